Background: an optimization exercise with open tools, aiming at small area. Do not read the settings as production practice. Function was checked by simulation only, so behaviour that the tests miss may differ from the original. Order is by start time. A run may have started before the one above it ended, and the first run may already hold edits. The series may have gaps, and a smaller design here may also do less where the tests do not look. The clock port is modelled as an ideal driver; clocking choices that lean on that would not hold on a real chip.

==> design.v <==
`timescale 1ns / 1ps
module line_buffer #(
    parameter WIDTH=8,
    parameter DEPTH=512,
    parameter LINE_BITS=10
)
(
    input clk,
    input reset,     
    input [WIDTH-1:0] data_in,  
    input data_in_valid, 
    output [WIDTH-1:0]  data_out,
    output data_out_done
    );
reg [WIDTH-1:0] line [DEPTH-1:0];
reg [LINE_BITS-1:0] wrPntr;  
reg [LINE_BITS-1:0] rdPntr;  
reg [LINE_BITS-1:0] cnt;  
reg done;
assign data_out = line[rdPntr];
always @(posedge clk) begin
    if (reset) begin
        done <= 0;
    end
    else begin
        done <= (cnt == DEPTH) ? 1:0;
    end 
end   
assign data_out_done = done;        
always @(posedge clk) begin : counter
    if (reset) begin
        cnt <= 0;
    end else begin
        if (data_in_valid==1) begin
            cnt <= (cnt == DEPTH) ? cnt:cnt+1;
        end
    end
end
always @(posedge clk) begin : write_pointer_logic
    if(reset) begin
        wrPntr <= 0;
    end else begin 
        if(data_in_valid==1) begin 
            line[wrPntr] <= data_in;
            wrPntr <= (wrPntr == DEPTH-1) ? 0:wrPntr+1;
        end 
    end                    
end
always @(posedge clk) begin : read_pointer_logic
    if(reset) begin 
        rdPntr <= 0;
    end else begin
        if(data_in_valid==1) begin 
            if (cnt == DEPTH) begin
                rdPntr <= (rdPntr == DEPTH-1)? 0:rdPntr+1;
            end
        end
    end                    
end
endmodule
`timescale 1ns / 1ps
module buffer_controller #(
    parameter WIDTH = 8,
    parameter DEPTH = 512,  
    parameter LINE_BITS = 10   
)
(
    input clk,
    input reset,
    input [WIDTH-1:0] data_in,
    input  data_in_valid,
    output  [WIDTH-1 :0] data_out_0,
    output  [WIDTH-1 :0] data_out_1,
    output  [WIDTH-1 :0] data_out_2,
    output data_out_valid
);
wire [WIDTH-1:0] line0_data_out;
wire [WIDTH-1:0] line1_data_out;
wire line0_data_out_ready;
wire line1_data_out_ready;
line_buffer #(
    .WIDTH(WIDTH),
    .DEPTH(DEPTH),
    .LINE_BITS(LINE_BITS)
)
inst0
(
    .clk(clk),
    .reset(reset),     
    .data_in(data_in),  
    .data_in_valid(data_in_valid),    
    .data_out(line0_data_out),   
    .data_out_done(line0_data_out_ready)  
    );
line_buffer #(
    .WIDTH(WIDTH),
    .DEPTH(DEPTH),
    .LINE_BITS(LINE_BITS)
)
inst1
(
    .clk(clk),
    .reset(reset),     
    .data_in(line0_data_out),  
    .data_in_valid(line0_data_out_ready),    
    .data_out(line1_data_out),
    .data_out_done(line1_data_out_ready)
    );
assign data_out_0 = data_in;
assign data_out_1 = line0_data_out;
assign data_out_2 = line1_data_out;
assign data_out_valid = line0_data_out_ready;
endmodule
`timescale 1ns / 1ps
module data_modulate#(
    parameter WIDTH = 8,
    parameter ROWS = 512,  
    parameter COLS = 512,  
    parameter LINE_BITS = 10  
)    
(
    input clk,
    input reset,
    input  [WIDTH-1 :0] data_in_0,
    input  [WIDTH-1 :0] data_in_1,
    input  [WIDTH-1 :0] data_in_2,
    input data_in_valid,
    output  [WIDTH-1 :0] data_out_0,
    output  [WIDTH-1 :0] data_out_1,
    output  [WIDTH-1 :0] data_out_2,
    output  [WIDTH-1 :0] data_out_3,
    output  [WIDTH-1 :0] data_out_4,
    output  [WIDTH-1 :0] data_out_5,
    output  [WIDTH-1 :0] data_out_6,
    output  [WIDTH-1 :0] data_out_7,
    output  [WIDTH-1 :0] data_out_8,
    output  data_out_done
    );
reg [WIDTH-1 :0] data_0;
reg [WIDTH-1 :0] data_1;
reg [WIDTH-1 :0] data_2;
reg [WIDTH-1 :0] data_3;
reg [WIDTH-1 :0] data_4;
reg [WIDTH-1 :0] data_5;
reg [WIDTH-1 :0] data_6;
reg [WIDTH-1 :0] data_7;
reg [WIDTH-1 :0] data_8;
reg [WIDTH-1 :0] cnt;
reg [LINE_BITS-1:0] iRows, iCols;
reg [WIDTH-1 :0] data_out0;
reg [WIDTH-1 :0] data_out1;
reg [WIDTH-1 :0] data_out2;
reg [WIDTH-1 :0] data_out3;
reg [WIDTH-1 :0] data_out4;
reg [WIDTH-1 :0] data_out5;
reg [WIDTH-1 :0] data_out6;
reg [WIDTH-1 :0] data_out7;
reg [WIDTH-1 :0] data_out8;
assign data_out_0 = data_out0;  
assign data_out_1 = data_out1;
assign data_out_2 = data_out2;
assign data_out_3 = data_out3;
assign data_out_4 = data_out4;
assign data_out_5 = data_out5;
assign data_out_6 = data_out6;
assign data_out_7 = data_out7;
assign data_out_8 = data_out8;
always @(posedge clk) begin
    if (reset) begin
        iRows <= 0;
        iCols <= 0;
    end else begin
        if (data_out_done ==1) begin
            iCols <= (iCols ==COLS-1) ? 0:iCols+1;
            if (iCols ==COLS-1) begin
                iRows <= (iRows==ROWS-1) ? 0:iRows + 1;
            end 
        end 
    end  
end
assign data_out_done = (cnt ==2) ? 1:0;
always @(posedge clk) begin
    if (reset) begin
        cnt <= 0;
    end else begin
        if (data_in_valid ==1) begin
            cnt <= (cnt ==2)? cnt: cnt+1;
        end 
    end         
end
always @(*) begin
    if (reset) begin
        data_out0<=0;
        data_out1<=0;
        data_out2<=0;
        data_out3<=0;
        data_out4<=0;
        data_out5<=0;
        data_out6<=0;
        data_out7<=0;
        data_out8<=0;
    end  else begin
        data_out0<=0;
        data_out1<=0;
        data_out2<=0;
        data_out3<=0;
        data_out4<=0;
        data_out5<=0;
        data_out6<=0;
        data_out7<=0;
        data_out8<=0;
        if (data_out_done==1) begin
            if (iRows ==0 && iCols ==0) 
            begin  
                data_out0<=0;
                data_out1<=0;
                data_out2<=0;
                data_out3<=0;
                data_out4<=data_4;
                data_out5<=data_5;
                data_out6<=0;
                data_out7<=data_7;
                data_out8<=data_8;
            end 
            else if (iRows ==0 && iCols >0 && iCols < COLS-1) 
            begin   
                data_out0<=0;
                data_out1<=0;
                data_out2<=0;
                data_out3<=data_3;
                data_out4<=data_4;
                data_out5<=data_5;
                data_out6<=data_6;
                data_out7<=data_7;
                data_out8<=data_8;
            end 
            else if (iRows ==0 && iCols == COLS-1) 
            begin   
                data_out0<=0;
                data_out1<=0;
                data_out2<=0;
                data_out3<=data_3;
                data_out4<=data_4;
                data_out5<=0;
                data_out6<=data_6;
                data_out7<=data_7;
                data_out8<=0;
            end 
            else if (iRows >0 && iRows < ROWS-1 && iCols ==0) 
            begin   
                data_out0<=0;
                data_out1<=data_1;
                data_out2<=data_2;
                data_out3<=0;
                data_out4<=data_4;
                data_out5<=data_5;
                data_out6<=0;
                data_out7<=data_7;
                data_out8<=data_8;
            end
            else if (iRows >0 && iRows < ROWS-1 && iCols >0 && iCols < COLS-1) 
            begin   
                data_out0<=data_0;
                data_out1<=data_1;
                data_out2<=data_2;
                data_out3<=data_3;
                data_out4<=data_4;
                data_out5<=data_5;
                data_out6<=data_6;
                data_out7<=data_7;
                data_out8<=data_8;
            end                        
            else if (iRows > 0 && iRows < ROWS-1 &&  iCols == COLS-1) 
            begin   
                data_out0<=data_0;
                data_out1<=data_1;
                data_out2<=0;
                data_out3<=data_3;
                data_out4<=data_4;
                data_out5<=0;
                data_out6<=data_6;
                data_out7<=data_7;
                data_out8<=0;
            end                        
            else if (iRows ==ROWS-1 && iCols ==0) 
            begin   
                data_out0<=0;
                data_out1<=data_1;
                data_out2<=data_2;
                data_out3<=0;
                data_out4<=data_4;
                data_out5<=data_5;
                data_out6<=0;
                data_out7<=0;
                data_out8<=0;
            end                        
            else if (iRows == ROWS-1  && iCols >0 && iCols < COLS-1) 
            begin   
                data_out0<=data_0;
                data_out1<=data_1;
                data_out2<=data_2;
                data_out3<=data_3;
                data_out4<=data_4;
                data_out5<=data_5;
                data_out6<=0;
                data_out7<=0;
                data_out8<=0;
            end                        
            else if (iRows ==ROWS-1  && iCols == COLS-1)
            begin   
                data_out0<=data_0;
                data_out1<=data_1;
                data_out2<=0;
                data_out3<=data_3;
                data_out4<=data_4;
                data_out5<=0;
                data_out6<=0;
                data_out7<=0;
                data_out8<=0;
            end                        
        end 
    end 
end 
always @(posedge clk) begin
    if (reset) begin
        data_0 <= 0;
        data_1 <= 0;
        data_2 <= 0;
        data_3 <= 0;
        data_4 <= 0;
        data_5 <= 0;
        data_6 <= 0;
        data_7 <= 0;
        data_8 <= 0;
    end else begin
        if (data_in_valid==1) begin
            data_0<= data_1;
            data_1<= data_2;
            data_2<= data_in_2;
            data_3<= data_4;
            data_4<= data_5;
            data_5<= data_in_1;
            data_6<= data_7;
            data_7<= data_8;
            data_8<= data_in_0;
        end  
    end
end 
endmodule
`timescale 1ns / 1ps
module filter_data_buffer #(
    parameter WIDTH = 8,
    parameter DEPTH = 512,
    parameter LINE_BITS = 10,
    parameter ROWS = 512,
    parameter COLS = 512
)
(
    input clk,
    input reset, 
    input [WIDTH-1:0] data_in,  
    input data_in_done,
    output  [WIDTH-1 :0] data_out_0,
    output  [WIDTH-1 :0] data_out_1,
    output  [WIDTH-1 :0] data_out_2,
    output  [WIDTH-1 :0] data_out_3,
    output  [WIDTH-1 :0] data_out_4,
    output  [WIDTH-1 :0] data_out_5,
    output  [WIDTH-1 :0] data_out_6,
    output  [WIDTH-1 :0] data_out_7,
    output  [WIDTH-1 :0] data_out_8,
    output   data_out_done
    );
wire [WIDTH-1 :0] double_line_fifo_data0;
wire [WIDTH-1 :0] double_line_fifo_data1;
wire [WIDTH-1 :0] double_line_fifo_data2;
wire double_line_fifo_done;
buffer_controller #(
    .WIDTH(WIDTH),
    .DEPTH(DEPTH), 
    .LINE_BITS(LINE_BITS) 
)
inst0
(
    .clk(clk),
    .reset(reset),
    .data_in(data_in),
    .data_in_valid(data_in_done),
    .data_out_0(double_line_fifo_data0),
    .data_out_1(double_line_fifo_data1),
    .data_out_2(double_line_fifo_data2),
    .data_out_valid(double_line_fifo_done)
);
data_modulate #(
    .WIDTH(WIDTH),
    .ROWS(ROWS),  
    .COLS(COLS),  
    .LINE_BITS(LINE_BITS)  
)    inst1
(
    .clk(clk),
    .reset(reset),
    .data_in_0(double_line_fifo_data0),
    .data_in_1(double_line_fifo_data1),
    .data_in_2(double_line_fifo_data2),
    .data_in_valid(double_line_fifo_done),
    .data_out_0(data_out_0),
    .data_out_1(data_out_1),
    .data_out_2(data_out_2),
    .data_out_3(data_out_3),
    .data_out_4(data_out_4),
    .data_out_5(data_out_5),
    .data_out_6(data_out_6),
    .data_out_7(data_out_7),
    .data_out_8(data_out_8),
    .data_out_done(data_out_done)
    );
endmodule
`timescale 1ns / 1ps
module mult_addition2 #(
    parameter WIDTH=8
)(
    input clk,
    input reset, 
    input  [WIDTH-1 :0] data_in_0,
    input  [WIDTH-1 :0] data_in_1,
    input  [WIDTH-1 :0] data_in_2,
    input  [WIDTH-1 :0] data_in_3,
    input  [WIDTH-1 :0] data_in_4,
    input  [WIDTH-1 :0] data_in_5,
    input  [WIDTH-1 :0] data_in_6,
    input  [WIDTH-1 :0] data_in_7,
    input  [WIDTH-1 :0] data_in_8,
    input  data_in_done,
    output reg [WIDTH-1 :0] data_out,
    output data_out_done     
    );
reg [11:0] g_p;
reg [11:0] g_n;
reg [11:0] g_d;
reg [11:0] d0, d1, d2, d3, d4, d5, d6, d7, d8;
reg [11:0] sum;
reg [3:0] done_shift;
always @(posedge clk) begin
    if (reset) begin 
        g_p <= 0;
        g_n <= 0;
    end  else begin 
        g_p <= (data_in_4 *4) + data_in_4;  
        g_n <= data_in_1 + data_in_3 + data_in_5 + data_in_7;  
    end
end 
always @(posedge clk) begin
    if (reset) begin 
        g_d <= 0;
    end  else begin 
        if (g_p>g_n) begin
            if (g_p-g_n >=255) begin
                g_d<= 255;
            end else begin
                g_d <= g_p-g_n;
            end
        end else begin
            g_d<= 0;
        end
    end 
end    
always @(posedge clk) begin
    if (reset) begin 
        sum <= 0;
    end  else begin 
        sum<= g_d;
    end 
end 
always @(posedge clk) begin
    if (reset) begin 
        data_out <= 0;
    end  else begin 
        data_out<= sum[7:0];
    end 
end 
always @(posedge clk) begin
    if (reset) begin 
        done_shift <= 0;
    end  else begin 
        done_shift<= {done_shift[2:0], data_in_done};
    end 
end    
assign data_out_done = done_shift[3];
endmodule
`timescale 1ns / 1ps
module filter_kernel #(
    parameter WIDTH = 8,
    parameter DEPTH = 6,
    parameter LINE_BITS = 10,
    parameter ROWS = 5,
    parameter COLS = 6
)
(
    input clk,     
    input reset,   
    input [WIDTH-1:0] data_in,
    input data_in_done,
    output [WIDTH-1:0] data_out,
    output data_out_done
    );
wire [WIDTH-1:0] data [0:8];    
wire filter_data_buffer_done;    
filter_data_buffer #(
    .WIDTH(WIDTH),
    .DEPTH(DEPTH),
    .LINE_BITS(LINE_BITS),
    .ROWS(ROWS),
    .COLS(COLS)
)
inst0
(
    .clk(clk),
    .reset(reset),
    .data_in(data_in),  
    .data_in_done(data_in_done),
    .data_out_0(data[0]),
    .data_out_1(data[1]),
    .data_out_2(data[2]),
    .data_out_3(data[3]),
    .data_out_4(data[4]),
    .data_out_5(data[5]),
    .data_out_6(data[6]),
    .data_out_7(data[7]),
    .data_out_8(data[8]),
    .data_out_done(filter_data_buffer_done)
    );
mult_addition2 #(
    .WIDTH(WIDTH)
)
inst1
(
    .clk(clk),
    .reset(reset),
    .data_in_0(data[0]),
    .data_in_1(data[1]),
    .data_in_2(data[2]),
    .data_in_3(data[3]),
    .data_in_4(data[4]),
    .data_in_5(data[5]),
    .data_in_6(data[6]),
    .data_in_7(data[7]),
    .data_in_8(data[8]),
    .data_in_done(filter_data_buffer_done),
    .data_out(data_out),
    .data_out_done(data_out_done)     
    );    
endmodule
`timescale 1ns / 1ps
module rgb2gray #(
    parameter WIDTH = 8
)
(
    input clk,
    input reset,
    input [WIDTH-1:0] r_data_in,
    input [WIDTH-1:0] g_data_in,
    input [WIDTH-1:0] b_data_in,
    input [1:0] mode,  
    input data_in_done,
    output reg [WIDTH-1:0] data_out,
    output reg data_out_done
    );
always @(posedge clk) 
begin 
    if (reset) 
    begin 
        data_out <= 0;
        data_out_done<= 0;
    end else 
        begin 
            if (data_in_done) 
            begin
                case (mode) 
                0: begin 
                    data_out<= r_data_in;
                end
                1: begin 
                    data_out<= g_data_in;
                end             
                2: begin 
                    data_out<= b_data_in;
                end             
                3: begin                                              
                    data_out <= (r_data_in>>2) + (r_data_in>>5) + (g_data_in>>1) + (g_data_in>>4) + (b_data_in>>4) + (b_data_in>>5);
                end
                endcase                                            
                data_out_done<= 1;
            end
            else 
            begin 
                data_out <=0;
                data_out_done<= 0;
            end  
        end
end 
endmodule
`timescale 1ns / 1ps
module channels2RGB #(
    parameter WIDTH = 8
)
(
    input clk,
    input reset,
    input [WIDTH-1:0] r_data_in,  
    input [WIDTH-1:0] g_data_in,  
    input [WIDTH-1:0] b_data_in,  
    input data_in_done, 
    output reg [WIDTH-1:0] r_data_out,
    output reg [WIDTH-1:0] g_data_out,
    output reg [WIDTH-1:0] b_data_out,
    output reg data_out_done
    );
always @(posedge clk) begin 
    if (reset) begin
        r_data_out <= 8'd0;
        g_data_out <= 8'd0;
        b_data_out <= 8'd0;
        data_out_done <= 1'b0;
    end else begin 
    if (data_in_done) begin 
        r_data_out <= r_data_in;
        g_data_out <= g_data_in;
        b_data_out <= b_data_in;
    end 
    data_out_done <= data_in_done;
    end
end     
endmodule
`timescale 1ns / 1ps
module filter_mod #( 
    parameter WIDTH = 8, 
    parameter DEPTH = 64,
    parameter LINE_BITS = 10,
    parameter ROWS = 48,
    parameter COLS = 64
)
(
    input clk,     
    input reset,   
    input [WIDTH-1:0] r_data_in,
    input [WIDTH-1:0] g_data_in,
    input [WIDTH-1:0] b_data_in,
    input data_in_done,
    output [WIDTH-1:0] r_data_out,
    output [WIDTH-1:0] g_data_out,
    output [WIDTH-1:0] b_data_out,
    output data_out_done
    );
wire [WIDTH-1:0] r_channel_i;
wire [WIDTH-1:0] g_channel_i;     
wire [WIDTH-1:0] b_channel_i;     
wire r_channel_i_done;
wire b_channel_i_done;
wire g_channel_i_done;
wire [WIDTH-1:0] r_channel_filtered_o;     
wire [WIDTH-1:0] g_channel_filtered_o;
wire [WIDTH-1:0] b_channel_filtered_o;
wire r_channel_filtered_o_done;
wire g_channel_filtered_o_done;
wire b_channel_filtered_o_done;
rgb2gray #(
    .WIDTH(WIDTH)
)
inst0
(
    .clk(clk),
    .reset(reset),
    .r_data_in(r_data_in),
    .g_data_in(g_data_in),
    .b_data_in(b_data_in),
    .mode(2'b00),
    .data_in_done(data_in_done),
    .data_out(r_channel_i),
    .data_out_done(r_channel_i_done)
    );
rgb2gray #(
    .WIDTH(WIDTH)
)
inst1
(
    .clk(clk),
    .reset(reset),
    .r_data_in(r_data_in),
    .g_data_in(g_data_in),
    .b_data_in(b_data_in),
    .mode(2'b01),
    .data_in_done(data_in_done),
    .data_out(g_channel_i),
    .data_out_done(g_channel_i_done)
    );
rgb2gray #(
    .WIDTH(WIDTH)
)
inst2
(
    .clk(clk),
    .reset(reset),
    .r_data_in(r_data_in),
    .g_data_in(g_data_in),
    .b_data_in(b_data_in),
    .mode(2'b10),
    .data_in_done(data_in_done),
    .data_out(b_channel_i),
    .data_out_done(b_channel_i_done)
    );    
filter_kernel #(
    .WIDTH(WIDTH),
    .DEPTH(DEPTH),
    .LINE_BITS(LINE_BITS),
    .ROWS(ROWS),
    .COLS(COLS)
)
inst3
(
    .clk(clk),
    .reset(reset),
    .data_in(r_channel_i),
    .data_in_done(r_channel_i_done),
    .data_out(r_channel_filtered_o),
    .data_out_done(r_channel_filtered_o_done)
    );    
filter_kernel #(
    .WIDTH(WIDTH),
    .DEPTH(DEPTH),
    .LINE_BITS(LINE_BITS),
    .ROWS(ROWS),
    .COLS(COLS)
)
inst4
(
    .clk(clk),
    .reset(reset),
    .data_in(g_channel_i),
    .data_in_done(g_channel_i_done),
    .data_out(g_channel_filtered_o),
    .data_out_done(g_channel_filtered_o_done)
    );    
filter_kernel #(
    .WIDTH(WIDTH),
    .DEPTH(DEPTH),
    .LINE_BITS(LINE_BITS),
    .ROWS(ROWS),
    .COLS(COLS)
)
inst5
(
    .clk(clk),
    .reset(reset),
    .data_in(b_channel_i),
    .data_in_done(b_channel_i_done),
    .data_out(b_channel_filtered_o),
    .data_out_done(b_channel_filtered_o_done)
    );    
channels2RGB #(
    .WIDTH(WIDTH)
)
inst6
(
    .clk(clk),
    .reset(reset),
    .r_data_in(b_channel_filtered_o),
    .g_data_in(g_channel_filtered_o),
    .b_data_in(r_channel_filtered_o),
    .data_in_done(r_channel_filtered_o_done),
    .r_data_out(r_data_out),
    .g_data_out(g_data_out),
    .b_data_out(b_data_out),
    .data_out_done(data_out_done)
    );
endmodule
==> run.sh <==
#!/bin/bash
# synth_recipe.tcl (not shown) runs the flow's synth.tcl, then flattens the netlist and writes it again
# the make line also repeats each setting of config.mk as NAME=value (left out here)
make -C /OpenROAD-flow-scripts/flow DESIGN_CONFIG=/design/flow/config.mk WORK_HOME=/design/flow/orfs CLKGATE_MAP_FILE= SYNTH_SCRIPT=/design/flow/synth_recipe.tcl finish
==> config.mk <==
export PLATFORM = sky130hd
export DESIGN_NAME = filter_mod
export DESIGN_NICKNAME = filter_mod
export VERILOG_FILES = /design/flow/design.v
export SDC_FILE = /design/flow/constraint.sdc
export NUM_CORES = 4
export LEC_CHECK = 0
export CAP_MARGIN = 20
export CORE_MARGIN = 2
export CORE_UTILIZATION = 40
export SLEW_MARGIN = 20
==> constraint.sdc <==
create_clock -name core_clock -period 6.0 [get_ports {clk}]
set_input_delay 1.2000 -clock core_clock [delete_from_list [all_inputs] [get_ports {clk}]]
set_output_delay 1.2000 -clock core_clock [all_outputs]
set_load 0.01 [all_outputs]
==> flow_metrics.py, run 1 <==
metrics = {
    "outcome": {
        "outcome": "no timing/DRC/antenna violations",
    },
    "clock_tree": {
        "h-tree-depth": 5,
        "cts_tree": "done",
        "postCtsSetupRepairBufs": 0,
        "tritoncts_num_sinks": 3714,
        "cts-root-to-sink-buffers": 4,
        "cts_buffers": 370,
        "clk_pin_slew_ps": 60,
        "cts_resized": 0,
        "clk_latency_ps": 930,
        "ctsHoldBuffers": 0,
        "cts-root-buf": "sky130_fd_sc_hd__clkbuf_16",
    },
    "critical_path": {
        "worst-endpoint-arrival_ps": 6010,
        "max_fanout_on_critical_path": 10,
        "startpoint": "inst3.inst0.inst1.cnt[1]",
        "worst-r2r-setup-slack_ps": 760,
        "worst-endpoint-required_ps": 6770,
        "critPathKind": "flip-flop to flip-flop",
        "endpoint_class_of_the_critical_path": "flip-flop",
        "worstReg2RegStart": "inst3.inst0.inst1.cnt[1]",
        "worst-r2r-cell-count": 17,
        "regToRegEndpoint": "inst3.inst1.g_n[9]",
        "start_kind": "flip-flop",
    },
    "timing": {
        "fin_crit_sh_pct": 87.26,
        "worst_slew_pin_slew_ps": 1100,
        "timing.clock.skew_ps": 41.26,
        "grt_setup_unrepaired": "false",
        "final_period_minus_worst_setup_slack_ps": 5236,
        "pins_over_their_slew_limit": 0,
        "finalSetupViolations": 0,
        "fin_worst_hold_slack_ps": 433.2,
        "max_slew_margin_pct": 26.65,
        "hold_violations": 0,
        "fmax_ghz": 0.1910,
        "totalNegativeSetupSlack_ps": 0,
    },
    "detailed_routing": {
        "avgViaCountPerCell": 5.448,
        "drt.antenna.violating_nets": 0,
        "vias": 77020,
        "detail_route.first_pass.iterations": 5,
        "wirelength_um": 331200,
        "route.detailed.drc": 0,
        "routed_wire_length_per_instance_um": 23.43,
        "drt-initial-drc-count": 6972,
    },
    "die": {
        "placementRows": 223,
        "core_area_um2": 368300,
        "floorplan.io_pins": 52,
        "die_y_um": 611.9,
        "die_w_um": 611.9,
        "floorplan.die_area_um2": 374400,
        "start_util_pct": 40.14,
    },
    "yosys": {
        "synth.lib_cells_used.distinct": 81,
        "syn-num-nets": 9063,
        "syn_inst": 8865,
        "synth_simple_gate_area_share_pct": 6.768,
        "ys_warns": 6,
        "synth_mux_area_share_pct": 13.84,
        "postSynthAreaPerCell_um2": 16.68,
        "synth_top_family_by_area": "multiplexers",
        "yosys.area_share.adder_pct": 1.722,
        "synth-main-ff-cell": "sky130_fd_sc_hd__edfxtp_1",
        "postSynthRegisterBits": 3714,
        "synth_compound_gate_area_share_pct": 3.174,
        "synth-edff-count": 3072,
        "postSynth.asyncResetShare_pct": 0,
        "synthXorXnorAreaFrac_pct": 1.552,
        "synth-seq-area-share_pct": 71.10,
        "post_synth_instance_area_um2": 147800,
    },
    "layout": {
        "multi_input_combinational_cell_area_um2": 40240,
        "drive_above_1_share_pct": 16.10,
        "n_fill_cell": 31450,
        "finalNetCount": 9183,
        "layout.area.seq_um2": 105200,
        "syn_to_final_growth_pct": 12.51,
    },
    "placed_design": {
        "place.port_buffers": 51,
        "gpl.final_weighted_congestion": 0.8263,
        "post-dp-hpwl_um": 206700,
    },
    "worst_hold_path": {
        "hold_start": "inst4.inst1.sum[3]",
        "holdPathStages": 1,
        "whs_endpoint": "inst4.inst1.data_out[3]",
        "hold_class": "flip-flop to flip-flop",
    },
    "global_route": {
        "first_pass_grt_wire_length_um": 497900,
        "track_usage_pct": 17.36,
        "antenna_violations_before_repair": 2,
        "globalRouteOverflowTotal": 0,
        "pin_count_of_the_biggest_net_entering_global_routing": 110,
        "grt_pass1_vias": 78160,
    },
    "flow_run": {
        "max_cap_viol_count": 0,
    },
}
==> worst max-delay path by stage <==
stage                                     to  slack [ps]
final                     inst3.inst1.g_n[9]         760
after global routing      inst3.inst1.g_n[9]         260
after CTS                 inst3.inst1.g_n[9]         800
after detailed placement  inst3.inst1.g_n[9]         560
after global placement    inst3.inst1.g_n[9]         540
after floorplan           inst3.inst1.g_n[9]         970
==> cell usage in the layout, fill, tap and decap left out, types with 88 or more instances in the layout <==
master                      synthesis  routed
sky130_fd_sc_hd__a21oi_1          164     164
sky130_fd_sc_hd__a22oi_1          120     120
sky130_fd_sc_hd__and2_1           129     129
sky130_fd_sc_hd__buf_4             27     122
sky130_fd_sc_hd__clkbuf_16          0     387
sky130_fd_sc_hd__dfxtp_1          642     594
sky130_fd_sc_hd__edfxtp_1        3072    3072
sky130_fd_sc_hd__ha_1             117     117
sky130_fd_sc_hd__inv_1            202     195
sky130_fd_sc_hd__mux2i_1          536     536
sky130_fd_sc_hd__mux4_2           655     655
sky130_fd_sc_hd__nand2_1          362     362
sky130_fd_sc_hd__nand3_1          130     130
sky130_fd_sc_hd__nand4_1           88      88
sky130_fd_sc_hd__nor2_1           968     963
sky130_fd_sc_hd__nor2b_1          156     153
sky130_fd_sc_hd__nor3_1            94      90
sky130_fd_sc_hd__xnor2_1           98      98
sky130_fd_sc_hd__xor2_1           164     164
==> state kept, by name, indices dropped and copies added, names as in the netlist, 11 cells and up, named ones only <==
register and flops:
inst3.inst0.inst0.inst0.line 512, inst3.inst0.inst0.inst1.line 512, inst4.inst0.inst0.inst0.line 512, inst4.inst0.inst0.inst1.line 512, inst5.inst0.inst0.inst0.line 512, inst5.inst0.inst0.inst1.line 512
inst3.inst1.g_p 11, inst4.inst1.g_p 11, inst5.inst1.g_p 11
==> stage by stage <==
stage	std cells	instance area [um2]	setup WS [ps]	utilization [%]
floorplan	8865	147800	967.8	-
global placement	13440	154000	536.7	41.81
detailed placement	13450	154000	557.2	41.83
CTS	14130	166200	804.4	45.13
global route	14140	166300	264.9	45.16
finish	14140	166300	764.2	45.16
==> final cells by class <==
cell class,instances,area share (%)
flip-flops and latches,3714,63.25
clock inverters,206,1.174
multi-input cells,4498,24.19
repair buffers,195,1.137
diodes,1,0.001505
well taps,4837,3.639
inverters,206,0.4664
clock buffers,479,6.138
==> metal layers <==
metal | track usage (%) | vias to the layer above | routed length, um | part of all wire, %
met5 | 0 | - | 0 | 0
met4 | 4.337 | 0 | 7397 | 2.2
met3 | 2.580 | 417 | 19220 | 5.8
met2 | 28.12 | 2249 | 158000 | 48
met1 | 24.63 | 39980 | 146500 | 44
li1 | - | 34370 | - | -
==> cell usage after synthesis, drive strengths merged (29+ instances only) <==
master | count | area [um2]
nand2b | 32 | 200.2
o21ai | 59 | 295.3
clkbuf | 240 | 900.9
a22oi | 120 | 900.9
nor4 | 31 | 200.2
nor2b | 156 | 975.9
xor2 | 164 | 1436
or3 | 29 | 181.4
mux4 | 655 | 14750
nor2 | 968 | 3633
nand2 | 362 | 1359
edfxtp | 3072 | 92250
buf | 207 | 1061
o22ai | 61 | 381.6
nor3 | 95 | 480.5
dfxtp | 642 | 12850
mux2i | 536 | 5365
nand4 | 88 | 550.5
ha | 117 | 1464
and3 | 52 | 325.3
a22o | 37 | 324.1
nand3 | 130 | 650.6
fa | 54 | 1081
and2 | 132 | 825.8
a21oi | 164 | 820.8
xnor2 | 98 | 858.3
mux2 | 30 | 337.8
inv | 202 | 758.2
a31oi | 53 | 331.6
a211oi | 40 | 300.3
==> critical path, cell delays in order (launching register included) <==
cell                        delay [ps]
sky130_fd_sc_hd__dfxtp_1           440
sky130_fd_sc_hd__ha_1              190
sky130_fd_sc_hd__nor4b_1           330
sky130_fd_sc_hd__nand2_1           330
sky130_fd_sc_hd__a2111oi_2         480
sky130_fd_sc_hd__a21boi_1          570
sky130_fd_sc_hd__and2_1            230
sky130_fd_sc_hd__fa_1              430
sky130_fd_sc_hd__fa_1              440
sky130_fd_sc_hd__ha_1              220
sky130_fd_sc_hd__fa_1              460
sky130_fd_sc_hd__a21o_1            170
sky130_fd_sc_hd__a21oi_1           220
sky130_fd_sc_hd__o21bai_1           90
sky130_fd_sc_hd__a21oi_1           220
sky130_fd_sc_hd__o21bai_1           90
sky130_fd_sc_hd__a21oi_1           150
sky130_fd_sc_hd__nor2_1             50
==> cells by family (layout without fill, tap and decap cells) <==
group | Yosys count | after routing
flops | 3714 | 3714
simple gates | 2153 | 2153
mux | 1221 | 1221
compound gates | 691 | 691
buf+inv | 653 | 1086
xor+xnor | 262 | 262
fa+ha+maj | 171 | 171
other cells | 0 | 1
Power of run 1 is not shown: the default activity estimate is doubtful for this run.
==> run 2: changes to the inputs <==
==> design.v (replaced) <==
`timescale 1ns / 1ps
module filter_mod #(
    parameter WIDTH = 8,
    parameter DEPTH = 64,
    parameter LINE_BITS = 10,
    parameter ROWS = 48,
    parameter COLS = 64
)
(
    input clk,
    input reset,
    input [WIDTH-1:0] r_data_in,
    input [WIDTH-1:0] g_data_in,
    input [WIDTH-1:0] b_data_in,
    input data_in_done,
    output [WIDTH-1:0] r_data_out,
    output [WIDTH-1:0] g_data_out,
    output [WIDTH-1:0] b_data_out,
    output data_out_done
);
localparam TAPS = 2 * COLS;
reg [3*WIDTH-1:0] hist [0:TAPS-1];
wire [3*WIDTH-1:0] pix_in = {r_data_in, g_data_in, b_data_in};
integer k;
always @(posedge clk) begin
    hist[0] <= pix_in;
    for (k = 1; k < TAPS; k = k + 1)
        hist[k] <= hist[k-1];
end
reg [5:0] col;       
reg [5:0] row;       
reg       line_in;   
reg       run;       
always @(posedge clk) begin
    if (reset) begin
        col <= 6'd0;
        row <= 6'd0;
        line_in <= 1'b0;
        run <= 1'b0;
    end else if (data_in_done) begin
        col <= col + 6'd1;
        if (run && col == 6'd0)
            row <= (row == ROWS-1) ? 6'd0 : row + 6'd1;
        if (col == COLS-1)
            line_in <= 1'b1;
        if (line_in)
            run <= 1'b1;
    end
end
assign data_out_done = data_in_done & run;
wire top_row = (row == 6'd0);
wire bot_row = (row == ROWS-1);
wire lft_col = (col == 6'd1);    
wire rgt_col = (col == 6'd0);    
wire [3*WIDTH-1:0] p_below  = pix_in;
wire [3*WIDTH-1:0] p_right  = hist[COLS-2];
wire [3*WIDTH-1:0] p_centre = hist[COLS-1];
wire [3*WIDTH-1:0] p_left   = hist[COLS];
wire [3*WIDTH-1:0] p_above  = hist[TAPS-1];
function [WIDTH-1:0] sharpen;
    input [WIDTH-1:0] c, l, r, a, b;
    reg [11:0] s;    
    begin
        s = {2'b00, c, 2'b00} + {4'b0000, c}
          - {4'b0000, l} - {4'b0000, r}
          - {4'b0000, a} - {4'b0000, b};
        if (s[11])
            sharpen = {WIDTH{1'b0}};
        else if (s[10:8] != 3'b000)
            sharpen = {WIDTH{1'b1}};
        else
            sharpen = s[7:0];
    end
endfunction
genvar ch;
generate
    for (ch = 0; ch < 3; ch = ch + 1) begin : chan
        wire [WIDTH-1:0] c = p_centre[ch*WIDTH +: WIDTH];
        wire [WIDTH-1:0] l = lft_col ? {WIDTH{1'b0}} : p_left[ch*WIDTH +: WIDTH];
        wire [WIDTH-1:0] r = rgt_col ? {WIDTH{1'b0}} : p_right[ch*WIDTH +: WIDTH];
        wire [WIDTH-1:0] a = top_row ? {WIDTH{1'b0}} : p_above[ch*WIDTH +: WIDTH];
        wire [WIDTH-1:0] b = bot_row ? {WIDTH{1'b0}} : p_below[ch*WIDTH +: WIDTH];
        wire [WIDTH-1:0] y = sharpen(c, l, r, a, b);
    end
endgenerate
assign r_data_out = chan[0].y;
assign g_data_out = chan[1].y;
assign b_data_out = chan[2].y;
endmodule
==> run 2 against run 1 <==
Compared with the run above: now fails the layout checks on negative setup slack; routed wire length fell by 76%; hold slack got worse by 160 ps; die area is 55% lower; sequential cell count is 628 lower; global-route usage shrank 7.7 points; fmax decreased by 21%; worst setup slack got worse by 1400 ps; via count is 68% lower; utilization increased by 3.8 points; non-clock buffer count decreased by 17; largest cell class unchanged.
==> flow_metrics.py, run 2 <==
metrics = {
    "yosys": {
        "postSynthRegisterBits": 3086,
        "synth.top_cell.area_share_pct": 92.77,
        "synth.lib_cells_used.distinct": 39,
        "syn-num-nets": 3842,
        "netlist_top_cells_area": "sky130_fd_sc_hd__dfxtp_1 (93%), sky130_fd_sc_hd__fa_1 (2.7%), sky130_fd_sc_hd__ha_1 (0.94%)",
        "synth_largest_area_cell": "sky130_fd_sc_hd__dfxtp_1",
        "post_synth_instance_area_um2": 66590,
        "synth-edff-count": 0,
        "synth.most_common_cell": "sky130_fd_sc_hd__dfxtp_1",
        "postSynthAreaPerCell_um2": 18.12,
        "syn_inst": 3675,
        "synth_top_cells_by_count": "sky130_fd_sc_hd__dfxtp_1 (3086), sky130_fd_sc_hd__inv_1 (131), sky130_fd_sc_hd__fa_1 (90)",
        "ys_warns": 2,
        "synth-seq-area-share_pct": 92.77,
        "postSynth.asyncResetShare_pct": 0,
        "synth-main-ff-cell": "sky130_fd_sc_hd__dfxtp_1",
    },
    "flow_run": {
        "max_cap_viol_count": 0,
    },
    "die": {
        "floorplan.die_area_um2": 169800,
        "die_y_um": 412.0,
        "start_util_pct": 40.32,
        "floorplan.io_pins": 52,
        "core_area_um2": 165200,
        "placementRows": 149,
        "die_w_um": 412.0,
    },
    "timing": {
        "pins_over_their_slew_limit": 0,
        "fmax_ghz": 0.1507,
        "finalSetupViolations": 24,
        "final_period_minus_worst_setup_slack_ps": 6636,
        "totalNegativeSetupSlack_ps": -14490,
        "timing.clock.skew_ps": 55.34,
        "hold_violations": 0,
        "worst_slew_pin_slew_ps": 544.0,
        "max_slew_margin_pct": 63.62,
        "fin_crit_sh_pct": 110.6,
        "setup_slack_ps": -636.3,
        "grt_setup_unrepaired": "true",
    },
    "clock_tree": {
        "cts_buffers": 289,
        "tritoncts_num_sinks": 3086,
        "clk_pin_slew_ps": 60,
        "ctsHoldBuffers": 0,
        "cts-root-to-sink-buffers": 4,
        "clk_latency_ps": 890,
        "cts_tree": "done",
        "h-tree-depth": 5,
        "cts-root-buf": "sky130_fd_sc_hd__clkbuf_16",
    },
    "detailed_routing": {
        "avgViaCountPerCell": 3.771,
        "detail_route.first_pass.iterations": 4,
        "vias": 24610,
        "routed_wire_length_per_instance_um": 12.19,
        "drt-initial-drc-count": 921,
        "route.detailed.drc": 0,
        "drt.antenna.violating_nets": 0,
        "wirelength_um": 79520,
    },
    "critical_path": {
        "start_kind": "flip-flop",
        "worst-endpoint-arrival_ps": 5440,
        "startpoint": "col[4]",
        "endpoint_class_of_the_critical_path": "output pin",
        "max_fanout_on_critical_path": 6,
        "critPathKind": "flip-flop to output pin",
        "worst-endpoint-required_ps": 4800,
        "worstReg2RegStart": "col[4]",
    },
    "layout": {
        "regMostFlops": "hist",
        "syn_to_final_growth_pct": 21.36,
        "biggestRegsByFlops": "hist: 3072 flops, col: 6 flops, row: 6 flops",
        "finalNetCount": 4301,
        "most_used_cells_in_the_layout_excluding_fill_and_tap_cells": "sky130_fd_sc_hd__dfxtp_1 (3080), sky130_fd_sc_hd__clkbuf_16 (297), sky130_fd_sc_hd__inv_1 (120)",
        "stdcell_area_um2": 80820,
        "layout_commonest_cell": "sky130_fd_sc_hd__dfxtp_1",
        "max_ffs_per_register": 3072,
        "drive_above_1_share_pct": 16.24,
    },
    "worst_hold_path": {
        "hold_class": "flip-flop to flip-flop",
        "hold_start": "hist[123][17]",
    },
    "placed_design": {
        "gpl.final_weighted_congestion": 0.7455,
        "postPlaceCellArea_um2": 70700,
        "place.port_buffers": 51,
        "post-dp-hpwl_um": 42010,
    },
    "global_route": {
        "pin_count_of_the_biggest_net_entering_global_routing": 17,
        "track_usage_pct": 9.681,
        "globalRouteOverflowTotal": 0,
        "grt_pass1_vias": 25270,
        "first_pass_grt_wire_length_um": 130700,
        "antenna_violations_before_repair": 4,
    },
    "outcome": {
        "checkFailReasons": "negative setup slack",
        "outcome": "failed layout checks",
    },
}
-- run 2: changes by cell type in the layout (fill, tap and decap cells not counted), moves of 152 or more --
cell | before | now
sky130_fd_sc_hd__dfxtp_1 | 594 | 3080
sky130_fd_sc_hd__edfxtp_1 | 3072 | 0
sky130_fd_sc_hd__mux2i_1 | 536 | 1
sky130_fd_sc_hd__mux4_2 | 655 | 0
sky130_fd_sc_hd__nand2_1 | 362 | 60
sky130_fd_sc_hd__nor2_1 | 963 | 16
sky130_fd_sc_hd__nor2b_1 | 153 | 1
-- run 2: kinds of logic after synthesis --
| logic type | Yosys count | share of synthesized area [%] |
|---|---|---|
| AO/OA/AOI/OAI | 102 | 0.9563 |
| XOR/XNOR | 39 | 0.5129 |
| adder cells (fa/ha/maj) | 140 | 3.645 |
| buffers and inverters | 141 | 0.7966 |
| flip-flops | 3086 | 92.77 |
| multiplexers | 1 | 0.01503 |
| AND/OR/NAND/NOR | 166 | 1.304 |
-- run 2: cell type report --
type	instances	area [um2]
sequential	3086	61790
inverter	131	491.7
clock buffer	413	8458
tap	2189	2739
antenna	2	5.005
timing repair buffer	178	1572
fill	13650	84360
multi-input combinational	448	4796
clock inverter	78	972.2
-- run 2: metrics by stage --
step / util (%) / instances / setup slack (ps) / hold slack (ps)
6_report: 48.93 / 6525 / -636.3 / 275.1
5_1_grt: 48.93 / 6525 / -890.1 / 283.8
4_1_cts: 48.84 / 6522 / -683.0 / 274.0
3_5_place_dp: 42.80 / 6011 / -947.9 / 312.1
3_3_place_gp: 42.80 / 6011 / -903.2 / 309.6
2_1_floorplan: - / 3675 / 390.8 / 309.6
-- run 2: path summary, 6_finish.rpt --
path / end / slack, ps / depth (start not counted)
max: r_data_out[1] / -640 / 18
min reg2reg: hist[124][17] / 280 / 0
min: hist[124][17] / 280 / 0
max reg2reg: row[5] / 3970 / 9
-- run 2: timing repair --
item,CTS,global route
setup endpoints to repair,24,24
pin swaps,55,45
gates cloned,2,0
hold endpoints to repair,0,0
setup buffers,19,3
gates resized for setup,205,35
-- run 2: worst max-delay path: stages (launching register included) --
cell and delay, ps:
sky130_fd_sc_hd__dfxtp_2 340, sky130_fd_sc_hd__nor4_4 310, sky130_fd_sc_hd__buf_4 180, sky130_fd_sc_hd__nand2_4 70, sky130_fd_sc_hd__buf_12 160, sky130_fd_sc_hd__and2_4 170
sky130_fd_sc_hd__fa_1 610, sky130_fd_sc_hd__inv_2 50, sky130_fd_sc_hd__fa_1 470, sky130_fd_sc_hd__fa_1 570, sky130_fd_sc_hd__ha_4 210, sky130_fd_sc_hd__a21o_4 200
sky130_fd_sc_hd__a21o_1 180, sky130_fd_sc_hd__a221oi_4 290, sky130_fd_sc_hd__xnor2_2 130, sky130_fd_sc_hd__nor3_4 220, sky130_fd_sc_hd__buf_12 190, sky130_fd_sc_hd__a21oi_2 60
sky130_fd_sc_hd__buf_2 150
-- run 2: layer usage --
layer,GRT usage [%],share of wire (%),vias to the layer above
li1,-,-,12310
met1,14.37,53,11640
met2,12.59,38,425
met3,3.219,6.1,228
met4,4.398,3.2,2
met5,0,0.015,-
Power of run 2 is not shown: the default activity estimate is doubtful for this run.
==> run 3: changes to the inputs <==
--- a/design.v
+++ b/design.v
@@ -47,7 +47,6 @@
             run <= 1'b1;
     end
 end
-assign data_out_done = data_in_done & run;
 wire top_row = (row == 6'd0);
 wire bot_row = (row == ROWS-1);
 wire lft_col = (col == 6'd1);    
@@ -83,7 +82,21 @@
         wire [WIDTH-1:0] y = sharpen(c, l, r, a, b);
     end
 endgenerate
-assign r_data_out = chan[0].y;
-assign g_data_out = chan[1].y;
-assign b_data_out = chan[2].y;
+reg [WIDTH-1:0] r_q, g_q, b_q;
+reg done_q;
+always @(posedge clk) begin
+    r_q <= chan[0].y;
+    g_q <= chan[1].y;
+    b_q <= chan[2].y;
+end
+always @(posedge clk) begin
+    if (reset)
+        done_q <= 1'b0;
+    else
+        done_q <= data_in_done & run;
+end
+assign r_data_out = r_q;
+assign g_data_out = g_q;
+assign b_data_out = b_q;
+assign data_out_done = done_q;
 endmodule
==> run 3 against run 2 <==
Compared with the run above: the run now finishes clean; non-clock buffer count decreased by 122; register-to-register slack got worse by 3300 ps; hold slack gained 5.1 ps; sequential share of layout area rose by 2.0 points; critical endpoint is now g_q[2]; largest cell class unchanged.
==> flow_metrics.py, run 3 <==
metrics = {
    "placed_design": {
        "place.port_buffers": 51,
        "gpl.final_weighted_congestion": 0.7375,
        "post-dp-hpwl_um": 42800,
    },
    "timing": {
        "max_slew_margin_pct": 32.69,
        "totalNegativeSetupSlack_ps": 0,
        "timing.clock.skew_ps": 45.64,
        "final_period_minus_worst_setup_slack_ps": 5281,
        "pins_over_their_slew_limit": 0,
        "worst_slew_pin_slew_ps": 1007,
        "fin_crit_sh_pct": 88.01,
        "finalSetupViolations": 0,
        "fmax_ghz": 0.1894,
        "hold_violations": 0,
        "grt_setup_unrepaired": "false",
    },
    "die": {
        "start_util_pct": 40.19,
        "die_y_um": 413.5,
        "core_area_um2": 166800,
        "die_w_um": 413.5,
        "floorplan.die_area_um2": 170900,
        "placementRows": 150,
        "floorplan.io_pins": 52,
    },
    "critical_path": {
        "critical_path_s_largest_stage_delay_ps": 670,
        "worst-r2r-cell-count": 16,
        "max_fanout_on_critical_path": 15,
        "worst-endpoint-arrival_ps": 5970,
        "slowest_stage": "sky130_fd_sc_hd__nand2_1",
        "endpoint_class_of_the_critical_path": "flip-flop",
        "worst-endpoint-required_ps": 6690,
        "critPathKind": "flip-flop to flip-flop",
        "ordered_cell_list_for_the_critical_path": "nor4_2 -> nand2_1 -> buf_4 -> nand2_1 -> fa_1 -> fa_1 -> inv_1 -> fa_1 -> inv_1 -> ha_1 -> a21oi_1 -> o211ai_1 -> a31oi_1 -> o21ai_0 -> a21oi_1 -> a21oi_1",
        "start_kind": "flip-flop",
    },
    "clock_tree": {
        "clk_pin_slew_ps": 60,
        "tritoncts_num_sinks": 3111,
        "cts_tree": "done",
        "cts_resized": 0,
        "cts-root-buf": "sky130_fd_sc_hd__clkbuf_16",
        "h-tree-depth": 5,
        "ctsHoldBuffers": 0,
        "clk_latency_ps": 880,
        "cts_buffers": 282,
        "postCtsSetupRepairBufs": 0,
        "cts-root-to-sink-buffers": 4,
    },
    "yosys": {
        "yosys.area_share.adder_pct": 3.619,
        "synth_top_cells_by_count": "sky130_fd_sc_hd__dfxtp_1 (3111), sky130_fd_sc_hd__inv_1 (137), sky130_fd_sc_hd__fa_1 (90)",
        "postSynth.asyncResetShare_pct": 0,
        "ys_warns": 2,
        "synth_simple_gate_area_share_pct": 1.207,
        "synth.most_common_cell": "sky130_fd_sc_hd__dfxtp_1",
        "postSynthAreaPerCell_um2": 18.09,
        "syn-num-nets": 3875,
        "synthXorXnorAreaFrac_pct": 0.5093,
        "postSynthRegisterBits": 3111,
        "netlist_top_cells_area": "sky130_fd_sc_hd__dfxtp_1 (93%), sky130_fd_sc_hd__fa_1 (2.7%), sky130_fd_sc_hd__ha_1 (0.93%)",
        "synth-edff-count": 0,
        "post_synth_instance_area_um2": 67060,
        "synth.top_cell.area_share_pct": 92.87,
        "synth_mux_area_share_pct": 0.02985,
        "syn_inst": 3708,
        "synth_top_family_by_area": "adder cells",
        "synth-main-ff-cell": "sky130_fd_sc_hd__dfxtp_1",
        "synth_compound_gate_area_share_pct": 0.9440,
        "synth-seq-area-share_pct": 92.87,
        "synth.lib_cells_used.distinct": 33,
        "synth_largest_area_cell": "sky130_fd_sc_hd__dfxtp_1",
    },
    "global_route": {
        "track_usage_pct": 9.494,
        "grt_pass1_vias": 24960,
        "globalRouteOverflowTotal": 0,
        "antenna_violations_before_repair": 3,
        "pin_count_of_the_biggest_net_entering_global_routing": 27,
        "first_pass_grt_wire_length_um": 128100,
    },
    "flow_run": {
        "max_cap_viol_count": 0,
    },
    "layout": {
        "n_fill_cell": 13890,
        "finalNetCount": 4205,
        "most_used_cells_in_the_layout_excluding_fill_and_tap_cells": "sky130_fd_sc_hd__dfxtp_1 (3111), sky130_fd_sc_hd__clkbuf_16 (285), sky130_fd_sc_hd__inv_1 (137)",
        "layout_commonest_cell": "sky130_fd_sc_hd__dfxtp_1",
        "syn_to_final_growth_pct": 18.32,
        "drive_above_1_share_pct": 10.35,
        "max_ffs_per_register": 3072,
        "regMostFlops": "hist",
        "fin_util_pct": 47.56,
    },
    "outcome": {
        "outcome": "no timing/DRC/antenna violations",
    },
    "worst_hold_path": {
        "hold_class": "flip-flop to flip-flop",
        "holdPathStages": 0,
    },
    "detailed_routing": {
        "route.detailed.drc": 0,
        "avgViaCountPerCell": 3.766,
        "vias": 24210,
        "wirelength_um": 78050,
        "detail_route.first_pass.iterations": 4,
        "drt.antenna.violating_nets": 0,
        "routed_wire_length_per_instance_um": 12.14,
        "drt-initial-drc-count": 815,
    },
}
run 3: critical path, delay by kind of cell, from the launching register on:
family	cells	cell delay, ps
AND/OR/NAND/NOR	3	1130
flip-flops	1	340
AO/OA/AOI/OAI	6	1440
buffers and inverters	3	550
adder cells (fa/ha/maj)	4	1650
run 3: final cells by class:
type	count	area, um2	area share [%]
inverters	137	514.2	0.6481
clock inverters	76	908.4	1.145
flip-flops and latches	3111	62280	78.49
diodes	4	10.01	0.01261
clock buffers	391	8100	10.21
well taps	2204	2758	3.475
multi-input cells	450	4232	5.333
repair buffers	56	548.0	0.6906
run 3: cells by family after synthesis:
logic type      count (synthesis)
mux                             2
xor+xnor                       39
flops                        3111
compound gates                101
fa+ha+maj                     140
simple gates                  168
buf+inv                       147
run 3: final timing paths:
check	slack, ps	endpoint	startpoint
hold / removal	280	hist[7][9]	hist[6][9]
setup / recovery	720	g_q[2]	col[5]
hold reg to reg	280	hist[7][9]	hist[6][9]
setup reg to reg	720	g_q[2]	col[5]
run 3: routing by layer:
metal | wire length [um] | global-route usage [%] | share of wire (%) | vias to the layer above
met5 | 0 | 0 | 0 | -
met4 | 2608 | 4.759 | 3.3 | 0
met3 | 4007 | 2.784 | 5.1 | 211
li1 | - | - | - | 12100
met2 | 29830 | 12.54 | 38 | 397
met1 | 41610 | 13.98 | 53 | 11500
run 3: metrics by stage:
stage | setup WS, ps | hold slack, ps | area, um2 | std cells
global route | 253.4 | 290.9 | 79340 | 6425
floorplan | 1481 | 309.6 | 67060 | 3708
global placement | 763.0 | 309.5 | 70330 | 5958
CTS | 648.2 | 272.2 | 79340 | 6425
detailed placement | 631.5 | 312.1 | 70330 | 5958
finish | 719.2 | 280.2 | 79350 | 6429
Power of run 3 is not shown: the default activity estimate is doubtful for this run.
==> run 4: changes to the inputs <==
--- a/config.mk
+++ b/config.mk
@@ -5,7 +5,11 @@
 export SDC_FILE = /design/flow/constraint.sdc
 export NUM_CORES = 4
 export LEC_CHECK = 0
+export ABC_AREA = 1
 export CAP_MARGIN = 20
 export CORE_MARGIN = 2
-export CORE_UTILIZATION = 40
+export CORE_UTILIZATION = 70
+export CTS_CLUSTER_DIAMETER = 50
+export CTS_CLUSTER_SIZE = 30
+export PLACE_DENSITY = 0.8
 export SLEW_MARGIN = 20
==> run 4 against run 3 <==
Compared with the run above: routed wire length is 33% higher; final cell count is 15% lower; area after synthesis increased by 0.85%; utilization up 30 points; die area shrank 42%; sequential share of layout area increased by 4.8 points; design area shrank 5.8%; sequential cell count is the same; largest cell class unchanged.
==> flow_metrics.py, run 4 <==
metrics = {
    "clock_tree": {
        "clk_pin_slew_ps": 110,
        "cts_tree": "done",
        "clk_latency_ps": 800,
        "cts-root-to-sink-buffers": 3,
        "cts_resized": 0,
        "tritoncts_num_sinks": 3111,
        "h-tree-depth": 4,
        "cts_buffers": 145,
        "cts-root-buf": "sky130_fd_sc_hd__clkbuf_16",
        "postCtsSetupRepairBufs": 0,
        "ctsHoldBuffers": 0,
    },
    "yosys": {
        "synth_compound_gate_area_share_pct": 0.4514,
        "postSynthRegisterBits": 3111,
        "postSynth.asyncResetShare_pct": 0,
        "synth-main-ff-cell": "sky130_fd_sc_hd__dfxtp_1",
        "synth_top_family_by_area": "adder cells",
        "synth.lib_cells_used.distinct": 33,
        "synth.most_common_cell": "sky130_fd_sc_hd__dfxtp_1",
        "synth-edff-count": 0,
        "post_synth_instance_area_um2": 67640,
        "synthXorXnorAreaFrac_pct": 0.2978,
        "syn-num-nets": 4081,
        "ys_warns": 2,
        "synth.top_cell.area_share_pct": 92.08,
        "synth_top_cells_by_count": "sky130_fd_sc_hd__dfxtp_1 (3111), sky130_fd_sc_hd__inv_1 (225), sky130_fd_sc_hd__nand2_1 (224)",
        "netlist_top_cells_area": "sky130_fd_sc_hd__dfxtp_1 (92%), sky130_fd_sc_hd__fa_1 (2.7%), sky130_fd_sc_hd__inv_1 (1.2%)",
        "synth_mux_area_share_pct": 0,
        "syn_inst": 3914,
        "yosys.area_share.adder_pct": 3.589,
        "synth-seq-area-share_pct": 92.08,
        "synth_largest_area_cell": "sky130_fd_sc_hd__dfxtp_1",
        "synth_simple_gate_area_share_pct": 2.255,
        "postSynthAreaPerCell_um2": 17.28,
    },
    "layout": {
        "most_used_cells_in_the_layout_excluding_fill_and_tap_cells": "sky130_fd_sc_hd__dfxtp_1 (3111), sky130_fd_sc_hd__inv_1 (225), sky130_fd_sc_hd__nand2_1 (224)",
        "drive_above_1_share_pct": 6.442,
        "layout_commonest_cell": "sky130_fd_sc_hd__dfxtp_1",
        "max_ffs_per_register": 3072,
        "final-instance-count-excl-fill": 5483,
        "fin_util_pct": 77.64,
        "finalNetCount": 4275,
        "syn_to_final_growth_pct": 10.52,
        "regMostFlops": "hist",
        "num_antenna_cells": 0,
    },
    "critical_path": {
        "critical_path_s_largest_stage_delay_ps": 580,
        "worstReg2RegStart": "row[1]",
        "max_fanout_on_critical_path": 13,
        "worst-endpoint-arrival_ps": 6230,
        "regToRegEndpoint": "r_q[4]",
        "endpoint_class_of_the_critical_path": "flip-flop",
        "start_kind": "flip-flop",
        "setup.worst_path.end": "r_q[4]",
        "slowest_stage": "sky130_fd_sc_hd__fa_1",
        "ordered_cell_list_for_the_critical_path": "ha_1 -> inv_1 -> nor3_1 -> nand3_2 -> clkinv_1 -> nor2_1 -> fa_1 -> inv_1 -> fa_1 -> inv_1 -> fa_1 -> inv_1 -> ha_1 -> nand2_1 -> nand2_1 -> nand2_1 -> nand2_1 -> nand2_1 -> nand3_1 -> nand2_1 -> nand3_1 -> nor2_4 -> a21oi_1",
        "worst-r2r-setup-slack_ps": 390,
        "worst-endpoint-required_ps": 6620,
        "worst-r2r-cell-count": 23,
        "startpoint": "row[1]",
        "critPathKind": "flip-flop to flip-flop",
        "worst_path_most_repeated_cell": "sky130_fd_sc_hd__nand2_1",
    },
    "timing": {
        "hold_violations": 0,
        "finalSetupViolations": 0,
        "max_slew_margin_pct": 52.27,
        "fmax_ghz": 0.1784,
        "grt_setup_unrepaired": "false",
        "fin_crit_sh_pct": 93.42,
        "worst_slew_pin_slew_ps": 713.3,
        "pins_over_their_slew_limit": 0,
        "final_period_minus_worst_setup_slack_ps": 5605,
        "timing.clock.skew_ps": 35.99,
        "totalNegativeSetupSlack_ps": 0,
    },
    "global_route": {
        "track_usage_pct": 21.74,
        "antenna_violations_before_repair": 1,
        "first_pass_grt_wire_length_um": 162600,
        "globalRouteOverflowTotal": 0,
        "pin_count_of_the_biggest_net_entering_global_routing": 31,
        "grt_pass1_vias": 28090,
    },
    "detailed_routing": {
        "wirelength_um": 103700,
        "routed_wire_length_per_instance_um": 18.91,
        "route.detailed.drc": 0,
        "drt.antenna.violating_nets": 0,
        "vias": 25490,
        "detail_route.first_pass.iterations": 5,
        "drt-initial-drc-count": 1639,
        "avgViaCountPerCell": 4.650,
    },
    "die": {
        "die_y_um": 314.8,
        "floorplan.io_pins": 52,
        "placementRows": 114,
        "floorplan.die_area_um2": 99120,
        "core_area_um2": 96280,
        "start_util_pct": 70.25,
        "die_w_um": 314.8,
    },
    "flow_run": {
        "max_cap_viol_count": 0,
    },
    "placed_design": {
        "place.port_buffers": 51,
        "post-dp-hpwl_um": 51280,
        "dp.cells": 5237,
        "gpl.final_weighted_congestion": 0.7774,
    },
    "worst_hold_path": {
        "hold_class": "flip-flop to flip-flop",
        "hold_start": "hist[58][22]",
    },
    "outcome": {
        "outcome": "no timing/DRC/antenna violations",
    },
}
[run 4: cell families (layout without fill, tap and decap cells)]
logic type,Yosys count,after routing
fa+ha+maj,140,140
flops,3111,3111
compound gates,58,58
simple gates,344,344
buf+inv,238,531
xor+xnor,23,23
[run 4: cell type report]
cell class	instances	area, um2
clock inverters	89	1229
repair buffers	56	548.0
fillers	4734	21530
well taps	1276	1597
multi-input cells	565	4459
inverters	229	859.6
flip-flops and latches	3111	62280
clock buffers	157	3777
[run 4: per-layer routing]
metal	global-route usage, %	up-vias	wire length [um]
met5	0	-	13
met2	36.52	612	51530
li1	-	12270	-
met3	4.177	224	4656
met1	28.32	12390	44300
met4	8.149	2	3181
[run 4: per-stage QoR]
step / cell area (um2) / hold slack (ps) / setup slack [ps]
6_report: 74750 / 308.6 / 394.9
5_1_grt: 74750 / 304.8 / 233.1
4_1_cts: 74750 / 301.9 / 521.1
3_5_place_dp: 69740 / 312.1 / 875.2
3_3_place_gp: 69740 / 309.7 / 988.6
2_1_floorplan: 67640 / 309.6 / 1859
[run 4: worst min-delay path by stage]
stage | depth (start not counted) | endpoint | slack (ps)
3_5_place_dp | 0 | hist[10][7] | 310
6_report | 0 | hist[59][22] | 310
3_3_place_gp | 0 | hist[4][14] | 310
5_1_grt | 0 | hist[59][22] | 300
4_1_cts | 0 | hist[59][22] | 300
2_1_floorplan | 0 | hist[100][0] | 310
[run 4: worst max-delay path: cells and delay by family (launching register included)]
kind,cells,cell delay (ps)
adders and majority gates,5,2210
and+or+nand+nor,12,2090
buffers and inverters,5,640
DFF,1,380
AOI/OAI and AO/OA,1,120
Power of run 4 is not shown: the default activity estimate is doubtful for this run.
==> run 5: changes to the inputs <==
==> flow/run.sh (new file) <==
#!/bin/bash
# The standard layout, with clock tree synthesis told not to add dummy loads.
set -euo pipefail
export CTS_ARGS="-sink_clustering_enable -repair_clock_nets -dont_use_dummy_load -sink_clustering_size 30 -sink_clustering_max_diameter 50"
bash standard.sh > standard_flow.log 2>&1
==> standard.sh (new file) <==
#!/bin/bash
# synth_recipe.tcl (not shown) runs the flow's synth.tcl, then flattens the netlist and writes it again
# the make line also repeats each setting of config.mk as NAME=value (left out here)
make -C /OpenROAD-flow-scripts/flow DESIGN_CONFIG=/design/flow/config.mk WORK_HOME=/design/flow/orfs CLKGATE_MAP_FILE= SYNTH_SCRIPT=/design/flow/synth_recipe.tcl "${@:-finish}"
--- a/config.mk
+++ b/config.mk
@@ -9,7 +9,5 @@
 export CAP_MARGIN = 20
 export CORE_MARGIN = 2
 export CORE_UTILIZATION = 70
-export CTS_CLUSTER_DIAMETER = 50
-export CTS_CLUSTER_SIZE = 30
 export PLACE_DENSITY = 0.8
 export SLEW_MARGIN = 20
removed: run.sh
==> run 5 against run 4 <==
Compared with the run above: clock skew is 50 ps higher; synthesized cell count is the same; register-to-register slack improved by 140 ps; global-route usage decreased by 0.94 points; routed wire length down 4.9%; non-clock buffer count did not move; die area unchanged; utilization decreased by 1.4 points; critical path type unchanged; highest routed layer unchanged.
==> flow_metrics.py, run 5 <==
metrics = {
    "outcome": {
        "outcome": "no timing/DRC/antenna violations",
    },
    "die": {
        "start_util_pct": 70.25,
        "placementRows": 114,
        "die_w_um": 314.8,
        "floorplan.die_area_um2": 99120,
        "core_area_um2": 96280,
        "die_y_um": 314.8,
        "floorplan.io_pins": 52,
    },
    "detailed_routing": {
        "avgViaCountPerCell": 4.638,
        "drt.antenna.violating_nets": 0,
        "route.detailed.drc": 0,
        "drt-initial-drc-count": 1538,
        "detail_route.first_pass.iterations": 5,
        "routed_wire_length_per_instance_um": 18.32,
        "vias": 24960,
        "wirelength_um": 98600,
    },
    "yosys": {
        "post_synth_instance_area_um2": 67640,
        "synth.most_common_cell": "sky130_fd_sc_hd__dfxtp_1",
        "netlist_top_cells_area": "sky130_fd_sc_hd__dfxtp_1 (92%), sky130_fd_sc_hd__fa_1 (2.7%), sky130_fd_sc_hd__inv_1 (1.2%)",
        "synth-main-ff-cell": "sky130_fd_sc_hd__dfxtp_1",
        "synth-edff-count": 0,
        "synth_top_cells_by_count": "sky130_fd_sc_hd__dfxtp_1 (3111), sky130_fd_sc_hd__inv_1 (225), sky130_fd_sc_hd__nand2_1 (224)",
        "syn-num-nets": 4081,
        "synth.top_cell.area_share_pct": 92.08,
        "ys_warns": 2,
        "synth_largest_area_cell": "sky130_fd_sc_hd__dfxtp_1",
        "synth-seq-area-share_pct": 92.08,
        "postSynthAreaPerCell_um2": 17.28,
        "postSynthRegisterBits": 3111,
        "syn_inst": 3914,
        "synth.lib_cells_used.distinct": 33,
        "postSynth.asyncResetShare_pct": 0,
    },
    "global_route": {
        "grt.busiest_layer": "met2",
        "grt_pass1_vias": 27220,
        "first_pass_grt_wire_length_um": 155900,
        "gr-usage-met2_pct": 35.00,
        "antenna_violations_before_repair": 3,
        "grt.met3_usage_pct": 4.039,
        "track_usage_pct": 20.80,
        "grtUsageMet1_pct": 27.37,
        "globalRouteOverflowTotal": 0,
        "pin_count_of_the_biggest_net_entering_global_routing": 31,
    },
    "flow_run": {
        "max_cap_viol_count": 0,
    },
    "placed_design": {
        "post-dp-hpwl_um": 51280,
        "place.port_buffers": 51,
        "gpl.final_weighted_congestion": 0.7774,
    },
    "timing": {
        "hold_violations": 0,
        "fmax_ghz": 0.1831,
        "fin_crit_sh_pct": 91.02,
        "worst_slew_pin_slew_ps": 699.0,
        "grt_setup_unrepaired": "false",
        "final_period_minus_worst_setup_slack_ps": 5461,
        "finalSetupViolations": 0,
        "max_slew_margin_pct": 53.23,
        "pins_over_their_slew_limit": 0,
        "timing.clock.skew_ps": 86.43,
        "totalNegativeSetupSlack_ps": 0,
    },
    "clock_tree": {
        "clk_pin_slew_ps": 100,
        "cts-root-buf": "sky130_fd_sc_hd__clkbuf_16",
        "h-tree-depth": 4,
        "cts_resized": 0,
        "clk_latency_ps": 770,
        "cts_tree": "done",
        "cts-root-to-sink-buffers": 3,
        "cts_buffers": 145,
        "tritoncts_num_sinks": 3111,
        "postCtsSetupRepairBufs": 0,
        "ctsHoldBuffers": 0,
    },
    "layout": {
        "max_ffs_per_register": 3072,
        "num_antenna_cells": 0,
        "multi_input_combinational_cell_area_um2": 4459,
        "most_used_cells_in_the_layout_excluding_fill_and_tap_cells": "sky130_fd_sc_hd__dfxtp_1 (3111), sky130_fd_sc_hd__inv_1 (225), sky130_fd_sc_hd__nand2_1 (224)",
        "n_fill_cell": 4920,
        "finalNetCount": 4275,
        "layout_commonest_cell": "sky130_fd_sc_hd__dfxtp_1",
        "regMostFlops": "hist",
        "drive_above_1_share_pct": 4.262,
        "layout.area.seq_um2": 62280,
        "syn_to_final_growth_pct": 8.480,
    },
    "critical_path": {
        "endpoint_class_of_the_critical_path": "flip-flop",
        "worst-endpoint-arrival_ps": 6130,
        "critPathKind": "flip-flop to flip-flop",
        "worst-endpoint-required_ps": 6670,
        "start_kind": "flip-flop",
        "max_fanout_on_critical_path": 13,
    },
    "worst_hold_path": {
        "hold_class": "flip-flop to flip-flop",
    },
}
==> run 5: cell counts after synthesis <==
No cell type changed its count.
==> run 5: area by class of cell <==
class | instances | share of cell area, %
Clock buffer | 145 | 4.945
Multi-Input combinational cell | 565 | 6.078
Inverter | 229 | 1.172
Timing Repair Buffer | 56 | 0.7469
Tap cell | 1276 | 2.176
Sequential cell | 3111 | 84.88
==> run 5: through the flow <==
step           hold WS (ps)  instance area, um2  setup WS (ps)  util, %  std cells
3_3_place_gp          309.7               69740          988.6    72.44       5237
3_5_place_dp          312.1               69740          875.2    72.44       5237
2_1_floorplan         309.6               67640           1859        -       3914
5_1_grt               243.6               73370          246.1    76.21       5382
6_report              250.2               73370          538.8    76.21       5382
4_1_cts               243.5               73370          607.8    76.21       5382
==> run 5: critical path, stage by stage, from the launching register on <==
cell	delay, ps
sky130_fd_sc_hd__dfxtp_1	390
sky130_fd_sc_hd__ha_1	230
sky130_fd_sc_hd__inv_1	60
sky130_fd_sc_hd__nor3_1	270
sky130_fd_sc_hd__nand3_2	460
sky130_fd_sc_hd__clkinv_1	350
sky130_fd_sc_hd__nor2_1	180
sky130_fd_sc_hd__fa_1	530
sky130_fd_sc_hd__inv_1	80
sky130_fd_sc_hd__fa_1	530
sky130_fd_sc_hd__inv_1	80
sky130_fd_sc_hd__fa_1	550
sky130_fd_sc_hd__inv_1	50
sky130_fd_sc_hd__ha_1	370
sky130_fd_sc_hd__nand2_1	130
sky130_fd_sc_hd__inv_1	70
sky130_fd_sc_hd__nand2_1	90
sky130_fd_sc_hd__nand2_1	90
sky130_fd_sc_hd__nand2_1	120
sky130_fd_sc_hd__nand3_1	100
sky130_fd_sc_hd__nand2_1	120
sky130_fd_sc_hd__nand2_4	70
sky130_fd_sc_hd__nor2_8	140
sky130_fd_sc_hd__nand3_1	150
sky130_fd_sc_hd__nand2_1	110
sky130_fd_sc_hd__inv_1	50
==> run 5: logic make-up (layout without fill, tap and decap cells) <==
logic type               Yosys count  in the layout  synth area share [%]
flip-flops                      3111           3111                 92.08
AND/OR/NAND/NOR                  344            344                 2.255
buffers and inverters            238            430                 1.326
adder cells (fa/ha/maj)          140            140                 3.589
AO/OA/AOI/OAI                     58             58                0.4514
XOR/XNOR                          23             23                0.2978
==> run 5: path summary, 6_finish.rpt <==
| path | depth (start not counted) | startpoint | slack, ps | endpoint |
|---|---|---|---|---|
| min | 0 | hist[58][22] | 250 | hist[59][22] |
| min reg2reg | 0 | hist[58][22] | 250 | hist[59][22] |
| max reg2reg | 25 | row[1] | 540 | b_q[1] |
| max | 25 | row[1] | 540 | b_q[1] |
==> run 5: per-layer routing <==
layer / wire length, um / vias up / share of wire, %
met5: 10 / - / 0.010
met4: 2681 / 2 / 2.7
met3: 4368 / 218 / 4.4
met2: 48440 / 528 / 49
met1: 43100 / 12070 / 44
li1: - / 12150 / -
Power of run 5 is not shown: the default activity estimate is doubtful for this run.
==> run 6: changes to the inputs <==
--- a/config.mk
+++ b/config.mk
@@ -5,9 +5,8 @@
 export SDC_FILE = /design/flow/constraint.sdc
 export NUM_CORES = 4
 export LEC_CHECK = 0
-export ABC_AREA = 1
 export CAP_MARGIN = 20
 export CORE_MARGIN = 2
-export CORE_UTILIZATION = 70
-export PLACE_DENSITY = 0.8
+export CORE_UTILIZATION = 85
+export PLACE_DENSITY = 0.9
 export SLEW_MARGIN = 20
==> run 6 against run 5 <==
Compared with the run above: the flow now stops in 3_5_place_dp; area after synthesis shrank 0.85%; synthesized cell count decreased by 5.3%.
==> flow_metrics.py, run 6 <==
metrics = {
    "outcome": {
        "outcome": "stopped before the end",
        "failed_stage": "3_5_place_dp",
        "first_error_line_in_the_log": "Error: detail_place.tcl, 38 bad optional access",
    },
    "yosys": {
        "netlist_top_cells_area": "sky130_fd_sc_hd__dfxtp_1 (93%), sky130_fd_sc_hd__fa_1 (2.7%), sky130_fd_sc_hd__ha_1 (0.93%)",
        "postSynthRegisterBits": 3111,
        "synth.top_cell.area_share_pct": 92.87,
        "synth.most_common_cell": "sky130_fd_sc_hd__dfxtp_1",
        "synth-seq-area-share_pct": 92.87,
        "postSynthAreaPerCell_um2": 18.09,
        "post_synth_instance_area_um2": 67060,
        "synth.lib_cells_used.distinct": 33,
        "synth-main-ff-cell": "sky130_fd_sc_hd__dfxtp_1",
        "syn_inst": 3708,
        "ys_warns": 2,
        "synth_largest_area_cell": "sky130_fd_sc_hd__dfxtp_1",
        "synth-edff-count": 0,
        "synth_top_cells_by_count": "sky130_fd_sc_hd__dfxtp_1 (3111), sky130_fd_sc_hd__inv_1 (137), sky130_fd_sc_hd__fa_1 (90)",
        "postSynth.asyncResetShare_pct": 0,
        "syn-num-nets": 3875,
    },
    "die": {
        "floorplan.io_pins": 52,
        "placementRows": 103,
        "start_util_pct": 85.45,
        "die_y_um": 284.9,
        "die_w_um": 284.9,
    },
    "placed_design": {
        "gpl.final_weighted_congestion": 0.8091,
        "place.port_buffers": 51,
    },
}
## run 6: changes by cell type after synthesis, sizes merged, moves of 14 or more
cell / delta
nand2: -144
nor2: -29
xnor2: +14
and2: +36
nand3: -32
inv: -91
## run 6: cells by family after synthesis
logic type                 after synthesis  synth area share [%]
AOI/OAI and AO/OA                      101                0.9440
xor gates and xnor gates                39                0.5093
DFF                                   3111                 92.87
adders and majority gates              140                 3.619
muxes                                    2               0.02985
and+or+nand+nor                        168                 1.207
buffers and inverters                  147                0.8228
## run 6: how the worst max path moves through the flow
stage	startpoint	to	slack, ps
after global placement	r_data_in[4]	b_q[2]	740
after floorplan	g_data_in[2]	g_q[0]	1480
## run 6: through the flow
step / instance area (um2) / hold slack, ps
after floorplan: 67060 / 309.6
after global placement: 68880 / 309.5
==> run 7: changes to the inputs <==
--- a/design.v
+++ b/design.v
@@ -29,28 +29,33 @@
 end
 reg [5:0] col;       
 reg [5:0] row;       
-reg       line_in;   
-reg       run;       
+reg lft_col;         
+reg rgt_col;         
+reg top_row;         
+reg bot_row;         
+wire row_step = data_in_done & rgt_col;
 always @(posedge clk) begin
     if (reset) begin
         col <= 6'd0;
-        row <= 6'd0;
-        line_in <= 1'b0;
-        run <= 1'b0;
-    end else if (data_in_done) begin
-        col <= col + 6'd1;
-        if (run && col == 6'd0)
+        row <= 6'd62;
+        lft_col <= 1'b0;
+        rgt_col <= 1'b1;
+        top_row <= 1'b0;
+        bot_row <= 1'b0;
+    end else begin
+        if (data_in_done) begin
+            col <= col + 6'd1;
+            lft_col <= rgt_col;
+            rgt_col <= (col == COLS-1);
+        end
+        if (row_step) begin
             row <= (row == ROWS-1) ? 6'd0 : row + 6'd1;
-        if (col == COLS-1)
-            line_in <= 1'b1;
-        if (line_in)
-            run <= 1'b1;
+            top_row <= (row == ROWS-1) | (row == 6'd63);
+            bot_row <= (row == ROWS-2);
+        end
     end
 end
-wire top_row = (row == 6'd0);
-wire bot_row = (row == ROWS-1);
-wire lft_col = (col == 6'd1);    
-wire rgt_col = (col == 6'd0);    
+wire run = ~(row[5] & row[4]);    
 wire [3*WIDTH-1:0] p_below  = pix_in;
 wire [3*WIDTH-1:0] p_right  = hist[COLS-2];
 wire [3*WIDTH-1:0] p_centre = hist[COLS-1];
==> flow/run.sh (replaced) <==
#!/bin/bash
# The standard layout, with small port buffers and no CTS dummy loads.
set -euo pipefail
export BUFFER_PORTS_ARGS="-buffer_cell sky130_fd_sc_hd__buf_1"
export CTS_ARGS="-sink_clustering_enable -repair_clock_nets -dont_use_dummy_load -sink_clustering_size 30 -sink_clustering_max_diameter 50"
bash standard.sh > standard_flow.log 2>&1
--- a/config.mk
+++ b/config.mk
@@ -7,6 +7,6 @@
 export LEC_CHECK = 0
 export CAP_MARGIN = 20
 export CORE_MARGIN = 2
-export CORE_UTILIZATION = 85
-export PLACE_DENSITY = 0.9
+export CORE_UTILIZATION = 75
+export PLACE_DENSITY = 0.85
 export SLEW_MARGIN = 20
==> run 7 against run 6 <==
Compared with the run above: now fails the layout checks on negative setup slack; area after synthesis up 0.21%; synthesized cell count shrank 0.11%.
==> flow_metrics.py, run 7 <==
metrics = {
    "outcome": {
        "outcome": "failed layout checks",
        "checkFailReasons": "negative setup slack",
    },
    "yosys": {
        "synthXorXnorAreaFrac_pct": 0.5083,
        "netlist_top_cells_area": "sky130_fd_sc_hd__dfxtp_1 (93%), sky130_fd_sc_hd__fa_1 (2.7%), sky130_fd_sc_hd__ha_1 (0.89%)",
        "synth.most_common_cell": "sky130_fd_sc_hd__dfxtp_1",
        "syn-num-nets": 3869,
        "postSynth.asyncResetShare_pct": 0,
        "synth_simple_gate_area_share_pct": 1.387,
        "post_synth_instance_area_um2": 67200,
        "synth_mux_area_share_pct": 0.01489,
        "synth_top_family_by_area": "adder cells",
        "postSynthAreaPerCell_um2": 18.14,
        "synth_top_cells_by_count": "sky130_fd_sc_hd__dfxtp_1 (3113), sky130_fd_sc_hd__inv_1 (130), sky130_fd_sc_hd__fa_1 (90)",
        "synth.lib_cells_used.distinct": 35,
        "synth.top_cell.area_share_pct": 92.73,
        "synth-main-ff-cell": "sky130_fd_sc_hd__dfxtp_1",
        "postSynthRegisterBits": 3113,
        "ys_warns": 2,
        "syn_inst": 3704,
        "synth-edff-count": 0,
        "synth_compound_gate_area_share_pct": 0.9886,
        "synth-seq-area-share_pct": 92.73,
        "yosys.area_share.adder_pct": 3.575,
        "synth_largest_area_cell": "sky130_fd_sc_hd__dfxtp_1",
    },
    "timing": {
        "finalSetupViolations": 8,
        "grt_setup_unrepaired": "false",
        "hold_violations": 0,
        "totalNegativeSetupSlack_ps": -937.9,
        "fin_crit_sh_pct": 104.1,
        "worst_slew_pin_slew_ps": 964.0,
        "pins_over_their_slew_limit": 0,
        "timing.clock.skew_ps": 78.65,
        "final_period_minus_worst_setup_slack_ps": 6247,
        "max_slew_margin_pct": 35.73,
        "setup_slack_ps": -247.2,
        "fmax_ghz": 0.1601,
    },
    "die": {
        "placementRows": 109,
        "floorplan.die_area_um2": 92020,
        "die_y_um": 303.3,
        "die_w_um": 303.3,
        "start_util_pct": 75.81,
        "core_area_um2": 88650,
        "floorplan.io_pins": 52,
    },
    "detailed_routing": {
        "drt.antenna.violating_nets": 0,
        "routed_wire_length_per_instance_um": 27.37,
        "avgViaCountPerCell": 5.249,
        "route.detailed.drc": 0,
        "drt-initial-drc-count": 2465,
        "vias": 26560,
        "detail_route.first_pass.iterations": 7,
        "wirelength_um": 138500,
    },
    "clock_tree": {
        "clk_latency_ps": 780,
        "cts-root-to-sink-buffers": 3,
        "cts_tree": "done",
        "ctsHoldBuffers": 0,
        "cts_buffers": 141,
        "tritoncts_num_sinks": 3113,
        "cts-root-buf": "sky130_fd_sc_hd__clkbuf_16",
        "h-tree-depth": 4,
        "clk_pin_slew_ps": 110,
    },
    "worst_hold_path": {
        "hold_class": "flip-flop to flip-flop",
    },
    "layout": {
        "layout_commonest_cell": "sky130_fd_sc_hd__dfxtp_1",
        "syn_to_final_growth_pct": 7.727,
        "drive_above_1_share_pct": 4.167,
        "n_fill_cell": 3507,
        "regMostFlops": "hist",
        "final-instance-count-excl-fill": 5059,
        "most_used_cells_in_the_layout_excluding_fill_and_tap_cells": "sky130_fd_sc_hd__dfxtp_1 (3109), sky130_fd_sc_hd__clkbuf_16 (141), sky130_fd_sc_hd__inv_1 (130)",
        "max_ffs_per_register": 3072,
        "finalNetCount": 4055,
    },
    "placed_design": {
        "place.port_buffers": 51,
        "post-dp-hpwl_um": 66620,
        "dp.cells": 4912,
        "gpl.final_weighted_congestion": 0.8264,
    },
    "global_route": {
        "grt_pass1_vias": 29470,
        "first_pass_grt_wire_length_um": 199800,
        "antenna_violations_before_repair": 13,
        "track_usage_pct": 31.06,
        "pin_count_of_the_biggest_net_entering_global_routing": 31,
        "globalRouteOverflowTotal": 0,
    },
    "critical_path": {
        "critPathKind": "flip-flop to flip-flop",
        "start_kind": "flip-flop",
        "ordered_cell_list_for_the_critical_path": "buf_4 -> nor2b_1 -> fa_1 -> inv_1 -> fa_1 -> inv_1 -> fa_1 -> inv_1 -> ha_1 -> o211ai_1 -> o21ai_2 -> a221oi_2 -> xnor2_1 -> nor3_4 -> a21oi_1",
        "critical_path_s_largest_stage_delay_ps": 640,
        "worst-endpoint-arrival_ps": 6830,
        "cp.buffers_inverters": 4,
        "crit_family": "adder cells",
        "endpoint_class_of_the_critical_path": "flip-flop",
        "max_fanout_on_critical_path": 18,
        "slowest_stage": "sky130_fd_sc_hd__nor2b_1",
        "worst-endpoint-required_ps": 6590,
    },
    "flow_run": {
        "max_cap_viol_count": 0,
    },
}
-- run 7: changes by cell type after synthesis, moves of 2 or more --
cell / change
sky130_fd_sc_hd__ha_1: -2
sky130_fd_sc_hd__nand3_1: -2
sky130_fd_sc_hd__a211o_1: +2
sky130_fd_sc_hd__dfxtp_1: +2
sky130_fd_sc_hd__and2_1: -35
sky130_fd_sc_hd__nand4_1: -2
sky130_fd_sc_hd__clkbuf_1: +2
sky130_fd_sc_hd__nor2b_1: +35
sky130_fd_sc_hd__nand2_1: -60
sky130_fd_sc_hd__nand2b_1: +61
sky130_fd_sc_hd__inv_1: -7
sky130_fd_sc_hd__o21ai_0: +3
-- run 7: stage by stage --
| stage | worst slack [ps] | utilization, % | hold WS, ps | instance area [um2] |
|---|---|---|---|---|
| finish | -247.2 | 81.67 | 260.7 | 72400 |
| global route | 16.20 | 81.65 | 266.7 | 72380 |
| CTS | 42.78 | 81.64 | 260.7 | 72370 |
| detailed placement | 645.3 | 77.65 | 312.1 | 68840 |
| global placement | 1119 | 77.65 | 309.8 | 68840 |
| floorplan | 1501 | - | 309.6 | 67200 |
-- run 7: worst register-to-register path, stage by stage (launching register included) --
cell	delay, ps
sky130_fd_sc_hd__dfxtp_2	500
sky130_fd_sc_hd__buf_4	300
sky130_fd_sc_hd__nor2b_1	640
sky130_fd_sc_hd__fa_1	590
sky130_fd_sc_hd__inv_1	300
sky130_fd_sc_hd__fa_1	500
sky130_fd_sc_hd__inv_1	120
sky130_fd_sc_hd__fa_1	470
sky130_fd_sc_hd__inv_1	100
sky130_fd_sc_hd__ha_1	340
sky130_fd_sc_hd__o211ai_1	450
sky130_fd_sc_hd__o21ai_2	220
sky130_fd_sc_hd__a221oi_2	480
sky130_fd_sc_hd__xnor2_1	210
sky130_fd_sc_hd__nor3_4	540
sky130_fd_sc_hd__a21oi_1	320
-- run 7: metal layers --
metal / GRT usage (%) / part of all wire (%) / up-vias
li1: - / - / 11630
met1: 36.22 / 37 / 12720
met2: 49.78 / 47 / 1492
met3: 9.724 / 7.7 / 704
met4: 20.59 / 7.8 / 10
met5: 1.087 / 0.14 / -
-- run 7: timing repair --
item                                    CTS  global route
endpoints found under the setup margin    2            16
cloned                                    0             0
setup buffers                             0             0
gates resized for setup                   1             6
-- run 7: area by class of cell --
cell class	count	area (um2)	area share (%)
Sequential cell	3113	62320	86.09
Timing Repair Buffer	55	221.5	0.3059
Tap cell	1165	1458	2.013
Antenna cell	6	15.01	0.02074
Clock buffer	141	3528	4.874
Multi-Input combinational cell	449	4360	6.023
Inverter	130	488.0	0.6740
-- run 7: final timing paths --
check	from	end	slack, ps	depth (start not counted)
worst min-delay path	hist[33][15]	hist[34][15]	260	0
worst max-delay path	bot_row	r_q[2]	-250	15
worst max register to register	bot_row	r_q[2]	-250	15
worst min register to register	hist[33][15]	hist[34][15]	260	0
-- run 7: cell families (layout without fill, tap and decap cells) --
logic type                 Yosys count  count (layout)
other                                0               6
buffers and inverters              142             326
and+or+nand+nor                    164             164
muxes                                1               1
AOI/OAI and AO/OA                  107             107
DFF                               3113            3113
adders and majority gates          138             138
xor gates and xnor gates            39              39
Power of run 7 is not shown: the default activity estimate is doubtful for this run.
==> run 8: changes to the inputs <==
==> flow/run.sh (replaced) <==
#!/bin/bash
# The standard layout, with small port buffers, smaller clock tree buffers above the
# leaves and no CTS dummy loads.
set -euo pipefail
export BUFFER_PORTS_ARGS="-buffer_cell sky130_fd_sc_hd__buf_1"
export CTS_ARGS="-sink_clustering_enable -repair_clock_nets -dont_use_dummy_load -root_buf sky130_fd_sc_hd__clkbuf_16 -tree_buf sky130_fd_sc_hd__clkbuf_8 -sink_clustering_buffer sky130_fd_sc_hd__clkbuf_16 -sink_clustering_size 30 -sink_clustering_max_diameter 40"
bash standard.sh > standard_flow.log 2>&1
--- a/config.mk
+++ b/config.mk
@@ -9,4 +9,5 @@
 export CORE_MARGIN = 2
 export CORE_UTILIZATION = 75
 export PLACE_DENSITY = 0.85
+export SETUP_SLACK_MARGIN = 0.4
 export SLEW_MARGIN = 20
==> run 8 against run 7 <==
Compared with the run above: the flow now stops in 5_1_grt; area after synthesis unchanged; synthesized cell count unchanged.
==> flow_metrics.py, run 8 <==
metrics = {
    "outcome": {
        "outcome": "stopped before the end",
        "failed_stage": "5_1_grt",
        "first_error_line_in_the_log": "[ERROR DPL-0033] detailed placement checks failed during check placement.",
    },
    "clock_tree": {
        "h-tree-depth": 4,
        "cts_buffers": 173,
        "postCtsSetupRepairBufs": 0,
        "cts-root-to-sink-buffers": 3,
        "tritoncts_num_sinks": 3113,
        "cts-root-buf": "sky130_fd_sc_hd__clkbuf_16",
    },
    "yosys": {
        "syn_inst": 3704,
        "postSynthRegisterBits": 3113,
        "synth-seq-area-share_pct": 92.73,
        "synth.top_cell.area_share_pct": 92.73,
        "synth_top_cells_by_count": "sky130_fd_sc_hd__dfxtp_1 (3113), sky130_fd_sc_hd__inv_1 (130), sky130_fd_sc_hd__fa_1 (90)",
        "ys_warns": 2,
        "synth_largest_area_cell": "sky130_fd_sc_hd__dfxtp_1",
        "postSynthAreaPerCell_um2": 18.14,
        "synth.lib_cells_used.distinct": 35,
        "synth-edff-count": 0,
        "postSynth.asyncResetShare_pct": 0,
        "synth.most_common_cell": "sky130_fd_sc_hd__dfxtp_1",
        "synth-main-ff-cell": "sky130_fd_sc_hd__dfxtp_1",
        "netlist_top_cells_area": "sky130_fd_sc_hd__dfxtp_1 (93%), sky130_fd_sc_hd__fa_1 (2.7%), sky130_fd_sc_hd__ha_1 (0.89%)",
        "syn-num-nets": 3869,
        "post_synth_instance_area_um2": 67200,
    },
    "placed_design": {
        "place.port_buffers": 51,
        "postPlaceCellArea_um2": 68840,
        "gpl.final_weighted_congestion": 0.8264,
        "post-dp-hpwl_um": 66620,
        "dp.cells": 4912,
    },
    "timing": {
        "postGrtWorstEndpoint": "r_q[7]$_SDFF_PN0_/D",
        "timing.repair.worst_endpoint_type": "register input",
    },
    "global_route": {
        "pin_count_of_the_biggest_net_entering_global_routing": 31,
        "antenna_violations_before_repair": 26,
    },
    "die": {
        "die_y_um": 303.3,
        "die_w_um": 303.3,
        "floorplan.io_pins": 52,
        "placementRows": 109,
        "start_util_pct": 75.81,
    },
}
-- run 8: cell counts after synthesis --
Identical to the previous run, type by type.
-- run 8: worst max-delay path by stage --
stage | startpoint | end | depth (start not counted)
floorplan | g_data_in[2] | g_q[0] | 14
global placement | g_data_in[2] | g_q[6] | 15
detailed placement | g_data_in[4] | g_q[1] | 15
CTS | bot_row | r_q[2] | 15
-- run 8: cell families after synthesis --
logic type	count (synthesis)	share of synthesized area, %
AOI/OAI and AO/OA	107	0.9886
muxes	1	0.01490
buffers and inverters	142	0.7931
and+or+nand+nor	164	1.387
xor gates and xnor gates	39	0.5083
adders and majority gates	138	3.575
DFF	3113	92.73
-- run 8: what timing repair did --
item | in CTS
gates resized for setup | 6
hold buffers | 0
endpoints found under the setup margin | 24
pin swaps | 0
cloned | 0
-- run 8: through the flow --
step | hold WS (ps) | setup slack (ps)
after CTS | 241.0 | 410.6
after global placement | 309.8 | 1119
after detailed placement | 312.1 | 645.3
after floorplan | 309.6 | 1501
==> run 9: changes to the inputs <==
--- a/config.mk
+++ b/config.mk
@@ -7,7 +7,6 @@
 export LEC_CHECK = 0
 export CAP_MARGIN = 20
 export CORE_MARGIN = 2
-export CORE_UTILIZATION = 75
-export PLACE_DENSITY = 0.85
+export CORE_UTILIZATION = 55
 export SETUP_SLACK_MARGIN = 0.4
 export SLEW_MARGIN = 20
==> run 9 against run 8 <==
Compared with the run above: the run now finishes clean; synthesized cell count did not move; area after synthesis did not move.
==> flow_metrics.py, run 9 <==
metrics = {
    "timing": {
        "worst_slew_pin_slew_ps": 774.4,
        "finalSetupViolations": 0,
        "hold_violations": 0,
        "final_period_minus_worst_setup_slack_ps": 4691,
        "setup_slack_ps": 1309,
        "pins_over_their_slew_limit": 0,
        "totalNegativeSetupSlack_ps": 0,
        "fmax_ghz": 0.2132,
        "fin_worst_hold_slack_ps": 258.3,
        "timing.clock.skew_ps": 69.89,
        "fin_crit_sh_pct": 78.18,
        "max_slew_margin_pct": 48.37,
        "grt_setup_unrepaired": "false",
    },
    "die": {
        "die_y_um": 353.6,
        "floorplan.die_area_um2": 125000,
        "placementRows": 128,
        "start_util_pct": 55.29,
        "die_w_um": 353.6,
        "core_area_um2": 121600,
        "floorplan.io_pins": 52,
    },
    "worst_hold_path": {
        "hold_start": "hist[110][11]",
        "holdPathStages": 0,
        "hold_class": "flip-flop to flip-flop",
        "whs_endpoint": "hist[111][11]",
    },
    "yosys": {
        "post_synth_instance_area_um2": 67200,
        "synth-seq-area-share_pct": 92.73,
        "syn-num-nets": 3869,
        "synth.lib_cells_used.distinct": 35,
        "ys_warns": 2,
        "postSynth.asyncResetShare_pct": 0,
        "synth.most_common_cell": "sky130_fd_sc_hd__dfxtp_1",
        "syn_inst": 3704,
        "synth-main-ff-cell": "sky130_fd_sc_hd__dfxtp_1",
        "postSynthRegisterBits": 3113,
        "synth_top_cells_by_count": "sky130_fd_sc_hd__dfxtp_1 (3113), sky130_fd_sc_hd__inv_1 (130), sky130_fd_sc_hd__fa_1 (90)",
        "postSynthAreaPerCell_um2": 18.14,
        "netlist_top_cells_area": "sky130_fd_sc_hd__dfxtp_1 (93%), sky130_fd_sc_hd__fa_1 (2.7%), sky130_fd_sc_hd__ha_1 (0.89%)",
        "synth_largest_area_cell": "sky130_fd_sc_hd__dfxtp_1",
        "synth.top_cell.area_share_pct": 92.73,
        "synth-edff-count": 0,
    },
    "global_route": {
        "track_usage_pct": 12.39,
        "first_pass_grt_wire_length_um": 121600,
        "antenna_violations_before_repair": 6,
        "pin_count_of_the_biggest_net_entering_global_routing": 31,
        "grt_pass1_vias": 23380,
        "globalRouteOverflowTotal": 0,
    },
    "layout": {
        "drive_above_1_share_pct": 5.804,
        "layout.area.seq_um2": 62320,
        "regMostFlops": "hist",
        "max_ffs_per_register": 3072,
        "n_fill_cell": 8878,
        "most_used_cells_in_the_layout_excluding_fill_and_tap_cells": "sky130_fd_sc_hd__dfxtp_1 (3113), sky130_fd_sc_hd__clkbuf_16 (199), sky130_fd_sc_hd__inv_1 (130)",
        "layout_commonest_cell": "sky130_fd_sc_hd__dfxtp_1",
        "syn_to_final_growth_pct": 11.05,
        "multi_input_combinational_cell_area_um2": 4350,
        "finalNetCount": 4130,
        "final-instance-count-excl-fill": 5591,
    },
    "critical_path": {
        "worst-endpoint-arrival_ps": 5310,
        "worst-r2r-setup-slack_ps": 1310,
        "ordered_cell_list_for_the_critical_path": "buf_4 -> nand2b_1 -> fa_1 -> fa_1 -> inv_1 -> fa_1 -> inv_1 -> ha_1 -> a21oi_1 -> o211ai_1 -> a31oi_1 -> o21ai_0 -> a21oi_1 -> a21oi_1",
        "worst-endpoint-required_ps": 6620,
        "worst-r2r-cell-count": 14,
        "slowest_stage": "sky130_fd_sc_hd__dfxtp_1",
        "crit_family": "adder cells",
        "endpoint_class_of_the_critical_path": "flip-flop",
        "max_fanout_on_critical_path": 15,
        "critPathKind": "flip-flop to flip-flop",
        "regToRegEndpoint": "r_q[3]",
        "cp.buffers_inverters": 3,
        "critical_path_s_largest_stage_delay_ps": 740,
        "worstReg2RegStart": "lft_col",
        "start_kind": "flip-flop",
    },
    "placed_design": {
        "place.port_buffers": 51,
        "dp.cells": 5373,
        "post-dp-hpwl_um": 42360,
        "preCtsSetupSlack_ps": 983.6,
        "gpl.final_weighted_congestion": 0.7620,
    },
    "detailed_routing": {
        "avgViaCountPerCell": 4.150,
        "vias": 23200,
        "wirelength_um": 73560,
        "drt-initial-drc-count": 948,
        "detail_route.first_pass.iterations": 4,
        "route.detailed.drc": 0,
        "drt.antenna.violating_nets": 0,
        "routed_wire_length_per_instance_um": 13.16,
    },
    "clock_tree": {
        "h-tree-depth": 4,
        "ctsHoldBuffers": 0,
        "cts_buffers": 215,
        "clk_latency_ps": 810,
        "cts-root-buf": "sky130_fd_sc_hd__clkbuf_16",
        "cts_resized": 0,
        "cts-root-to-sink-buffers": 3,
        "postCtsSetupRepairBufs": 0,
        "cts_tree": "done",
        "tritoncts_num_sinks": 3113,
        "clk_pin_slew_ps": 70,
    },
    "outcome": {
        "outcome": "no timing/DRC/antenna violations",
    },
    "flow_run": {
        "max_cap_viol_count": 0,
    },
}
-- run 9: cell counts after synthesis --
No cell type changed its count.
-- run 9: how the worst max path moves through the flow --
stage / start / to / slack [ps] / cells past startpoint
floorplan: g_data_in[2] / g_q[0] / 1500 / 14
global placement: g_data_in[2] / g_q[1] / 1030 / 15
detailed placement: b_data_in[2] / r_q[3] / 980 / 15
CTS: lft_col / r_q[3] / 1280 / 14
global route: lft_col / r_q[6] / 960 / 14
finish: lft_col / r_q[3] / 1310 / 14
-- run 9: cell type report --
class,count,share of cell area [%]
antenna,3,0.01006
clock buffer,215,6.968
inverter,130,0.6539
multi-input combinational,449,5.829
sequential,3113,83.51
tap,1625,2.724
timing repair buffer,56,0.3068
-- run 9: stage by stage --
step | util, % | area (um2)
2_1_floorplan | - | 67200
3_3_place_gp | 57.11 | 69420
3_5_place_dp | 57.11 | 69420
4_1_cts | 61.39 | 74620
5_1_grt | 61.39 | 74620
6_report | 61.39 | 74630
-- run 9: cell families (layout without fill, tap and decap cells) --
logic type      after synthesis  in the layout  share of synthesized area [%]
flops                      3113           3113                          92.73
simple gates                164            164                          1.387
buf+inv                     142            401                         0.7931
fa+ha+maj                   138            138                          3.575
compound gates              107            107                         0.9886
xor+xnor                     39             39                         0.5083
mux                           1              1                        0.01490
other cells                   0              3                              0
-- run 9: per-layer routing --
metal | share of wire, % | GRT usage [%] | vias up
li1 | - | - | 11790
met1 | 55 | 19.22 | 10900
met2 | 37 | 16.27 | 324
met3 | 4.9 | 3.253 | 182
met4 | 2.8 | 5.217 | 0
met5 | 0 | 0 | -
Power of run 9 is not shown: the default activity estimate is doubtful for this run.
==> run 10: changes to the inputs <==
==> flow/run.sh (replaced) <==
#!/bin/bash
# The standard layout, with small port buffers, smaller clock tree buffers above the
# leaves and no CTS dummy loads.
set -euo pipefail
export BUFFER_PORTS_ARGS="-buffer_cell sky130_fd_sc_hd__buf_1"
export CTS_ARGS="-sink_clustering_enable -repair_clock_nets -dont_use_dummy_load -root_buf sky130_fd_sc_hd__clkbuf_16 -tree_buf sky130_fd_sc_hd__clkbuf_8 -sink_clustering_buffer sky130_fd_sc_hd__clkbuf_16 -sink_clustering_size 30 -sink_clustering_max_diameter 70"
bash standard.sh > standard_flow.log 2>&1
--- a/config.mk
+++ b/config.mk
@@ -7,6 +7,6 @@
 export LEC_CHECK = 0
 export CAP_MARGIN = 20
 export CORE_MARGIN = 2
-export CORE_UTILIZATION = 55
-export SETUP_SLACK_MARGIN = 0.4
+export CORE_UTILIZATION = 60
+export SETUP_SLACK_MARGIN = 0.3
 export SLEW_MARGIN = 20
==> run 10 against run 9 <==
Compared with the run above: via count shrank 1.7%; global-route usage grew 0.97 points; still clean on timing, DRC and antenna; largest cell class unchanged; critical endpoint is now b_q[5]; routed wire length up 2.1%; critical path type unchanged; register-to-register slack worse by 130 ps; design area decreased by 3.3%; die area down 8.2%; first-iteration DRC count rose by 19%; non-clock buffer count decreased by 1.
==> flow_metrics.py, run 10 <==
metrics = {
    "clock_tree": {
        "tritoncts_num_sinks": 3113,
        "cts-root-buf": "sky130_fd_sc_hd__clkbuf_16",
        "cts_resized": 0,
        "cts_tree": "done",
        "ctsHoldBuffers": 0,
        "postCtsSetupRepairBufs": 0,
        "cts_buffers": 118,
        "h-tree-depth": 3,
        "clk_latency_ps": 720,
        "clk_pin_slew_ps": 100,
        "cts-root-to-sink-buffers": 3,
    },
    "layout": {
        "most_used_cells_in_the_layout_excluding_fill_and_tap_cells": "sky130_fd_sc_hd__dfxtp_1 (3113), sky130_fd_sc_hd__inv_1 (130), sky130_fd_sc_hd__clkbuf_16 (118)",
        "layout_commonest_cell": "sky130_fd_sc_hd__dfxtp_1",
        "max_ffs_per_register": 3072,
        "finalNetCount": 4032,
        "multi_input_combinational_cell_area_um2": 4350,
        "n_fill_cell": 7680,
        "final-instance-count-excl-fill": 5355,
        "drive_above_1_share_pct": 3.415,
        "fin_util_pct": 65.15,
        "layout.area.seq_um2": 62320,
        "regMostFlops": "hist",
        "syn_to_final_growth_pct": 7.434,
    },
    "critical_path": {
        "endpoint_class_of_the_critical_path": "flip-flop",
        "setup.worst_path.end": "b_q[5]",
        "slowest_stage": "sky130_fd_sc_hd__dfxtp_1",
        "worst-r2r-cell-count": 14,
        "worst_path_most_repeated_cell": "sky130_fd_sc_hd__fa_1",
        "regToRegEndpoint": "b_q[5]",
        "worst-endpoint-required_ps": 6520,
        "worst-path-stages": 14,
        "critPathKind": "flip-flop to flip-flop",
        "max_fanout_on_critical_path": 17,
        "ordered_cell_list_for_the_critical_path": "buf_4 -> nand2b_1 -> fa_1 -> fa_1 -> inv_1 -> fa_1 -> inv_1 -> fa_1 -> a211oi_2 -> o21ai_1 -> a221oi_2 -> xnor2_1 -> nor3_4 -> a21oi_1",
        "worst-endpoint-arrival_ps": 5350,
        "startpoint": "rgt_col",
        "critical_path_s_largest_stage_delay_ps": 900,
        "worstReg2RegStart": "rgt_col",
        "worst-r2r-setup-slack_ps": 1170,
        "cp.buffers_inverters": 3,
        "start_kind": "flip-flop",
        "crit_family": "adder cells",
    },
    "yosys": {
        "synth-edff-count": 0,
        "synth.most_common_cell": "sky130_fd_sc_hd__dfxtp_1",
        "postSynth.asyncResetShare_pct": 0,
        "syn-num-nets": 3869,
        "netlist_top_cells_area": "sky130_fd_sc_hd__dfxtp_1 (93%), sky130_fd_sc_hd__fa_1 (2.7%), sky130_fd_sc_hd__ha_1 (0.89%)",
        "synth.lib_cells_used.distinct": 35,
        "postSynthAreaPerCell_um2": 18.14,
        "syn_inst": 3704,
        "synth_top_cells_by_count": "sky130_fd_sc_hd__dfxtp_1 (3113), sky130_fd_sc_hd__inv_1 (130), sky130_fd_sc_hd__fa_1 (90)",
        "postSynthRegisterBits": 3113,
        "synth-seq-area-share_pct": 92.73,
        "post_synth_instance_area_um2": 67200,
        "synth.top_cell.area_share_pct": 92.73,
        "ys_warns": 2,
        "synth_largest_area_cell": "sky130_fd_sc_hd__dfxtp_1",
        "synth-main-ff-cell": "sky130_fd_sc_hd__dfxtp_1",
    },
    "global_route": {
        "track_usage_pct": 13.36,
        "pin_count_of_the_biggest_net_entering_global_routing": 31,
        "grt_pass1_vias": 23340,
        "first_pass_grt_wire_length_um": 123300,
        "antenna_violations_before_repair": 8,
        "globalRouteOverflowTotal": 0,
    },
    "detailed_routing": {
        "detail_route.first_pass.iterations": 5,
        "vias": 22810,
        "avgViaCountPerCell": 4.259,
        "wirelength_um": 75130,
        "drt-initial-drc-count": 1132,
        "route.detailed.drc": 0,
        "drt.antenna.violating_nets": 0,
        "routed_wire_length_per_instance_um": 14.03,
    },
    "timing": {
        "totalNegativeSetupSlack_ps": 0,
        "finalSetupViolations": 0,
        "pins_over_their_slew_limit": 0,
        "timing.clock.skew_ps": 84.30,
        "max_slew_margin_pct": 39.99,
        "hold_violations": 0,
        "worst_slew_pin_slew_ps": 898.9,
        "setup_slack_ps": 1175,
        "final_period_minus_worst_setup_slack_ps": 4825,
        "fin_crit_sh_pct": 80.42,
        "grt_setup_unrepaired": "false",
        "fmax_ghz": 0.2072,
    },
    "worst_hold_path": {
        "hold_class": "flip-flop to flip-flop",
    },
    "die": {
        "placementRows": 122,
        "core_area_um2": 110800,
        "die_w_um": 338.7,
        "start_util_pct": 60.64,
        "floorplan.io_pins": 52,
        "floorplan.die_area_um2": 114700,
        "die_y_um": 338.7,
    },
    "placed_design": {
        "preCtsSetupSlack_ps": 958.9,
        "gpl.final_weighted_congestion": 0.7999,
        "post-dp-hpwl_um": 43890,
        "place.port_buffers": 51,
        "dp.cells": 5235,
    },
    "flow_run": {
        "max_cap_viol_count": 0,
    },
    "outcome": {
        "outcome": "no timing/DRC/antenna violations",
    },
}
run 10: cell types whose count changed in the layout (fill, tap and decap cells not counted), sizes merged:
cell    change
clkbuf     -97
buf         -1
diode       -1
run 10: kinds of logic after synthesis:
kind of cell | synth area share [%]
AOI/OAI and AO/OA | 0.9886
xor gates and xnor gates | 0.5083
adders and majority gates | 3.575
buffers and inverters | 0.7931
DFF | 92.73
muxes | 0.01490
and+or+nand+nor | 1.387
run 10: worst min path at each step:
| stage | slack, ps | cells past startpoint | from | end |
|---|---|---|---|---|
| 2_1_floorplan | 310 | 0 | hist[99][0] | hist[100][0] |
| 3_3_place_gp | 310 | 0 | hist[8][2] | hist[9][2] |
| 3_5_place_dp | 310 | 0 | hist[101][22] | hist[102][22] |
| 4_1_cts | 230 | 0 | hist[69][3] | hist[70][3] |
| 5_1_grt | 240 | 0 | hist[69][3] | hist[70][3] |
| 6_report | 250 | 0 | hist[69][3] | hist[70][3] |
run 10: cell type report:
| class | instances | area share [%] |
|---|---|---|
| clock buffers | 118 | 4.090 |
| repair buffers | 55 | 0.3067 |
| inverters | 130 | 0.6759 |
| flip-flops and latches | 3113 | 86.32 |
| diodes | 2 | 0.006932 |
| well taps | 1488 | 2.579 |
| multi-input cells | 449 | 6.026 |
run 10: per-stage QoR:
stage / instance area, um2 / hold slack [ps]
finish: 72200 / 252.9
global route: 72190 / 237.7
CTS: 72190 / 231.0
detailed placement: 69240 / 312.1
global placement: 69240 / 309.5
floorplan: 67200 / 309.6
run 10: worst reg2reg max path: stages, from the launching register on:
cell                       delay [ps]
sky130_fd_sc_hd__dfxtp_1          900
sky130_fd_sc_hd__buf_4            330
sky130_fd_sc_hd__nand2b_1         170
sky130_fd_sc_hd__fa_1             470
sky130_fd_sc_hd__fa_1             500
sky130_fd_sc_hd__inv_1             50
sky130_fd_sc_hd__fa_1             490
sky130_fd_sc_hd__inv_1             70
sky130_fd_sc_hd__fa_1             440
sky130_fd_sc_hd__a211oi_2         250
sky130_fd_sc_hd__o21ai_1          170
sky130_fd_sc_hd__a221oi_2         300
sky130_fd_sc_hd__xnor2_1          140
sky130_fd_sc_hd__nor3_4           310
sky130_fd_sc_hd__a21oi_1          130
run 10: layer usage:
layer | global-route usage [%] | vias up | wire (um)
met5 | 0 | - | 0
li1 | - | 11570 | -
met1 | 21.73 | 10770 | 42230
met2 | 17.87 | 314 | 27880
met4 | 4.574 | 0 | 1995
met3 | 2.361 | 149 | 3016
Power of run 10 is not shown: the default activity estimate is doubtful for this run.
==> run 11: changes to the inputs <==
--- a/design.v
+++ b/design.v
@@ -29,33 +29,21 @@
 end
 reg [5:0] col;       
 reg [5:0] row;       
-reg lft_col;         
-reg rgt_col;         
-reg top_row;         
-reg bot_row;         
-wire row_step = data_in_done & rgt_col;
 always @(posedge clk) begin
     if (reset) begin
         col <= 6'd0;
         row <= 6'd62;
-        lft_col <= 1'b0;
-        rgt_col <= 1'b1;
-        top_row <= 1'b0;
-        bot_row <= 1'b0;
-    end else begin
-        if (data_in_done) begin
-            col <= col + 6'd1;
-            lft_col <= rgt_col;
-            rgt_col <= (col == COLS-1);
-        end
-        if (row_step) begin
+    end else if (data_in_done) begin
+        col <= col + 6'd1;
+        if (col == 6'd0)
             row <= (row == ROWS-1) ? 6'd0 : row + 6'd1;
-            top_row <= (row == ROWS-1) | (row == 6'd63);
-            bot_row <= (row == ROWS-2);
-        end
     end
 end
 wire run = ~(row[5] & row[4]);    
+wire top_row = (row == 6'd0);
+wire bot_row = (row == ROWS-1);
+wire lft_col = (col == 6'd1);    
+wire rgt_col = (col == 6'd0);    
 wire [3*WIDTH-1:0] p_below  = pix_in;
 wire [3*WIDTH-1:0] p_right  = hist[COLS-2];
 wire [3*WIDTH-1:0] p_centre = hist[COLS-1];
==> run 11 against run 10 <==
Compared with the run above: count of clock-buffer cells in the layout increased by 3; non-clock buffer count did not move; global-route usage about the same; design area down 0.15%; clock skew decreased by 9.8 ps; critical path type unchanged; utilization about the same; worst setup slack lost 320 ps; critical endpoint is now r_q[5]; via count up 0.11%; sequential cell count down 4; highest routed layer unchanged; routed wire length shrank 2.0%; first-iteration DRC count shrank 6.9%; sequential share of layout area barely moved.
==> flow_metrics.py, run 11 <==
metrics = {
    "placed_design": {
        "gpl.final_weighted_congestion": 0.8001,
        "postPlaceCellArea_um2": 69060,
        "post-dp-hpwl_um": 43550,
        "place.port_buffers": 51,
    },
    "die": {
        "start_util_pct": 60.56,
        "floorplan.io_pins": 52,
        "floorplan.die_area_um2": 114400,
        "placementRows": 122,
        "die_w_um": 338.2,
        "core_area_um2": 110700,
        "die_y_um": 338.2,
    },
    "yosys": {
        "postSynthAreaPerCell_um2": 18.09,
        "synth-main-ff-cell": "sky130_fd_sc_hd__dfxtp_1",
        "synth-seq-area-share_pct": 92.87,
        "synth.lib_cells_used.distinct": 35,
        "postSynth.asyncResetShare_pct": 0,
        "synth.most_common_cell": "sky130_fd_sc_hd__dfxtp_1",
        "syn-num-nets": 3872,
        "postSynthRegisterBits": 3109,
        "post_synth_instance_area_um2": 67020,
        "synth_top_cells_by_count": "sky130_fd_sc_hd__dfxtp_1 (3109), sky130_fd_sc_hd__inv_1 (139), sky130_fd_sc_hd__fa_1 (90)",
        "synth-edff-count": 0,
        "syn_inst": 3705,
        "synth.top_cell.area_share_pct": 92.87,
        "ys_warns": 2,
        "synth_largest_area_cell": "sky130_fd_sc_hd__dfxtp_1",
        "netlist_top_cells_area": "sky130_fd_sc_hd__dfxtp_1 (93%), sky130_fd_sc_hd__fa_1 (2.7%), sky130_fd_sc_hd__ha_1 (0.93%)",
    },
    "critical_path": {
        "critical_path_s_largest_stage_delay_ps": 510,
        "start_kind": "flip-flop",
        "worst-r2r-cell-count": 17,
        "ordered_cell_list_for_the_critical_path": "inv_1 -> ha_1 -> nand2_1 -> buf_4 -> nand2_1 -> fa_1 -> fa_1 -> inv_1 -> fa_1 -> inv_1 -> ha_1 -> a21oi_1 -> o211ai_1 -> a31oi_1 -> o21ai_0 -> a21oi_1 -> a21oi_1",
        "critPathKind": "flip-flop to flip-flop",
        "max_fanout_on_critical_path": 13,
        "endpoint_class_of_the_critical_path": "flip-flop",
        "worst-endpoint-arrival_ps": 5660,
        "regToRegEndpoint": "r_q[5]",
        "worstReg2RegStart": "row[0]",
        "worst-r2r-setup-slack_ps": 850,
        "slowest_stage": "sky130_fd_sc_hd__fa_1",
        "worst-endpoint-required_ps": 6510,
    },
    "layout": {
        "stdcell_area_um2": 72090,
        "regMostFlops": "hist",
        "most_used_cells_in_the_layout_excluding_fill_and_tap_cells": "sky130_fd_sc_hd__dfxtp_1 (3109), sky130_fd_sc_hd__inv_1 (139), sky130_fd_sc_hd__clkbuf_16 (121)",
        "layout_commonest_cell": "sky130_fd_sc_hd__dfxtp_1",
        "syn_to_final_growth_pct": 7.574,
        "max_ffs_per_register": 3072,
        "drive_above_1_share_pct": 3.513,
        "finalNetCount": 4040,
    },
    "detailed_routing": {
        "drt.antenna.violating_nets": 0,
        "wirelength_um": 73600,
        "avgViaCountPerCell": 4.260,
        "route.detailed.drc": 0,
        "detail_route.first_pass.iterations": 4,
        "routed_wire_length_per_instance_um": 13.73,
        "vias": 22830,
        "drt-initial-drc-count": 1054,
    },
    "global_route": {
        "gr-usage-met2_pct": 17.71,
        "pin_count_of_the_biggest_net_entering_global_routing": 31,
        "track_usage_pct": 13.31,
        "globalRouteOverflowTotal": 0,
        "grt.busiest_layer": "met1",
        "grtUsageMet1_pct": 21.52,
        "antenna_violations_before_repair": 3,
        "first_pass_grt_wire_length_um": 122500,
        "grt.met3_usage_pct": 2.757,
        "grt_pass1_vias": 23460,
    },
    "clock_tree": {
        "clk_latency_ps": 700,
        "tritoncts_num_sinks": 3109,
        "clk_pin_slew_ps": 100,
        "cts_buffers": 121,
        "ctsHoldBuffers": 0,
        "postCtsSetupRepairBufs": 0,
        "cts_tree": "done",
        "cts-root-buf": "sky130_fd_sc_hd__clkbuf_16",
        "cts-root-to-sink-buffers": 3,
        "cts_resized": 0,
        "h-tree-depth": 3,
    },
    "worst_hold_path": {
        "holdPathStages": 0,
        "hold_start": "hist[65][21]",
        "whs_endpoint": "hist[66][21]",
        "hold_class": "flip-flop to flip-flop",
    },
    "timing": {
        "worst_slew_pin_slew_ps": 609.8,
        "pins_over_their_slew_limit": 0,
        "timing.clock.skew_ps": 74.46,
        "fin_crit_sh_pct": 85.79,
        "grt_setup_unrepaired": "false",
        "final_period_minus_worst_setup_slack_ps": 5147,
        "hold_violations": 0,
        "finalSetupViolations": 0,
        "fmax_ghz": 0.1943,
        "totalNegativeSetupSlack_ps": 0,
        "max_slew_margin_pct": 59.25,
    },
    "flow_run": {
        "max_cap_viol_count": 0,
    },
    "outcome": {
        "outcome": "no timing/DRC/antenna violations",
    },
}
==> run 11: worst max-delay path by stage <==
stage	from	end	slack, ps	depth (start not counted)
2_1_floorplan	g_data_in[2]	g_q[0]	1480	14
3_3_place_gp	row[5]	b_q[6]	1070	16
3_5_place_dp	row[0]	r_q[4]	910	17
4_1_cts	row[0]	r_q[5]	790	17
5_1_grt	row[0]	r_q[5]	410	17
6_report	row[0]	r_q[5]	850	17
==> run 11: metal layers <==
layer,routed length (um),share of wire [%]
met1,40880,56
met2,27660,38
met3,2821,3.8
met4,2232,3.0
met5,0,0
==> run 11: area by class of cell <==
class	count	area, um2
inverters	139	521.8
clock buffers	121	3028
repair buffers	55	221.5
multi-input cells	447	4218
fillers	7608	38580
diodes	1	2.502
well taps	1488	1862
flip-flops and latches	3109	62240
==> run 11: metrics by stage <==
stage / util (%) / cells / setup slack [ps] / hold slack, ps
after floorplan: - / 3705 / 1481 / 309.6
after global placement: 62.40 / 5238 / 1071 / 309.5
after detailed placement: 62.40 / 5238 / 905.1 / 312.1
after CTS: 65.14 / 5359 / 790.6 / 244.9
after global routing: 65.14 / 5359 / 409.8 / 249.0
final: 65.14 / 5360 / 852.7 / 242.8
==> run 11: worst max-delay path, delay by kind of cell, from the launching register on <==
kind,cells,cell delay (ps)
fa+ha+maj,5,2010
compound gates,6,1390
simple gates,2,600
buf+inv,4,500
flops,1,410
==> run 11: cells by family (layout without fill, tap and decap cells) <==
group           after synthesis  in the layout  share of synthesized area, %
mux                           1              1                       0.01494
compound gates              104            104                        0.9746
simple gates                164            164                         1.186
xor+xnor                     38             38                        0.4966
other cells                   0              1                             0
fa+ha+maj                   140            140                         3.622
buf+inv                     149            315                        0.8345
flops                      3109           3109                         92.87
Power of run 11 is not shown: the default activity estimate is doubtful for this run.
==> run 12: changes to the inputs <==
--- a/design.v
+++ b/design.v
@@ -29,21 +29,33 @@
 end
 reg [5:0] col;       
 reg [5:0] row;       
+reg lft_col;         
+reg rgt_col;         
+reg top_row;         
+reg bot_row;         
+wire row_step = data_in_done & rgt_col;
 always @(posedge clk) begin
     if (reset) begin
         col <= 6'd0;
         row <= 6'd62;
-    end else if (data_in_done) begin
-        col <= col + 6'd1;
-        if (col == 6'd0)
+        lft_col <= 1'b0;
+        rgt_col <= 1'b1;
+        top_row <= 1'b0;
+        bot_row <= 1'b0;
+    end else begin
+        if (data_in_done) begin
+            col <= col + 6'd1;
+            lft_col <= rgt_col;
+            rgt_col <= (col == COLS-1);
+        end
+        if (row_step) begin
             row <= (row == ROWS-1) ? 6'd0 : row + 6'd1;
+            top_row <= (row == ROWS-1) | (row == 6'd63);
+            bot_row <= (row == ROWS-2);
+        end
     end
 end
 wire run = ~(row[5] & row[4]);    
-wire top_row = (row == 6'd0);
-wire bot_row = (row == ROWS-1);
-wire lft_col = (col == 6'd1);    
-wire rgt_col = (col == 6'd0);    
 wire [3*WIDTH-1:0] p_below  = pix_in;
 wire [3*WIDTH-1:0] p_right  = hist[COLS-2];
 wire [3*WIDTH-1:0] p_centre = hist[COLS-1];
==> flow/run.sh (replaced) <==
#!/bin/bash
# The standard layout with three changes that leave every register as the standard
# synthesis makes it:
#  - carry lookahead mapped with Yosys's own Brent-Kung $lcu instead of Kogge-Stone
#    (SYNTH_OPERATIONS_ARGS set, so synth.tcl adds no -extra-map),
#  - redundant inverters between full adders removed from the synthesised netlist
#    (flow/invpush.py: a full adder is self-dual),
#  - small port buffers, and clock tree synthesis without dummy loads.
# Each step's output goes to a log file of its own in this folder.
set -euo pipefail
export BUFFER_PORTS_ARGS="-buffer_cell sky130_fd_sc_hd__buf_1"
export CTS_ARGS="-sink_clustering_enable -repair_clock_nets -dont_use_dummy_load -root_buf sky130_fd_sc_hd__clkbuf_16 -tree_buf sky130_fd_sc_hd__clkbuf_8 -sink_clustering_buffer sky130_fd_sc_hd__clkbuf_16 -sink_clustering_size 30 -sink_clustering_max_diameter 70"
export SYNTH_OPERATIONS_ARGS="-nofsm"
RES=orfs/results/sky130hd/filter_mod/base
bash standard.sh synth > flow_synth.log 2>&1
cp $RES/1_2_yosys.v 1_2_yosys.orig.v
python3 flow/invpush.py 1_2_yosys.orig.v $RES/1_2_yosys.v > flow_invpush.log 2>&1
rm -f $RES/1_synth.odb $RES/1_synth.sdc
bash standard.sh finish > flow_finish.log 2>&1
==> flow/invpush.py (new file) <==
#!/usr/bin/env python3
"""Remove redundant inverters around full adders in a flat Yosys netlist.

A full adder is self-dual: FA(~a, ~b, ~c) = (~cout, ~sum). Each fa_1 may thus be
"flipped" (inputs and outputs complemented) without changing the function.
This chooses flips greedily to minimise the number of inverters, then rewrites the
netlist with one inverter per signal that still needs its complement.

usage: invpush.py IN.v OUT.v
"""
import re
import sys
from collections import defaultdict

INV = "sky130_fd_sc_hd__inv_1"
FA = "sky130_fd_sc_hd__fa_1"
OUT_PINS = {"X", "Y", "Q", "Q_N", "SUM", "COUT", "HI", "LO"}

src = open(sys.argv[1]).read()
cell_re = re.compile(r"^(\s*)(sky130_fd_sc_hd__\w+)\s+(\S+)\s*\((.*?)\);\s*$", re.S | re.M)
pin_re = re.compile(r"\.(\w+)\(\s*(\\\S+\s|[^()\s]+)\s*\)")

mod_start = src.index("module ")
mod_end = src.rindex("endmodule")
header_end = src.index(");", mod_start) + 2
header = src[mod_start:header_end]
ports = set()
for m in re.finditer(r"^\s*(input|output|inout)\s+(\[[^\]]*\]\s*)?(\\\S+\s|[^\s;]+)\s*;", src, re.M):
    ports.add(m.group(3).strip())

cells = []
for m in cell_re.finditer(src):
    pins = [(p, n.strip()) for p, n in pin_re.findall(m.group(4))]
    cells.append({"type": m.group(2), "name": m.group(3), "pins": pins, "span": m.span()})

def base_name(net):
    # strip bit select for port membership tests
    return re.sub(r"\s*\[\d+\]$", "", net)

def is_port(net):
    return base_name(net) in ports or net in ports

driver = {}
for i, c in enumerate(cells):
    for p, n in c["pins"]:
        if p in OUT_PINS:
            driver[n] = (i, p)

# inverters that may be removed: internal input and output nets
removable = set()
for i, c in enumerate(cells):
    if c["type"] == INV:
        d = dict(c["pins"])
        if not is_port(d["Y"]) and not is_port(d["A"]):
            removable.add(i)

def resolve(net):
    par = 0
    seen = 0
    while net in driver and driver[net][0] in removable and seen < 100:
        i = driver[net][0]
        net = dict(cells[i]["pins"])["A"]
        par ^= 1
        seen += 1
    return net, par

# loads per base net: (cell index, pin, parity)
loads = defaultdict(list)
for i, c in enumerate(cells):
    if i in removable:
        continue
    for p, n in c["pins"]:
        if p not in OUT_PINS:
            b, par = resolve(n)
            loads[b].append((i, p, par))

# flippable full adders: output nets internal
flippable = set()
for i, c in enumerate(cells):
    if c["type"] == FA and not any(is_port(n) for p, n in c["pins"]):
        flippable.add(i)
flip = defaultdict(int)

def base_of_driver_pin(i, p):
    return dict(cells[i]["pins"])[p]

def net_cost(b):
    prov = 0
    if b in driver and driver[b][0] in flippable:
        prov = flip[driver[b][0]]
    for (i, p, par) in loads[b]:
        need = par ^ (flip[i] if i in flippable else 0)
        if need != prov:
            return 1
    return 0

def cell_nets(i):
    nets = set()
    for p, n in cells[i]["pins"]:
        if p in OUT_PINS:
            nets.add(n)
        else:
            nets.add(resolve(n)[0])
    return nets

before = sum(net_cost(b) for b in list(loads.keys()))
improved = True
while improved:
    improved = False
    for i in sorted(flippable):
        nets = cell_nets(i)
        c0 = sum(net_cost(b) for b in nets)
        flip[i] ^= 1
        c1 = sum(net_cost(b) for b in nets)
        if c1 < c0:
            improved = True
        else:
            flip[i] ^= 1
after = sum(net_cost(b) for b in list(loads.keys()))

# rewrite connections
new_pins = {i: dict(c["pins"]) for i, c in enumerate(cells)}
new_invs = []
k = 0
for b in list(loads.keys()):
    prov = flip[driver[b][0]] if (b in driver and driver[b][0] in flippable) else 0
    comp = None
    for (i, p, par) in loads[b]:
        need = par ^ (flip[i] if i in flippable else 0)
        if need == prov:
            new_pins[i][p] = b
        else:
            if comp is None:
                comp = "_ipush%d_" % k
                k += 1
                new_invs.append((comp, b))
            new_pins[i][p] = comp

def fmt(typ, name, pins, indent="  "):
    body = ",\n".join("%s  .%s(%s)" % (indent, p, n if not n.startswith("\\") else n + " ") for p, n in pins)
    return "%s%s %s (\n%s\n%s);" % (indent, typ, name, body, indent)

out = []
pos = 0
for i, c in enumerate(cells):
    s, e = c["span"]
    out.append(src[pos:s])
    if i not in removable:
        order = [p for p, n in c["pins"]]
        out.append("\n" + fmt(c["type"], c["name"], [(p, new_pins[i][p]) for p in order]))
    pos = e
tail = src[pos:]
extra_wires = "".join("  wire %s;\n" % w for w, _ in new_invs)
extra_cells = "".join("\n" + fmt(INV, "%s_c" % w[:-1] + "_", [("A", b if not b.startswith("\\") else b), ("Y", w)]) for w, b in new_invs)
tail = tail.replace("endmodule", extra_cells + "\nendmodule", 1)
text = "".join(out) + tail
# declare new wires right after the header
text = text[:header_end] + "\n" + extra_wires + text[header_end:]
open(sys.argv[2], "w").write(text)
print("invpush: %d removable inverters, signal complements %d -> %d, %d adders flipped"
      % (len(removable), before, after, sum(1 for i in flippable if flip[i])))
==> run 12 against run 11 <==
Compared with the run above: synthesized cell count is 3.1% lower; non-clock buffer count is 2 higher; die area is 0.28% lower; sequential cell count is 4 higher; utilization is 0.10 points lower; critical path type unchanged; largest cell class unchanged.
==> flow_metrics.py, run 12 <==
metrics = {
    "outcome": {
        "outcome": "no timing/DRC/antenna violations",
    },
    "detailed_routing": {
        "avgViaCountPerCell": 4.224,
        "drt-initial-drc-count": 1082,
        "vias": 22150,
        "wirelength_um": 74010,
        "routed_wire_length_per_instance_um": 14.11,
        "detail_route.first_pass.iterations": 4,
        "drt.antenna.violating_nets": 0,
        "route.detailed.drc": 0,
    },
    "critical_path": {
        "startpoint": "lft_col",
        "worst-endpoint-arrival_ps": 5610,
        "endpoint_class_of_the_critical_path": "flip-flop",
        "crit_family": "adder cells",
        "worst-r2r-setup-slack_ps": 890,
        "regToRegEndpoint": "g_q[5]",
        "critPathKind": "flip-flop to flip-flop",
        "max_fanout_on_critical_path": 18,
        "setup.worst_path.end": "g_q[5]",
        "cp.buffers_inverters": 3,
        "worst-r2r-cell-count": 15,
        "worst_path_most_repeated_cell": "sky130_fd_sc_hd__fa_1",
        "ordered_cell_list_for_the_critical_path": "buf_4 -> nor2b_1 -> fa_1 -> inv_1 -> fa_1 -> inv_1 -> fa_1 -> fa_1 -> nand3b_1 -> nand2_1 -> a21oi_1 -> o21ai_0 -> fa_1 -> nor3_1 -> a21boi_0",
        "start_kind": "flip-flop",
        "worst-path-stages": 15,
        "critical_path_s_largest_stage_delay_ps": 880,
        "slowest_stage": "sky130_fd_sc_hd__dfxtp_1",
        "worstReg2RegStart": "lft_col",
        "worst-endpoint-required_ps": 6500,
    },
    "timing": {
        "grt_setup_unrepaired": "false",
        "max_slew_margin_pct": 39.23,
        "final_period_minus_worst_setup_slack_ps": 5112,
        "timing.clock.skew_ps": 63.82,
        "fmax_ghz": 0.1956,
        "pins_over_their_slew_limit": 0,
        "worst_slew_pin_slew_ps": 906.1,
        "fin_crit_sh_pct": 85.20,
        "finalSetupViolations": 0,
        "hold_violations": 0,
        "totalNegativeSetupSlack_ps": 0,
    },
    "die": {
        "floorplan.io_pins": 52,
        "start_util_pct": 60.47,
        "die_w_um": 337.7,
        "die_y_um": 337.7,
        "core_area_um2": 110500,
        "placementRows": 122,
        "floorplan.die_area_um2": 114100,
    },
    "clock_tree": {
        "clk_latency_ps": 720,
        "clk_pin_slew_ps": 100,
        "ctsHoldBuffers": 0,
        "cts-root-to-sink-buffers": 3,
        "h-tree-depth": 3,
        "cts_buffers": 120,
        "tritoncts_num_sinks": 3113,
        "cts_resized": 0,
        "cts-root-buf": "sky130_fd_sc_hd__clkbuf_16",
        "cts_tree": "done",
        "postCtsSetupRepairBufs": 0,
    },
    "global_route": {
        "pin_count_of_the_biggest_net_entering_global_routing": 31,
        "globalRouteOverflowTotal": 0,
        "antenna_violations_before_repair": 11,
        "first_pass_grt_wire_length_um": 119400,
        "grt_pass1_vias": 22590,
        "track_usage_pct": 13.37,
    },
    "yosys": {
        "postSynthAreaPerCell_um2": 18.62,
        "syn_inst": 3590,
        "post_synth_instance_area_um2": 66830,
        "ys_warns": 2,
        "syn-num-nets": 3768,
    },
    "layout": {
        "regMostFlops": "hist",
        "most_used_cells_in_the_layout_excluding_fill_and_tap_cells": "sky130_fd_sc_hd__dfxtp_1 (3113), sky130_fd_sc_hd__clkbuf_16 (120), sky130_fd_sc_hd__fa_1 (105)",
        "n_fill_cell": 7647,
        "layout_commonest_cell": "sky130_fd_sc_hd__dfxtp_1",
        "max_ffs_per_register": 3072,
        "drive_above_1_share_pct": 3.490,
        "syn_to_final_growth_pct": 7.558,
        "finalNetCount": 3934,
    },
    "flow_run": {
        "max_cap_viol_count": 0,
    },
    "placed_design": {
        "post-dp-hpwl_um": 43950,
        "gpl.final_weighted_congestion": 0.7671,
        "place.port_buffers": 51,
    },
    "worst_hold_path": {
        "hold_class": "flip-flop to flip-flop",
    },
}
-- run 12: worst min-delay path by stage --
stage                       from      endpoint  slack, ps  depth (start not counted)
floorplan            hist[99][0]  hist[100][0]        310                          0
global placement    hist[16][18]  hist[17][18]        310                          0
detailed placement  hist[107][5]  hist[108][5]        310                          0
CTS                 hist[66][11]  hist[67][11]        270                          0
global route        hist[66][11]  hist[67][11]        270                          0
finish              hist[66][11]  hist[67][11]        260                          0
-- run 12: metal layers --
metal / global-route usage (%) / up-vias / share of wire, %
met5: 0 / - / 0.015
met4: 4.019 / 2 / 2.6
met3: 2.805 / 125 / 4.2
met2: 17.81 / 252 / 37
met1: 21.71 / 10550 / 56
li1: - / 11220 / -
-- run 12: area by class of cell --
class                   instances  area [um2]  area share, %
diodes                          2       5.005       0.006963
clock buffers                 120        3003          4.178
inverters                      70       262.8         0.3655
multi-input cells             394        4193          5.833
flip-flops and latches       3113       62320          86.70
well taps                    1488        1862          2.590
repair buffers                 57       236.5         0.3290
-- run 12: through the flow --
stage	utilization [%]	hold WS [ps]	instance area (um2)	cells	setup WS [ps]
floorplan	-	309.6	66830	3590	1134
global placement	62.32	309.5	68870	5122	577.3
global route	65.04	274.0	71880	5242	453.3
detailed placement	62.32	312.1	68870	5122	425.9
finish	65.04	263.2	71880	5244	887.8
CTS	65.04	267.7	71880	5242	788.5
Power of run 12 is not shown: the default activity estimate is doubtful for this run.
==> run 13: changes to the inputs <==
--- a/design.v
+++ b/design.v
@@ -29,33 +29,21 @@
 end
 reg [5:0] col;       
 reg [5:0] row;       
-reg lft_col;         
-reg rgt_col;         
-reg top_row;         
-reg bot_row;         
-wire row_step = data_in_done & rgt_col;
 always @(posedge clk) begin
     if (reset) begin
         col <= 6'd0;
         row <= 6'd62;
-        lft_col <= 1'b0;
-        rgt_col <= 1'b1;
-        top_row <= 1'b0;
-        bot_row <= 1'b0;
-    end else begin
-        if (data_in_done) begin
-            col <= col + 6'd1;
-            lft_col <= rgt_col;
-            rgt_col <= (col == COLS-1);
-        end
-        if (row_step) begin
+    end else if (data_in_done) begin
+        col <= col + 6'd1;
+        if (col == 6'd0)
             row <= (row == ROWS-1) ? 6'd0 : row + 6'd1;
-            top_row <= (row == ROWS-1) | (row == 6'd63);
-            bot_row <= (row == ROWS-2);
-        end
     end
 end
 wire run = ~(row[5] & row[4]);    
+wire top_row = (row == 6'd0);
+wire bot_row = (row == ROWS-1);
+wire lft_col = (col == 6'd1);    
+wire rgt_col = (col == 6'd0);    
 wire [3*WIDTH-1:0] p_below  = pix_in;
 wire [3*WIDTH-1:0] p_right  = hist[COLS-2];
 wire [3*WIDTH-1:0] p_centre = hist[COLS-1];
--- a/flow/run.sh
+++ b/flow/run.sh
@@ -9,7 +9,7 @@
 # Each step's output goes to a log file of its own in this folder.
 set -euo pipefail
 export BUFFER_PORTS_ARGS="-buffer_cell sky130_fd_sc_hd__buf_1"
-export CTS_ARGS="-sink_clustering_enable -repair_clock_nets -dont_use_dummy_load -root_buf sky130_fd_sc_hd__clkbuf_16 -tree_buf sky130_fd_sc_hd__clkbuf_8 -sink_clustering_buffer sky130_fd_sc_hd__clkbuf_16 -sink_clustering_size 30 -sink_clustering_max_diameter 70"
+export CTS_ARGS="-sink_clustering_enable -repair_clock_nets -dont_use_dummy_load -root_buf sky130_fd_sc_hd__clkbuf_16 -tree_buf sky130_fd_sc_hd__clkbuf_8 -sink_clustering_buffer sky130_fd_sc_hd__clkbuf_16 -sink_clustering_size 32 -sink_clustering_max_diameter 70"
 export SYNTH_OPERATIONS_ARGS="-nofsm"
 RES=orfs/results/sky130hd/filter_mod/base
 bash standard.sh synth > flow_synth.log 2>&1
==> run 13 against run 12 <==
Compared with the run above: still clean; area after synthesis decreased by 0.28%; count of clock-buffer cells in the layout is 5 lower; hold slack worse by 22 ps; critical path depth did not move; utilization down 0.15 points; critical path type unchanged; highest routed layer unchanged.
==> flow_metrics.py, run 13 <==
metrics = {
    "global_route": {
        "grtUsageMet1_pct": 20.67,
        "antenna_violations_before_repair": 7,
        "grt.met3_usage_pct": 2.684,
        "globalRouteOverflowTotal": 0,
        "grt_pass1_vias": 22360,
        "first_pass_grt_wire_length_um": 117400,
        "pin_count_of_the_biggest_net_entering_global_routing": 33,
        "grt.busiest_layer": "met1",
        "gr-usage-met2_pct": 18.14,
        "track_usage_pct": 13.14,
    },
    "timing": {
        "max_slew_margin_pct": 59.16,
        "final_period_minus_worst_setup_slack_ps": 5272,
        "totalNegativeSetupSlack_ps": 0,
        "worst_slew_pin_slew_ps": 612.5,
        "grt_setup_unrepaired": "false",
        "hold_violations": 0,
        "fin_crit_sh_pct": 87.87,
        "finalSetupViolations": 0,
        "pins_over_their_slew_limit": 0,
        "fmax_ghz": 0.1897,
        "setup_slack_ps": 728.1,
        "timing.clock.skew_ps": 67.57,
    },
    "layout": {
        "n_fill_cell": 7496,
        "stdcell_area_um2": 71620,
        "syn_to_final_growth_pct": 7.471,
        "most_used_cells_in_the_layout_excluding_fill_and_tap_cells": "sky130_fd_sc_hd__dfxtp_1 (3109), sky130_fd_sc_hd__clkbuf_16 (115), sky130_fd_sc_hd__fa_1 (105)",
        "drive_above_1_share_pct": 3.751,
        "finalNetCount": 3914,
        "regMostFlops": "hist",
        "layout_commonest_cell": "sky130_fd_sc_hd__dfxtp_1",
        "final-instance-count-excl-fill": 5225,
        "max_ffs_per_register": 3072,
    },
    "yosys": {
        "syn-num-nets": 3750,
        "syn_inst": 3570,
        "post_synth_instance_area_um2": 66640,
        "postSynthAreaPerCell_um2": 18.67,
        "ys_warns": 2,
    },
    "placed_design": {
        "preCtsSetupSlack_ps": 300.3,
        "post-dp-hpwl_um": 42680,
        "postPlaceCellArea_um2": 68680,
        "gpl.final_weighted_congestion": 0.7772,
        "dp.cells": 5103,
        "place.port_buffers": 51,
    },
    "clock_tree": {
        "clk_pin_slew_ps": 110,
        "h-tree-depth": 3,
        "cts-root-buf": "sky130_fd_sc_hd__clkbuf_16",
        "clk_latency_ps": 700,
        "cts-root-to-sink-buffers": 3,
        "tritoncts_num_sinks": 3109,
        "cts_buffers": 115,
        "cts_tree": "done",
    },
    "detailed_routing": {
        "detail_route.first_pass.iterations": 4,
        "drt-initial-drc-count": 1026,
        "routed_wire_length_per_instance_um": 13.93,
        "wirelength_um": 72780,
        "avgViaCountPerCell": 4.232,
        "vias": 22110,
        "drt.antenna.violating_nets": 0,
        "route.detailed.drc": 0,
    },
    "critical_path": {
        "worst-endpoint-arrival_ps": 5840,
        "critPathKind": "flip-flop to flip-flop",
        "critical_path_s_largest_stage_delay_ps": 550,
        "start_kind": "flip-flop",
        "ordered_cell_list_for_the_critical_path": "nor4_4 -> nand2_2 -> buf_4 -> nand2_1 -> fa_1 -> fa_1 -> inv_1 -> fa_1 -> fa_1 -> o21ai_0 -> a21o_1 -> a31o_2 -> fa_1 -> nor3_2 -> a21boi_0",
        "max_fanout_on_critical_path": 10,
        "worst_path_most_repeated_cell": "sky130_fd_sc_hd__fa_1",
        "worst-endpoint-required_ps": 6570,
        "slowest_stage": "sky130_fd_sc_hd__fa_1",
        "endpoint_class_of_the_critical_path": "flip-flop",
    },
    "die": {
        "start_util_pct": 60.38,
        "die_y_um": 337.3,
        "placementRows": 122,
        "die_w_um": 337.3,
        "core_area_um2": 110400,
        "floorplan.io_pins": 52,
        "floorplan.die_area_um2": 113800,
    },
    "worst_hold_path": {
        "hold_class": "flip-flop to flip-flop",
    },
    "outcome": {
        "outcome": "no timing/DRC/antenna violations",
    },
    "flow_run": {
        "max_cap_viol_count": 0,
    },
}
## run 13: changes by cell type in the layout (fill, tap and decap cells not counted), sizes merged, moves of 4 or more
cell	delta
clkbuf	-5
nor3b	+5
and2	+35
nand2b	-57
o21ai	-8
a21o	+6
a21oi	-13
dfxtp	-4
nor2	-7
nand2	+49
inv	+5
nor2b	-41
## run 13: worst max-delay path, delay by kind of cell, from the launching register on
kind | cells | cell delay, ps
fa+ha+maj | 5 | 2380
simple gates | 4 | 1120
compound gates | 4 | 950
flops | 1 | 370
buf+inv | 2 | 320
## run 13: final cells by class
cell class                 instances  area, um2  area share, %
antenna                            5      12.51        0.01747
inverter                          75      281.5         0.3931
timing repair buffer              59      264.0         0.3686
multi-input combinational        374       4083          5.700
clock buffer                     115       2878          4.018
sequential                      3109      62240          86.90
tap                             1488       1862          2.600
## run 13: repair_timing
action | 4_1_cts | 5_1_grt
setup buffers | 2 | 0
hold buffers | 0 | 0
endpoints found under the setup margin | 14 | 22
gates resized for setup | 1 | 4
## run 13: path summary, 6_finish.rpt
check              startpoint          end  slack (ps)  depth (start not counted)
setup reg to reg       col[2]       b_q[2]         730                         15
setup / recovery       col[2]       b_q[2]         730                         15
hold reg to reg   hist[12][3]  hist[13][3]         240                          0
hold / removal    hist[12][3]  hist[13][3]         240                          0
## run 13: metal layers
| layer | vias up | routed length, um |
|---|---|---|
| li1 | 11160 | - |
| met2 | 248 | 27850 |
| met3 | 143 | 3234 |
| met5 | - | 30 |
| met1 | 10560 | 39520 |
| met4 | 4 | 2142 |
## run 13: through the flow
step           util (%)  hold WS (ps)
2_1_floorplan         -         309.6
3_3_place_gp      62.23         309.6
3_5_place_dp      62.23         312.1
4_1_cts           64.87         239.2
5_1_grt           64.88         232.5
6_report          64.89         241.7
Power of run 13 is not shown: the default activity estimate is doubtful for this run.
==> run 14: changes to the inputs <==
--- a/flow/run.sh
+++ b/flow/run.sh
@@ -9,7 +9,7 @@
 # Each step's output goes to a log file of its own in this folder.
 set -euo pipefail
 export BUFFER_PORTS_ARGS="-buffer_cell sky130_fd_sc_hd__buf_1"
-export CTS_ARGS="-sink_clustering_enable -repair_clock_nets -dont_use_dummy_load -root_buf sky130_fd_sc_hd__clkbuf_16 -tree_buf sky130_fd_sc_hd__clkbuf_8 -sink_clustering_buffer sky130_fd_sc_hd__clkbuf_16 -sink_clustering_size 32 -sink_clustering_max_diameter 70"
+export CTS_ARGS="-sink_clustering_enable -repair_clock_nets -dont_use_dummy_load -root_buf sky130_fd_sc_hd__clkbuf_16 -tree_buf sky130_fd_sc_hd__clkbuf_8 -sink_clustering_buffer sky130_fd_sc_hd__clkbuf_16 -sink_clustering_size 34 -sink_clustering_max_diameter 75"
 export SYNTH_OPERATIONS_ARGS="-nofsm"
 RES=orfs/results/sky130hd/filter_mod/base
 bash standard.sh synth > flow_synth.log 2>&1
==> run 14 against run 13 <==
Compared with the run above: still clean on timing, DRC and antenna; die area unchanged; critical path depth up 3; first-iteration DRC count down 3.4%; clock skew is 1.1 ps lower; sequential cell count unchanged; sequential share of layout area increased by 0.30 points; via count shrank 0.20%; area after synthesis unchanged; routed wire length fell by 0.92%; hold slack improved by 37 ps; final cell count down 0.21%; synthesized cell count did not move; highest routed layer unchanged.
==> flow_metrics.py, run 14 <==
metrics = {
    "critical_path": {
        "max_fanout_on_critical_path": 9,
        "endpoint_class_of_the_critical_path": "flip-flop",
        "worstReg2RegStart": "row[0]",
        "worst-endpoint-required_ps": 6510,
        "startpoint": "row[0]",
        "worst-r2r-setup-slack_ps": 710,
        "worst-endpoint-arrival_ps": 5800,
        "start_kind": "flip-flop",
        "critPathKind": "flip-flop to flip-flop",
    },
    "detailed_routing": {
        "dr_wl_met2_um": 27450,
        "vias": 22070,
        "drt.antenna.violating_nets": 0,
        "route.detailed.drc": 0,
        "detailroute.wirelength.met3_um": 3811,
        "m1WireLength_um": 38750,
        "wirelength_um": 72110,
        "top_signal_layer_used": "met5",
        "avgViaCountPerCell": 4.232,
        "routed_wire_length_per_instance_um": 13.83,
        "detail_route.first_pass.iterations": 4,
        "drt-initial-drc-count": 991,
    },
    "yosys": {
        "post_synth_instance_area_um2": 66640,
        "syn_inst": 3570,
        "ys_warns": 2,
        "syn-num-nets": 3750,
        "postSynthAreaPerCell_um2": 18.67,
    },
    "flow_run": {
        "max_cap_viol_count": 0,
    },
    "timing": {
        "timing.clock.skew_ps": 66.49,
        "fmax_ghz": 0.1890,
        "fin_crit_sh_pct": 88.20,
        "worst_slew_pin_slew_ps": 600.9,
        "totalNegativeSetupSlack_ps": 0,
        "fin_worst_hold_slack_ps": 278.7,
        "max_slew_margin_pct": 59.94,
        "pins_over_their_slew_limit": 0,
        "grt_setup_unrepaired": "false",
        "hold_violations": 0,
        "final_period_minus_worst_setup_slack_ps": 5292,
        "finalSetupViolations": 0,
    },
    "placed_design": {
        "gpl.final_weighted_congestion": 0.7772,
        "place.port_buffers": 51,
        "post-dp-hpwl_um": 42680,
    },
    "global_route": {
        "antenna_violations_before_repair": 7,
        "globalRouteOverflowTotal": 0,
        "grt_pass1_vias": 22310,
        "first_pass_grt_wire_length_um": 116600,
        "track_usage_pct": 13.04,
        "pin_count_of_the_biggest_net_entering_global_routing": 35,
    },
    "clock_tree": {
        "cts-root-to-sink-buffers": 3,
        "tritoncts_num_sinks": 3109,
        "cts-root-buf": "sky130_fd_sc_hd__clkbuf_16",
        "clk_pin_slew_ps": 110,
        "ctsHoldBuffers": 0,
        "cts_buffers": 106,
        "h-tree-depth": 3,
        "cts_tree": "done",
        "clk_latency_ps": 710,
    },
    "die": {
        "die_y_um": 337.3,
        "core_area_um2": 110400,
        "start_util_pct": 60.38,
        "placementRows": 122,
        "floorplan.die_area_um2": 113800,
        "die_w_um": 337.3,
        "floorplan.io_pins": 52,
    },
    "layout": {
        "max_ffs_per_register": 3072,
        "finalNetCount": 3905,
        "syn_to_final_growth_pct": 7.106,
        "regMostFlops": "hist",
        "layout_commonest_cell": "sky130_fd_sc_hd__dfxtp_1",
        "fin_util_pct": 64.67,
        "drive_above_1_share_pct": 3.519,
        "most_used_cells_in_the_layout_excluding_fill_and_tap_cells": "sky130_fd_sc_hd__dfxtp_1 (3109), sky130_fd_sc_hd__clkbuf_16 (106), sky130_fd_sc_hd__fa_1 (105)",
    },
    "worst_hold_path": {
        "hold_start": "hist[69][8]",
        "hold_class": "flip-flop to flip-flop",
    },
    "outcome": {
        "outcome": "no timing/DRC/antenna violations",
    },
}
run 14: per-stage QoR:
stage | cells | instance area, um2 | setup slack [ps]
5_1_grt | 5211 | 71370 | 362.7
4_1_cts | 5211 | 71350 | 335.3
2_1_floorplan | 3570 | 66640 | 967.1
3_5_place_dp | 5103 | 68680 | 300.3
3_3_place_gp | 5103 | 68680 | 471.3
6_report | 5214 | 71380 | 707.8
run 14: area by class of cell:
class	count	area [um2]
inverters	75	281.5
repair buffers	59	251.5
clock buffers	106	2653
flip-flops and latches	3109	62240
well taps	1488	1862
multi-input cells	374	4083
diodes	3	7.507
fillers	7552	38990
run 14: worst paths after layout:
check	endpoint	cells past startpoint
max reg2reg	r_q[2]	18
max	r_q[2]	18
min	hist[70][8]	0
min reg2reg	hist[70][8]	0
run 14: repair_timing:
| item | in CTS | in global routing |
|---|---|---|
| hold endpoints to repair | 0 | 0 |
| setup endpoints to repair | 13 | 21 |
| cloned | 0 | 0 |
| pin swaps | 0 | 0 |
| gates resized for setup | 1 | 5 |
| setup buffers | 2 | 0 |
run 14: per-layer routing:
metal	global-route usage (%)	vias up
li1	-	11150
met1	20.59	10530
met2	17.95	244
met3	2.702	141
met4	4.151	4
met5	0	-
run 14: worst max-delay path: stages, from the launching register on:
cell                       delay (ps)
sky130_fd_sc_hd__dfxtp_1          400
sky130_fd_sc_hd__ha_1             190
sky130_fd_sc_hd__and3_1           220
sky130_fd_sc_hd__nand3b_1         110
sky130_fd_sc_hd__buf_4            180
sky130_fd_sc_hd__buf_4            160
sky130_fd_sc_hd__buf_4            150
sky130_fd_sc_hd__nand2_1           80
sky130_fd_sc_hd__fa_1             440
sky130_fd_sc_hd__fa_1             570
sky130_fd_sc_hd__fa_1             410
sky130_fd_sc_hd__ha_1             340
sky130_fd_sc_hd__a21o_1           190
sky130_fd_sc_hd__a31o_2           240
sky130_fd_sc_hd__a21o_1           190
sky130_fd_sc_hd__a31o_2           260
sky130_fd_sc_hd__fa_1             490
sky130_fd_sc_hd__nor3_2           330
sky130_fd_sc_hd__a21boi_0         160
Power of run 14 is not shown: the default activity estimate is doubtful for this run.
==> run 15: changes to the inputs <==
--- a/flow/run.sh
+++ b/flow/run.sh
@@ -9,7 +9,7 @@
 # Each step's output goes to a log file of its own in this folder.
 set -euo pipefail
 export BUFFER_PORTS_ARGS="-buffer_cell sky130_fd_sc_hd__buf_1"
-export CTS_ARGS="-sink_clustering_enable -repair_clock_nets -dont_use_dummy_load -root_buf sky130_fd_sc_hd__clkbuf_16 -tree_buf sky130_fd_sc_hd__clkbuf_8 -sink_clustering_buffer sky130_fd_sc_hd__clkbuf_16 -sink_clustering_size 34 -sink_clustering_max_diameter 75"
+export CTS_ARGS="-sink_clustering_enable -repair_clock_nets -dont_use_dummy_load -root_buf sky130_fd_sc_hd__clkbuf_16 -tree_buf sky130_fd_sc_hd__clkbuf_8 -sink_clustering_buffer sky130_fd_sc_hd__clkbuf_16 -sink_clustering_size 36 -sink_clustering_max_diameter 80"
 export SYNTH_OPERATIONS_ARGS="-nofsm"
 RES=orfs/results/sky130hd/filter_mod/base
 bash standard.sh synth > flow_synth.log 2>&1
==> run 15 against run 14 <==
Compared with the run above: still clean; critical path depth down 3; sequential share of layout area rose by 0.19 points; count of clock-buffer cells in the layout down 7; register-to-register slack about the same; sequential cell count is the same.
==> flow_metrics.py, run 15 <==
metrics = {
    "placed_design": {
        "dp.cells": 5103,
        "post-dp-hpwl_um": 42680,
        "place.port_buffers": 51,
        "gpl.final_weighted_congestion": 0.7772,
    },
    "timing": {
        "pins_over_their_slew_limit": 0,
        "finalSetupViolations": 0,
        "worst_slew_pin_slew_ps": 593.2,
        "final_period_minus_worst_setup_slack_ps": 5303,
        "totalNegativeSetupSlack_ps": 0,
        "max_slew_margin_pct": 60.45,
        "fmax_ghz": 0.1886,
        "timing.clock.skew_ps": 82.24,
        "grt_setup_unrepaired": "false",
        "hold_violations": 0,
        "fin_crit_sh_pct": 88.38,
    },
    "detailed_routing": {
        "wirelength_um": 72350,
        "avgViaCountPerCell": 4.218,
        "route.detailed.drc": 0,
        "drt-initial-drc-count": 988,
        "vias": 21980,
        "detail_route.first_pass.iterations": 4,
        "routed_wire_length_per_instance_um": 13.89,
        "drt.antenna.violating_nets": 0,
    },
    "clock_tree": {
        "cts_tree": "done",
        "clk_latency_ps": 720,
        "cts-root-buf": "sky130_fd_sc_hd__clkbuf_16",
        "ctsHoldBuffers": 0,
        "cts-root-to-sink-buffers": 3,
        "cts_buffers": 99,
        "clk_pin_slew_ps": 120,
        "h-tree-depth": 3,
        "tritoncts_num_sinks": 3109,
    },
    "global_route": {
        "antenna_violations_before_repair": 7,
        "track_usage_pct": 13.06,
        "grt_pass1_vias": 22200,
        "grtUsageMet1_pct": 20.70,
        "globalRouteOverflowTotal": 0,
        "grt.busiest_layer": "met1",
        "grt.met3_usage_pct": 2.725,
        "pin_count_of_the_biggest_net_entering_global_routing": 37,
        "first_pass_grt_wire_length_um": 116800,
        "gr-usage-met2_pct": 18.03,
    },
    "yosys": {
        "postSynthAreaPerCell_um2": 18.67,
        "syn_inst": 3570,
        "post_synth_instance_area_um2": 66640,
        "syn-num-nets": 3750,
        "ys_warns": 2,
    },
    "die": {
        "core_area_um2": 110400,
        "floorplan.die_area_um2": 113800,
        "floorplan.io_pins": 52,
        "die_y_um": 337.3,
        "placementRows": 122,
        "die_w_um": 337.3,
        "start_util_pct": 60.38,
    },
    "layout": {
        "drive_above_1_share_pct": 3.337,
        "max_ffs_per_register": 3072,
        "final-instance-count-excl-fill": 5210,
        "regMostFlops": "hist",
        "syn_to_final_growth_pct": 6.874,
        "most_used_cells_in_the_layout_excluding_fill_and_tap_cells": "sky130_fd_sc_hd__dfxtp_1 (3109), sky130_fd_sc_hd__fa_1 (105), sky130_fd_sc_hd__clkbuf_16 (99)",
        "layout_commonest_cell": "sky130_fd_sc_hd__dfxtp_1",
        "finalNetCount": 3898,
    },
    "critical_path": {
        "start_kind": "flip-flop",
        "startpoint": "col[2]",
        "critPathKind": "flip-flop to flip-flop",
        "worst-endpoint-arrival_ps": 5860,
        "worst-r2r-cell-count": 15,
        "max_fanout_on_critical_path": 10,
        "setup.worst_path.end": "b_q[4]",
        "regToRegEndpoint": "b_q[4]",
        "endpoint_class_of_the_critical_path": "flip-flop",
        "worstReg2RegStart": "col[2]",
        "worst-endpoint-required_ps": 6560,
        "worst-r2r-setup-slack_ps": 700,
    },
    "worst_hold_path": {
        "hold_class": "flip-flop to flip-flop",
    },
    "outcome": {
        "outcome": "no timing/DRC/antenna violations",
    },
    "flow_run": {
        "max_cap_viol_count": 0,
    },
}
-- run 15: stage by stage --
stage / setup WS, ps / utilization [%] / hold WS [ps] / area [um2]
5_1_grt: 318.3 / 64.52 / 247.9 / 71210
4_1_cts: 348.7 / 64.51 / 241.5 / 71190
3_3_place_gp: 471.3 / 62.23 / 309.6 / 68680
2_1_floorplan: 967.1 / - / 309.6 / 66640
3_5_place_dp: 300.3 / 62.23 / 312.1 / 68680
6_report: 697.3 / 64.53 / 241.9 / 71220
-- run 15: final cells by class --
type | instances | area, um2
Sequential cell | 3109 | 62240
Fill cell | 7553 | 39140
Multi-Input combinational cell | 374 | 4083
Clock buffer | 99 | 2477
Tap cell | 1488 | 1862
Inverter | 75 | 281.5
Timing Repair Buffer | 59 | 264.0
Antenna cell | 6 | 15.01
-- run 15: how the worst min path moves through the flow --
stage                      start            to  slack [ps]  cells after the start
finish              hist[126][8]  hist[127][8]         240                      0
detailed placement   hist[99][5]  hist[100][5]         310                      0
CTS                 hist[126][8]  hist[127][8]         240                      0
global route         hist[0][13]   hist[1][13]         250                      0
floorplan            hist[99][0]  hist[100][0]         310                      0
global placement    hist[85][10]  hist[86][10]         310                      0
-- run 15: worst max-delay path, stage by stage, from the launching register on --
cell and delay, ps:
sky130_fd_sc_hd__dfxtp_1 370, sky130_fd_sc_hd__nor4_4 400, sky130_fd_sc_hd__nand2_2 300, sky130_fd_sc_hd__buf_4 270, sky130_fd_sc_hd__nand2_1 90, sky130_fd_sc_hd__fa_1 440
sky130_fd_sc_hd__fa_1 550, sky130_fd_sc_hd__inv_1 50, sky130_fd_sc_hd__fa_1 500, sky130_fd_sc_hd__fa_1 440, sky130_fd_sc_hd__o21ai_0 430, sky130_fd_sc_hd__a21o_1 230
sky130_fd_sc_hd__a31o_2 180, sky130_fd_sc_hd__fa_1 450, sky130_fd_sc_hd__nor3_2 330, sky130_fd_sc_hd__a21boi_0 160
-- run 15: layer usage --
layer	up-vias	wire (um)
met5	-	30
met4	4	1846
met3	126	3223
met2	225	27520
met1	10480	39730
li1	11140	-
-- run 15: repair_timing --
item | CTS | global route
endpoints found under the setup margin | 13 | 21
setup buffers | 2 | 0
pin swaps | 0 | 0
resized for setup | 1 | 4
endpoints found under the hold margin | 0 | 0
Power of run 15 is not shown: the default activity estimate is doubtful for this run.
==> run 16: changes to the inputs <==
--- a/config.mk
+++ b/config.mk
@@ -8,5 +8,5 @@
 export CAP_MARGIN = 20
 export CORE_MARGIN = 2
 export CORE_UTILIZATION = 60
-export SETUP_SLACK_MARGIN = 0.3
+export SETUP_SLACK_MARGIN = 0.1
 export SLEW_MARGIN = 20
==> run 16 against run 15 <==
Compared with the run above: design area unchanged; routed wire length decreased by 0.13%; area after synthesis unchanged; via count about the same; sequential share of layout area unchanged; count of clock-buffer cells in the layout unchanged; die area unchanged; fmax about the same; global-route usage about the same; utilization unchanged; critical endpoint unchanged.
==> flow_metrics.py, run 16 <==
metrics = {
    "yosys": {
        "postSynthAreaPerCell_um2": 18.67,
        "syn-num-nets": 3750,
        "post_synth_instance_area_um2": 66640,
        "ys_warns": 2,
        "syn_inst": 3570,
    },
    "layout": {
        "finalNetCount": 3898,
        "layout_commonest_cell": "sky130_fd_sc_hd__dfxtp_1",
        "regMostFlops": "hist",
        "max_ffs_per_register": 3072,
        "syn_to_final_growth_pct": 6.874,
        "n_fill_cell": 7551,
        "most_used_cells_in_the_layout_excluding_fill_and_tap_cells": "sky130_fd_sc_hd__dfxtp_1 (3109), sky130_fd_sc_hd__fa_1 (105), sky130_fd_sc_hd__clkbuf_16 (99)",
        "stdcell_area_um2": 71220,
        "drive_above_1_share_pct": 3.337,
    },
    "global_route": {
        "pin_count_of_the_biggest_net_entering_global_routing": 37,
        "track_usage_pct": 13.05,
        "first_pass_grt_wire_length_um": 116800,
        "grt_pass1_vias": 22180,
        "globalRouteOverflowTotal": 0,
        "antenna_violations_before_repair": 7,
    },
    "flow_run": {
        "max_cap_viol_count": 0,
    },
    "clock_tree": {
        "cts-root-buf": "sky130_fd_sc_hd__clkbuf_16",
        "tritoncts_num_sinks": 3109,
        "cts_tree": "done",
        "cts_buffers": 99,
        "clk_pin_slew_ps": 120,
        "h-tree-depth": 3,
        "ctsHoldBuffers": 0,
        "cts-root-to-sink-buffers": 3,
        "clk_latency_ps": 720,
    },
    "die": {
        "core_area_um2": 110400,
        "placementRows": 122,
        "floorplan.io_pins": 52,
        "die_y_um": 337.3,
        "floorplan.die_area_um2": 113800,
        "die_w_um": 337.3,
        "start_util_pct": 60.38,
    },
    "placed_design": {
        "postPlaceCellArea_um2": 68680,
        "preCtsSetupSlack_ps": 300.3,
        "post-dp-hpwl_um": 42680,
        "gpl.final_weighted_congestion": 0.7772,
        "place.port_buffers": 51,
    },
    "timing": {
        "max_slew_margin_pct": 59.55,
        "final_period_minus_worst_setup_slack_ps": 5298,
        "totalNegativeSetupSlack_ps": 0,
        "worst_slew_pin_slew_ps": 606.8,
        "finalSetupViolations": 0,
        "grt_setup_unrepaired": "false",
        "pins_over_their_slew_limit": 0,
        "fmax_ghz": 0.1888,
        "timing.clock.skew_ps": 82.24,
        "setup_slack_ps": 702.2,
        "hold_violations": 0,
        "fin_crit_sh_pct": 88.30,
    },
    "outcome": {
        "outcome": "no timing/DRC/antenna violations",
    },
    "worst_hold_path": {
        "hold_class": "flip-flop to flip-flop",
    },
    "detailed_routing": {
        "drt-initial-drc-count": 974,
        "top_signal_layer_used": "met5",
        "m1WireLength_um": 39480,
        "detailroute.wirelength.met3_um": 3403,
        "wirelength_um": 72250,
        "routed_wire_length_per_instance_um": 13.87,
        "drt.antenna.violating_nets": 0,
        "detail_route.first_pass.iterations": 4,
        "dr_wl_met2_um": 27510,
        "vias": 21970,
        "route.detailed.drc": 0,
        "avgViaCountPerCell": 4.216,
    },
    "critical_path": {
        "crit_family": "adder cells",
        "max_fanout_on_critical_path": 10,
        "start_kind": "flip-flop",
        "cp.buffers_inverters": 2,
        "critical_path_s_largest_stage_delay_ps": 550,
        "slowest_stage": "sky130_fd_sc_hd__fa_1",
        "ordered_cell_list_for_the_critical_path": "nor4_4 -> nand2_2 -> buf_4 -> nand2_1 -> fa_1 -> fa_1 -> inv_1 -> fa_1 -> fa_1 -> o21ai_0 -> a21o_1 -> a31o_2 -> fa_1 -> nor3_2 -> a21boi_0",
        "critPathKind": "flip-flop to flip-flop",
        "endpoint_class_of_the_critical_path": "flip-flop",
        "worst-endpoint-required_ps": 6560,
        "worst-endpoint-arrival_ps": 5850,
        "worst_path_most_repeated_cell": "sky130_fd_sc_hd__fa_1",
    },
}
[run 16: what timing repair did]
item	in CTS	in global routing
setup endpoints to repair	0	21
resized for setup	0	5
setup buffers	0	2
[run 16: area by class of cell]
| class | instances | area [um2] | share of cell area (%) |
|---|---|---|---|
| inverter | 75 | 281.5 | 0.3953 |
| antenna | 6 | 15.01 | 0.02108 |
| clock buffer | 99 | 2477 | 3.478 |
| timing repair buffer | 59 | 264.0 | 0.3707 |
| tap | 1488 | 1862 | 2.614 |
| sequential | 3109 | 62240 | 87.39 |
| multi-input combinational | 374 | 4083 | 5.732 |
[run 16: worst paths after layout]
check / startpoint / to / slack, ps / depth (start not counted)
worst max-delay path: col[2] / b_q[4] / 700 / 15
worst min-delay path: hist[126][8] / hist[127][8] / 240 / 0
worst max register to register: col[2] / b_q[4] / 700 / 15
worst min register to register: hist[126][8] / hist[127][8] / 240 / 0
[run 16: worst register-to-register path, cell delays in order, from the launching register on]
cell and delay, ps:
sky130_fd_sc_hd__dfxtp_1 370, sky130_fd_sc_hd__nor4_4 400, sky130_fd_sc_hd__nand2_2 300, sky130_fd_sc_hd__buf_4 270
sky130_fd_sc_hd__nand2_1 90, sky130_fd_sc_hd__fa_1 440, sky130_fd_sc_hd__fa_1 550, sky130_fd_sc_hd__inv_1 50
sky130_fd_sc_hd__fa_1 500, sky130_fd_sc_hd__fa_1 440, sky130_fd_sc_hd__o21ai_0 430, sky130_fd_sc_hd__a21o_1 230
sky130_fd_sc_hd__a31o_2 180, sky130_fd_sc_hd__fa_1 450, sky130_fd_sc_hd__nor3_2 330, sky130_fd_sc_hd__a21boi_0 160
[run 16: stage by stage]
step	hold WS, ps	utilization (%)	std cells
CTS	241.5	64.48	5202
finish	241.9	64.53	5210
floorplan	309.6	-	3570
global route	247.9	64.52	5204
detailed placement	312.1	62.23	5103
global placement	309.6	62.23	5103
[run 16: layer usage]
layer	global-route usage (%)	vias up
met3	2.725	124
met1	20.69	10480
met5	0	-
met4	3.866	4
li1	-	11140
met2	18.01	223
Power of run 16 is not shown: the default activity estimate is doubtful for this run.
==> run 17: changes to the inputs <==
--- a/config.mk
+++ b/config.mk
@@ -7,6 +7,6 @@
 export LEC_CHECK = 0
 export CAP_MARGIN = 20
 export CORE_MARGIN = 2
-export CORE_UTILIZATION = 60
-export SETUP_SLACK_MARGIN = 0.1
+export CORE_UTILIZATION = 50
+export SETUP_SLACK_MARGIN = 0.3
 export SLEW_MARGIN = 20
==> run 17 against run 16 <==
Compared with the run above: area after synthesis unchanged; utilization shrank 10 points; via count down 0.36%; synthesized cell count is the same; critical path type unchanged.
==> flow_metrics.py, run 17 <==
metrics = {
    "clock_tree": {
        "h-tree-depth": 3,
        "cts-root-to-sink-buffers": 3,
        "cts_buffers": 101,
        "clk_latency_ps": 750,
        "cts-root-buf": "sky130_fd_sc_hd__clkbuf_16",
        "clk_pin_slew_ps": 120,
        "cts_tree": "done",
        "ctsHoldBuffers": 0,
        "tritoncts_num_sinks": 3109,
    },
    "detailed_routing": {
        "routed_wire_length_per_instance_um": 12.92,
        "wirelength_um": 70730,
        "drt.antenna.violating_nets": 0,
        "detail_route.first_pass.iterations": 4,
        "avgViaCountPerCell": 3.998,
        "vias": 21890,
        "drt-initial-drc-count": 1199,
        "route.detailed.drc": 0,
    },
    "yosys": {
        "postSynthAreaPerCell_um2": 18.67,
        "syn_inst": 3570,
        "ys_warns": 2,
        "syn-num-nets": 3750,
        "post_synth_instance_area_um2": 66640,
    },
    "worst_hold_path": {
        "hold_class": "flip-flop to flip-flop",
        "hold_start": "hist[45][15]",
        "whs_endpoint": "hist[46][15]",
        "holdPathStages": 0,
    },
    "timing": {
        "final_period_minus_worst_setup_slack_ps": 5360,
        "grt_setup_unrepaired": "false",
        "hold_violations": 0,
        "worst_slew_pin_slew_ps": 654.6,
        "fmax_ghz": 0.1866,
        "fin_crit_sh_pct": 89.34,
        "totalNegativeSetupSlack_ps": 0,
        "pins_over_their_slew_limit": 0,
        "finalSetupViolations": 0,
        "max_slew_margin_pct": 56.10,
        "timing.clock.skew_ps": 93.05,
    },
    "layout": {
        "finalNetCount": 3900,
        "drive_above_1_share_pct": 3.335,
        "regMostFlops": "hist",
        "syn_to_final_growth_pct": 7.424,
        "multi_input_combinational_cell_area_um2": 4078,
        "max_ffs_per_register": 3072,
        "layout_commonest_cell": "sky130_fd_sc_hd__dfxtp_1",
        "layout.area.seq_um2": 62240,
        "n_fill_cell": 10330,
        "most_used_cells_in_the_layout_excluding_fill_and_tap_cells": "sky130_fd_sc_hd__dfxtp_1 (3109), sky130_fd_sc_hd__fa_1 (105), sky130_fd_sc_hd__clkbuf_16 (101)",
    },
    "critical_path": {
        "endpoint_class_of_the_critical_path": "flip-flop",
        "critPathKind": "flip-flop to flip-flop",
        "cp.buffers_inverters": 1,
        "worst-r2r-setup-slack_ps": 640,
        "worstReg2RegStart": "col[5]",
        "worst_path_most_repeated_cell": "sky130_fd_sc_hd__fa_1",
        "crit_family": "adder cells",
        "critical_path_s_largest_stage_delay_ps": 520,
        "worst-r2r-cell-count": 15,
        "start_kind": "flip-flop",
        "worst-endpoint-arrival_ps": 5910,
        "max_fanout_on_critical_path": 9,
        "worst-endpoint-required_ps": 6550,
        "ordered_cell_list_for_the_critical_path": "nor4_4 -> nand2_1 -> buf_4 -> nand2_1 -> fa_1 -> fa_1 -> fa_1 -> ha_1 -> a21oi_1 -> o21ai_0 -> a21o_1 -> a31o_2 -> fa_1 -> nor3_2 -> a21boi_0",
        "slowest_stage": "sky130_fd_sc_hd__fa_1",
        "regToRegEndpoint": "b_q[5]",
    },
    "outcome": {
        "outcome": "no timing/DRC/antenna violations",
    },
    "die": {
        "start_util_pct": 50.50,
        "core_area_um2": 132000,
        "die_w_um": 369.1,
        "floorplan.io_pins": 52,
        "floorplan.die_area_um2": 136200,
        "die_y_um": 369.1,
        "placementRows": 133,
    },
    "global_route": {
        "globalRouteOverflowTotal": 0,
        "grtUsageMet1_pct": 17.48,
        "antenna_violations_before_repair": 11,
        "grt.met3_usage_pct": 2.414,
        "grt_pass1_vias": 21530,
        "gr-usage-met2_pct": 13.62,
        "track_usage_pct": 10.67,
        "pin_count_of_the_biggest_net_entering_global_routing": 37,
        "grt.busiest_layer": "met1",
        "first_pass_grt_wire_length_um": 113800,
    },
    "placed_design": {
        "gpl.final_weighted_congestion": 0.7710,
        "place.port_buffers": 51,
        "post-dp-hpwl_um": 43050,
    },
    "flow_run": {
        "max_cap_viol_count": 0,
    },
}
==> run 17: cell types whose count changed in the layout (fill, tap and decap cells not counted), sizes merged <==
cell,delta
clkbuf,+2
diode,-5
==> run 17: through the flow <==
step	instances	cell area, um2	hold slack [ps]	utilization [%]	worst slack, ps
global route	5473	71590	243.8	54.25	330.0
finish	5474	71590	241.6	54.25	639.8
detailed placement	5371	69020	312.1	52.31	256.5
CTS	5473	71570	247.2	54.24	417.4
floorplan	3570	66640	309.6	-	967.1
global placement	5371	69020	309.5	52.31	365.1
==> run 17: worst max-delay path by stage <==
| stage | startpoint | slack (ps) | endpoint | depth (start not counted) |
|---|---|---|---|---|
| CTS | col[5] | 420 | r_q[7] | 15 |
| global route | col[5] | 330 | r_q[7] | 15 |
| finish | col[5] | 640 | b_q[5] | 15 |
| floorplan | r_data_in[7] | 970 | b_q[3] | 13 |
| detailed placement | row[0] | 260 | r_q[7] | 16 |
| global placement | row[0] | 370 | r_q[7] | 16 |
==> run 17: final cells by class <==
cell class / instances / area share [%]
inverters: 75 / 0.3932
diodes: 1 / 0.003496
well taps: 1755 / 3.067
flip-flops and latches: 3109 / 86.94
clock buffers: 101 / 3.530
multi-input cells: 374 / 5.696
repair buffers: 59 / 0.3688
==> run 17: metal layers <==
layer / share of wire (%) / up-vias
met5: 0 / -
met4: 2.3 / 0
met3: 7.2 / 115
met2: 35 / 224
met1: 55 / 10400
li1: - / 11150
==> run 17: what timing repair did <==
item,4_1_cts,5_1_grt
resized for setup,0,3
setup endpoints to repair,21,21
cloned,0,0
hold endpoints to repair,0,0
buffers inserted,1,0
==> run 17: worst reg2reg max path: cells and delay by family (launching register included) <==
family | cells | cell delay [ps]
fa+ha+maj | 5 | 2320
simple gates | 4 | 1180
compound gates | 5 | 1060
buf+inv | 1 | 310
flops | 1 | 360
Power of run 17 is not shown: the default activity estimate is doubtful for this run.
==> run 18: changes to the inputs <==
--- a/flow/run.sh
+++ b/flow/run.sh
@@ -9,7 +9,7 @@
 # Each step's output goes to a log file of its own in this folder.
 set -euo pipefail
 export BUFFER_PORTS_ARGS="-buffer_cell sky130_fd_sc_hd__buf_1"
-export CTS_ARGS="-sink_clustering_enable -repair_clock_nets -dont_use_dummy_load -root_buf sky130_fd_sc_hd__clkbuf_16 -tree_buf sky130_fd_sc_hd__clkbuf_8 -sink_clustering_buffer sky130_fd_sc_hd__clkbuf_16 -sink_clustering_size 36 -sink_clustering_max_diameter 80"
+export CTS_ARGS="-sink_clustering_enable -repair_clock_nets -dont_use_dummy_load -root_buf sky130_fd_sc_hd__clkbuf_16 -tree_buf sky130_fd_sc_hd__clkbuf_8 -sink_clustering_buffer sky130_fd_sc_hd__clkbuf_16 -sink_clustering_size 38 -sink_clustering_max_diameter 60"
 export SYNTH_OPERATIONS_ARGS="-nofsm"
 RES=orfs/results/sky130hd/filter_mod/base
 bash standard.sh synth > flow_synth.log 2>&1
--- a/config.mk
+++ b/config.mk
@@ -7,6 +7,6 @@
 export LEC_CHECK = 0
 export CAP_MARGIN = 20
 export CORE_MARGIN = 2
-export CORE_UTILIZATION = 50
+export CORE_UTILIZATION = 60
 export SETUP_SLACK_MARGIN = 0.3
 export SLEW_MARGIN = 20
==> run 18 against run 17 <==
Compared with the run above: synthesized cell count unchanged; utilization up 11 points; largest cell class unchanged; count of clock-buffer cells in the layout is 33 higher; register-to-register slack improved by 50 ps; still clean on timing, DRC and antenna; global-route usage grew 2.7 points; via count is 1.6% higher; worst setup slack better by 53 ps; sequential cell count unchanged; routed wire length up 3.0%; critical path type unchanged; non-clock buffer count up 2.
==> flow_metrics.py, run 18 <==
metrics = {
    "outcome": {
        "outcome": "no timing/DRC/antenna violations",
    },
    "die": {
        "floorplan.die_area_um2": 113800,
        "placementRows": 122,
        "die_y_um": 337.3,
        "floorplan.io_pins": 52,
        "die_w_um": 337.3,
        "start_util_pct": 60.38,
        "core_area_um2": 110400,
    },
    "timing": {
        "max_slew_margin_pct": 61.36,
        "worst_slew_pin_slew_ps": 579.6,
        "pins_over_their_slew_limit": 0,
        "finalSetupViolations": 0,
        "totalNegativeSetupSlack_ps": 0,
        "fin_crit_sh_pct": 88.45,
        "fmax_ghz": 0.1884,
        "grt_setup_unrepaired": "false",
        "timing.clock.skew_ps": 86.42,
        "final_period_minus_worst_setup_slack_ps": 5307,
        "hold_violations": 0,
    },
    "layout": {
        "n_fill_cell": 7483,
        "drive_above_1_share_pct": 4.290,
        "finalNetCount": 3935,
        "layout_commonest_cell": "sky130_fd_sc_hd__dfxtp_1",
        "multi_input_combinational_cell_area_um2": 4083,
        "syn_to_final_growth_pct": 7.932,
        "layout.area.seq_um2": 62240,
        "most_used_cells_in_the_layout_excluding_fill_and_tap_cells": "sky130_fd_sc_hd__dfxtp_1 (3109), sky130_fd_sc_hd__clkbuf_16 (118), sky130_fd_sc_hd__fa_1 (105)",
        "max_ffs_per_register": 3072,
        "regMostFlops": "hist",
    },
    "clock_tree": {
        "ctsHoldBuffers": 0,
        "h-tree-depth": 4,
        "clk_latency_ps": 750,
        "clk_pin_slew_ps": 110,
        "cts_tree": "done",
        "cts-root-buf": "sky130_fd_sc_hd__clkbuf_16",
        "cts-root-to-sink-buffers": 3,
        "cts_buffers": 134,
        "tritoncts_num_sinks": 3109,
    },
    "detailed_routing": {
        "routed_wire_length_per_instance_um": 13.88,
        "wirelength_um": 72820,
        "vias": 22240,
        "drt-initial-drc-count": 998,
        "avgViaCountPerCell": 4.240,
        "detail_route.first_pass.iterations": 4,
        "drt.antenna.violating_nets": 0,
        "route.detailed.drc": 0,
    },
    "critical_path": {
        "worst-r2r-cell-count": 16,
        "worst-endpoint-required_ps": 6540,
        "critPathKind": "flip-flop to flip-flop",
        "endpoint_class_of_the_critical_path": "flip-flop",
        "start_kind": "flip-flop",
        "worst-endpoint-arrival_ps": 5850,
        "max_fanout_on_critical_path": 10,
        "worstReg2RegStart": "col[5]",
        "regToRegEndpoint": "b_q[4]",
        "worst-r2r-setup-slack_ps": 690,
    },
    "global_route": {
        "grtUsageMet1_pct": 20.64,
        "grt.met3_usage_pct": 3.000,
        "first_pass_grt_wire_length_um": 118000,
        "pin_count_of_the_biggest_net_entering_global_routing": 39,
        "grt.busiest_layer": "met1",
        "track_usage_pct": 13.32,
        "globalRouteOverflowTotal": 0,
        "antenna_violations_before_repair": 8,
        "gr-usage-met2_pct": 18.20,
        "grt_pass1_vias": 22660,
    },
    "placed_design": {
        "post-dp-hpwl_um": 42680,
        "place.port_buffers": 51,
        "gpl.final_weighted_congestion": 0.7772,
    },
    "worst_hold_path": {
        "holdPathStages": 0,
        "hold_class": "flip-flop to flip-flop",
        "whs_endpoint": "hist[85][6]",
        "hold_start": "hist[84][6]",
    },
    "yosys": {
        "ys_warns": 2,
        "syn-num-nets": 3750,
        "syn_inst": 3570,
        "postSynthAreaPerCell_um2": 18.67,
        "post_synth_instance_area_um2": 66640,
    },
    "flow_run": {
        "max_cap_viol_count": 0,
    },
}
run 18: how the worst max path moves through the flow:
stage | start | end
6_report | col[5] | b_q[4]
5_1_grt | col[2] | b_q[4]
4_1_cts | col[5] | b_q[3]
3_5_place_dp | row[0] | b_q[7]
3_3_place_gp | b_data_in[3] | r_q[7]
2_1_floorplan | r_data_in[7] | b_q[3]
run 18: cell type report:
class                      count  share of cell area [%]
clock buffer                 134                   4.411
tap                         1488                   2.588
multi-input combinational    374                   5.676
inverter                      75                  0.3914
timing repair buffer          61                  0.3879
sequential                  3109                   86.53
antenna                        4                 0.01392
run 18: worst max-delay path, cell delays in order, from the launching register on:
cell and delay (ps):
sky130_fd_sc_hd__dfxtp_1 350, sky130_fd_sc_hd__nor4_4 420, sky130_fd_sc_hd__nand2_2 300, sky130_fd_sc_hd__buf_4 270, sky130_fd_sc_hd__and2_1 170, sky130_fd_sc_hd__fa_1 460
sky130_fd_sc_hd__fa_1 490, sky130_fd_sc_hd__inv_1 50, sky130_fd_sc_hd__fa_1 460, sky130_fd_sc_hd__ha_1 350, sky130_fd_sc_hd__a21o_1 200, sky130_fd_sc_hd__a31o_2 210
sky130_fd_sc_hd__a21o_1 180, sky130_fd_sc_hd__a31o_2 260, sky130_fd_sc_hd__fa_1 490, sky130_fd_sc_hd__nor3_2 330, sky130_fd_sc_hd__a21boi_0 160
run 18: routing by layer:
layer / share of wire (%) / vias up
li1: - / 11210
met4: 2.7 / 4
met5: 0.041 / -
met2: 38 / 272
met1: 54 / 10610
met3: 4.7 / 147
run 18: repair_timing:
action / in CTS / in global routing
buffers inserted: 4 / 0
pin swaps: 0 / 0
cloned: 0 / 0
resized for setup: 2 / 5
setup endpoints to repair: 12 / 21
run 18: metrics by stage:
step	area, um2	cells	hold slack (ps)	utilization [%]	setup WS (ps)
6_report	71930	5245	237.8	65.17	693.2
5_1_grt	71920	5241	245.3	65.16	394.8
4_1_cts	71900	5241	237.5	65.15	445.0
3_5_place_dp	68680	5103	312.1	62.23	300.3
3_3_place_gp	68680	5103	309.6	62.23	471.3
2_1_floorplan	66640	3570	309.6	-	967.1
Power of run 18 is not shown: the default activity estimate is doubtful for this run.
==> run 19: changes to the inputs <==
--- a/flow/run.sh
+++ b/flow/run.sh
@@ -9,7 +9,7 @@
 # Each step's output goes to a log file of its own in this folder.
 set -euo pipefail
 export BUFFER_PORTS_ARGS="-buffer_cell sky130_fd_sc_hd__buf_1"
-export CTS_ARGS="-sink_clustering_enable -repair_clock_nets -dont_use_dummy_load -root_buf sky130_fd_sc_hd__clkbuf_16 -tree_buf sky130_fd_sc_hd__clkbuf_8 -sink_clustering_buffer sky130_fd_sc_hd__clkbuf_16 -sink_clustering_size 38 -sink_clustering_max_diameter 60"
+export CTS_ARGS="-sink_clustering_enable -repair_clock_nets -buf_list {sky130_fd_sc_hd__clkbuf_8 sky130_fd_sc_hd__clkbuf_16} -dont_use_dummy_load -root_buf sky130_fd_sc_hd__clkbuf_16 -tree_buf sky130_fd_sc_hd__clkbuf_8 -sink_clustering_buffer sky130_fd_sc_hd__clkbuf_16 -sink_clustering_size 36 -sink_clustering_max_diameter 80"
 export SYNTH_OPERATIONS_ARGS="-nofsm"
 RES=orfs/results/sky130hd/filter_mod/base
 bash standard.sh synth > flow_synth.log 2>&1
==> run 19 against run 18 <==
Compared with the run above: fmax barely moved; still clean on timing, DRC and antenna; register-to-register slack barely moved; sequential share of layout area rose by 0.86 points; via count fell by 1.2%; worst setup slack improved by 4.0 ps; final cell count fell by 0.67%; global-route usage fell by 0.26 points.
==> flow_metrics.py, run 19 <==
metrics = {
    "yosys": {
        "syn_inst": 3570,
        "post_synth_instance_area_um2": 66640,
        "postSynthAreaPerCell_um2": 18.67,
        "ys_warns": 2,
        "syn-num-nets": 3750,
    },
    "timing": {
        "totalNegativeSetupSlack_ps": 0,
        "hold_violations": 0,
        "worst_slew_pin_slew_ps": 593.2,
        "finalSetupViolations": 0,
        "setup_slack_ps": 697.3,
        "fmax_ghz": 0.1886,
        "fin_crit_sh_pct": 88.38,
        "timing.clock.skew_ps": 82.24,
        "max_slew_margin_pct": 60.45,
        "fin_worst_hold_slack_ps": 241.9,
        "pins_over_their_slew_limit": 0,
        "grt_setup_unrepaired": "false",
        "final_period_minus_worst_setup_slack_ps": 5303,
    },
    "die": {
        "die_y_um": 337.3,
        "floorplan.io_pins": 52,
        "start_util_pct": 60.38,
        "core_area_um2": 110400,
        "placementRows": 122,
        "floorplan.die_area_um2": 113800,
        "die_w_um": 337.3,
    },
    "critical_path": {
        "endpoint_class_of_the_critical_path": "flip-flop",
        "ordered_cell_list_for_the_critical_path": "nor4_4 -> nand2_2 -> buf_4 -> nand2_1 -> fa_1 -> fa_1 -> inv_1 -> fa_1 -> fa_1 -> o21ai_0 -> a21o_1 -> a31o_2 -> fa_1 -> nor3_2 -> a21boi_0",
        "start_kind": "flip-flop",
        "worst-endpoint-arrival_ps": 5860,
        "worst-r2r-cell-count": 15,
        "slowest_stage": "sky130_fd_sc_hd__fa_1",
        "critical_path_s_largest_stage_delay_ps": 550,
        "critPathKind": "flip-flop to flip-flop",
        "worst_path_most_repeated_cell": "sky130_fd_sc_hd__fa_1",
        "max_fanout_on_critical_path": 10,
        "worst-endpoint-required_ps": 6560,
    },
    "worst_hold_path": {
        "hold_class": "flip-flop to flip-flop",
        "holdPathStages": 0,
    },
    "layout": {
        "n_fill_cell": 7553,
        "max_ffs_per_register": 3072,
        "fin_util_pct": 64.53,
        "syn_to_final_growth_pct": 6.874,
        "finalNetCount": 3898,
        "layout_commonest_cell": "sky130_fd_sc_hd__dfxtp_1",
        "regMostFlops": "hist",
        "most_used_cells_in_the_layout_excluding_fill_and_tap_cells": "sky130_fd_sc_hd__dfxtp_1 (3109), sky130_fd_sc_hd__fa_1 (105), sky130_fd_sc_hd__clkbuf_16 (99)",
        "drive_above_1_share_pct": 3.337,
    },
    "detailed_routing": {
        "detail_route.first_pass.iterations": 4,
        "drt-initial-drc-count": 988,
        "avgViaCountPerCell": 4.218,
        "routed_wire_length_per_instance_um": 13.89,
        "wirelength_um": 72350,
        "drt.antenna.violating_nets": 0,
        "vias": 21980,
        "route.detailed.drc": 0,
    },
    "global_route": {
        "grt_pass1_vias": 22200,
        "grt.met3_usage_pct": 2.725,
        "grt.busiest_layer": "met1",
        "first_pass_grt_wire_length_um": 116800,
        "track_usage_pct": 13.06,
        "globalRouteOverflowTotal": 0,
        "grtUsageMet1_pct": 20.70,
        "antenna_violations_before_repair": 7,
        "pin_count_of_the_biggest_net_entering_global_routing": 37,
        "gr-usage-met2_pct": 18.03,
    },
    "clock_tree": {
        "tritoncts_num_sinks": 3109,
        "ctsHoldBuffers": 0,
        "h-tree-depth": 3,
        "cts_tree": "done",
        "cts-root-buf": "sky130_fd_sc_hd__clkbuf_16",
        "clk_latency_ps": 720,
        "cts-root-to-sink-buffers": 3,
        "clk_pin_slew_ps": 120,
        "cts_buffers": 99,
    },
    "outcome": {
        "outcome": "no timing/DRC/antenna violations",
    },
    "placed_design": {
        "place.port_buffers": 51,
        "preCtsSetupSlack_ps": 300.3,
        "gpl.final_weighted_congestion": 0.7772,
        "post-dp-hpwl_um": 42680,
    },
    "flow_run": {
        "max_cap_viol_count": 0,
    },
}
## run 19: through the flow
| step | instances | cell area (um2) |
|---|---|---|
| final | 5210 | 71220 |
| after CTS | 5204 | 71190 |
| after global placement | 5103 | 68680 |
| after global routing | 5204 | 71210 |
| after detailed placement | 5103 | 68680 |
| after floorplan | 3570 | 66640 |
## run 19: critical path: cells and delay by family (launching register included)
family / cells / cell delay [ps]
DFF: 1 / 370
adders and majority gates: 5 / 2380
AOI/OAI and AO/OA: 4 / 1000
buffers and inverters: 2 / 320
and+or+nand+nor: 4 / 1120
## run 19: final cells by class
cell class	instances	area, um2	share of cell area (%)
repair buffers	59	264.0	0.3707
multi-input cells	374	4083	5.732
flip-flops and latches	3109	62240	87.39
well taps	1488	1862	2.614
inverters	75	281.5	0.3953
clock buffers	99	2477	3.478
diodes	6	15.01	0.02108
## run 19: metal layers
metal | wire length [um] | share of wire, %
met5 | 30 | 0.041
met4 | 1846 | 2.6
met3 | 3223 | 4.5
met2 | 27520 | 38
met1 | 39730 | 55
## run 19: timing repair
action	in CTS	in global routing
gates resized for setup	1	4
buffers inserted	2	0
endpoints found under the setup margin	13	21
gates cloned	0	0
pin swaps	0	0
endpoints found under the hold margin	0	0
## run 19: final timing paths
| kind | startpoint | to | slack (ps) |
|---|---|---|---|
| max reg2reg | col[2] | b_q[4] | 700 |
| min reg2reg | hist[126][8] | hist[127][8] | 240 |
| max | col[2] | b_q[4] | 700 |
| min | hist[126][8] | hist[127][8] | 240 |
Power of run 19 is not shown: the default activity estimate is doubtful for this run.
==> run 20: changes to the inputs <==
--- a/flow/run.sh
+++ b/flow/run.sh
@@ -9,7 +9,7 @@
 # Each step's output goes to a log file of its own in this folder.
 set -euo pipefail
 export BUFFER_PORTS_ARGS="-buffer_cell sky130_fd_sc_hd__buf_1"
-export CTS_ARGS="-sink_clustering_enable -repair_clock_nets -buf_list {sky130_fd_sc_hd__clkbuf_8 sky130_fd_sc_hd__clkbuf_16} -dont_use_dummy_load -root_buf sky130_fd_sc_hd__clkbuf_16 -tree_buf sky130_fd_sc_hd__clkbuf_8 -sink_clustering_buffer sky130_fd_sc_hd__clkbuf_16 -sink_clustering_size 36 -sink_clustering_max_diameter 80"
+export CTS_ARGS="-sink_clustering_enable -repair_clock_nets -dont_use_dummy_load -root_buf sky130_fd_sc_hd__clkbuf_16 -tree_buf sky130_fd_sc_hd__clkbuf_8 -sink_clustering_buffer sky130_fd_sc_hd__clkbuf_16 -sink_clustering_size 36 -sink_clustering_max_diameter 100"
 export SYNTH_OPERATIONS_ARGS="-nofsm"
 RES=orfs/results/sky130hd/filter_mod/base
 bash standard.sh synth > flow_synth.log 2>&1
==> run 20 against run 19 <==
Compared with the run above: via count down 0.11%; clock skew up 13 ps; still clean on timing, DRC and antenna; utilization about the same; design area about the same; sequential share of layout area up 0.052 points; register-to-register slack worse by 50 ps; synthesized cell count unchanged.
==> flow_metrics.py, run 20 <==
metrics = {
    "detailed_routing": {
        "routed_wire_length_per_instance_um": 13.91,
        "drt-initial-drc-count": 1083,
        "wirelength_um": 72450,
        "vias": 21950,
        "avgViaCountPerCell": 4.216,
        "drt.antenna.violating_nets": 0,
        "detail_route.first_pass.iterations": 5,
        "route.detailed.drc": 0,
    },
    "yosys": {
        "syn-num-nets": 3750,
        "postSynthAreaPerCell_um2": 18.67,
        "post_synth_instance_area_um2": 66640,
        "syn_inst": 3570,
        "ys_warns": 2,
    },
    "clock_tree": {
        "clk_latency_ps": 700,
        "cts-root-to-sink-buffers": 3,
        "tritoncts_num_sinks": 3109,
        "clk_pin_slew_ps": 120,
        "h-tree-depth": 3,
        "cts_tree": "done",
        "ctsHoldBuffers": 0,
        "cts-root-buf": "sky130_fd_sc_hd__clkbuf_16",
        "cts_buffers": 98,
    },
    "timing": {
        "final_period_minus_worst_setup_slack_ps": 5352,
        "max_slew_margin_pct": 59.87,
        "grt_setup_unrepaired": "false",
        "pins_over_their_slew_limit": 0,
        "worst_slew_pin_slew_ps": 601.9,
        "finalSetupViolations": 0,
        "hold_violations": 0,
        "setup_slack_ps": 647.6,
        "timing.clock.skew_ps": 94.96,
        "fin_crit_sh_pct": 89.21,
        "fmax_ghz": 0.1868,
        "totalNegativeSetupSlack_ps": 0,
    },
    "worst_hold_path": {
        "hold_class": "flip-flop to flip-flop",
        "hold_start": "hist[66][3]",
    },
    "critical_path": {
        "setup.worst_path.end": "r_q[6]",
        "worst-r2r-cell-count": 17,
        "startpoint": "row[0]",
        "ordered_cell_list_for_the_critical_path": "ha_1 -> and3_1 -> nand3b_1 -> buf_4 -> buf_4 -> nand2_1 -> fa_1 -> fa_1 -> fa_1 -> ha_1 -> a21o_1 -> a31o_2 -> a21o_1 -> a31o_2 -> fa_1 -> nor3_2 -> a21boi_0",
        "start_kind": "flip-flop",
        "critical_path_s_largest_stage_delay_ps": 570,
        "worst-endpoint-required_ps": 6500,
        "regToRegEndpoint": "r_q[6]",
        "max_fanout_on_critical_path": 7,
        "cp.buffers_inverters": 2,
        "worstReg2RegStart": "row[0]",
        "slowest_stage": "sky130_fd_sc_hd__fa_1",
        "crit_family": "adder cells",
        "worst-endpoint-arrival_ps": 5850,
        "worst-path-stages": 17,
        "critPathKind": "flip-flop to flip-flop",
        "endpoint_class_of_the_critical_path": "flip-flop",
        "worst-r2r-setup-slack_ps": 650,
        "worst_path_most_repeated_cell": "sky130_fd_sc_hd__fa_1",
    },
    "global_route": {
        "globalRouteOverflowTotal": 0,
        "first_pass_grt_wire_length_um": 116900,
        "track_usage_pct": 13.06,
        "pin_count_of_the_biggest_net_entering_global_routing": 37,
        "grt_pass1_vias": 22260,
        "antenna_violations_before_repair": 7,
    },
    "die": {
        "die_w_um": 337.3,
        "floorplan.io_pins": 52,
        "floorplan.die_area_um2": 113800,
        "core_area_um2": 110400,
        "start_util_pct": 60.38,
        "die_y_um": 337.3,
        "placementRows": 122,
    },
    "layout": {
        "finalNetCount": 3897,
        "final-instance-count-excl-fill": 5207,
        "max_ffs_per_register": 3072,
        "syn_to_final_growth_pct": 6.810,
        "drive_above_1_share_pct": 3.311,
        "layout_commonest_cell": "sky130_fd_sc_hd__dfxtp_1",
        "regMostFlops": "hist",
        "fin_util_pct": 64.50,
        "most_used_cells_in_the_layout_excluding_fill_and_tap_cells": "sky130_fd_sc_hd__dfxtp_1 (3109), sky130_fd_sc_hd__fa_1 (105), sky130_fd_sc_hd__clkbuf_16 (98)",
    },
    "placed_design": {
        "post-dp-hpwl_um": 42680,
        "place.port_buffers": 51,
        "preCtsSetupSlack_ps": 300.3,
        "gpl.final_weighted_congestion": 0.7772,
        "dp.cells": 5103,
    },
    "outcome": {
        "outcome": "no timing/DRC/antenna violations",
    },
    "flow_run": {
        "max_cap_viol_count": 0,
    },
}
-- run 20: area by class of cell --
type / instances / area, um2
Sequential cell: 3109 / 62240
Antenna cell: 4 / 10.01
Fill cell: 7538 / 39180
Multi-Input combinational cell: 374 / 4083
Timing Repair Buffer: 59 / 251.5
Clock buffer: 98 / 2452
Inverter: 75 / 281.5
Tap cell: 1488 / 1862
-- run 20: routing by layer --
metal  global-route usage (%)  up-vias  share of wire [%]
met2                    18.00      238                 38
met5                        0        -              0.041
met1                    20.70    10470                 55
met3                    2.495      117                4.9
met4                    4.293        4                2.3
li1                         -    11120                  -
-- run 20: worst min-delay path by stage --
stage	endpoint	slack [ps]	depth (start not counted)
6_report	hist[67][3]	270	0
5_1_grt	hist[67][3]	260	0
4_1_cts	hist[67][5]	270	0
3_5_place_dp	hist[100][5]	310	0
2_1_floorplan	hist[100][0]	310	0
3_3_place_gp	hist[86][10]	310	0
-- run 20: stage by stage --
stage | area [um2] | hold slack, ps
floorplan | 66640 | 309.6
global placement | 68680 | 309.6
detailed placement | 68680 | 312.1
CTS | 71150 | 265.6
global route | 71170 | 256.6
finish | 71180 | 266.1
-- run 20: timing repair --
action                                  CTS  global route
endpoints found under the setup margin   14            23
buffers inserted                          2             0
resized for setup                         1             6
Power of run 20 is not shown: the default activity estimate is doubtful for this run.

-- afterwards: timing with drivers on the ports --
Ports are ideal in the flow. The routed layouts listed here were re-timed in OpenROAD. Step 1: set_driving_cell puts a clkbuf_16 on clk and a buf_2 on each other input, an assumption about the parent block. Step 2 also shifts input and output timing later by t, the mid clock arrival at the registers, as if the neighbouring blocks saw the same clock. a / b / c = ideal / step 1 / step 2; a / b = the first two.
| run | t (ns) | setup slack, ns | worst setup path at the end | slew at the worst register clock pin (ns) | pins driven straight from the clock port |
|---|---|---|---|---|---|
| run 1 | 1.007 | 0.764 / 0.764 / 0.493 | input to register | 0.07 / 0.07 | 1 |
| run 2 | 0.923 | -0.636 / -0.704 / -0.461 | input to output | 0.06 / 0.06 | 1 |
| run 3 | 0.917 | 0.719 / 0.719 / 0.589 | input to register | 0.07 / 0.07 | 1 |
| run 4 | 0.839 | 0.395 / 0.395 / 0.395 | register to register | 0.11 / 0.11 | 1 |
| run 5 | 0.802 | 0.539 / 0.539 / 0.487 | input to register | 0.11 / 0.11 | 1 |
| run 7 | 0.816 | -0.247 / -0.247 / -0.881 | input to register | 0.12 / 0.12 | 1 |
| run 9 | 0.869 | 1.309 / 1.309 / 0.909 | input to register | 0.10 / 0.10 | 1 |
| run 10 | 0.762 | 1.175 / 1.175 / 0.890 | input to register | 0.11 / 0.11 | 1 |
| run 11 | 0.748 | 0.853 / 0.853 / 0.853 | register to register | 0.10 / 0.10 | 1 |
| run 12 | 0.750 | 0.888 / 0.888 / 0.447 | input to register | 0.11 / 0.11 | 1 |
| run 13 | 0.750 | 0.728 / 0.728 / 0.545 | input to register | 0.11 / 0.11 | 1 |
| run 14 | 0.748 | 0.708 / 0.708 / 0.529 | input to register | 0.11 / 0.11 | 1 |
| run 15 | 0.740 | 0.697 / 0.697 / 0.508 | input to register | 0.12 / 0.12 | 1 |
| run 16 | 0.740 | 0.702 / 0.702 / 0.509 | input to register | 0.12 / 0.12 | 1 |
| run 17 | 0.758 | 0.640 / 0.640 / 0.586 | input to register | 0.12 / 0.12 | 1 |
| run 18 | 0.764 | 0.693 / 0.693 / 0.515 | input to register | 0.12 / 0.12 | 1 |
| run 19 | 0.740 | 0.697 / 0.697 / 0.508 | input to register | 0.12 / 0.12 | 1 |
| run 20 | 0.729 | 0.648 / 0.648 / 0.505 | input to register | 0.12 / 0.12 | 1 |
The setup slack of run 7, which loses most, moves by 0.000 ns with the drivers and by -0.634 ns with both steps.
